Source: an optimization exercise on an open RTL-to-GDS flow (aim: small area, a short achievable clock period and few clock cycles). Production flows keep margins and buffers that such runs may drop. At most, simulation tests tie the RTL to the original design; equivalence was not proved. Order is by start time. A run may have started before the one above it ended, and the first run may already hold edits. Some runs may be left out. An edit can pass the tests and still lose a function that they never use. Function not checked in runs 9, 15, 17 and 20: the RTL went through the layout flow alone. In runs 6 to 18 and 20 to 24 the design's own scripts or RTL, not TritonCTS, make the clock network. The flow treats the clock pin as an ideal source. Dropping or thinning the clock tree relies on that and would not hold on a real chip. No activity file was given, so power comes from the tool's default toggle rates.

==> flow/design.v <==
`timescale 1ns / 1ns
module L1_cache( out_data, cache_clk, read_select, write_select, write_data, write_enable, rst);
input cache_clk;
input [7:0] write_data;
input [2:0] write_select;
input	[2:0] read_select;
input write_enable;
input rst;
output reg [7:0] out_data;
reg [7:0] data_memory [0:7];				 
integer i;
		always @ (posedge cache_clk)
				begin
					if(rst)
						out_data<=0;
					else
						out_data <= data_memory [read_select];
				end
		always @ (posedge cache_clk)
				begin
					if(rst)
						for (i = 0; i < 8; i = i + 1) 
						begin 
							data_memory[i] <= 8'd0;
						end   
					else
						if(write_enable)
						begin
							data_memory [write_select] <= write_data;
						end
				 end
endmodule
`timescale 1ns / 1ns
module Tag_array( out_data, TA_clk, read_select, write_select, write_data, write_enable, rst, finish, read_enable);
input TA_clk;
input [5:0] write_data;
input [2:0] write_select;
input	[2:0] read_select;
input write_enable;
input rst;
input read_enable;
output reg [5:0] out_data;
output reg finish;
reg [5:0] data_memory [0:7];				 
integer i;		
		always @ (posedge TA_clk)
				begin	
					if(rst)
					begin
						out_data<=0;
						finish<=0;
					end	
					else	if(finish == 1)
						finish <= 0;
					else if(read_enable)
						begin
							finish <= 1;
							out_data <= data_memory [read_select];
						end
				end
		always @ (posedge TA_clk)
				begin
					if(rst)
						for (i = 0; i < 8; i = i + 1) 
						begin 
							data_memory[i] <= 6'd0;
						end  
					else
					if(write_enable)
						begin
							data_memory [write_select] <= write_data;
						end
				 end
endmodule
`timescale 1ns / 1ns
module cache_ctrl (CC_clk, rst, address, read_data, write_data, start, read_operation, cache_busy,
                   write_opn_to_bus, bus_rdata, bus_address, bus_wdata, finish, bus_access, finish_out,
                   flag_snoop, snoop_address);
input CC_clk;
input rst;
input start;
input [7:0] address;
input read_operation;
input [7:0] write_data;
input finish;                    
input [7:0] bus_rdata;
input flag_snoop;
input [7:0] snoop_address;
output reg [7:0] read_data;
output cache_busy;
output reg write_opn_to_bus;
output reg bus_access;
output [7:0] bus_address;
output [7:0] bus_wdata;
output reg finish_out;
localparam IDLE = 2'd0, TAG = 2'd1, BUS = 2'd2;
reg [1:0] state;
reg [7:0] local_address;
reg [7:0] local_data;
reg local_read;
reg [2:0] L1_read_address, TA_read_address;
reg TA_read_enable;
wire [7:0] out_data_L1;
wire [5:0] out_data_TA;
wire TA_finish;
wire own_done = (state == BUS) && finish;
wire hit = out_data_TA[5] && (out_data_TA[4:0] == local_address[7:3]);
wire write_mem_enable_L1 = own_done;
wire [2:0] L1_write_address = local_address[2:0];
wire [7:0] write_data_L1 = local_read ? bus_rdata : local_data;
wire write_mem_enable_TA = own_done || flag_snoop;
wire [2:0] TA_write_address = flag_snoop ? snoop_address[2:0] : local_address[2:0];
wire [5:0] write_data_TA = flag_snoop ? 6'd0 : {1'b1, local_address[7:3]};
L1_cache L1 ( out_data_L1 , CC_clk, L1_read_address , L1_write_address , write_data_L1 , write_mem_enable_L1, rst);
Tag_array TA( out_data_TA , CC_clk, TA_read_address , TA_write_address , write_data_TA , write_mem_enable_TA, rst, TA_finish, TA_read_enable);
assign cache_busy = (state != IDLE);
assign bus_address = local_address;
assign bus_wdata = local_data;
always @(posedge CC_clk)
begin
	if(rst)
	begin
		state <= IDLE;
		local_address <= 0;
		local_data <= 0;
		local_read <= 0;
		L1_read_address <= 0;
		TA_read_address <= 0;
		TA_read_enable <= 0;
		read_data <= 0;
		finish_out <= 0;
		bus_access <= 0;
		write_opn_to_bus <= 0;
	end
	else
	begin
		finish_out <= 0;
		case(state)
		IDLE:
			if(start)
			begin
				local_address <= address;
				local_data <= write_data;
				local_read <= read_operation;
				TA_read_address <= address[2:0];
				L1_read_address <= address[2:0];
				TA_read_enable <= 1;
				state <= TAG;
			end
		TAG:
			if(TA_finish)
			begin
				TA_read_enable <= 0;
				if(local_read && hit)
				begin
					read_data <= out_data_L1;
					finish_out <= 1;
					state <= IDLE;
				end
				else
				begin
					bus_access <= 1;
					write_opn_to_bus <= ~local_read;
					state <= BUS;
				end
			end
		default:
			if(finish)
			begin
				bus_access <= 0;
				finish_out <= 1;
				if(local_read)
					read_data <= bus_rdata;
				state <= IDLE;
			end
		endcase
	end
end
endmodule
`timescale 1ns / 1ns
module bus_arb(clk, rst, write_op1, write_op2, in_address1, in_address2, in_data1, in_data2, start1, start2,
               out_data1, out_data2, finish_flag1, finish_flag2, flag_to_1, flag_to_2, address_to_1, address_to_2,
               mem_req, mem_we, mem_addr, mem_wdata, mem_ack, mem_rdata);
input clk, rst;
input write_op1, write_op2, start1, start2;
input [7:0] in_address1, in_address2, in_data1, in_data2;
output [7:0] out_data1, out_data2;
output finish_flag1, finish_flag2;
output flag_to_1, flag_to_2;
output [7:0] address_to_1, address_to_2;
output reg mem_req;
output reg mem_we;
output reg [7:0] mem_addr;
output reg [7:0] mem_wdata;
input mem_ack;
input [7:0] mem_rdata;
localparam NN = 2'd0, C1 = 2'd1, C2 = 2'd2;
reg [1:0] state;
always @(posedge clk)
begin
	if(rst)
	begin
		state <= NN;
		mem_req <= 0;
		mem_we <= 0;
		mem_addr <= 0;
		mem_wdata <= 0;
	end
	else if(state == NN)
	begin
		if(start1)
		begin
			state <= C1;
			mem_req <= 1;
			mem_we <= write_op1;
			mem_addr <= in_address1;
			mem_wdata <= in_data1;
		end
		else if(start2)
		begin
			state <= C2;
			mem_req <= 1;
			mem_we <= write_op2;
			mem_addr <= in_address2;
			mem_wdata <= in_data2;
		end
	end
	else if(mem_ack)
	begin
		state <= NN;
		mem_req <= 0;
	end
end
assign finish_flag1 = mem_ack && (state == C1);
assign finish_flag2 = mem_ack && (state == C2);
assign out_data1 = mem_rdata;
assign out_data2 = mem_rdata;
assign flag_to_2 = finish_flag1 && mem_we;
assign flag_to_1 = finish_flag2 && mem_we;
assign address_to_1 = mem_addr;
assign address_to_2 = mem_addr;
endmodule
`timescale 1ns / 1ns
module dual_cache(clk, rst,
                  start1, read_operation1, in_address1, in_data1, out_data1, finish1, cache_busy1,
                  start2, read_operation2, in_address2, in_data2, out_data2, finish2, cache_busy2,
                  mem_req, mem_we, mem_addr, mem_wdata, mem_ack, mem_rdata);
input clk, rst;
input start1, read_operation1, start2, read_operation2;
input [7:0] in_address1, in_address2;
input [7:0] in_data1, in_data2;
output [7:0] out_data1, out_data2;
output finish1, finish2;
output cache_busy1, cache_busy2;
output mem_req, mem_we;
output [7:0] mem_addr, mem_wdata;
input mem_ack;
input [7:0] mem_rdata;
wire write_op1, write_op2;
wire finish_flag1, finish_flag2;
wire [7:0] write_select_Mem1, write_select_Mem2, write_data_Mem1, write_data_Mem2;
wire bus_access1, bus_access2;
wire [7:0] out_data_Mem1, out_data_Mem2;
wire flag_to_1, flag_to_2;
wire [7:0] address_to_1, address_to_2;
bus_arb busmem1(clk, rst, write_op1, write_op2, write_select_Mem1, write_select_Mem2, write_data_Mem1, write_data_Mem2,
                bus_access1, bus_access2, out_data_Mem1, out_data_Mem2, finish_flag1, finish_flag2,
                flag_to_1, flag_to_2, address_to_1, address_to_2,
                mem_req, mem_we, mem_addr, mem_wdata, mem_ack, mem_rdata);
cache_ctrl cc1(clk, rst, in_address1, out_data1, in_data1, start1, read_operation1, cache_busy1,
               write_op1, out_data_Mem1, write_select_Mem1, write_data_Mem1, finish_flag1, bus_access1, finish1,
               flag_to_1, address_to_1);
cache_ctrl cc2(clk, rst, in_address2, out_data2, in_data2, start2, read_operation2, cache_busy2,
               write_op2, out_data_Mem2, write_select_Mem2, write_data_Mem2, finish_flag2, bus_access2, finish2,
               flag_to_2, address_to_2);
endmodule
==> flow/run.sh <==
#!/bin/bash
# synth_recipe.tcl (not shown) runs the flow's synth.tcl, then flattens the netlist and writes it again
# the make line also repeats each setting of config.mk as NAME=value (left out here)
make -C /OpenROAD-flow-scripts/flow DESIGN_CONFIG=/design/flow/config.mk WORK_HOME=/design/flow/orfs CLKGATE_MAP_FILE= SYNTH_SCRIPT=/design/flow/synth_recipe.tcl finish
==> flow/config.mk <==
export PLATFORM = sky130hd
export DESIGN_NAME = dual_cache
export DESIGN_NICKNAME = dual_cache
export VERILOG_FILES = /design/flow/design.v
export SDC_FILE = /design/flow/constraint.sdc
export NUM_CORES = 4
export LEC_CHECK = 0
export CAP_MARGIN = 20
export CORE_MARGIN = 2
export CORE_UTILIZATION = 40
export SLEW_MARGIN = 20
==> flow/constraint.sdc <==
create_clock -name core_clock -period 5.0 [get_ports {clk}]
set_input_delay 1.0000 -clock core_clock [delete_from_list [all_inputs] [get_ports {clk}]]
set_output_delay 1.0000 -clock core_clock [all_outputs]
set_load 0.01 [all_outputs]
==> out/qor.csv, run 1 <==
stage,metric,value,unit
outcome,outcome,"complete, no violations",
place,dpl hpwl,26.8,mm
grt,initial antenna violation count,0,
floorplan,Die ar.,38000,um2
yosys,Synth area leader,edfxtp_1,
grt,total gr overflow,0,
final_layout,"commonest non-fill, non-tap cell in the layout",edfxtp_1,
sta,f_max,299,MHz
critical_path,critical path launch point type,input pin,
final_layout,"commonest cells after routing, fill and taps aside","224 x edfxtp_1, 181 x nor2_1, 112 x nand2_1",
floorplan,Die Wd,195,um
clock_network,setup bufs post-CTS,0,
yosys,"Avg Cell Area, Syn",12.6,um2
hold_path,Hold Crit Class,register to register,
floorplan,Starting Density,40.8,%
yosys,Post-synth EDFFs,224,
sta,Period minus WS final,3340,ps
routing,final antenna-violating net count,0,
floorplan,die height,195,um
power,Leak,6.09,nW
place,# port buffers,84,
critical_path,crit path max fanout,20,
yosys,Synth warnings,4,
clock_network,clk buf depth,3,
sta,Rel. slew slack,25.0,%
sta,setup TNS,0,ps
job,max_cap viols,0,
yosys,#FFs+latches synth,336,
clock_network,CTS tree,built,
routing,WL/cell,23.0,um
routing,Via density,5.55,
routing,Pre-Repair DR Iteration Count,5,
sta,Final Hold Fails,0,
clock_network,Clock Pin Slew Worst Setup and Hold Paths,60,ps
floorplan,Core ar.,35700,um2
grt,Tot GR Track Use,20.9,%
sta,skew final,16.9,ps
clock_network,H-tree depth,2,
grt,number of global-route vias before repair,9359,
yosys,Netlist Area Pre-Place,14600,um2
yosys,post-synthesis sequential area ratio,61.5,%
hold_path,Hold Path Depth,2,
floorplan,Site Rows,69,
sta,fin crit share,66.8,%
routing,DRT iter0 DRCs,943,
critical_path,Crit Reg-Reg Startpoint,cc1.L1_read_address[1],
clock_network,root buf cell,clkbuf_16,
critical_path,R2R depth,3,
clock_network,TritonCTS Buffers,36,
critical_path,worst setup path category,input pin to register,
grt,met1 usage,30.4,%
final_layout,Synth-to-Final Area Change,16.8,%
routing,total routed wirelength,39.3,mm
critical_path,Worst R2R Setup Slack,1850,ps
critical_path,worst reg2reg endpoint,cc1.TA.data_memory[3][2],
clock_network,post-cts gate resize count,0,
yosys,"top cells by area, synth","edfxtp_1 46%, dfxtp_1 15%, mux4_2 8.7%",
power,VDD IR max,0.000225,V
hold_path,hold endpoint,cc1.write_opn_to_bus,
yosys,number of distinct library cells after synthesis,47,
power,Final Power,6.47,mW
grt,first-pass GRT wire length,59.8,mm
routing,# DRC,0,
grt,met2 Usage GRT,32.9,%
clock_network,"Hold-fix buffers, CTS",0,
final_layout,fin cells,1707,
final_layout,Inserted Diodes,0,
sta,fin. max-slew vios,0,
grt,most used routing layer,met2,
clock_network,Sink Count,336,
place,global placement routability congestion,0.837,
critical_path,Worst EP required,5150,ps
sta,Final setup viols,0,
clock_network,worst skew pair latency,540,ps
critical_path,Worst setup EP type,register,
grt,largest net degree at the start of global routing,49,
sta,Worst-Margin Slew,1090,ps
critical_path,CP arrival,3490,ps
yosys,Synth top area share,46.2,%
hold_path,hold path start,cc1.write_opn_to_bus,
yosys,fraction of registers with async set/reset,0,%
place,dpl cells,1641,
power,pwr dens,380,nW/um2
final_layout,ratio of cells with drive above 1 in the final layout,13.2,%
final_layout,Filler cells,3192,
sta,RSZ-0062 raised after global routing,false,
yosys,Cells after Synth,1155,
sta,WHS,467,ps
final_layout,Final #Nets,1265,
routing,vias post-DR,9479,
yosys,Synth Flop Type,edfxtp_1,
final_layout,Layout Utilization,47.6,%
critical_path,Setup crit start,mem_ack,
grt,met3 Use GR,3.44,%
floorplan,io pins,85,
yosys,Syn Nets,1202,
==> flip-flops by register name (all words and copies together) (netlist names), 48 cells and up <==
name / count
cc2.TA.data_memory: 48
cc1.TA.data_memory: 48
cc2.L1.data_memory: 64
cc1.L1.data_memory: 64
==> routing by layer <==
layer  vias to the layer above  part of all wire [%]
met5                         -                     0
met4                         0                   2.0
met2                       332                    47
li1                       4345                     -
met1                      4746                    45
met3                        56                   6.7
==> critical path, cell delays in order <==
cell,delay [ps]
clkdlybuf4s50_1,730
and4b_1,310
and3_1,540
a21oi_1,150
o21ai_0,750
==> Yosys cell counts, drive strengths merged, types with 4 or more instances <==
| cell type | number |
|---|---|
| nor3 | 5 |
| a31oi | 17 |
| dfxtp | 112 |
| edfxtp | 224 |
| buf | 38 |
| a21oi | 55 |
| nor2b | 8 |
| mux2i | 79 |
| and3 | 45 |
| nand3 | 7 |
| nor2 | 181 |
| nor4 | 4 |
| nand4b | 4 |
| xor2 | 10 |
| mux4 | 56 |
| clkbuf | 43 |
| o21ai | 28 |
| a211oi | 35 |
| inv | 19 |
| nand2 | 112 |
| and2 | 44 |
==> logic make-up after synthesis <==
logic type      after synthesis  share of synthesized area [%]
simple gates                422                           13.7
buf+inv                     100                           2.94
compound gates              150                           6.95
flops                       336                           61.5
xor+xnor                     10                          0.601
mux                         137                           14.3
==> how the worst max path moves through the flow <==
stage	end	slack, ps	depth (start not counted)
finish	cc1.TA.data_memory[3][2]	1660	5
global route	cc1.TA.data_memory[3][2]	1470	5
floorplan	cc2.TA.data_memory[2][0]	2080	5
detailed placement	cc1.TA.data_memory[3][0]	1170	5
global placement	cc1.TA.data_memory[3][5]	1240	5
CTS	cc2.TA.data_memory[2][4]	1710	5
==> report_power, final <==
| part | switching (mW) | internal (mW) |
|---|---|---|
| combinational | 0.324 | 0.222 |
| clock | 1.10 | 1.64 |
| sequential | 0.113 | 3.07 |
==> cell type report <==
| type | count | area (um2) | area share (%) |
|---|---|---|---|
| Tap cell | 461 | 577 | 3.39 |
| Timing Repair Buffer | 106 | 1000 | 5.90 |
| Clock buffer | 54 | 1070 | 6.29 |
| Sequential cell | 336 | 8970 | 52.7 |
| Clock inverter | 12 | 145 | 0.853 |
| Multi-Input combinational cell | 719 | 5180 | 30.4 |
| Inverter | 19 | 71.3 | 0.419 |
==> through the flow <==
step / setup WS, ps / instance area (um2)
detailed placement: 1170 / 15800
floorplan: 2080 / 14600
global placement: 1240 / 15800
global route: 1470 / 17000
CTS: 1710 / 17000
finish: 1660 / 17000
Testbench counts, summed over its fixed seeds: cycles 18,012.
==> run 2, diff against run 1 <==
==> flow/design.v (replaced) <==
`timescale 1ns / 1ns
module bus_arb(clk, rst,
               start1, read_operation1, in_address1, in_data1,
               start2, read_operation2, in_address2, in_data2,
               out_data1, out_data2, finish1, finish2, cache_busy1, cache_busy2,
               mem_req, mem_we, mem_addr, mem_wdata, mem_ack, mem_rdata);
input clk, rst;
input start1, read_operation1, start2, read_operation2;
input [7:0] in_address1, in_address2, in_data1, in_data2;
output [7:0] out_data1, out_data2;
output reg finish1, finish2;
output cache_busy1, cache_busy2;
output reg mem_req;
output reg mem_we;
output reg [7:0] mem_addr, mem_wdata;
input mem_ack;
input [7:0] mem_rdata;
reg smp;             
reg owner;           
reg [7:0] rdata;
wire start_owner = owner ? start2 : start1;
wire start_other = owner ? start1 : start2;
wire free = ~mem_req | (smp & mem_ack);
wire load = free & start_other;
always @(posedge clk)
begin
	if(rst)
	begin
		mem_req <= 0;
		smp <= 0;
		owner <= 0;
		finish1 <= 0;
		finish2 <= 0;
	end
	else
	begin
		finish1 <= smp & mem_ack & ~owner;
		finish2 <= smp & mem_ack & owner;
		if(mem_req & ~smp)
			smp <= 1;
		else if(free)
		begin
			smp <= 0;
			mem_req <= start_other;
			if(start_other | start_owner)
				owner <= ~owner;
		end
	end
end
always @(posedge clk)
begin
	rdata <= mem_rdata;
	if(load)
	begin
		mem_we <= owner ? ~read_operation1 : ~read_operation2;
		mem_addr <= owner ? in_address1 : in_address2;
		mem_wdata <= owner ? in_data1 : in_data2;
	end
end
assign cache_busy1 = ~(mem_req & ~smp & ~owner);
assign cache_busy2 = ~(mem_req & ~smp & owner);
assign out_data1 = rdata;
assign out_data2 = rdata;
endmodule
`timescale 1ns / 1ns
module dual_cache(clk, rst,
                  start1, read_operation1, in_address1, in_data1, out_data1, finish1, cache_busy1,
                  start2, read_operation2, in_address2, in_data2, out_data2, finish2, cache_busy2,
                  mem_req, mem_we, mem_addr, mem_wdata, mem_ack, mem_rdata);
input clk, rst;
input start1, read_operation1, start2, read_operation2;
input [7:0] in_address1, in_address2;
input [7:0] in_data1, in_data2;
output [7:0] out_data1, out_data2;
output finish1, finish2;
output cache_busy1, cache_busy2;
output mem_req, mem_we;
output [7:0] mem_addr, mem_wdata;
input mem_ack;
input [7:0] mem_rdata;
bus_arb busmem1(.clk(clk), .rst(rst),
                .start1(start1), .read_operation1(read_operation1), .in_address1(in_address1), .in_data1(in_data1),
                .start2(start2), .read_operation2(read_operation2), .in_address2(in_address2), .in_data2(in_data2),
                .out_data1(out_data1), .out_data2(out_data2), .finish1(finish1), .finish2(finish2),
                .cache_busy1(cache_busy1), .cache_busy2(cache_busy2),
                .mem_req(mem_req), .mem_we(mem_we), .mem_addr(mem_addr), .mem_wdata(mem_wdata),
                .mem_ack(mem_ack), .mem_rdata(mem_rdata));
endmodule
==> run 2 against run 1 <==
- clock power fell by 95%
- power fell by 91%
- combinational power fell by about 70%
- largest cell class is now buffers
- highest routed layer unchanged
- fmax rose by 27%
- wire length fell by 93%
- worst setup slack improved by 700 ps
- first-iteration DRC count fell by 99%
==> out/qor.csv, run 2 <==
stage,metric,value,unit,change
sta,Final setup viols,0,,unchanged
place,Placement Setup Slack,2250,ps,was 1170 ps
place,global placement routability congestion,0.748,,was 0.837
floorplan,Core ar.,2980,um2,was 35700 um2
clock_network,"Hold-fix buffers, CTS",0,,unchanged
power,VDD IR max,0.000203,V,was 0.000225 V
yosys,Syn Nets,120,,was 1202
clock_network,TritonCTS Buffers,5,,was 36
grt,first-pass GRT wire length,3.96,mm,was 59.8 mm
floorplan,Starting Density,41.1,%,was 40.8%
yosys,#FFs+latches synth,30,,was 336
outcome,outcome,"complete, no violations",,unchanged
final_layout,Filler cells,242,,was 3192
sta,RSZ-0062 raised after global routing,false,,unchanged
floorplan,Site Rows,20,,was 69
final_layout,post-route cell area,2060,um2,was 17000 um2
yosys,Synth warnings,1,,was 4
yosys,Synth Area in Compound Gates,1.53,%,was 6.95%
final_layout,Synth-to-Final Area Change,68.4,%,was 16.8%
yosys,Adder-Cell Fraction of Synth Area,0,%,unchanged
clock_network,H-tree depth,2,,unchanged
place,dpl hpwl,2.02,mm,was 26.8 mm
grt,met3 Use GR,6.11,%,was 3.44%
critical_path,worst setup path category,register to output port,,was input pin to register
critical_path,cell with the largest stage delay on the worst path,clkdlybuf4s50_1,,was o21ai_0
grt,met2 Usage GRT,28.3,%,was 32.9%
final_layout,Inserted Diodes,0,,unchanged
power,pwr dens,287,nW/um2,was 380 nW/um2
yosys,Synth Flop Type,edfxtp_1,,unchanged
yosys,Synth Area in Simple Gates,4.60,%,was 13.7%
critical_path,CP arrival,1640,ps,was 3490 ps
yosys,post-synthesis sequential area ratio,63.0,%,was 61.5%
routing,vias post-DR,884,,was 9479
routing,WL/cell,13.7,um,was 23.0 um
sta,setup TNS,0,ps,unchanged
yosys,top post-synthesis cells by count,"17 x edfxtp_1, 16 x mux2_4, 13 x dfxtp_1, 8 x buf_4",,"was 224 x edfxtp_1, 181 x nor2_1, 112 x dfxtp_1, 112 x nand2_1, 78 x mux2i_1"
critical_path,crit path max fanout,23,,was 20
sta,skew final,3.80,ps,was 16.9 ps
hold_path,Hold Crit Class,register to register,,unchanged
clock_network,root buf cell,clkbuf_4,,was clkbuf_16
yosys,multiplexer share of the synthesized area,22.2,%,was 14.3%
yosys,"top cells by area, synth","edfxtp_1 42%, dfxtp_1 21%, mux2_4 20%",,"was edfxtp_1 46%, dfxtp_1 15%, mux4_2 8.7%"
yosys,largest family of logic cells by synthesized area,multiplexers,,unchanged
floorplan,die height,59.3,um,was 195 um
power,Leak,0.789,nW,was 6.09 nW
job,max_cap viols,0,,unchanged
critical_path,Worst setup EP type,output port,,was register
clock_network,setup bufs post-CTS,0,,unchanged
routing,# DRC,0,,unchanged
grt,number of global-route vias before repair,922,,was 9359
place,placed inst area,2010,um2,was 15800 um2
clock_network,worst skew pair latency,320,ps,was 540 ps
yosys,number of distinct library cells after synthesis,19,,was 47
yosys,Synth area leader,edfxtp_1,,unchanged
final_layout,Layout Utilization,69.2,%,was 47.6%
yosys,fraction of registers with async set/reset,0,%,unchanged
final_layout,largest registers,"busmem1.mem_addr (8), busmem1.mem_wdata (8), busmem1.rdata (8)",,"was cc1.L1.data_memory (64), cc2.L1.data_memory (64)"
grt,most used routing layer,met2,,unchanged
grt,largest net degree at the start of global routing,24,,was 49
final_layout,"commonest non-fill, non-tap cell in the layout",clkdlybuf4s50_1,,was edfxtp_1
critical_path,Worst EP required,4000,ps,was 5150 ps
routing,DRT iter0 DRCs,8,,was 943
clock_network,Sink Count,30,,was 336
clock_network,CTS tree,built,,unchanged
floorplan,io pins,85,,unchanged
floorplan,Die Wd,59.3,um,was 195 um
grt,initial antenna violation count,0,,unchanged
final_layout,"commonest cells after routing, fill and taps aside","84 x clkdlybuf4s50_1, 17 x edfxtp_1, 16 x mux2_4",,"was 224 x edfxtp_1, 181 x nor2_1, 112 x nand2_1"
clock_network,post-cts gate resize count,0,,unchanged
power,Final Power,591,uW,was 6.47 mW
grt,met1 usage,15.0,%,was 30.4%
sta,fin. max-slew vios,0,,unchanged
yosys,Synth top area share,41.7,%,was 46.2%
sta,Period minus WS final,2640,ps,was 3340 ps
routing,Via density,4.70,,was 5.55
sta,Final Hold Fails,0,,unchanged
floorplan,Die ar.,3520,um2,was 38000 um2
clock_network,Clock Pin Slew Worst Setup and Hold Paths,90,ps,was 60 ps
sta,Worst-Margin Slew,910,ps,was 1090 ps
yosys,most common cell in the netlist,edfxtp_1,,unchanged
yosys,"Avg Cell Area, Syn",16.8,um2,was 12.6 um2
routing,Pre-Repair DR Iteration Count,2,,was 5
critical_path,"Largest stage delay, worst path",500,ps,was 750 ps
sta,Final WS setup,2360,ps,was 1660 ps
sta,fin crit share,52.7,%,was 66.8%
yosys,Cells after Synth,73,,was 1155
yosys,Post-synth EDFFs,17,,was 224
clock_network,clk buf depth,2,,was 3
yosys,post-synthesis xor/xnor area fraction,0,%,was 0.601%
routing,total routed wirelength,2.58,mm,was 39.3 mm
grt,Tot GR Track Use,16.3,%,was 20.9%
final_layout,ratio of cells with drive above 1 in the final layout,17.4,%,was 13.2%
place,# port buffers,84,,unchanged
yosys,Netlist Area Pre-Place,1220,um2,was 14600 um2
final_layout,Final #Nets,201,,was 1265
sta,Rel. slew slack,39.4,%,was 25.0%
grt,total gr overflow,0,,unchanged
sta,f_max,379,MHz,was 299 MHz
critical_path,critical path launch point type,register,,was input pin
routing,final antenna-violating net count,0,,unchanged
critical_path,crit path cell chain,buf_4 > nand3b_1 > clkdlybuf4s50_1,,was clkdlybuf4s50_1 > and4b_1 > and3_1 > a21oi_1 > o21ai_0
## run 2: layout make-up
cell class                 instances  area [um2]  area share (%)
timing repair buffer              85         848            41.2
sequential                        30         771            37.4
multi-input combinational         32         350            17.0
clock buffer                       6        41.3            2.00
tap                               33        41.3            2.00
clock inverter                     2        8.76           0.425
## run 2: logic make-up after synthesis
kind of cell           Yosys count
AO/OA/AOI/OAI                    3
buffers and inverters           11
flip-flops                      30
multiplexers                    19
AND/OR/NAND/NOR                 10
## run 2: final timing paths
| kind | startpoint | slack (ps) | to | cells after the start |
|---|---|---|---|---|
| max | busmem1.owner | 2360 | cache_busy2 | 3 |
| min | busmem1.mem_req | 560 | busmem1.smp | 2 |
| max reg2reg | busmem1.owner | 3080 | busmem1.mem_addr[0] | 3 |
| min reg2reg | busmem1.mem_req | 560 | busmem1.smp | 2 |
## run 2: critical path, delay by kind of cell (launching register included)
| kind | cells | cell delay (ps) |
|---|---|---|
| flops | 1 | 340 |
| simple gates | 1 | 130 |
| buf+inv | 2 | 850 |
## run 2: through the flow
step | hold slack, ps | cells
5_1_grt | 595 | 188
6_report | 556 | 188
3_5_place_dp | 543 | 180
2_1_floorplan | 519 | 73
4_1_cts | 559 | 188
3_3_place_gp | 529 | 180
## run 2: metal layers
metal / routed length [um] / up-vias
met3: 266 / 4
met1: 855 / 409
li1: - / 419
met5: 0 / -
met2: 1420 / 52
met4: 38 / 0
## run 2: where the power goes
part,switching [mW],total [mW],internal [mW]
registers,0.00842,0.299,0.291
clock network,0.0768,0.129,0.0527
logic,0.0555,0.163,0.107
Testbench counts for the RTL of run 2, summed over its fixed seeds: cycles 14,280.
==> run 3, diff against run 2 <==
--- a/flow/design.v
+++ b/flow/design.v
@@ -9,7 +9,7 @@
 input [7:0] in_address1, in_address2, in_data1, in_data2;
 output [7:0] out_data1, out_data2;
 output reg finish1, finish2;
-output cache_busy1, cache_busy2;
+output reg cache_busy1, cache_busy2;
 output reg mem_req;
 output reg mem_we;
 output reg [7:0] mem_addr, mem_wdata;
@@ -21,7 +21,7 @@
 wire start_owner = owner ? start2 : start1;
 wire start_other = owner ? start1 : start2;
 wire free = ~mem_req | (smp & mem_ack);
-wire load = free & start_other;
+wire load = free & start_other;    
 always @(posedge clk)
 begin
 	if(rst)
@@ -31,11 +31,15 @@
 		owner <= 0;
 		finish1 <= 0;
 		finish2 <= 0;
+		cache_busy1 <= 1;
+		cache_busy2 <= 1;
 	end
 	else
 	begin
 		finish1 <= smp & mem_ack & ~owner;
 		finish2 <= smp & mem_ack & owner;
+		cache_busy1 <= ~(load & owner);
+		cache_busy2 <= ~(load & ~owner);
 		if(mem_req & ~smp)
 			smp <= 1;
 		else if(free)
@@ -50,15 +54,13 @@
 always @(posedge clk)
 begin
 	rdata <= mem_rdata;
-	if(load)
+	if(free)
 	begin
 		mem_we <= owner ? ~read_operation1 : ~read_operation2;
 		mem_addr <= owner ? in_address1 : in_address2;
 		mem_wdata <= owner ? in_data1 : in_data2;
 	end
 end
-assign cache_busy1 = ~(mem_req & ~smp & ~owner);
-assign cache_busy2 = ~(mem_req & ~smp & owner);
 assign out_data1 = rdata;
 assign out_data2 = rdata;
 endmodule
--- a/flow/config.mk
+++ b/flow/config.mk
@@ -5,6 +5,7 @@
 export SDC_FILE = /design/flow/constraint.sdc
 export NUM_CORES = 4
 export LEC_CHECK = 0
+export ABC_AREA = 1
 export CAP_MARGIN = 20
 export CORE_MARGIN = 2
 export CORE_UTILIZATION = 40
==> run 3 against run 2 <==
- largest cell class unchanged
- final area decreased by 2.2%
- worst hold slack got worse by 76 ps
- register-to-register slack improved by 290 ps
- synthesized area decreased by 4.8%
- sequential cell count increased by 2
- clock-buffer cell count increased by 1
- worst setup slack improved by 400 ps
- utilization increased by 3.8 points
- sequential power increased by 9.4%
==> out/qor.csv, run 3 <==
stage,metric,value,unit,change
outcome,outcome,"complete, no violations",,unchanged
clock_network,worst skew pair latency,330,ps,was 320 ps
grt,first-pass GRT wire length,4.16,mm,was 3.96 mm
yosys,Synth top area share,43.8,%,was 41.7%
sta,WHS,480,ps,was 556 ps
yosys,Syn Nets,158,,was 120
clock_network,CTS tree,built,,unchanged
clock_network,root buf cell,clkbuf_4,,unchanged
routing,vias post-DR,1027,,was 884
yosys,number of distinct library cells after synthesis,14,,was 19
clock_network,setup bufs post-CTS,0,,unchanged
grt,Tot GR Track Use,17.0,%,was 16.3%
yosys,most common cell in the netlist,nand2_1,,was edfxtp_1
floorplan,Starting Density,42.2,%,was 41.1%
hold_path,hold path start,busmem1.smp,,was busmem1.mem_req
floorplan,Site Rows,19,,was 20
critical_path,crit path max fanout,23,,unchanged
critical_path,worst setup path category,input pin to register,,was register to output port
clock_network,TritonCTS Buffers,5,,unchanged
clock_network,Sink Count,32,,was 30
sta,fin. max-slew vios,0,,unchanged
hold_path,Hold Crit Class,register to register,,unchanged
place,# port buffers,84,,unchanged
yosys,Netlist Area Pre-Place,1160,um2,was 1220 um2
power,switching part of the total,24.8,%,was 23.8%
power,pwr dens,303,nW/um2,was 287 nW/um2
yosys,fraction of registers with async set/reset,0,%,unchanged
power,Clk pwr share,21.8,%,was 21.9%
routing,WL/cell,12.1,um,was 13.7 um
final_layout,ratio of cells with drive above 1 in the final layout,3.65,%,was 17.4%
final_layout,"commonest cells after routing, fill and taps aside","84 x clkdlybuf4s50_1, 54 x nand2_1, 17 x edfxtp_1",,"was 84 x clkdlybuf4s50_1, 17 x edfxtp_1, 16 x mux2_4"
floorplan,Die Wd,58.0,um,was 59.3 um
sta,Worst-Margin Slew,832,ps,was 910 ps
sta,f_max,447,MHz,was 379 MHz
floorplan,io pins,85,,unchanged
routing,Pre-Repair DR Iteration Count,4,,was 2
power,Comb pwr share,24.5,%,was 27.5%
sta,setup TNS,0,ps,unchanged
floorplan,Core ar.,2760,um2,was 2980 um2
final_layout,largest registers,"busmem1.mem_addr (8), busmem1.mem_wdata (8), busmem1.rdata (8)",,unchanged
power,Final Power,610,uW,was 591 uW
yosys,Synth warnings,1,,unchanged
critical_path,worst reg2reg endpoint,busmem1.mem_addr[4],,was busmem1.mem_addr[0]
clock_network,Clock Pin Slew Worst Setup and Hold Paths,90,ps,about the same
clock_network,clk buf depth,2,,unchanged
grt,initial antenna violation count,0,,unchanged
yosys,"Avg Cell Area, Syn",10.5,um2,was 16.8 um2
job,max_cap viols,0,,unchanged
sta,Period minus WS final,2230,ps,was 2640 ps
routing,DRT iter0 DRCs,14,,was 8
final_layout,Synth-to-Final Area Change,72.9,%,was 68.4%
clock_network,post-cts gate resize count,0,,unchanged
clock_network,H-tree depth,2,,unchanged
routing,Via density,4.61,,was 4.70
yosys,post-synthesis sequential area ratio,69.6,%,was 63.0%
final_layout,Inserted Diodes,0,,unchanged
final_layout,Final #Nets,238,,was 201
sta,fin crit share,44.7,%,was 52.7%
yosys,Synth area leader,edfxtp_1,,unchanged
sta,skew final,7.18,ps,was 3.80 ps
yosys,#FFs+latches synth,32,,was 30
grt,total gr overflow,0,,unchanged
sta,RSZ-0062 raised after global routing,false,,unchanged
critical_path,critical path launch point type,input pin,,was register
sta,Rel. slew slack,44.4,%,was 39.4%
routing,final antenna-violating net count,0,,unchanged
yosys,Post-synth EDFFs,17,,unchanged
yosys,top post-synthesis cells by count,"54 x nand2_1, 17 x edfxtp_1, 15 x dfxtp_1, 10 x buf_4, 3 x inv_1",,"was 17 x edfxtp_1, 16 x mux2_4, 13 x dfxtp_1, 8 x buf_4"
yosys,Synth Flop Type,edfxtp_1,,unchanged
critical_path,CP arrival,2450,ps,was 1640 ps
place,placed inst area,1960,um2,was 2010 um2
routing,total routed wirelength,2.71,mm,was 2.58 mm
hold_path,hold endpoint,busmem1.finish2,,was busmem1.smp
yosys,"top cells by area, synth","edfxtp_1 44%, dfxtp_1 26%, nand2_1 17%",,"was edfxtp_1 42%, dfxtp_1 21%, mux2_4 20%"
yosys,Cells after Synth,111,,was 73
critical_path,Worst R2R Setup Slack,3370,ps,was 3080 ps
power,cell internal pwr,459,uW,was 451 uW
grt,largest net degree at the start of global routing,24,,unchanged
critical_path,Worst EP required,5220,ps,was 4000 ps
grt,number of global-route vias before repair,943,,was 922
final_layout,post-route cell area,2010,um2,was 2060 um2
critical_path,Worst setup EP type,register,,was output port
hold_path,Hold Path Depth,2,,unchanged
sta,Final setup viols,0,,unchanged
floorplan,Die ar.,3360,um2,was 3520 um2
routing,# DRC,0,,unchanged
place,dpl hpwl,2.15,mm,was 2.02 mm
critical_path,R2R depth,3,,unchanged
power,sequential share of power,53.7,%,was 50.6%
final_layout,"commonest non-fill, non-tap cell in the layout",clkdlybuf4s50_1,,unchanged
power,VDD IR max,0.000236,V,was 0.000203 V
sta,Final Hold Fails,0,,unchanged
place,global placement routability congestion,0.832,,was 0.748
clock_network,"Hold-fix buffers, CTS",0,,unchanged
critical_path,Crit Reg-Reg Startpoint,busmem1.owner,,unchanged
floorplan,die height,58.0,um,was 59.3 um
power,P_sw,151,uW,was 141 uW
power,Leak,0.844,nW,was 0.789 nW
## run 3: area by class of cell
| type | count | area (um2) |
|---|---|---|
| timing repair buffer | 84 | 841 |
| sequential | 32 | 811 |
| fill | 216 | 743 |
| multi-input combinational | 64 | 259 |
| clock buffer | 7 | 45.0 |
| tap | 31 | 38.8 |
| inverter | 4 | 15.0 |
| clock inverter | 1 | 5.00 |
## run 3: critical path, cell delays in order
cell	delay [ps]
clkdlybuf4s50_1	460
nand2_1	80
nand2_1	620
nand3_1	140
nand2_1	100
nor2_1	40
## run 3: per-layer routing
metal  vias to the layer above  routed length, um  track usage (%)
met5                         -                  0                0
met4                         0                 65             7.97
met3                         9                231             5.80
met2                        43               1560             33.3
met1                       466                847             15.2
li1                        509                  -                -
## run 3: power groups by stage
stage	clock [mW]	combinational, mW	sequential (mW)
floorplan	0	0.0423	0.344
global placement	0	0.148	0.333
detailed placement	0	0.152	0.334
CTS	0.138	0.152	0.328
global route	0.150	0.161	0.331
finish	0.133	0.150	0.327
## run 3: through the flow
stage / cells / setup slack [ps] / utilization [%]
global route: 223 / 2620 / 73.0
detailed placement: 215 / 2400 / 71.2
floorplan: 111 / 3080 / -
CTS: 223 / 2760 / 73.0
finish: 223 / 2770 / 73.0
global placement: 215 / 2460 / 71.2
## run 3: cell families after synthesis
group | after synthesis | synth area share [%]
AOI/OAI and AO/OA | 2 | 0.967
buffers and inverters | 15 | 8.16
DFF | 32 | 69.6
muxes | 1 | 0.859
and+or+nand+nor | 61 | 20.4
## run 3: how the worst max path moves through the flow
| stage | start | depth (start not counted) | endpoint |
|---|---|---|---|
| finish | mem_ack | 6 | busmem1.owner |
| global route | mem_ack | 6 | busmem1.owner |
| CTS | busmem1.rdata[3] | 1 | out_data1[3] |
| detailed placement | mem_ack | 6 | busmem1.owner |
| global placement | mem_ack | 3 | busmem1.mem_addr[4] |
| floorplan | mem_ack | 2 | busmem1.mem_addr[0] |
Testbench counts for the RTL of run 3, summed over its fixed seeds: cycles 14,280.
==> run 4, diff against run 3 <==
==> flow/flow/run.sh (new file) <==
#!/bin/bash
# Standard layout, with the port buffers made from sky130_fd_sc_hd__buf_1
# instead of the delay buffer buffer_ports picks by default.
set -euo pipefail
bash standard.sh 'BUFFER_PORTS_ARGS=-buffer_cell sky130_fd_sc_hd__buf_1' finish > standard_make.log 2>&1
==> flow/standard.sh (new file) <==
#!/bin/bash
# synth_recipe.tcl (not shown) runs the flow's synth.tcl, then flattens the netlist and writes it again
# the make line also repeats each setting of config.mk as NAME=value (left out here)
make -C /OpenROAD-flow-scripts/flow DESIGN_CONFIG=/design/flow/config.mk WORK_HOME=/design/flow/orfs CLKGATE_MAP_FILE= SYNTH_SCRIPT=/design/flow/synth_recipe.tcl "${@:-finish}"
--- a/flow/config.mk
+++ b/flow/config.mk
@@ -5,8 +5,8 @@
 export SDC_FILE = /design/flow/constraint.sdc
 export NUM_CORES = 4
 export LEC_CHECK = 0
-export ABC_AREA = 1
 export CAP_MARGIN = 20
 export CORE_MARGIN = 2
 export CORE_UTILIZATION = 40
+export SETUP_SLACK_MARGIN = 3.5
 export SLEW_MARGIN = 20
removed: flow/run.sh
==> run 4 against run 3 <==
- register-to-register slack better by 330 ps
- worst hold slack better by 3.5 ps
- global-route usage is 2.8 points lower
- clock-buffer cell count is 1 lower
- non-clock buffer count stayed put
- largest cell class is now flip-flops and latches
- die area is 0.10% higher
- sequential share of layout area is 8.5 points higher
- worst setup slack better by 380 ps
- critical path depth is 5 lower
- still clean
- fmax is 20% higher
- cell count is 17% lower
- sequential power hardly changed
- largest power group unchanged
==> out/qor.csv, run 4 <==
stage,metric,value,unit,change
outcome,outcome,"complete, no violations",,unchanged
sta,fin. max-slew vios,0,,unchanged
yosys,"top cells by area, synth","edfxtp_1 44%, dfxtp_1 26%, mux2_2 15%",,"was edfxtp_1 44%, dfxtp_1 26%, nand2_1 17%"
place,global placement routability congestion,0.634,,was 0.832
final_layout,Filler cells,239,,was 216
clock_network,TritonCTS Buffers,5,,unchanged
critical_path,worst reg2reg endpoint,busmem1.mem_wdata[5],,was busmem1.mem_addr[4]
routing,Via density,4.55,,was 4.61
yosys,Netlist Area Pre-Place,1170,um2,was 1160 um2
sta,Worst-Margin Slew,481,ps,was 832 ps
hold_path,Hold Path Depth,2,,unchanged
yosys,post-synthesis sequential area ratio,69.5,%,was 69.6%
routing,Pre-Repair DR Iteration Count,4,,unchanged
routing,# DRC,0,,unchanged
sta,RSZ-0062 raised after global routing,true,,was false
yosys,Cells after Synth,73,,was 111
floorplan,die height,58.0,um,about the same
critical_path,crit path max fanout,1,,was 23
grt,total gr overflow,0,,unchanged
routing,Highest Signal Layer,met4,,unchanged
hold_path,hold endpoint,busmem1.finish1,,was busmem1.finish2
final_layout,largest registers,"busmem1.mem_addr (8), busmem1.mem_wdata (8), busmem1.rdata (8)",,unchanged
yosys,#FFs+latches synth,32,,unchanged
critical_path,Crit Reg-Reg Startpoint,busmem1.owner,,unchanged
critical_path,worst path bufs/invs,1,,unchanged
yosys,Post-synth EDFFs,17,,unchanged
floorplan,io pins,85,,unchanged
sta,f_max,538,MHz,was 447 MHz
grt,largest net degree at the start of global routing,23,,was 24
critical_path,CP arrival,860,ps,was 2450 ps
final_layout,"commonest cells after routing, fill and taps aside","53 x buf_1, 18 x buf_6, 17 x edfxtp_1",,"was 84 x clkdlybuf4s50_1, 54 x nand2_1, 17 x edfxtp_1"
job,max_cap viols,0,,unchanged
critical_path,Setup crit start,busmem1.mem_addr[1],,was mem_ack
final_layout,"commonest non-fill, non-tap cell in the layout",buf_1,,was clkdlybuf4s50_1
routing,total routed wirelength,2.27,mm,was 2.71 mm
clock_network,Clock Pin Slew Worst Setup and Hold Paths,100,ps,was 90 ps
power,Final Power,601,uW,was 610 uW
hold_path,Hold Crit Class,register to register,,unchanged
yosys,most common cell in the netlist,edfxtp_1,,was nand2_1
yosys,Synth warnings,1,,unchanged
critical_path,R2R depth,1,,was 3
place,dpl hpwl,1.59,mm,was 2.15 mm
yosys,Synth area leader,edfxtp_1,,unchanged
sta,fin crit share,37.2,%,was 44.7%
clock_network,worst skew pair latency,330,ps,about the same
clock_network,setup bufs post-CTS,0,,unchanged
floorplan,Die Wd,58.0,um,about the same
critical_path,Worst R2R Setup Slack,3700,ps,was 3370 ps
final_layout,Inserted Diodes,0,,unchanged
clock_network,H-tree depth,2,,unchanged
place,dpl cells,178,,was 215
routing,final antenna-violating net count,0,,unchanged
sta,Period minus WS final,1860,ps,was 2230 ps
floorplan,Core ar.,2760,um2,unchanged
final_layout,fin cells,186,,was 223
clock_network,clk buf depth,2,,unchanged
critical_path,worst setup path category,register to output port,,was input pin to register
sta,Final setup viols,0,,unchanged
hold_path,hold path start,busmem1.smp,,unchanged
critical_path,Worst EP required,4000,ps,was 5220 ps
final_layout,ratio of cells with drive above 1 in the final layout,44.5,%,was 3.65%
yosys,fraction of registers with async set/reset,0,%,unchanged
power,pwr dens,356,nW/um2,was 303 nW/um2
critical_path,Worst setup EP type,output port,,was register
final_layout,Layout Utilization,61.3,%,was 73.0%
floorplan,Die ar.,3360,um2,about the same
sta,setup TNS,0,ps,unchanged
yosys,"Avg Cell Area, Syn",16.0,um2,was 10.5 um2
routing,DRT iter0 DRCs,9,,was 14
place,# port buffers,84,,unchanged
floorplan,Starting Density,42.3,%,was 42.2%
grt,first-pass GRT wire length,3.34,mm,was 4.16 mm
clock_network,root buf cell,clkbuf_4,,unchanged
yosys,Synth top area share,43.8,%,about the same
yosys,top post-synthesis cells by count,"17 x edfxtp_1, 16 x mux2_2, 15 x dfxtp_1, 9 x buf_4, 4 x nor2_1",,"was 54 x nand2_1, 17 x edfxtp_1, 15 x dfxtp_1, 10 x buf_4, 3 x inv_1"
routing,wl on met1,791,um,was 847 um
clock_network,Sink Count,32,,unchanged
critical_path,"Largest stage delay, worst path",390,ps,was 620 ps
critical_path,crit path cell chain,clkbuf_2,,was clkdlybuf4s50_1 > nand2_1 > nand2_1 > nand3_1 > nand2_1 > nor2_1
sta,skew final,11.6,ps,was 7.18 ps
grt,Tot GR Track Use,14.2,%,was 17.0%
routing,vias post-DR,846,,was 1027
power,Leak,0.666,nW,was 0.844 nW
yosys,number of distinct library cells after synthesis,15,,was 14
grt,initial antenna violation count,0,,unchanged
critical_path,critical path launch point type,register,,was input pin
final_layout,Final #Nets,201,,was 238
critical_path,cell with the largest stage delay on the worst path,edfxtp_1,,was nand2_1
grt,number of global-route vias before repair,753,,was 943
routing,routed length on met2,1.15,mm,was 1.56 mm
clock_network,CTS tree,built,,unchanged
sta,Rel. slew slack,67.9,%,was 44.4%
final_layout,Synth-to-Final Area Change,45.0,%,was 72.9%
clock_network,"Hold-fix buffers, CTS",0,,unchanged
yosys,Synth Flop Type,edfxtp_1,,unchanged
floorplan,Site Rows,19,,unchanged
routing,WL/cell,12.2,um,was 12.1 um
critical_path,"Largest delay share family, worst path",flip-flops,,was simple AND/OR/NAND/NOR gates
power,VDD IR max,0.000283,V,was 0.000236 V
yosys,Syn Nets,120,,was 158
routing,WL met3,283,um,was 231 um
sta,Final Hold Fails,0,,unchanged
-- run 4: what timing repair did --
item,CTS,global route
setup endpoints to repair,54,38
gates resized for setup,45,15
endpoints found under the hold margin,0,0
gates cloned,0,0
-- run 4: layout make-up --
type / count / area [um2] / share of cell area, %
Timing Repair Buffer: 84 / 467 / 27.6
Clock inverter: 2 / 11.3 / 0.666
Clock buffer: 6 / 62.6 / 3.70
Multi-Input combinational cell: 31 / 287 / 17.0
Tap cell: 31 / 38.8 / 2.29
Sequential cell: 32 / 825 / 48.8
-- run 4: worst max-delay path by stage --
| stage | end | slack (ps) | cells past startpoint |
|---|---|---|---|
| after floorplan | busmem1.owner | 3400 | 3 |
| after global placement | busmem1.mem_wdata[0] | 3230 | 2 |
| after detailed placement | busmem1.owner | 3200 | 4 |
| after CTS | mem_addr[1] | 3130 | 1 |
| after global routing | mem_wdata[4] | 3070 | 1 |
| final | mem_addr[1] | 3140 | 1 |
-- run 4: kinds of logic after synthesis --
kind of cell	after synthesis	synth area share, %
compound gates	3	1.72
mux	19	18.0
simple gates	9	3.97
buf+inv	10	6.76
flops	32	69.5
-- run 4: per-layer routing --
| metal | global-route usage [%] | up-vias |
|---|---|---|
| met1 | 14.1 | 371 |
| li1 | - | 416 |
| met2 | 24.0 | 53 |
| met3 | 7.81 | 6 |
| met5 | 0 | - |
| met4 | 6.98 | 0 |
-- run 4: power breakdown --
part	internal [mW]	total, mW	switching [mW]
clock	0.0846	0.171	0.0860
sequential	0.312	0.330	0.0184
combinational	0.0569	0.101	0.0439
total	0.453	0.601	0.148
-- run 4: stage by stage --
stage          worst slack (ps)  instance area (um2)  hold slack [ps]
6_report                   3140                 1690              484
2_1_floorplan              3400                 1180              450
3_3_place_gp               3230                 1450              475
3_5_place_dp               3200                 1450              474
5_1_grt                    3070                 1690              519
4_1_cts                    3130                 1660              489
==> run 5, diff against run 4 <==
--- a/flow/config.mk
+++ b/flow/config.mk
@@ -8,5 +8,7 @@
 export CAP_MARGIN = 20
 export CORE_MARGIN = 2
 export CORE_UTILIZATION = 40
-export SETUP_SLACK_MARGIN = 3.5
+export CTS_BUF_LIST = sky130_fd_sc_hd__clkbuf_16
+export CTS_CLUSTER_DIAMETER = 500
+export CTS_CLUSTER_SIZE = 100
 export SLEW_MARGIN = 20
==> run 5 against run 4 <==
- still clean
- combinational power down 15%
- clock power rose by about 60%
- clock-buffer cell count fell by 1
- global-route usage shrank 0.46 points
- fmax up 4.2%
- worst setup slack improved by 75 ps
- synthesized area unchanged
- critical path type is now input pin to register
==> out/qor.csv, run 5 <==
stage,metric,value,unit,change
floorplan,io pins,85,,unchanged
power,pwr dens,434,nW/um2,was 356 nW/um2
floorplan,Site Rows,19,,unchanged
yosys,Post-synth EDFFs,17,,unchanged
place,Placement Setup Slack,2930,ps,was 3200 ps
sta,fin crit share,35.7,%,was 37.2%
critical_path,worst setup path category,input pin to register,,was register to output port
sta,Rel. slew slack,41.4,%,was 67.9%
floorplan,Core ar.,2760,um2,unchanged
critical_path,Stages on worst setup path,4,,was 1
final_layout,Inserted Diodes,0,,unchanged
yosys,number of distinct library cells after synthesis,15,,unchanged
yosys,fraction of registers with async set/reset,0,%,unchanged
clock_network,CTS tree,built,,unchanged
grt,total gr overflow,0,,unchanged
clock_network,post-cts gate resize count,0,,was 45
grt,number of global-route vias before repair,790,,was 753
routing,final antenna-violating net count,0,,unchanged
yosys,most common cell in the netlist,edfxtp_1,,unchanged
yosys,Cells after Synth,73,,unchanged
critical_path,worst path bufs/invs,1,,unchanged
floorplan,Die Wd,58.0,um,unchanged
routing,WL/cell,11.7,um,was 12.2 um
yosys,Synth warnings,1,,unchanged
place,# port buffers,84,,unchanged
clock_network,setup bufs post-CTS,0,,unchanged
grt,met1 usage,16.4,%,was 14.1%
routing,Pre-Repair DR Iteration Count,4,,unchanged
final_layout,"commonest non-fill, non-tap cell in the layout",buf_1,,unchanged
grt,initial antenna violation count,0,,unchanged
yosys,Synth area leader,edfxtp_1,,unchanged
clock_network,TritonCTS Buffers,5,,unchanged
yosys,"Avg Cell Area, Syn",16.0,um2,unchanged
yosys,Netlist Area Pre-Place,1170,um2,unchanged
floorplan,die height,58.0,um,unchanged
critical_path,Worst EP required,5150,ps,was 4000 ps
clock_network,clk buf depth,2,,unchanged
power,cell internal pwr,532,uW,was 453 uW
final_layout,Synth-to-Final Area Change,35.4,%,was 45.0%
yosys,Synth Flop Type,edfxtp_1,,unchanged
clock_network,H-tree depth,2,,unchanged
place,dpl hpwl,1.67,mm,was 1.59 mm
final_layout,Layout Utilization,57.3,%,was 61.3%
floorplan,Starting Density,42.3,%,unchanged
critical_path,R2R depth,1,,unchanged
power,sequential share of power,47.7,%,was 54.9%
routing,DRT iter0 DRCs,11,,was 9
yosys,Synth top area share,43.8,%,unchanged
grt,first-pass GRT wire length,3.37,mm,was 3.34 mm
clock_network,worst skew pair latency,260,ps,was 330 ps
power,Final Power,686,uW,was 601 uW
job,max_cap viols,0,,unchanged
power,Leak,0.568,nW,was 0.666 nW
yosys,#FFs+latches synth,32,,unchanged
grt,met3 Use GR,6.92,%,was 7.81%
critical_path,CP arrival,1930,ps,was 860 ps
grt,met2 Usage GRT,21.1,%,was 24.0%
sta,RSZ-0062 raised after global routing,false,,was true
place,global placement routability congestion,0.652,,was 0.634
hold_path,Hold Path Depth,2,,unchanged
final_layout,largest registers,"busmem1.mem_addr (8), busmem1.mem_wdata (8), busmem1.rdata (8)",,unchanged
critical_path,"Largest delay share family, worst path",compound AO/OA/AOI/OAI gates,,was flip-flops
hold_path,Hold Crit Class,register to register,,unchanged
sta,f_max,560,MHz,was 538 MHz
outcome,outcome,"complete, no violations",,unchanged
critical_path,Worst setup EP type,register,,was output port
floorplan,Die ar.,3360,um2,unchanged
yosys,top post-synthesis cells by count,"17 x edfxtp_1, 16 x mux2_2, 15 x dfxtp_1, 9 x buf_4, 4 x nor2_1",,unchanged
sta,setup TNS,0,ps,unchanged
final_layout,ratio of cells with drive above 1 in the final layout,15.5,%,was 44.5%
sta,Worst-Margin Slew,878,ps,was 481 ps
yosys,post-synthesis sequential area ratio,69.5,%,unchanged
routing,Via density,4.51,,was 4.55
clock_network,Clock Pin Slew Worst Setup and Hold Paths,50,ps,was 100 ps
final_layout,Final #Nets,201,,unchanged
sta,fin. max-slew vios,0,,unchanged
critical_path,cell with the largest stage delay on the worst path,a21bo_2,,was edfxtp_1
power,Comb pwr share,12.5,%,was 16.8%
grt,most used routing layer,met2,,unchanged
routing,total routed wirelength,2.17,mm,was 2.27 mm
yosys,Syn Nets,120,,unchanged
yosys,"top cells by area, synth","edfxtp_1 44%, dfxtp_1 26%, mux2_2 15%",,unchanged
clock_network,"Hold-fix buffers, CTS",0,,unchanged
critical_path,critical path launch point type,input pin,,was register
sta,Final setup viols,0,,unchanged
power,VDD IR max,0.000301,V,was 0.000283 V
clock_network,root buf cell,clkbuf_16,,was clkbuf_4
power,P_sw,153,uW,was 148 uW
grt,largest net degree at the start of global routing,23,,unchanged
sta,Final Hold Fails,0,,unchanged
clock_network,Sink Count,32,,unchanged
sta,Final WS setup,3220,ps,was 3140 ps
power,switching part of the total,22.4,%,was 24.7%
final_layout,"commonest cells after routing, fill and taps aside","84 x buf_1, 17 x edfxtp_1, 16 x mux2_2",,"was 53 x buf_1, 18 x buf_6, 17 x edfxtp_1"
critical_path,crit path max fanout,22,,was 1
sta,Period minus WS final,1780,ps,was 1860 ps
sta,skew final,3.84,ps,was 11.6 ps
critical_path,crit path cell chain,buf_1 > a21bo_2 > o21ai_0 > mux2i_1,,was clkbuf_2
routing,# DRC,0,,unchanged
grt,Tot GR Track Use,13.8,%,was 14.2%
routing,vias post-DR,839,,was 846
power,Clk pwr share,39.8,%,was 28.4%
critical_path,"Largest stage delay, worst path",460,ps,was 390 ps
## run 5: cell counts after synthesis
Identical to the previous run, type by type.
## run 5: routing by layer
layer / share of wire, % / vias to the layer above / routed length (um)
li1: - / 414 / -
met3: 14 / 2 / 305
met4: 0.60 / 0 / 13
met2: 47 / 52 / 1020
met5: 0 / - / 0
met1: 38 / 371 / 834
## run 5: cell type report
cell class	instances	area (um2)
fillers	261	1180
flip-flops and latches	32	811
repair buffers	84	315
multi-input cells	31	277
clock buffers	5	125
well taps	31	38.8
clock inverters	3	12.5
## run 5: path summary, 6_finish.rpt
path | end | slack (ps) | startpoint
setup / recovery | busmem1.owner | 3220 | mem_ack
hold reg to reg | busmem1.finish1 | 470 | busmem1.smp
hold / removal | busmem1.finish1 | 470 | busmem1.smp
setup reg to reg | busmem1.mem_addr[3] | 3430 | busmem1.owner
## run 5: per-stage QoR
stage          instance area (um2)  std cells  hold slack (ps)
2_1_floorplan                 1170         73              437
3_3_place_gp                  1440        178              451
3_5_place_dp                  1440        178              461
4_1_cts                       1580        186              468
5_1_grt                       1580        186              499
6_report                      1580        186              466
## run 5: tightest hold or removal path: stages, from the launching register on
cell	delay [ps]
dfxtp_1	300
nand2_1	70
nor2_1	40
## run 5: cell families (layout without fill, tap and decap cells)
family                 Yosys count  in the layout  share of synthesized area, %
AOI/OAI and AO/OA                3              3                          1.72
and+or+nand+nor                  9              9                          3.97
buffers and inverters           10             92                          6.76
muxes                           19             19                          18.0
DFF                             32             32                          69.5
## run 5: power groups by stage
| stage | registers [mW] | logic [mW] | clock network (mW) |
|---|---|---|---|
| 2_1_floorplan | 0.339 | 0.0483 | 0 |
| 3_3_place_gp | 0.332 | 0.0853 | 0 |
| 3_5_place_dp | 0.333 | 0.0873 | 0 |
| 4_1_cts | 0.328 | 0.0879 | 0.280 |
| 5_1_grt | 0.331 | 0.0956 | 0.293 |
| 6_report | 0.327 | 0.0858 | 0.273 |
==> run 6, diff against run 5 <==
==> flow/flow/run.sh (replaced) <==
#!/bin/bash
# Standard layout with two changes:
#  - the port buffers are sky130_fd_sc_hd__buf_1 instead of the delay buffer
#    buffer_ports picks by default;
#  - after clock tree synthesis, flow/clock.tcl replaces the two-level clock
#    tree with a single clock buffer that drives every flip-flop.
set -euo pipefail
here=$(pwd)
bash standard.sh 'BUFFER_PORTS_ARGS=-buffer_cell sky130_fd_sc_hd__buf_1' "POST_CTS_TCL=$here/flow/clock.tcl" finish > standard_make.log 2>&1
==> flow/flow/clock.tcl (new file) <==
# Replace the clock tree that clock_tree_synthesis built with a single clock
# buffer: clk -> one buffer -> every flip-flop clock pin. The design is small
# enough that one buffer drives all its flip-flops with low slew, and the
# clock then reaches every flip-flop through the same single buffer.
set clkbuf_master sky130_fd_sc_hd__clkbuf_16
if {[info exists ::env(CLOCK_ROOT_BUF)]} { set clkbuf_master $::env(CLOCK_ROOT_BUF) }
set block [ord::get_db_block]
set db [ord::get_db]
set clknet [[$block findBTerm clk] getNet]

# every flip-flop clock pin
set sinks {}
foreach pin [all_registers -clock_pins -edge_triggered] {
  lappend sinks [sta::sta_to_db_pin $pin]
}

# the clock tree cells: everything reached from clk through nets of buffers
# and inverters, that is not a flip-flop
set tree {}
set todo [list $clknet]
while {[llength $todo]} {
  set net [lindex $todo 0]
  set todo [lrange $todo 1 end]
  foreach it [$net getITerms] {
    if {![$it isInputSignal]} { continue }
    set inst [$it getInst]
    if {[lsearch -exact $sinks $it] >= 0} { continue }
    if {[lsearch -exact $tree $inst] >= 0} { continue }
    lappend tree $inst
    foreach o [$inst getITerms] {
      if {[$o isOutputSignal] && [$o getNet] ne "NULL"} { lappend todo [$o getNet] }
    }
  }
}

set newnet [odb::dbNet_create $block clk_root]
$newnet setSigType CLOCK
set sx 0; set sy 0
foreach it $sinks {
  set bb [[$it getInst] getBBox]
  set sx [expr {$sx + ([$bb xMin] + [$bb xMax]) / 2}]
  set sy [expr {$sy + ([$bb yMin] + [$bb yMax]) / 2}]
  $it disconnect
  $it connect $newnet
}
foreach inst $tree {
  puts "clock.tcl: removing [$inst getName] ([[$inst getMaster] getName])"
  set nets {}
  foreach o [$inst getITerms] {
    if {[$o isOutputSignal] && [$o getNet] ne "NULL"} { lappend nets [$o getNet] }
  }
  odb::dbInst_destroy $inst
  foreach n $nets { if {[llength [$n getITerms]] == 0 && [llength [$n getBTerms]] == 0} { odb::dbNet_destroy $n } }
}
set inst [odb::dbInst_create $block [$db findMaster $clkbuf_master] clkbuf_root]
$inst setLocation [expr {$sx / [llength $sinks]}] [expr {$sy / [llength $sinks]}]
$inst setPlacementStatus PLACED
[$inst findITerm A] connect $clknet
[$inst findITerm X] connect $newnet
puts "clock.tcl: [llength $sinks] flip-flops on $clkbuf_master clkbuf_root"
detailed_placement
estimate_parasitics -placement
report_clock_skew
--- a/flow/config.mk
+++ b/flow/config.mk
@@ -8,7 +8,4 @@
 export CAP_MARGIN = 20
 export CORE_MARGIN = 2
 export CORE_UTILIZATION = 40
-export CTS_BUF_LIST = sky130_fd_sc_hd__clkbuf_16
-export CTS_CLUSTER_DIAMETER = 500
-export CTS_CLUSTER_SIZE = 100
 export SLEW_MARGIN = 20
==> run 6 against run 5 <==
- still clean on timing, DRC and antenna
- synthesized cell count unchanged
- clock power is 64% lower
- critical path depth did not move
==> out/qor.csv, run 6 <==
stage,metric,value,unit,change
yosys,top post-synthesis cells by count,"17 x edfxtp_1, 16 x mux2_2, 15 x dfxtp_1, 9 x buf_4, 4 x nor2_1",,unchanged
routing,# DRC,0,,unchanged
critical_path,worst path bufs/invs,1,,unchanged
floorplan,Die Wd,58.0,um,unchanged
power,pwr dens,348,nW/um2,was 434 nW/um2
final_layout,sequential standard cell area,811,um2,unchanged
power,Leak,0.504,nW,was 0.568 nW
sta,Worst-Margin Slew,878,ps,about the same
final_layout,fin cells,179,,was 186
final_layout,"commonest non-fill, non-tap cell in the layout",buf_1,,unchanged
yosys,most common cell in the netlist,edfxtp_1,,unchanged
critical_path,"Largest delay share family, worst path",compound AO/OA/AOI/OAI gates,,unchanged
sta,f_max,538,MHz,was 560 MHz
routing,total routed wirelength,2.12,mm,was 2.17 mm
hold_path,Hold Path Depth,2,,unchanged
yosys,post-synthesis sequential area ratio,69.5,%,unchanged
yosys,number of distinct library cells after synthesis,15,,unchanged
final_layout,largest registers,"busmem1.mem_addr (8), busmem1.mem_wdata (8), busmem1.rdata (8)",,unchanged
final_layout,Final #Nets,201,,unchanged
final_layout,Layout Utilization,53.2,%,was 57.3%
critical_path,Worst setup EP type,register,,unchanged
floorplan,Die ar.,3360,um2,unchanged
outcome,outcome,"complete, no violations",,unchanged
yosys,Synth area leader,edfxtp_1,,unchanged
critical_path,Stages on worst setup path,4,,unchanged
critical_path,Worst EP required,5070,ps,was 5150 ps
final_layout,Synth-to-Final Area Change,25.8,%,was 35.4%
place,dpl cells,178,,unchanged
place,# port buffers,84,,unchanged
critical_path,cell with the largest stage delay on the worst path,a21bo_2,,unchanged
critical_path,CP arrival,1930,ps,about the same
yosys,Netlist Area Pre-Place,1170,um2,unchanged
sta,fin crit share,37.2,%,was 35.7%
grt,first-pass GRT wire length,3.33,mm,was 3.37 mm
hold_path,Hold Crit Class,register to register,,unchanged
critical_path,R2R depth,1,,unchanged
sta,fin. max-slew vios,0,,unchanged
critical_path,worst setup path category,input pin to register,,unchanged
grt,Tot GR Track Use,12.9,%,was 13.8%
yosys,Synth warnings,1,,unchanged
yosys,Post-synth EDFFs,17,,unchanged
place,global placement routability congestion,0.652,,unchanged
routing,final antenna-violating net count,0,,unchanged
final_layout,"commonest cells after routing, fill and taps aside","84 x buf_1, 17 x edfxtp_1, 16 x mux2_2",,unchanged
routing,vias post-DR,818,,was 839
clock_network,Sink Count,32,,unchanged
sta,Final WS setup,3140,ps,was 3220 ps
routing,Via density,4.57,,was 4.51
yosys,#FFs+latches synth,32,,unchanged
grt,initial antenna violation count,0,,unchanged
routing,Pre-Repair DR Iteration Count,4,,unchanged
yosys,Synth Flop Type,edfxtp_1,,unchanged
place,Placement Setup Slack,2930,ps,unchanged
sta,Period minus WS final,1860,ps,was 1780 ps
final_layout,Inserted Diodes,0,,unchanged
sta,Final Hold Fails,0,,unchanged
clock_network,worst skew pair latency,170,ps,was 260 ps
job,max_cap viols,0,,unchanged
critical_path,crit path cell chain,buf_1 > a21bo_2 > o21ai_0 > mux2i_1,,unchanged
sta,Rel. slew slack,41.4,%,about the same
yosys,Synth top area share,43.8,%,unchanged
routing,WL/cell,11.8,um,was 11.7 um
sta,setup TNS,0,ps,unchanged
yosys,Syn Nets,120,,unchanged
critical_path,"Largest stage delay, worst path",460,ps,about the same
floorplan,Core ar.,2760,um2,unchanged
critical_path,critical path launch point type,input pin,,unchanged
yosys,"Avg Cell Area, Syn",16.0,um2,unchanged
grt,total gr overflow,0,,unchanged
floorplan,die height,58.0,um,unchanged
critical_path,crit path max fanout,22,,unchanged
final_layout,ratio of cells with drive above 1 in the final layout,12.8,%,was 15.5%
yosys,Cells after Synth,73,,unchanged
floorplan,Starting Density,42.3,%,unchanged
final_layout,Filler cells,271,,was 261
routing,DRT iter0 DRCs,10,,was 11
clock_network,Clock Pin Slew Worst Setup and Hold Paths,110,ps,was 50 ps
sta,skew final,4.12,ps,was 3.84 ps
yosys,"top cells by area, synth","edfxtp_1 44%, dfxtp_1 26%, mux2_2 15%",,unchanged
sta,Final setup viols,0,,unchanged
power,VDD IR max,0.000248,V,was 0.000301 V
place,dpl hpwl,1.67,mm,unchanged
sta,WHS,475,ps,was 466 ps
floorplan,Site Rows,19,,unchanged
floorplan,io pins,85,,unchanged
final_layout,area of the multi-input gates,277,um2,unchanged
yosys,fraction of registers with async set/reset,0,%,unchanged
sta,RSZ-0062 raised after global routing,false,,unchanged
grt,number of global-route vias before repair,758,,was 790
grt,largest net degree at the start of global routing,33,,was 23
-- run 6: cell count changes in the layout (fill, tap and decap cells not counted), sizes merged --
cell | previous run | this run
clkbuf | 5 | 1
clkinv | 1 | 0
inv | 2 | 0
-- run 6: final cells by class --
| class | instances | share of cell area, % |
|---|---|---|
| flip-flops and latches | 32 | 55.3 |
| plain buffers | 1 | 1.71 |
| well taps | 31 | 2.65 |
| repair buffers | 84 | 21.5 |
| multi-input cells | 31 | 18.9 |
-- run 6: path summary, 6_finish.rpt --
kind / endpoint / from / slack [ps]
worst min register to register: busmem1.finish1 / busmem1.smp / 480
worst min-delay path: busmem1.finish1 / busmem1.smp / 480
worst max-delay path: busmem1.owner / mem_ack / 3140
worst max register to register: busmem1.mem_wdata[5] / busmem1.owner / 3420
-- run 6: metrics by stage --
stage | power [mW] | area, um2
2_1_floorplan | 0.388 | 1170
3_3_place_gp | 0.417 | 1440
3_5_place_dp | 0.420 | 1440
5_1_grt | 0.539 | 1470
6_report | 0.510 | 1470
-- run 6: power breakdown --
group | leakage [nW] | internal [mW] | total, mW | switching [mW]
Clock | 0.0123 | 0.0373 | 0.0984 | 0.0611
Sequential | 0.297 | 0.310 | 0.326 | 0.0156
Combinational | 0.195 | 0.0419 | 0.0857 | 0.0438
-- run 6: logic make-up (layout without fill, tap and decap cells) --
group,after synthesis,in the layout,share of synthesized area [%]
and+or+nand+nor,9,9,3.97
DFF,32,32,69.5
muxes,19,19,18.0
buffers and inverters,10,85,6.76
AOI/OAI and AO/OA,3,3,1.72
-- run 6: per-layer routing --
layer	part of all wire, %	wire [um]	GRT usage, %
met2	48	1010	21.6
met1	37	784	16.2
met4	0.80	17	1.99
met5	0	0	0
met3	14	304	4.91
==> run 7, diff against run 6 <==
==> flow/flow/run.sh (replaced) <==
#!/bin/bash
# Standard layout with three changes:
#  - the port buffers are sky130_fd_sc_hd__buf_1 instead of the delay buffer
#    buffer_ports picks by default;
#  - after clock tree synthesis, flow/clock.tcl replaces the two-level clock
#    tree with a single clock buffer that drives every flip-flop;
#  - it then repairs setup timing with a margin, so that the resizer works on
#    the paths that set the achieved clock period.
set -euo pipefail
here=$(pwd)
export CLOCK_REPAIR_MARGIN=3.3
bash standard.sh 'BUFFER_PORTS_ARGS=-buffer_cell sky130_fd_sc_hd__buf_1' "POST_CTS_TCL=$here/flow/clock.tcl" finish > standard_make.log 2>&1
--- a/flow/flow/clock.tcl
+++ b/flow/flow/clock.tcl
@@ -61,3 +61,13 @@
 detailed_placement
 estimate_parasitics -placement
 report_clock_skew
+
+# With the final clock tree in place, let the resizer work on the paths that
+# set the achieved period, aiming for CLOCK_REPAIR_MARGIN ns of setup slack.
+if {[info exists ::env(CLOCK_REPAIR_MARGIN)]} {
+  repair_timing -setup -setup_margin $::env(CLOCK_REPAIR_MARGIN) -verbose
+  detailed_placement
+  estimate_parasitics -placement
+}
+report_worst_slack -max
+report_design_area
==> run 7 against run 6 <==
- still clean on timing, DRC and antenna
- register-to-register slack hardly changed
- clock skew up 5.0 ps
- combinational power rose by 2%
- sequential share of layout area decreased by 0.33 points
- worst hold slack gained 13 ps
- sequential power about the same
- synthesized cell count unchanged
- die area is the same
- cell count is the same
- wire length is 0.28% higher
- fmax grew 9.3%
- final area increased by 0.60%
- largest power group unchanged
==> out/qor.csv, run 7 <==
stage,metric,value,unit,change
sta,Final setup viols,0,,unchanged
critical_path,R2R depth,1,,unchanged
yosys,fraction of registers with async set/reset,0,%,unchanged
final_layout,largest registers,"busmem1.mem_addr (8), busmem1.mem_wdata (8), busmem1.rdata (8)",,unchanged
yosys,Synth warnings,1,,unchanged
critical_path,cell with the largest stage delay on the worst path,edfxtp_1,,was a21bo_2
yosys,"top cells by area, synth","edfxtp_1 44%, dfxtp_1 26%, mux2_2 15%",,unchanged
final_layout,"commonest non-fill, non-tap cell in the layout",buf_1,,unchanged
sta,setup TNS,0,ps,unchanged
yosys,Synth Flop Type,edfxtp_1,,unchanged
grt,first-pass GRT wire length,3.36,mm,was 3.33 mm
final_layout,Layout Utilization,53.5,%,was 53.2%
sta,skew final,9.14,ps,was 4.12 ps
floorplan,io pins,85,,unchanged
power,switching part of the total,23.5,%,was 23.6%
power,Leak,0.512,nW,was 0.504 nW
place,# port buffers,84,,unchanged
final_layout,Synth-to-Final Area Change,26.5,%,was 25.8%
power,Comb pwr share,17.1,%,was 16.8%
routing,DRT iter0 DRCs,8,,was 10
grt,initial antenna violation count,0,,unchanged
critical_path,Worst setup EP type,output port,,was register
sta,fin crit share,34.0,%,was 37.2%
routing,Via density,4.57,,unchanged
routing,# DRC,0,,unchanged
sta,f_max,589,MHz,was 538 MHz
outcome,outcome,"complete, no violations",,unchanged
routing,final antenna-violating net count,0,,unchanged
grt,largest net degree at the start of global routing,33,,unchanged
routing,WL/cell,11.8,um,about the same
grt,Tot GR Track Use,13.0,%,was 12.9%
critical_path,"Largest delay share family, worst path",flip-flops,,was compound AO/OA/AOI/OAI gates
critical_path,"Largest stage delay, worst path",390,ps,was 460 ps
sta,Period minus WS final,1700,ps,was 1860 ps
final_layout,Final #Nets,201,,unchanged
critical_path,crit path cell chain,buf_1,,was buf_1 > a21bo_2 > o21ai_0 > mux2i_1
floorplan,Core ar.,2760,um2,unchanged
routing,total routed wirelength,2.12,mm,about the same
routing,vias post-DR,818,,unchanged
final_layout,Filler cells,270,,was 271
critical_path,worst setup path category,register to output port,,was input pin to register
job,max_cap viols,0,,unchanged
yosys,most common cell in the netlist,edfxtp_1,,unchanged
yosys,post-synthesis sequential area ratio,69.5,%,unchanged
sta,fin. max-slew vios,0,,unchanged
critical_path,Stages on worst setup path,1,,was 4
floorplan,die height,58.0,um,unchanged
hold_path,Hold Path Depth,2,,unchanged
critical_path,critical path launch point type,register,,was input pin
yosys,number of distinct library cells after synthesis,15,,unchanged
critical_path,CP arrival,700,ps,was 1930 ps
yosys,Cells after Synth,73,,unchanged
clock_network,worst skew pair latency,170,ps,about the same
place,dpl hpwl,1.67,mm,unchanged
floorplan,Site Rows,19,,unchanged
floorplan,Die Wd,58.0,um,unchanged
grt,number of global-route vias before repair,765,,was 758
place,placed inst area,1440,um2,unchanged
critical_path,worst path bufs/invs,1,,unchanged
final_layout,"commonest cells after routing, fill and taps aside","82 x buf_1, 17 x edfxtp_1, 16 x mux2_2",,"was 84 x buf_1, 17 x edfxtp_1, 16 x mux2_2"
floorplan,Starting Density,42.3,%,unchanged
place,dpl cells,178,,unchanged
final_layout,fin cells,179,,unchanged
clock_network,Clock Pin Slew Worst Setup and Hold Paths,110,ps,about the same
yosys,top post-synthesis cells by count,"17 x edfxtp_1, 16 x mux2_2, 15 x dfxtp_1, 9 x buf_4, 4 x nor2_1",,unchanged
yosys,Synth top area share,43.8,%,unchanged
power,Clk pwr share,19.2,%,was 19.3%
power,cell internal pwr,391,uW,was 389 uW
yosys,Syn Nets,120,,unchanged
floorplan,Die ar.,3360,um2,unchanged
yosys,Post-synth EDFFs,17,,unchanged
power,sequential share of power,63.8,%,was 63.9%
final_layout,post-route cell area,1480,um2,was 1470 um2
power,pwr dens,346,nW/um2,was 348 nW/um2
yosys,"Avg Cell Area, Syn",16.0,um2,unchanged
grt,total gr overflow,0,,unchanged
place,global placement routability congestion,0.652,,unchanged
yosys,Synth area leader,edfxtp_1,,unchanged
sta,Final Hold Fails,0,,unchanged
final_layout,Inserted Diodes,0,,unchanged
clock_network,Sink Count,32,,unchanged
hold_path,Hold Crit Class,register to register,,unchanged
final_layout,ratio of cells with drive above 1 in the final layout,14.2,%,was 12.8%
sta,RSZ-0062 raised after global routing,false,,unchanged
sta,Worst-Margin Slew,880,ps,was 878 ps
power,P_sw,120,uW,was 121 uW
critical_path,Worst EP required,4000,ps,was 5070 ps
yosys,#FFs+latches synth,32,,unchanged
power,VDD IR max,0.000247,V,was 0.000248 V
yosys,Netlist Area Pre-Place,1170,um2,unchanged
sta,Rel. slew slack,41.2,%,was 41.4%
routing,Pre-Repair DR Iteration Count,4,,unchanged
critical_path,crit path max fanout,1,,was 22
[run 7: layout make-up]
type                            instances  area [um2]  share of cell area (%)
Multi-Input combinational cell         31         283                    19.2
Tap cell                               31        38.8                    2.63
Buffer                                  1        25.0                    1.70
Timing Repair Buffer                   84         318                    21.5
Sequential cell                        32         811                    55.0
[run 7: cells by family (layout without fill, tap and decap cells)]
kind of cell | Yosys count | count (layout) | share of synthesized area (%)
AOI/OAI and AO/OA | 3 | 3 | 1.72
buffers and inverters | 10 | 85 | 6.76
DFF | 32 | 32 | 69.5
muxes | 19 | 19 | 18.0
and+or+nand+nor | 9 | 9 | 3.97
[run 7: path summary, 6_finish.rpt]
| kind | from | end | slack (ps) |
|---|---|---|---|
| worst min register to register | busmem1.smp | busmem1.finish1 | 490 |
| worst max register to register | busmem1.owner | busmem1.mem_wdata[5] | 3420 |
| worst max-delay path | busmem1.mem_wdata[2] | mem_wdata[2] | 3300 |
| worst min-delay path | busmem1.smp | busmem1.finish1 | 490 |
[run 7: through the flow]
stage               setup slack (ps)  total power, mW  hold slack [ps]
floorplan                       3210            0.388              437
global placement                2980            0.417              451
detailed placement              2930            0.420              461
global route                    3250            0.541              522
finish                          3300            0.511              488
[run 7: routing by layer]
layer	up-vias	track usage (%)	part of all wire, %
li1	402	-	-
met1	364	16.2	39
met2	50	22.1	46
met3	2	4.91	14
met4	0	1.99	0.80
met5	-	0	0
[run 7: power groups by stage]
stage          sequential (mW)  combinational, mW  clock (mW)
6_report                 0.326             0.0871      0.0980
2_1_floorplan            0.339             0.0483           0
3_5_place_dp             0.333             0.0873           0
5_1_grt                  0.331             0.0974       0.112
3_3_place_gp             0.332             0.0853           0
==> run 8, diff against run 7 <==
--- a/flow/flow/run.sh
+++ b/flow/flow/run.sh
@@ -8,5 +8,5 @@
 #    the paths that set the achieved clock period.
 set -euo pipefail
 here=$(pwd)
-export CLOCK_REPAIR_MARGIN=3.3
+export CLOCK_REPAIR_MARGIN=3.45
 bash standard.sh 'BUFFER_PORTS_ARGS=-buffer_cell sky130_fd_sc_hd__buf_1' "POST_CTS_TCL=$here/flow/clock.tcl" finish > standard_make.log 2>&1
--- a/flow/config.mk
+++ b/flow/config.mk
@@ -6,6 +6,6 @@
 export NUM_CORES = 4
 export LEC_CHECK = 0
 export CAP_MARGIN = 20
-export CORE_MARGIN = 2
-export CORE_UTILIZATION = 40
+export CORE_AREA = 2.5 2.5 59.5 59.5
+export DIE_AREA = 0 0 62 62
 export SLEW_MARGIN = 20
==> run 8 against run 7 <==
- first-iteration DRC count up 25%
- cell count grew 8.4%
- fmax increased by 0.14%
- worst hold slack better by 21 ps
- clock power rose by 0.9%
- still clean
- critical path depth did not move
- clock skew is 4.4 ps lower
- utilization grew 0.73 points
- wire length rose by 14%
- highest routed layer is now met3
- combinational power up 18%
==> out/qor.csv, run 8 <==
stage,metric,value,unit,change
sta,Rel. slew slack,66.8,%,was 41.2%
yosys,Synth area leader,edfxtp_1,,unchanged
final_layout,largest registers,"busmem1.mem_addr (8), busmem1.mem_wdata (8), busmem1.rdata (8)",,unchanged
clock_network,Sink Count,32,,unchanged
power,Leak,0.637,nW,was 0.512 nW
yosys,Adder-Cell Fraction of Synth Area,0,%,unchanged
place,placed inst area,1460,um2,was 1440 um2
routing,DRT iter0 DRCs,10,,was 8
final_layout,"commonest cells after routing, fill and taps aside","55 x buf_1, 18 x buf_6, 17 x edfxtp_1",,"was 82 x buf_1, 17 x edfxtp_1, 16 x mux2_2"
critical_path,critical path launch point type,register,,unchanged
sta,Period minus WS final,1700,ps,about the same
critical_path,crit path max fanout,1,,unchanged
yosys,post-synthesis xor/xnor area fraction,0,%,unchanged
sta,Final setup viols,0,,unchanged
yosys,largest family of logic cells by synthesized area,multiplexers,,unchanged
grt,number of global-route vias before repair,809,,was 765
power,pwr dens,319,nW/um2,was 346 nW/um2
sta,Worst-Margin Slew,498,ps,was 880 ps
clock_network,worst skew pair latency,170,ps,about the same
floorplan,Site Rows,20,,was 19
sta,fin. max-slew vios,0,,unchanged
sta,f_max,589,MHz,about the same
routing,WL/cell,12.5,um,was 11.8 um
place,Placement Setup Slack,2910,ps,was 2930 ps
yosys,fraction of registers with async set/reset,0,%,unchanged
yosys,Synth top area share,43.8,%,unchanged
place,dpl cells,191,,was 178
final_layout,fin cells,194,,was 179
floorplan,Starting Density,37.9,%,was 42.3%
yosys,"Avg Cell Area, Syn",16.0,um2,unchanged
final_layout,Final #Nets,202,,was 201
place,dpl hpwl,1.73,mm,was 1.67 mm
sta,Final Hold Fails,0,,unchanged
final_layout,Synth-to-Final Area Change,43.1,%,was 26.5%
yosys,Synth Area in Simple Gates,3.97,%,unchanged
grt,first-pass GRT wire length,3.35,mm,was 3.36 mm
critical_path,Worst EP required,4000,ps,about the same
job,max_cap viols,0,,unchanged
routing,vias post-DR,866,,was 818
outcome,outcome,"complete, no violations",,unchanged
yosys,Netlist Area Pre-Place,1170,um2,unchanged
yosys,post-synthesis sequential area ratio,69.5,%,unchanged
place,global placement routability congestion,0.641,,was 0.652
routing,final antenna-violating net count,0,,unchanged
grt,largest net degree at the start of global routing,33,,unchanged
yosys,Post-synth EDFFs,17,,unchanged
hold_path,Hold Crit Class,register to register,,unchanged
yosys,"top cells by area, synth","edfxtp_1 44%, dfxtp_1 26%, mux2_2 15%",,unchanged
floorplan,die height,62,um,was 58.0 um
critical_path,Worst setup EP type,output port,,unchanged
place,# port buffers,84,,unchanged
sta,fin crit share,33.9,%,was 34.0%
critical_path,worst path bufs/invs,1,,unchanged
final_layout,ratio of cells with drive above 1 in the final layout,40.7,%,was 14.2%
critical_path,crit path cell chain,buf_1,,unchanged
grt,initial antenna violation count,0,,unchanged
final_layout,"commonest non-fill, non-tap cell in the layout",buf_1,,unchanged
floorplan,Die Wd,62,um,was 58.0 um
floorplan,Die ar.,3840,um2,was 3360 um2
sta,RSZ-0062 raised after global routing,false,,unchanged
yosys,#FFs+latches synth,32,,unchanged
yosys,number of distinct library cells after synthesis,15,,unchanged
yosys,most common cell in the netlist,edfxtp_1,,unchanged
critical_path,worst setup path category,register to output port,,unchanged
sta,setup TNS,0,ps,unchanged
routing,Pre-Repair DR Iteration Count,4,,unchanged
routing,Via density,4.46,,was 4.57
sta,WHS,509,ps,was 488 ps
grt,Tot GR Track Use,12.0,%,was 13.0%
grt,total gr overflow,0,,unchanged
floorplan,io pins,85,,unchanged
critical_path,"Largest delay share family, worst path",flip-flops,,unchanged
yosys,multiplexer share of the synthesized area,18.0,%,unchanged
yosys,top post-synthesis cells by count,"17 x edfxtp_1, 16 x mux2_2, 15 x dfxtp_1, 9 x buf_4, 4 x nor2_1",,unchanged
final_layout,post-route cell area,1670,um2,was 1480 um2
power,VDD IR max,0.000165,V,was 0.000247 V
yosys,Synth Area in Compound Gates,1.72,%,unchanged
routing,total routed wirelength,2.43,mm,was 2.12 mm
sta,Final WS setup,3300,ps,about the same
yosys,Cells after Synth,73,,unchanged
critical_path,cell with the largest stage delay on the worst path,edfxtp_1,,unchanged
sta,skew final,4.71,ps,was 9.14 ps
floorplan,Core ar.,3080,um2,was 2760 um2
yosys,Synth Flop Type,edfxtp_1,,unchanged
routing,# DRC,0,,unchanged
final_layout,Inserted Diodes,0,,unchanged
critical_path,CP arrival,700,ps,about the same
yosys,Synth warnings,1,,unchanged
critical_path,"Largest stage delay, worst path",390,ps,about the same
yosys,Syn Nets,120,,unchanged
clock_network,Clock Pin Slew Worst Setup and Hold Paths,110,ps,about the same
[run 8: cell counts after synthesis]
No cell type changed its count.
[run 8: worst paths after layout]
path                       start             endpoint  slack, ps  cells past startpoint
setup / recovery  busmem1.mem_we               mem_we       3300                      1
hold / removal       busmem1.smp      busmem1.finish1        510                      2
setup reg to reg   busmem1.owner  busmem1.mem_addr[5]       3690                      1
hold reg to reg      busmem1.smp      busmem1.finish1        510                      2
[run 8: report_power, final]
group	switching (mW)	internal, mW
registers	0.0189	0.311
logic	0.0446	0.0580
clock network	0.0615	0.0373
total	0.125	0.407
[run 8: layout make-up]
class | instances | area (um2)
Sequential cell | 32 | 825
Fill cell | 269 | 1410
Multi-Input combinational cell | 32 | 293
Buffer | 1 | 25.0
Tap cell | 44 | 55.1
Timing Repair Buffer | 85 | 472
[run 8: cells by family after synthesis]
logic type,Yosys count
simple gates,9
mux,19
compound gates,3
buf+inv,10
flops,32
[run 8: stage by stage]
stage | util [%] | total power, mW
2_1_floorplan | - | 0.388
3_3_place_gp | 47.4 | 0.418
3_5_place_dp | 47.4 | 0.421
5_1_grt | 54.2 | 0.559
6_report | 54.2 | 0.532
[run 8: metal layers]
metal | vias up | wire (um) | global-route usage, %
met5 | - | 0 | 0
met4 | 0 | 0 | 0.912
met3 | 0 | 225 | 2.90
met2 | 51 | 1300 | 25.0
met1 | 404 | 898 | 12.2
li1 | 411 | - | -
==> run 9, diff against run 8 <==
--- a/flow/design.v
+++ b/flow/design.v
@@ -51,15 +51,15 @@
 		end
 	end
 end
+wire sel1 = free & owner;
+wire sel2 = free & ~owner;
+wire hold = ~free;
 always @(posedge clk)
 begin
 	rdata <= mem_rdata;
-	if(free)
-	begin
-		mem_we <= owner ? ~read_operation1 : ~read_operation2;
-		mem_addr <= owner ? in_address1 : in_address2;
-		mem_wdata <= owner ? in_data1 : in_data2;
-	end
+	mem_we <= (sel1 & ~read_operation1) | (sel2 & ~read_operation2) | (hold & mem_we);
+	mem_addr <= ({8{sel1}} & in_address1) | ({8{sel2}} & in_address2) | ({8{hold}} & mem_addr);
+	mem_wdata <= ({8{sel1}} & in_data1) | ({8{sel2}} & in_data2) | ({8{hold}} & mem_wdata);
 end
 assign out_data1 = rdata;
 assign out_data2 = rdata;
--- a/flow/flow/run.sh
+++ b/flow/flow/run.sh
@@ -8,5 +8,5 @@
 #    the paths that set the achieved clock period.
 set -euo pipefail
 here=$(pwd)
-export CLOCK_REPAIR_MARGIN=3.45
+export CLOCK_REPAIR_MARGIN=3.3
 bash standard.sh 'BUFFER_PORTS_ARGS=-buffer_cell sky130_fd_sc_hd__buf_1' "POST_CTS_TCL=$here/flow/clock.tcl" finish > standard_make.log 2>&1
==> run 9 against run 8 <==
- cell count rose by 19%
- still clean on timing, DRC and antenna
- critical path depth did not move
- critical path type unchanged
- worst hold slack got worse by 47 ps
- clock skew rose by 1.0 ps
- worst setup slack got worse by 36 ps
- largest power group unchanged
- highest routed layer is now met4
==> out/qor.csv, run 9 <==
stage,metric,value,unit,change
floorplan,Site Rows,20,,unchanged
critical_path,worst reg2reg endpoint,busmem1.mem_we,,was busmem1.mem_addr[5]
final_layout,"commonest non-fill, non-tap cell in the layout",buf_1,,unchanged
yosys,"Avg Cell Area, Syn",10.3,um2,was 16.0 um2
hold_path,Hold Path Depth,2,,unchanged
yosys,largest family of logic cells by synthesized area,multiplexers,,unchanged
yosys,top post-synthesis cells by count,"32 x dfxtp_1, 17 x mux2i_1, 17 x nand2_1, 17 x o21ai_0, 11 x buf_4",,"was 17 x edfxtp_1, 16 x mux2_2, 15 x dfxtp_1, 9 x buf_4, 4 x nor2_1"
floorplan,die height,62,um,unchanged
outcome,outcome,"complete, no violations",,unchanged
grt,total gr overflow,0,,unchanged
clock_network,Sink Count,32,,unchanged
sta,fin. max-slew vios,0,,unchanged
hold_path,Hold Crit Class,register to register,,unchanged
sta,skew final,5.75,ps,was 4.71 ps
critical_path,R2R depth,2,,was 1
grt,largest net degree at the start of global routing,33,,unchanged
hold_path,hold path start,busmem1.mem_addr[2],,was busmem1.smp
floorplan,Die Wd,62,um,unchanged
critical_path,Worst EP required,4000,ps,about the same
routing,# DRC,0,,unchanged
critical_path,Worst R2R Setup Slack,3650,ps,was 3690 ps
final_layout,Layout Utilization,49.0,%,was 54.2%
yosys,Synth area leader,dfxtp_1,,was edfxtp_1
place,# port buffers,84,,unchanged
sta,Period minus WS final,1730,ps,was 1700 ps
routing,final antenna-violating net count,0,,unchanged
critical_path,crit path max fanout,4,,was 1
routing,Pre-Repair DR Iteration Count,3,,was 4
yosys,fraction of registers with async set/reset,0,%,unchanged
sta,f_max,577,MHz,was 589 MHz
sta,WHS,462,ps,was 509 ps
power,Final Power,513,uW,was 532 uW
yosys,number of distinct library cells after synthesis,17,,was 15
final_layout,"commonest cells after routing, fill and taps aside","81 x buf_1, 31 x dfxtp_1, 17 x mux2i_1, 17 x nand2_1, 17 x o21ai_0",,"was 55 x buf_1, 18 x buf_6, 17 x edfxtp_1"
final_layout,Filler cells,318,,was 269
yosys,#FFs+latches synth,32,,unchanged
clock_network,worst skew pair latency,170,ps,about the same
floorplan,io pins,85,,unchanged
critical_path,CP arrival,730,ps,was 700 ps
critical_path,"Largest delay share family, worst path",flip-flops,,unchanged
critical_path,cell with the largest stage delay on the worst path,dfxtp_1,,was edfxtp_1
critical_path,Crit Reg-Reg Startpoint,busmem1.owner,,unchanged
floorplan,Core ar.,3080,um2,unchanged
critical_path,"Largest stage delay, worst path",400,ps,was 390 ps
final_layout,ratio of cells with drive above 1 in the final layout,5.91,%,was 40.7%
grt,Tot GR Track Use,11.6,%,was 12.0%
yosys,Synth Area in Compound Gates,10.5,%,was 1.72%
yosys,Post-synth EDFFs,0,,was 17
sta,fin crit share,34.6,%,was 33.9%
yosys,post-synthesis sequential area ratio,55.7,%,was 69.5%
job,max_cap viols,0,,unchanged
sta,Final setup viols,0,,unchanged
critical_path,Setup crit start,busmem1.mem_req,,was busmem1.mem_we
final_layout,Inserted Diodes,0,,unchanged
routing,DRT iter0 DRCs,21,,was 10
critical_path,critical path launch point type,register,,unchanged
yosys,Synth Flop Type,dfxtp_1,,was edfxtp_1
power,pwr dens,340,nW/um2,was 319 nW/um2
grt,initial antenna violation count,0,,unchanged
power,Leak,0.550,nW,was 0.637 nW
hold_path,hold endpoint,busmem1.mem_addr[2],,was busmem1.finish1
yosys,Synth top area share,55.7,%,was 43.8%
final_layout,area of the multi-input gates,440,um2,was 293 um2
critical_path,worst setup path category,register to output port,,unchanged
critical_path,crit path cell chain,buf_1,,unchanged
power,VDD IR max,0.000167,V,was 0.000165 V
critical_path,Worst setup EP type,output port,,unchanged
place,global placement routability congestion,0.715,,was 0.641
yosys,multiplexer share of the synthesized area,15.8,%,was 18.0%
floorplan,Starting Density,37.4,%,was 37.9%
final_layout,post-route cell area,1510,um2,was 1670 um2
routing,Via density,4.44,,was 4.46
sta,Worst-Margin Slew,626,ps,was 498 ps
floorplan,Die ar.,3840,um2,unchanged
final_layout,largest registers,"busmem1.mem_addr (8), busmem1.mem_wdata (8), busmem1.rdata (8)",,unchanged
yosys,post-synthesis xor/xnor area fraction,0,%,unchanged
yosys,Synth Area in Simple Gates,9.67,%,was 3.97%
final_layout,sequential standard cell area,642,um2,was 825 um2
final_layout,Final #Nets,239,,was 202
yosys,Cells after Synth,112,,was 73
final_layout,Synth-to-Final Area Change,31.1,%,was 43.1%
sta,RSZ-0062 raised after global routing,false,,unchanged
place,dpl hpwl,1.80,mm,was 1.73 mm
critical_path,worst path bufs/invs,1,,unchanged
yosys,Netlist Area Pre-Place,1150,um2,was 1170 um2
clock_network,Clock Pin Slew Worst Setup and Hold Paths,110,ps,about the same
routing,vias post-DR,1022,,was 866
yosys,most common cell in the netlist,dfxtp_1,,was edfxtp_1
place,placed inst area,1430,um2,was 1460 um2
yosys,"top cells by area, synth","dfxtp_1 56%, mux2i_1 15%, o21ai_0 7.4%",,"was edfxtp_1 44%, dfxtp_1 26%, mux2_2 15%"
yosys,Synth warnings,1,,unchanged
routing,WL/cell,10.8,um,was 12.5 um
grt,first-pass GRT wire length,3.36,mm,was 3.35 mm
grt,number of global-route vias before repair,799,,was 809
sta,Rel. slew slack,58.3,%,was 66.8%
sta,setup TNS,0,ps,unchanged
sta,Final Hold Fails,0,,unchanged
yosys,Adder-Cell Fraction of Synth Area,0,%,unchanged
routing,total routed wirelength,2.47,mm,was 2.43 mm
yosys,Syn Nets,159,,was 120
run 9: kinds of logic (layout without fill, tap and decap cells):
| logic type | Yosys count | in the layout |
|---|---|---|
| muxes | 18 | 18 |
| DFF | 32 | 32 |
| AOI/OAI and AO/OA | 22 | 23 |
| buffers and inverters | 14 | 87 |
| and+or+nand+nor | 26 | 26 |
run 9: worst max-delay path by stage:
stage	end	cells past startpoint	slack [ps]
global placement	busmem1.owner	4	2610
global route	mem_req	1	3200
floorplan	busmem1.mem_addr[0]	3	3350
detailed placement	busmem1.owner	4	2560
finish	mem_req	1	3270
run 9: area by class of cell:
cell class,instances,area share [%]
sequential,32,42.5
multi-input combinational,67,29.2
timing repair buffer,86,23.0
tap,44,3.65
buffer,1,1.66
run 9: per-stage QoR:
stage / worst slack, ps / std cells
after floorplan: 3350 / 112
after global placement: 2610 / 226
after detailed placement: 2560 / 226
after global routing: 3200 / 230
final: 3270 / 230
run 9: metal layers:
metal | part of all wire, % | global-route usage [%]
met1 | 40 | 13.4
met3 | 11 | 3.31
met2 | 48 | 21.6
met5 | 0 | 0
met4 | 0.40 | 1.82
run 9: worst reg2reg max path, stage by stage (launching register included):
cell     delay [ps]
dfxtp_2         750
mux2_2          410
a21oi_1         130
run 9: power by group:
group          total, mW  switching [mW]  internal [mW]  leakage, nW
Sequential         0.311          0.0245          0.286        0.269
Clock             0.0976          0.0603         0.0373       0.0123
Combinational      0.105          0.0547         0.0503        0.270
Total              0.513           0.139          0.374        0.550
==> run 10, diff against run 9 <==
--- a/flow/design.v
+++ b/flow/design.v
@@ -51,15 +51,15 @@
 		end
 	end
 end
-wire sel1 = free & owner;
-wire sel2 = free & ~owner;
-wire hold = ~free;
 always @(posedge clk)
 begin
 	rdata <= mem_rdata;
-	mem_we <= (sel1 & ~read_operation1) | (sel2 & ~read_operation2) | (hold & mem_we);
-	mem_addr <= ({8{sel1}} & in_address1) | ({8{sel2}} & in_address2) | ({8{hold}} & mem_addr);
-	mem_wdata <= ({8{sel1}} & in_data1) | ({8{sel2}} & in_data2) | ({8{hold}} & mem_wdata);
+	if(free)
+	begin
+		mem_we <= owner ? ~read_operation1 : ~read_operation2;
+		mem_addr <= owner ? in_address1 : in_address2;
+		mem_wdata <= owner ? in_data1 : in_data2;
+	end
 end
 assign out_data1 = rdata;
 assign out_data2 = rdata;
==> run 10 against run 9 <==
- sequential share of layout area increased by 11 points
- cell count down 16%
- fmax grew 0.71%
- first-iteration DRC count decreased by 14%
- global-route usage decreased by 0.46 points
- sequential cell count stayed put
==> out/qor.csv, run 10 <==
stage,metric,value,unit,change
outcome,outcome,"complete, no violations",,unchanged
critical_path,worst setup path category,register to output port,,unchanged
place,global placement routability congestion,0.641,,was 0.715
critical_path,Worst EP required,4000,ps,about the same
sta,fin. max-slew vios,0,,unchanged
final_layout,sequential standard cell area,811,um2,was 642 um2
place,dpl cells,191,,was 226
routing,Pre-Repair DR Iteration Count,4,,was 3
critical_path,Worst setup EP type,output port,,unchanged
final_layout,Inserted Diodes,0,,unchanged
yosys,Synth warnings,1,,unchanged
critical_path,"Largest stage delay, worst path",380,ps,was 400 ps
sta,setup TNS,0,ps,unchanged
sta,Rel. slew slack,38.1,%,was 58.3%
critical_path,CP arrival,720,ps,was 730 ps
power,pwr dens,344,nW/um2,was 340 nW/um2
yosys,fraction of registers with async set/reset,0,%,unchanged
routing,final antenna-violating net count,0,,unchanged
critical_path,crit path cell chain,buf_1,,unchanged
yosys,Cells after Synth,73,,was 112
final_layout,Filler cells,288,,was 318
floorplan,die height,62,um,unchanged
final_layout,fin cells,193,,was 230
sta,WHS,511,ps,was 462 ps
yosys,number of distinct library cells after synthesis,15,,was 17
floorplan,Die Wd,62,um,unchanged
sta,Period minus WS final,1720,ps,was 1730 ps
sta,fin crit share,34.4,%,was 34.6%
critical_path,"Largest delay share family, worst path",flip-flops,,unchanged
critical_path,Setup crit start,busmem1.mem_req,,unchanged
yosys,#FFs+latches synth,32,,unchanged
routing,# DRC,0,,unchanged
grt,total gr overflow,0,,unchanged
critical_path,cell with the largest stage delay on the worst path,dfxtp_1,,unchanged
floorplan,Site Rows,20,,unchanged
hold_path,hold endpoint,busmem1.finish1,,was busmem1.mem_addr[2]
critical_path,Worst R2R Setup Slack,3390,ps,was 3650 ps
yosys,Netlist Area Pre-Place,1170,um2,was 1150 um2
sta,f_max,581,MHz,was 577 MHz
floorplan,io pins,85,,unchanged
sta,RSZ-0062 raised after global routing,false,,unchanged
clock_network,Clock Pin Slew Worst Setup and Hold Paths,110,ps,about the same
critical_path,Crit Reg-Reg Startpoint,busmem1.owner,,unchanged
final_layout,area of the multi-input gates,293,um2,was 440 um2
hold_path,Hold Path Depth,2,,unchanged
sta,skew final,3.01,ps,was 5.75 ps
final_layout,"commonest non-fill, non-tap cell in the layout",buf_1,,unchanged
critical_path,critical path launch point type,register,,unchanged
power,VDD IR max,0.000166,V,was 0.000167 V
power,Leak,0.523,nW,was 0.550 nW
yosys,Synth top area share,43.8,%,was 55.7%
critical_path,worst reg2reg endpoint,busmem1.mem_addr[5],,was busmem1.mem_we
hold_path,hold path start,busmem1.smp,,was busmem1.mem_addr[2]
floorplan,Die ar.,3840,um2,unchanged
yosys,Synth Flop Type,edfxtp_1,,was dfxtp_1
floorplan,Core ar.,3080,um2,unchanged
routing,vias post-DR,842,,was 1022
grt,number of global-route vias before repair,762,,was 799
yosys,Synth area leader,edfxtp_1,,was dfxtp_1
yosys,Syn Nets,120,,was 159
routing,Via density,4.36,,was 4.44
hold_path,Hold Crit Class,register to register,,unchanged
routing,DRT iter0 DRCs,18,,was 21
grt,Tot GR Track Use,11.2,%,was 11.6%
yosys,"top cells by area, synth","edfxtp_1 44%, dfxtp_1 26%, mux2_2 15%",,"was dfxtp_1 56%, mux2i_1 15%, o21ai_0 7.4%"
clock_network,Sink Count,32,,unchanged
final_layout,Synth-to-Final Area Change,29.0,%,was 31.1%
critical_path,crit path max fanout,3,,was 4
job,max_cap viols,0,,unchanged
yosys,post-synthesis sequential area ratio,69.5,%,was 55.7%
yosys,"Avg Cell Area, Syn",16.0,um2,was 10.3 um2
routing,WL/cell,11.9,um,was 10.8 um
clock_network,worst skew pair latency,170,ps,about the same
routing,total routed wirelength,2.29,mm,was 2.47 mm
grt,largest net degree at the start of global routing,33,,unchanged
grt,initial antenna violation count,0,,unchanged
grt,first-pass GRT wire length,3.13,mm,was 3.36 mm
sta,Final setup viols,0,,unchanged
floorplan,Starting Density,37.9,%,was 37.4%
final_layout,largest registers,"busmem1.mem_addr (8), busmem1.mem_wdata (8), busmem1.rdata (8)",,unchanged
sta,Worst-Margin Slew,927,ps,was 626 ps
critical_path,R2R depth,1,,was 2
place,# port buffers,84,,unchanged
sta,Final Hold Fails,0,,unchanged
yosys,top post-synthesis cells by count,"17 x edfxtp_1, 16 x mux2_2, 15 x dfxtp_1, 9 x buf_4, 4 x nor2_1",,"was 32 x dfxtp_1, 17 x mux2i_1, 17 x nand2_1, 17 x o21ai_0, 11 x buf_4"
yosys,Post-synth EDFFs,17,,was 0
yosys,most common cell in the netlist,edfxtp_1,,was dfxtp_1
final_layout,"commonest cells after routing, fill and taps aside","80 x buf_1, 17 x edfxtp_1, 16 x mux2_2",,"was 81 x buf_1, 31 x dfxtp_1, 17 x mux2i_1, 17 x nand2_1, 17 x o21ai_0"
critical_path,worst path bufs/invs,1,,unchanged
final_layout,ratio of cells with drive above 1 in the final layout,16.1,%,was 5.91%
final_layout,Layout Utilization,48.9,%,was 49.0%
final_layout,Final #Nets,201,,was 239
place,dpl hpwl,1.73,mm,was 1.80 mm
## run 10: cell count changes after synthesis, moves of 14 or more
cell      previous run  this run
o21ai_0             17         1
dfxtp_1             32        15
edfxtp_1             0        17
nand2_1             17         1
mux2_2               1        16
mux2i_1             17         3
## run 10: final cells by class
class,instances,area share (%)
Buffer,1,1.66
Multi-Input combinational cell,32,19.5
Sequential cell,32,53.9
Tap cell,44,3.66
Timing Repair Buffer,84,21.3
## run 10: worst max-delay path by stage
| stage | to | depth (start not counted) | slack, ps |
|---|---|---|---|
| 3_3_place_gp | busmem1.owner | 4 | 2970 |
| 6_report | mem_req | 1 | 3280 |
| 5_1_grt | mem_req | 1 | 3230 |
| 3_5_place_dp | busmem1.owner | 4 | 2910 |
| 2_1_floorplan | busmem1.owner | 3 | 3210 |
## run 10: logic make-up after synthesis
logic type,after synthesis,synth area share (%)
AO/OA/AOI/OAI,3,1.72
buffers and inverters,10,6.76
flip-flops,32,69.5
multiplexers,19,18.0
AND/OR/NAND/NOR,9,3.97
## run 10: per-layer routing
metal	vias to the layer above	part of all wire (%)	GRT usage, %
met5	-	0	0
met4	0	0	0.912
met3	0	9.8	3.11
met2	51	52	22.3
met1	384	38	11.9
li1	407	-	-
## run 10: per-stage QoR
stage | setup WS (ps) | cell area, um2 | power, mW
global route | 3230 | 1500 | 0.543
global placement | 2970 | 1460 | 0.418
floorplan | 3210 | 1170 | 0.388
finish | 3280 | 1500 | 0.518
detailed placement | 2910 | 1460 | 0.421
## run 10: where the power goes
part	switching (mW)	internal (mW)	total, mW	leakage, nW
Clock	0.0641	0.0374	0.102	0.0123
Combinational	0.0437	0.0450	0.0887	0.213
Sequential	0.0174	0.310	0.328	0.297
Total	0.125	0.393	0.518	0.523
Testbench counts for the RTL of run 10, summed over its fixed seeds: cycles 14,280.
==> run 11, diff against run 10 <==
==> flow/flow/run.sh (replaced) <==
#!/bin/bash
# Standard layout with three changes:
#  - the port buffers are sky130_fd_sc_hd__buf_1 instead of the delay buffer
#    buffer_ports picks by default;
#  - after clock tree synthesis, flow/clock.tcl replaces the two-level clock
#    tree with two clock buffers, each driving half of the flip-flops;
#  - it then repairs setup timing with a margin, so that the resizer works on
#    the paths that set the achieved clock period.
set -euo pipefail
here=$(pwd)
export CLOCK_REPAIR_MARGIN=3.33
export CLOCK_ROOT_BUFS=2
export CLOCK_ROOT_BUF=sky130_fd_sc_hd__clkbuf_8
bash standard.sh 'BUFFER_PORTS_ARGS=-buffer_cell sky130_fd_sc_hd__buf_1' "POST_CTS_TCL=$here/flow/clock.tcl" finish > standard_make.log 2>&1
--- a/flow/flow/clock.tcl
+++ b/flow/flow/clock.tcl
@@ -33,16 +33,16 @@
   }
 }
 
-set newnet [odb::dbNet_create $block clk_root]
-$newnet setSigType CLOCK
-set sx 0; set sy 0
+# CLOCK_ROOT_BUFS buffers (default 1), each driving an equal share of the
+# flip-flops, split by position (left to right).
+set nbuf 1
+if {[info exists ::env(CLOCK_ROOT_BUFS)]} { set nbuf $::env(CLOCK_ROOT_BUFS) }
+set keyed {}
 foreach it $sinks {
   set bb [[$it getInst] getBBox]
-  set sx [expr {$sx + ([$bb xMin] + [$bb xMax]) / 2}]
-  set sy [expr {$sy + ([$bb yMin] + [$bb yMax]) / 2}]
-  $it disconnect
-  $it connect $newnet
+  lappend keyed [list [expr {([$bb xMin] + [$bb xMax]) / 2}] [expr {([$bb yMin] + [$bb yMax]) / 2}] $it]
 }
+set keyed [lsort -integer -index 0 $keyed]
 foreach inst $tree {
   puts "clock.tcl: removing [$inst getName] ([[$inst getMaster] getName])"
   set nets {}
@@ -52,12 +52,27 @@
   odb::dbInst_destroy $inst
   foreach n $nets { if {[llength [$n getITerms]] == 0 && [llength [$n getBTerms]] == 0} { odb::dbNet_destroy $n } }
 }
-set inst [odb::dbInst_create $block [$db findMaster $clkbuf_master] clkbuf_root]
-$inst setLocation [expr {$sx / [llength $sinks]}] [expr {$sy / [llength $sinks]}]
-$inst setPlacementStatus PLACED
-[$inst findITerm A] connect $clknet
-[$inst findITerm X] connect $newnet
-puts "clock.tcl: [llength $sinks] flip-flops on $clkbuf_master clkbuf_root"
+set total [llength $keyed]
+for {set b 0} {$b < $nbuf} {incr b} {
+  set lo [expr {$b * $total / $nbuf}]
+  set hi [expr {($b + 1) * $total / $nbuf - 1}]
+  set group [lrange $keyed $lo $hi]
+  set newnet [odb::dbNet_create $block clk_root_$b]
+  $newnet setSigType CLOCK
+  set sx 0; set sy 0
+  foreach k $group {
+    lassign $k x y it
+    set sx [expr {$sx + $x}]; set sy [expr {$sy + $y}]
+    $it disconnect
+    $it connect $newnet
+  }
+  set inst [odb::dbInst_create $block [$db findMaster $clkbuf_master] clkbuf_root_$b]
+  $inst setLocation [expr {$sx / [llength $group]}] [expr {$sy / [llength $group]}]
+  $inst setPlacementStatus PLACED
+  [$inst findITerm A] connect $clknet
+  [$inst findITerm X] connect $newnet
+  puts "clock.tcl: [llength $group] flip-flops on $clkbuf_master clkbuf_root_$b"
+}
 detailed_placement
 estimate_parasitics -placement
 report_clock_skew
--- a/flow/config.mk
+++ b/flow/config.mk
@@ -6,6 +6,6 @@
 export NUM_CORES = 4
 export LEC_CHECK = 0
 export CAP_MARGIN = 20
-export CORE_AREA = 2.5 2.5 59.5 59.5
-export DIE_AREA = 0 0 62 62
+export CORE_AREA = 2.3 2.3 57.7 57.7
+export DIE_AREA = 0 0 60 60
 export SLEW_MARGIN = 20
==> run 11 against run 10 <==
- still clean
- via count increased by 2.0%
- worst setup slack improved by 27 ps
- combinational power about the same
- power decreased by 0.70%
- worst hold slack got worse by 1.4 ps
- critical path type unchanged
- critical endpoint unchanged
- largest power group unchanged
- highest routed layer unchanged
==> out/qor.csv, run 11 <==
stage,metric,value,unit,change
place,dpl hpwl,1.64,mm,was 1.73 mm
critical_path,Stages on worst setup path,1,,unchanged
grt,Tot GR Track Use,12.8,%,was 11.2%
sta,fin. max-slew vios,0,,unchanged
grt,first-pass GRT wire length,3.44,mm,was 3.13 mm
yosys,Synth top area share,43.8,%,unchanged
final_layout,Synth-to-Final Area Change,28.0,%,was 29.0%
critical_path,crit path max fanout,3,,unchanged
yosys,most common cell in the netlist,edfxtp_1,,unchanged
routing,final antenna-violating net count,0,,unchanged
yosys,fraction of registers with async set/reset,0,%,unchanged
routing,WL/cell,12.1,um,was 11.9 um
routing,vias post-DR,859,,was 842
grt,total gr overflow,0,,unchanged
sta,skew final,4.01,ps,was 3.01 ps
yosys,Synth area leader,edfxtp_1,,unchanged
power,Leak,0.525,nW,was 0.523 nW
sta,WHS,510,ps,was 511 ps
critical_path,Worst R2R Setup Slack,3400,ps,was 3390 ps
final_layout,Final #Nets,204,,was 201
yosys,Synth warnings,1,,unchanged
yosys,number of distinct library cells after synthesis,15,,unchanged
sta,Final setup viols,0,,unchanged
floorplan,Site Rows,20,,unchanged
routing,# DRC,0,,unchanged
critical_path,R2R depth,1,,unchanged
critical_path,worst path bufs/invs,1,,unchanged
floorplan,Starting Density,38.8,%,was 37.9%
power,VDD IR max,0.000250,V,was 0.000166 V
clock_network,Sink Count,32,,unchanged
critical_path,CP arrival,690,ps,was 720 ps
routing,Pre-Repair DR Iteration Count,2,,was 4
power,cell internal pwr,392,uW,was 393 uW
floorplan,io pins,85,,unchanged
place,Placement Setup Slack,2890,ps,was 2910 ps
hold_path,Hold Path Depth,2,,unchanged
hold_path,Hold Crit Class,register to register,,unchanged
final_layout,Inserted Diodes,0,,unchanged
critical_path,"Largest stage delay, worst path",380,ps,about the same
yosys,Post-synth EDFFs,17,,unchanged
yosys,post-synthesis sequential area ratio,69.5,%,unchanged
yosys,#FFs+latches synth,32,,unchanged
floorplan,die height,60,um,was 62 um
grt,largest net degree at the start of global routing,23,,was 33
final_layout,"commonest cells after routing, fill and taps aside","80 x buf_1, 17 x edfxtp_1, 16 x mux2_2",,unchanged
routing,total routed wirelength,2.22,mm,was 2.29 mm
power,sequential share of power,63.6,%,was 63.3%
sta,Worst-Margin Slew,910,ps,was 927 ps
place,global placement routability congestion,0.633,,was 0.641
sta,Rel. slew slack,39.2,%,was 38.1%
critical_path,"Largest delay share family, worst path",flip-flops,,unchanged
job,max_cap viols,0,,unchanged
power,switching part of the total,23.7,%,was 24.2%
floorplan,Die Wd,60,um,was 62 um
critical_path,cell with the largest stage delay on the worst path,dfxtp_1,,unchanged
sta,fin crit share,33.9,%,was 34.4%
clock_network,Clock Pin Slew Worst Setup and Hold Paths,100,ps,was 110 ps
yosys,"top cells by area, synth","edfxtp_1 44%, dfxtp_1 26%, mux2_2 15%",,unchanged
final_layout,ratio of cells with drive above 1 in the final layout,16.7,%,was 16.1%
critical_path,Worst setup EP type,output port,,unchanged
power,Clk pwr share,19.1,%,was 19.6%
sta,f_max,591,MHz,was 581 MHz
power,Final Power,514,uW,was 518 uW
grt,number of global-route vias before repair,806,,was 762
power,pwr dens,344,nW/um2,about the same
yosys,Synth Flop Type,edfxtp_1,,unchanged
routing,DRT iter0 DRCs,9,,was 18
critical_path,Worst EP required,4000,ps,about the same
clock_network,worst skew pair latency,150,ps,was 170 ps
final_layout,Layout Utilization,49.7,%,was 48.9%
power,P_sw,122,uW,was 125 uW
final_layout,largest registers,"busmem1.mem_addr (8), busmem1.mem_wdata (8), busmem1.rdata (8)",,unchanged
final_layout,Filler cells,294,,was 288
critical_path,critical path launch point type,register,,unchanged
floorplan,Die ar.,3600,um2,was 3840 um2
sta,Final WS setup,3310,ps,was 3280 ps
critical_path,crit path cell chain,buf_1,,unchanged
yosys,Netlist Area Pre-Place,1170,um2,unchanged
floorplan,Core ar.,3000,um2,was 3080 um2
final_layout,"commonest non-fill, non-tap cell in the layout",buf_1,,unchanged
yosys,Syn Nets,120,,unchanged
critical_path,worst setup path category,register to output port,,unchanged
power,Comb pwr share,17.2,%,was 17.1%
outcome,outcome,"complete, no violations",,unchanged
place,# port buffers,84,,unchanged
sta,setup TNS,0,ps,unchanged
grt,initial antenna violation count,0,,unchanged
sta,Period minus WS final,1690,ps,was 1720 ps
sta,Final Hold Fails,0,,unchanged
yosys,top post-synthesis cells by count,"17 x edfxtp_1, 16 x mux2_2, 15 x dfxtp_1, 9 x buf_4, 4 x nor2_1",,unchanged
yosys,"Avg Cell Area, Syn",16.0,um2,unchanged
yosys,Cells after Synth,73,,unchanged
routing,Via density,4.69,,was 4.36
sta,RSZ-0062 raised after global routing,false,,unchanged
run 11: changes by cell type in the layout (fill, tap and decap cells not counted), sizes merged:
cell / before / now
clkbuf: 5 / 6
run 11: layer usage:
layer / track usage (%) / vias to the layer above / wire length, um
met3: 4.11 / 0 / 203
met4: 0.952 / 0 / 0
met2: 25.6 / 51 / 1200
met5: 0 / - / 0
met1: 13.1 / 398 / 818
li1: - / 410 / -
run 11: worst paths after layout:
check	start	to
setup reg to reg	busmem1.owner	busmem1.mem_wdata[5]
hold reg to reg	busmem1.smp	busmem1.finish1
hold / removal	busmem1.smp	busmem1.finish1
setup / recovery	busmem1.mem_req	mem_req
run 11: power groups by stage:
stage / logic, mW / registers (mW) / clock network, mW
2_1_floorplan: 0.0483 / 0.339 / 0
3_3_place_gp: 0.0847 / 0.333 / 0
3_5_place_dp: 0.0864 / 0.333 / 0
5_1_grt: 0.0982 / 0.331 / 0.111
6_report: 0.0887 / 0.327 / 0.0983
run 11: final cells by class:
| class | instances | area [um2] | area share, % |
|---|---|---|---|
| repair buffers | 84 | 320 | 21.5 |
| flip-flops and latches | 32 | 811 | 54.3 |
| plain buffers | 2 | 27.5 | 1.84 |
| multi-input cells | 32 | 293 | 19.6 |
| well taps | 33 | 41.3 | 2.77 |
run 11: per-stage QoR:
step | cell area, um2 | instances
after detailed placement | 1440 | 180
after global placement | 1440 | 180
final | 1490 | 183
after floorplan | 1170 | 73
after global routing | 1490 | 183
run 11: logic make-up after synthesis:
logic type / count (synthesis) / synth area share (%)
simple gates: 9 / 3.97
mux: 19 / 18.0
buf+inv: 10 / 6.76
compound gates: 3 / 1.72
flops: 32 / 69.5
==> run 12, diff against run 11 <==
--- a/flow/design.v
+++ b/flow/design.v
@@ -16,17 +16,19 @@
 input mem_ack;
 input [7:0] mem_rdata;
 reg smp;             
+reg idle;            
 reg owner;           
 reg [7:0] rdata;
 wire start_owner = owner ? start2 : start1;
 wire start_other = owner ? start1 : start2;
-wire free = ~mem_req | (smp & mem_ack);
+wire free = idle | (smp & mem_ack);
 wire load = free & start_other;    
 always @(posedge clk)
 begin
 	if(rst)
 	begin
 		mem_req <= 0;
+		idle <= 1;
 		smp <= 0;
 		owner <= 0;
 		finish1 <= 0;
@@ -40,26 +42,27 @@
 		finish2 <= smp & mem_ack & owner;
 		cache_busy1 <= ~(load & owner);
 		cache_busy2 <= ~(load & ~owner);
-		if(mem_req & ~smp)
+		if(~idle & ~smp)
 			smp <= 1;
 		else if(free)
 		begin
 			smp <= 0;
 			mem_req <= start_other;
+			idle <= ~start_other;
 			if(start_other | start_owner)
 				owner <= ~owner;
 		end
 	end
 end
+wire sel1 = free & owner;
+wire sel2 = free & ~owner;
+wire hold = ~free;
 always @(posedge clk)
 begin
 	rdata <= mem_rdata;
-	if(free)
-	begin
-		mem_we <= owner ? ~read_operation1 : ~read_operation2;
-		mem_addr <= owner ? in_address1 : in_address2;
-		mem_wdata <= owner ? in_data1 : in_data2;
-	end
+	mem_we <= (sel1 & ~read_operation1) | (sel2 & ~read_operation2) | (hold & mem_we);
+	mem_addr <= ({8{sel1}} & in_address1) | ({8{sel2}} & in_address2) | ({8{hold}} & mem_addr);
+	mem_wdata <= ({8{sel1}} & in_data1) | ({8{sel2}} & in_data2) | ({8{hold}} & mem_wdata);
 end
 assign out_data1 = rdata;
 assign out_data2 = rdata;
==> run 12 against run 11 <==
- sequential power about the same
- clock power about the same
- worst setup slack better by 29 ps
- critical path depth unchanged
- die area unchanged
- power up 5.2%
- wire length up 14%
- sequential cell count up 1
- highest routed layer is now met4
==> out/qor.csv, run 12 <==
stage,metric,value,unit,change
final_layout,largest registers,"busmem1.mem_addr (8), busmem1.mem_wdata (8), busmem1.rdata (8)",,unchanged
floorplan,Core ar.,3000,um2,unchanged
final_layout,"commonest cells after routing, fill and taps aside","81 x buf_1, 32 x dfxtp_1, 17 x mux2i_1, 17 x nand2_1, 17 x o21ai_1",,"was 80 x buf_1, 17 x edfxtp_1, 16 x mux2_2"
sta,fin crit share,33.3,%,was 33.9%
hold_path,Hold Path Depth,2,,unchanged
critical_path,Worst setup EP type,output port,,unchanged
sta,Final WS setup,3340,ps,was 3310 ps
final_layout,Synth-to-Final Area Change,29.4,%,was 28.0%
routing,total routed wirelength,2.54,mm,was 2.22 mm
critical_path,CP arrival,660,ps,was 690 ps
critical_path,R2R depth,2,,was 1
power,sequential share of power,60.3,%,was 63.6%
hold_path,Hold Crit Class,register to register,,unchanged
floorplan,Starting Density,39.1,%,was 38.8%
floorplan,io pins,85,,unchanged
final_layout,Final #Nets,246,,was 204
sta,setup TNS,0,ps,unchanged
place,global placement routability congestion,0.601,,was 0.633
critical_path,crit path cell chain,buf_1,,unchanged
yosys,most common cell in the netlist,dfxtp_1,,was edfxtp_1
yosys,Synth warnings,1,,unchanged
clock_network,worst skew pair latency,150,ps,about the same
power,cell internal pwr,388,uW,was 392 uW
critical_path,Worst EP required,4000,ps,about the same
grt,number of global-route vias before repair,874,,was 806
sta,Rel. slew slack,59.8,%,was 39.2%
power,VDD IR max,0.000159,V,was 0.000250 V
yosys,number of distinct library cells after synthesis,17,,was 15
grt,initial antenna violation count,0,,unchanged
power,Clk pwr share,18.6,%,was 19.1%
grt,first-pass GRT wire length,3.71,mm,was 3.44 mm
power,Leak,0.566,nW,was 0.525 nW
routing,Pre-Repair DR Iteration Count,4,,was 2
sta,Worst-Margin Slew,602,ps,was 910 ps
power,P_sw,153,uW,was 122 uW
place,Placement Setup Slack,2930,ps,was 2890 ps
final_layout,fin cells,225,,was 183
job,max_cap viols,0,,unchanged
yosys,#FFs+latches synth,33,,was 32
critical_path,Stages on worst setup path,1,,unchanged
yosys,Synth top area share,56.3,%,was 43.8%
critical_path,worst path bufs/invs,1,,unchanged
yosys,top post-synthesis cells by count,"33 x dfxtp_1, 17 x mux2i_1, 17 x nand2_1, 17 x o21ai_1",,"was 17 x edfxtp_1, 16 x mux2_2, 15 x dfxtp_1, 9 x buf_4, 4 x nor2_1"
routing,vias post-DR,1054,,was 859
sta,fin. max-slew vios,0,,unchanged
yosys,Cells after Synth,115,,was 73
yosys,Synth area leader,dfxtp_1,,was edfxtp_1
grt,largest net degree at the start of global routing,22,,was 23
sta,Period minus WS final,1660,ps,was 1690 ps
yosys,"Avg Cell Area, Syn",10.2,um2,was 16.0 um2
place,dpl hpwl,1.77,mm,was 1.64 mm
sta,skew final,3.28,ps,was 4.01 ps
final_layout,ratio of cells with drive above 1 in the final layout,5.73,%,was 16.7%
critical_path,"Largest stage delay, worst path",350,ps,was 380 ps
outcome,outcome,"complete, no violations",,unchanged
routing,WL/cell,11.3,um,was 12.1 um
grt,total gr overflow,0,,unchanged
yosys,Syn Nets,162,,was 120
critical_path,"Largest delay share family, worst path",flip-flops,,unchanged
floorplan,Site Rows,20,,unchanged
final_layout,Inserted Diodes,0,,unchanged
place,dpl cells,219,,was 180
floorplan,die height,60,um,unchanged
final_layout,Layout Utilization,50.6,%,was 49.7%
power,pwr dens,356,nW/um2,was 344 nW/um2
routing,final antenna-violating net count,0,,unchanged
final_layout,"commonest non-fill, non-tap cell in the layout",buf_1,,unchanged
routing,# DRC,0,,unchanged
yosys,Synth Flop Type,dfxtp_1,,was edfxtp_1
grt,Tot GR Track Use,14.0,%,was 12.8%
routing,Via density,4.68,,was 4.69
yosys,Netlist Area Pre-Place,1170,um2,about the same
floorplan,Die Wd,60,um,unchanged
critical_path,crit path max fanout,2,,was 3
sta,RSZ-0062 raised after global routing,false,,unchanged
power,Final Power,541,uW,was 514 uW
power,switching part of the total,28.4,%,was 23.7%
yosys,fraction of registers with async set/reset,0,%,unchanged
yosys,Post-synth EDFFs,0,,was 17
sta,Final Hold Fails,0,,unchanged
critical_path,worst setup path category,register to output port,,unchanged
critical_path,cell with the largest stage delay on the worst path,dfxtp_1,,unchanged
place,# port buffers,84,,unchanged
clock_network,Sink Count,33,,was 32
final_layout,Filler cells,321,,was 294
clock_network,Clock Pin Slew Worst Setup and Hold Paths,100,ps,about the same
yosys,post-synthesis sequential area ratio,56.3,%,was 69.5%
routing,DRT iter0 DRCs,13,,was 9
critical_path,critical path launch point type,register,,unchanged
floorplan,Die ar.,3600,um2,unchanged
power,Comb pwr share,21.1,%,was 17.2%
sta,Final setup viols,0,,unchanged
yosys,"top cells by area, synth","dfxtp_1 56%, mux2i_1 14%, o21ai_1 7.2%",,"was edfxtp_1 44%, dfxtp_1 26%, mux2_2 15%"
sta,f_max,601,MHz,was 591 MHz
[run 12: cell types whose count changed after synthesis, sizes merged, moves of 2 or more]
cell / delta
buf: +3
dfxtp: +18
o21ai: +16
mux2: -15
mux2i: +14
a21o: +2
nand2: +16
edfxtp: -17
nor2: +4
[run 12: area by class of cell]
| type | instances | area (um2) | area share (%) |
|---|---|---|---|
| flip-flops and latches | 33 | 662 | 43.6 |
| multi-input cells | 71 | 454 | 29.9 |
| repair buffers | 86 | 334 | 22.0 |
| well taps | 33 | 41.3 | 2.72 |
| plain buffers | 2 | 27.5 | 1.81 |
[run 12: cells by family after synthesis]
kind of cell           count (synthesis)  synth area share, %
flip-flops                            33                 56.3
AND/OR/NAND/NOR                       29                 10.1
AO/OA/AOI/OAI                         22                 10.3
multiplexers                          18                 15.5
buffers and inverters                 13                 7.78
[run 12: power by group through the flow]
stage / sequential (mW) / clock [mW] / combinational, mW
6_report: 0.326 / 0.100 / 0.114
5_1_grt: 0.332 / 0.116 / 0.128
3_5_place_dp: 0.331 / 0 / 0.110
3_3_place_gp: 0.329 / 0 / 0.107
2_1_floorplan: 0.335 / 0 / 0.0637
[run 12: through the flow]
step | hold slack [ps] | area [um2]
2_1_floorplan | 463 | 1170
3_3_place_gp | 435 | 1440
3_5_place_dp | 441 | 1450
5_1_grt | 474 | 1520
6_report | 450 | 1520
[run 12: metal layers]
| layer | vias to the layer above | global-route usage, % | part of all wire, % |
|---|---|---|---|
| met2 | 47 | 24.1 | 48 |
| met3 | 3 | 4.55 | 8.9 |
| met4 | 0 | 3.81 | 1.1 |
| li1 | 535 | - | - |
| met5 | - | 0 | 0 |
| met1 | 469 | 16.5 | 42 |
[run 12: tightest hold or removal path, cell delays in order, from the launching register on]
cell and delay, ps:
dfxtp_1 320, nand2_1 40, o21ai_1 50
[run 12: final timing paths]
check / from / endpoint / slack (ps)
worst min-delay path: busmem1.mem_addr[6] / busmem1.mem_addr[6] / 450
worst max register to register: busmem1.owner / busmem1.cache_busy1 / 3610
worst max-delay path: busmem1.mem_wdata[5] / mem_wdata[5] / 3340
worst min register to register: busmem1.mem_addr[6] / busmem1.mem_addr[6] / 450
Testbench counts for the RTL of run 12, summed over its fixed seeds: cycles 14,280.
==> run 13, diff against run 12 <==
==> flow/design.v (replaced) <==
`timescale 1ns / 1ns
module cache_ctrl(clk, rst, start, read_operation, address, busy, hit,
                  own_ack, other_write_ack, mem_we, mem_addr, mem_wdata, mem_rdata, read_data);
input clk, rst;
input start, read_operation;
input [7:0] address;
input busy;                      
output hit;
input own_ack;                   
input other_write_ack;           
input mem_we;
input [7:0] mem_addr, mem_wdata, mem_rdata;
output reg [7:0] read_data;
reg [7:0] tag;
reg valid;
assign hit = start & busy & read_operation & valid & (address == tag);
always @(posedge clk)
begin
	if(rst)
		valid <= 0;
	else if(own_ack)
		valid <= 1;
	else if(other_write_ack)
		valid <= 0;
end
always @(posedge clk)
begin
	if(own_ack)
	begin
		tag <= mem_addr;
		read_data <= mem_we ? mem_wdata : mem_rdata;
	end
end
endmodule
`timescale 1ns / 1ns
module bus_arb(clk, rst,
               start1, read_operation1, in_address1, in_data1, hit1,
               start2, read_operation2, in_address2, in_data2, hit2,
               finish1, finish2, cache_busy1, cache_busy2, ack1, ack2,
               mem_req, mem_we, mem_addr, mem_wdata, mem_ack);
input clk, rst;
input start1, read_operation1, start2, read_operation2;
input [7:0] in_address1, in_address2, in_data1, in_data2;
input hit1, hit2;
output reg finish1, finish2;
output reg cache_busy1, cache_busy2;
output ack1, ack2;
output reg mem_req;
output reg mem_we;
output reg [7:0] mem_addr, mem_wdata;
input mem_ack;
reg smp;             
reg owner;           
wire start_other = owner ? start1 : start2;
wire busy_other  = owner ? cache_busy1 : cache_busy2;
wire hit_other   = owner ? hit1 : hit2;
wire free = ~mem_req | (smp & mem_ack);
wire load = free & start_other & busy_other & ~hit_other;    
assign ack1 = smp & mem_ack & ~owner;
assign ack2 = smp & mem_ack & owner;
always @(posedge clk)
begin
	if(rst)
	begin
		mem_req <= 0;
		smp <= 0;
		owner <= 0;
		finish1 <= 0;
		finish2 <= 0;
		cache_busy1 <= 1;
		cache_busy2 <= 1;
	end
	else
	begin
		finish1 <= ack1 | hit1;
		finish2 <= ack2 | hit2;
		cache_busy1 <= ~((load & owner) | hit1);
		cache_busy2 <= ~((load & ~owner) | hit2);
		if(mem_req & ~smp)
			smp <= 1;
		else if(free)
		begin
			smp <= 0;
			mem_req <= load;
			if(start1 | start2)
				owner <= ~owner;
		end
	end
end
always @(posedge clk)
begin
	if(free)
	begin
		mem_we <= owner ? ~read_operation1 : ~read_operation2;
		mem_addr <= owner ? in_address1 : in_address2;
		mem_wdata <= owner ? in_data1 : in_data2;
	end
end
endmodule
`timescale 1ns / 1ns
module dual_cache(clk, rst,
                  start1, read_operation1, in_address1, in_data1, out_data1, finish1, cache_busy1,
                  start2, read_operation2, in_address2, in_data2, out_data2, finish2, cache_busy2,
                  mem_req, mem_we, mem_addr, mem_wdata, mem_ack, mem_rdata);
input clk, rst;
input start1, read_operation1, start2, read_operation2;
input [7:0] in_address1, in_address2;
input [7:0] in_data1, in_data2;
output [7:0] out_data1, out_data2;
output finish1, finish2;
output cache_busy1, cache_busy2;
output mem_req, mem_we;
output [7:0] mem_addr, mem_wdata;
input mem_ack;
input [7:0] mem_rdata;
wire hit1, hit2, ack1, ack2;
bus_arb busmem1(.clk(clk), .rst(rst),
                .start1(start1), .read_operation1(read_operation1), .in_address1(in_address1), .in_data1(in_data1), .hit1(hit1),
                .start2(start2), .read_operation2(read_operation2), .in_address2(in_address2), .in_data2(in_data2), .hit2(hit2),
                .finish1(finish1), .finish2(finish2), .cache_busy1(cache_busy1), .cache_busy2(cache_busy2),
                .ack1(ack1), .ack2(ack2),
                .mem_req(mem_req), .mem_we(mem_we), .mem_addr(mem_addr), .mem_wdata(mem_wdata), .mem_ack(mem_ack));
cache_ctrl cc1(.clk(clk), .rst(rst), .start(start1), .read_operation(read_operation1), .address(in_address1),
               .busy(cache_busy1), .hit(hit1), .own_ack(ack1), .other_write_ack(ack2 & mem_we),
               .mem_we(mem_we), .mem_addr(mem_addr), .mem_wdata(mem_wdata), .mem_rdata(mem_rdata), .read_data(out_data1));
cache_ctrl cc2(.clk(clk), .rst(rst), .start(start2), .read_operation(read_operation2), .address(in_address2),
               .busy(cache_busy2), .hit(hit2), .own_ack(ack2), .other_write_ack(ack1 & mem_we),
               .mem_we(mem_we), .mem_addr(mem_addr), .mem_wdata(mem_wdata), .mem_rdata(mem_rdata), .read_data(out_data2));
endmodule
==> flow/flow/run.sh (replaced) <==
#!/bin/bash
# Standard layout with three changes:
#  - the port buffers are sky130_fd_sc_hd__buf_1 instead of the delay buffer
#    buffer_ports picks by default;
#  - after clock tree synthesis, flow/clock.tcl replaces the two-level clock
#    tree with four clock buffers, each driving a quarter of the flip-flops;
#  - it then repairs setup timing with a margin, so that the resizer works on
#    the paths that set the achieved clock period.
set -euo pipefail
here=$(pwd)
export CLOCK_REPAIR_MARGIN=3.33
export CLOCK_ROOT_BUFS=4
export CLOCK_ROOT_BUF=sky130_fd_sc_hd__clkbuf_8
bash standard.sh 'BUFFER_PORTS_ARGS=-buffer_cell sky130_fd_sc_hd__buf_1' "POST_CTS_TCL=$here/flow/clock.tcl" finish > standard_make.log 2>&1
--- a/flow/config.mk
+++ b/flow/config.mk
@@ -5,7 +5,8 @@
 export SDC_FILE = /design/flow/constraint.sdc
 export NUM_CORES = 4
 export LEC_CHECK = 0
+export ABC_CLOCK_PERIOD_IN_PS = 1500
 export CAP_MARGIN = 20
-export CORE_AREA = 2.3 2.3 57.7 57.7
-export DIE_AREA = 0 0 60 60
+export CORE_AREA = 2.3 2.3 72.7 72.7
+export DIE_AREA = 0 0 75 75
 export SLEW_MARGIN = 20
==> run 13 against run 12 <==
- clock power increased by 85%
- power increased by 89%
- still clean
- clock skew increased by 5.0 ps
- global-route usage increased by 3.6 points
- sequential cell count increased by 25
- critical path type is now input pin to register
- worst hold slack improved by 34 ps
- fmax decreased by 19%
- worst setup slack got worse by 390 ps
- via count increased by 42%
- cell count increased by 36%
==> out/qor.csv, run 13 <==
stage,metric,value,unit,change
outcome,outcome,"complete, no violations",,unchanged
routing,Pre-Repair DR Iteration Count,4,,unchanged
floorplan,Starting Density,47.5,%,was 39.1%
critical_path,critical path launch point type,input pin,,was register
final_layout,ratio of cells with drive above 1 in the final layout,35.8,%,was 5.73%
grt,total gr overflow,0,,unchanged
place,global placement routability congestion,0.766,,was 0.601
floorplan,io pins,85,,unchanged
floorplan,Die ar.,5630,um2,was 3600 um2
grt,initial antenna violation count,0,,unchanged
critical_path,Worst EP required,5030,ps,was 4000 ps
yosys,number of distinct library cells after synthesis,18,,was 17
final_layout,Filler cells,390,,was 321
yosys,most common cell in the netlist,edfxtp_1,,was dfxtp_1
floorplan,Site Rows,25,,was 20
sta,Worst-Margin Slew,386,ps,was 602 ps
critical_path,Worst R2R Setup Slack,3440,ps,was 3610 ps
sta,fin crit share,41.1,%,was 33.3%
power,Leak,1.08,nW,was 0.566 nW
yosys,Synth Flop Type,edfxtp_1,,was dfxtp_1
floorplan,Core ar.,4790,um2,was 3000 um2
critical_path,CP endpoint,busmem1.mem_req,,was mem_wdata[5]
routing,WL/cell,15.8,um,was 11.3 um
grt,Tot GR Track Use,17.6,%,was 14.0%
clock_network,Clock Pin Slew Worst Setup and Hold Paths,90,ps,was 100 ps
yosys,fraction of registers with async set/reset,0,%,unchanged
routing,Via density,4.88,,was 4.68
sta,fin. max-slew vios,0,,unchanged
clock_network,Sink Count,58,,was 33
yosys,Synth top area share,64.7,%,was 56.3%
place,dpl hpwl,3.29,mm,was 1.77 mm
sta,Period minus WS final,2050,ps,was 1660 ps
power,Final Power,1.02,mW,was 541 uW
floorplan,die height,75,um,was 60 um
final_layout,"commonest cells after routing, fill and taps aside","60 x buf_1, 49 x edfxtp_1, 24 x mux2_2",,"was 81 x buf_1, 32 x dfxtp_1, 17 x mux2i_1, 17 x nand2_1, 17 x o21ai_1"
routing,vias post-DR,1497,,was 1054
yosys,Synth warnings,2,,was 1
final_layout,Final #Nets,298,,was 246
clock_network,worst skew pair latency,150,ps,about the same
critical_path,crit path max fanout,3,,was 2
routing,total routed wirelength,4.84,mm,was 2.54 mm
yosys,Syn Nets,184,,was 162
yosys,post-synthesis sequential area ratio,72.6,%,was 56.3%
hold_path,Hold Crit Class,register to register,,unchanged
final_layout,Inserted Diodes,0,,unchanged
critical_path,CP arrival,2080,ps,was 660 ps
sta,setup TNS,0,ps,unchanged
yosys,Post-synth EDFFs,49,,was 0
yosys,Netlist Area Pre-Place,2270,um2,was 1170 um2
yosys,Synth area leader,edfxtp_1,,was dfxtp_1
critical_path,worst reg2reg endpoint,busmem1.mem_req,,was busmem1.cache_busy1
yosys,"top cells by area, synth","edfxtp_1 65%, mux2_2 12%, dfxtp_1 7.9%",,"was dfxtp_1 56%, mux2i_1 14%, o21ai_1 7.2%"
critical_path,R2R depth,5,,was 2
critical_path,Worst setup EP type,register,,was output port
sta,f_max,487,MHz,was 601 MHz
sta,Final setup viols,0,,unchanged
sta,RSZ-0062 raised after global routing,false,,unchanged
final_layout,"commonest non-fill, non-tap cell in the layout",buf_1,,unchanged
critical_path,Setup crit start,in_address1[7],,was busmem1.mem_wdata[5]
yosys,"Avg Cell Area, Syn",16.6,um2,was 10.2 um2
sta,skew final,8.28,ps,was 3.28 ps
final_layout,Synth-to-Final Area Change,34.9,%,was 29.4%
grt,first-pass GRT wire length,7.25,mm,was 3.71 mm
yosys,top post-synthesis cells by count,"49 x edfxtp_1, 24 x mux2_2, 14 x xnor2_1, 9 x dfxtp_1",,"was 33 x dfxtp_1, 17 x mux2i_1, 17 x nand2_1, 17 x o21ai_1"
routing,final antenna-violating net count,0,,unchanged
job,max_cap viols,0,,unchanged
routing,# DRC,0,,unchanged
critical_path,worst setup path category,input pin to register,,was register to output port
power,VDD IR max,0.000216,V,was 0.000159 V
critical_path,Crit Reg-Reg Startpoint,cc1.tag[5],,was busmem1.owner
sta,Final Hold Fails,0,,unchanged
power,pwr dens,333,nW/um2,was 356 nW/um2
floorplan,Die Wd,75,um,was 60 um
yosys,Cells after Synth,137,,was 115
grt,largest net degree at the start of global routing,24,,was 22
yosys,#FFs+latches synth,58,,was 33
routing,DRT iter0 DRCs,47,,was 13
place,# port buffers,84,,unchanged
grt,number of global-route vias before repair,1533,,was 874
sta,Rel. slew slack,74.2,%,was 59.8%
-- run 13: cell count changes after synthesis, sizes merged, moves of 3 or more --
cell    delta
o21ai     -16
mux2i     -16
nand2     -12
dfxtp     -24
nand3      +3
edfxtp    +49
nand4      +6
xor2       +3
mux2      +23
buf       -11
xnor2     +14
-- run 13: routing by layer --
metal / wire, um / track usage [%]
met3: 247 / 3.61
met5: 0 / 0
met2: 2580 / 31.0
met4: 16 / 2.38
met1: 2000 / 23.2
-- run 13: area by class of cell --
| type | instances | area [um2] | share of cell area [%] |
|---|---|---|---|
| flip-flops and latches | 58 | 1650 | 53.9 |
| plain buffers | 4 | 55.1 | 1.80 |
| multi-input cells | 74 | 706 | 23.0 |
| repair buffers | 102 | 558 | 18.2 |
| inverters | 2 | 11.3 | 0.367 |
| well taps | 67 | 83.8 | 2.73 |
-- run 13: how the worst min path moves through the flow --
| stage | startpoint | to | slack, ps | cells past startpoint |
|---|---|---|---|---|
| finish | busmem1.mem_addr[5] | cc1.tag[5] | 480 | 0 |
| global route | busmem1.mem_addr[5] | cc1.tag[5] | 520 | 0 |
| detailed placement | busmem1.mem_addr[1] | cc2.tag[1] | 460 | 0 |
| global placement | busmem1.mem_addr[2] | cc2.tag[2] | 460 | 0 |
| floorplan | cc1.valid | cc1.valid | 460 | 2 |
-- run 13: worst max-delay path, cell delays in order --
cell	delay, ps
buf_8	100
xnor2_2	130
nand4_1	120
or4_4	550
nand4_1	110
a31oi_1	80
-- run 13: stage by stage --
step | worst slack (ps) | utilization [%] | hold WS (ps) | instances | cell area, um2
after floorplan | 2790 | - | 457 | 137 | 2270
final | 2950 | 64.1 | 484 | 307 | 3070
after detailed placement | 2390 | 55.8 | 465 | 286 | 2670
after global routing | 2880 | 64.1 | 524 | 307 | 3070
after global placement | 2510 | 55.8 | 464 | 286 | 2670
-- run 13: power breakdown --
group / switching, mW / internal (mW)
registers: 0.0247 / 0.591
logic: 0.109 / 0.111
clock network: 0.111 / 0.0738
total: 0.246 / 0.776
-- run 13: logic make-up after synthesis --
logic type | count (synthesis) | synth area share (%)
AOI/OAI and AO/OA | 8 | 2.04
xor gates and xnor gates | 17 | 6.55
buffers and inverters | 6 | 1.10
DFF | 58 | 72.6
muxes | 25 | 12.3
and+or+nand+nor | 23 | 5.34
Testbench counts for the RTL of run 13, summed over its fixed seeds: cycles 14,041.
==> run 14, diff against run 13 <==
--- a/flow/config.mk
+++ b/flow/config.mk
@@ -5,7 +5,6 @@
 export SDC_FILE = /design/flow/constraint.sdc
 export NUM_CORES = 4
 export LEC_CHECK = 0
-export ABC_CLOCK_PERIOD_IN_PS = 1500
 export CAP_MARGIN = 20
 export CORE_AREA = 2.3 2.3 72.7 72.7
 export DIE_AREA = 0 0 75 75
==> run 14 against run 13 <==
- still clean on timing, DRC and antenna
- power is the same
- register-to-register slack hardly changed
- final area is the same
- cell count did not move
- worst hold slack stayed put
- worst setup slack is the same
- fmax did not move
- combinational power about the same
- clock skew did not move
- synthesized area stayed put
- sequential share of layout area unchanged
- via count did not move
- critical path type unchanged
==> out/qor.csv, run 14 <==
stage,metric,value,unit,change
outcome,outcome,"complete, no violations",,unchanged
grt,initial antenna violation count,0,,unchanged
critical_path,cell with the largest stage delay on the worst path,or4_4,,unchanged
place,global placement routability congestion,0.766,,unchanged
power,P_sw,246,uW,unchanged
hold_path,Hold Crit Class,register to register,,unchanged
yosys,post-synthesis sequential area ratio,72.6,%,unchanged
sta,skew final,8.28,ps,unchanged
yosys,Netlist Area Pre-Place,2270,um2,unchanged
routing,# DRC,0,,unchanged
floorplan,die height,75,um,unchanged
yosys,most common cell in the netlist,edfxtp_1,,unchanged
yosys,Synth area leader,edfxtp_1,,unchanged
yosys,"Avg Cell Area, Syn",16.6,um2,unchanged
critical_path,worst setup path category,input pin to register,,unchanged
final_layout,Synth-to-Final Area Change,34.9,%,unchanged
power,Leak,1.08,nW,unchanged
critical_path,crit path max fanout,3,,unchanged
yosys,Post-synth EDFFs,49,,unchanged
place,dpl hpwl,3.29,mm,unchanged
floorplan,Site Rows,25,,unchanged
yosys,Synth top area share,64.7,%,unchanged
floorplan,Starting Density,47.5,%,unchanged
yosys,Syn Nets,184,,unchanged
critical_path,crit path cell chain,buf_8 > xnor2_2 > nand4_1 > or4_4 > nand4_1 > a31oi_1,,unchanged
routing,Pre-Repair DR Iteration Count,4,,unchanged
place,Placement Setup Slack,2390,ps,unchanged
sta,Period minus WS final,2050,ps,unchanged
critical_path,Worst EP required,5030,ps,about the same
routing,vias post-DR,1497,,unchanged
sta,RSZ-0062 raised after global routing,false,,unchanged
final_layout,Final #Nets,298,,unchanged
final_layout,Filler cells,390,,unchanged
floorplan,io pins,85,,unchanged
sta,Final WS setup,2950,ps,unchanged
critical_path,Worst setup EP type,register,,unchanged
yosys,Synth Flop Type,edfxtp_1,,unchanged
yosys,Cells after Synth,137,,unchanged
critical_path,CP most frequent cell,nand4_1,,unchanged
sta,fin. max-slew vios,0,,unchanged
routing,total routed wirelength,4.84,mm,unchanged
grt,largest net degree at the start of global routing,24,,unchanged
power,Clk pwr share,18.1,%,about the same
grt,first-pass GRT wire length,7.25,mm,unchanged
final_layout,Inserted Diodes,0,,unchanged
grt,number of global-route vias before repair,1533,,unchanged
final_layout,area of the multi-input gates,706,um2,unchanged
final_layout,"commonest cells after routing, fill and taps aside","60 x buf_1, 49 x edfxtp_1, 24 x mux2_2",,unchanged
routing,Via density,4.88,,unchanged
place,# port buffers,84,,unchanged
critical_path,critical path launch point type,input pin,,unchanged
power,switching part of the total,24.0,%,unchanged
power,cell internal pwr,776,uW,unchanged
grt,total gr overflow,0,,unchanged
power,pwr dens,333,nW/um2,unchanged
clock_network,Clock Pin Slew Worst Setup and Hold Paths,90,ps,about the same
sta,Final Hold Fails,0,,unchanged
job,max_cap viols,0,,unchanged
clock_network,worst skew pair latency,150,ps,about the same
critical_path,worst path bufs/invs,1,,unchanged
floorplan,Die Wd,75,um,unchanged
critical_path,CP arrival,2080,ps,about the same
yosys,#FFs+latches synth,58,,unchanged
routing,DRT iter0 DRCs,47,,unchanged
floorplan,Die ar.,5630,um2,unchanged
power,Comb pwr share,21.6,%,about the same
yosys,"top cells by area, synth","edfxtp_1 65%, mux2_2 12%, dfxtp_1 7.9%",,unchanged
sta,fin crit share,41.1,%,unchanged
final_layout,sequential standard cell area,1650,um2,unchanged
grt,Tot GR Track Use,17.6,%,unchanged
power,sequential share of power,60.3,%,about the same
sta,f_max,487,MHz,unchanged
sta,Rel. slew slack,74.2,%,unchanged
sta,Final setup viols,0,,unchanged
yosys,top post-synthesis cells by count,"49 x edfxtp_1, 24 x mux2_2, 14 x xnor2_1, 9 x dfxtp_1",,unchanged
yosys,Synth warnings,2,,unchanged
sta,Worst-Margin Slew,386,ps,unchanged
final_layout,"commonest non-fill, non-tap cell in the layout",buf_1,,unchanged
yosys,fraction of registers with async set/reset,0,%,unchanged
clock_network,Sink Count,58,,unchanged
final_layout,ratio of cells with drive above 1 in the final layout,35.8,%,unchanged
floorplan,Core ar.,4790,um2,unchanged
routing,final antenna-violating net count,0,,unchanged
yosys,number of distinct library cells after synthesis,18,,unchanged
routing,WL/cell,15.8,um,unchanged
power,VDD IR max,0.000216,V,unchanged
sta,setup TNS,0,ps,unchanged
critical_path,"Largest delay share family, worst path",simple AND/OR/NAND/NOR gates,,unchanged
critical_path,"Largest stage delay, worst path",550,ps,about the same
run 14: cell counts in the layout (fill, tap and decap cells not counted):
Identical to the previous run, type by type.
run 14: cell families after synthesis:
logic type	after synthesis	share of synthesized area, %
muxes	25	12.3
and+or+nand+nor	23	5.34
buffers and inverters	6	1.10
AOI/OAI and AO/OA	8	2.04
DFF	58	72.6
xor gates and xnor gates	17	6.55
run 14: path summary, 6_finish.rpt:
kind              depth (start not counted)               to  slack (ps)                 from
hold / removal                            0       cc1.tag[5]         480  busmem1.mem_addr[5]
setup / recovery                          6  busmem1.mem_req        2950       in_address1[7]
setup reg to reg                          5  busmem1.mem_req        3440           cc1.tag[5]
hold reg to reg                           0       cc1.tag[5]         480  busmem1.mem_addr[5]
run 14: final cells by class:
| type | instances | share of cell area [%] |
|---|---|---|
| Sequential cell | 58 | 53.9 |
| Inverter | 2 | 0.367 |
| Tap cell | 67 | 2.73 |
| Buffer | 4 | 1.80 |
| Timing Repair Buffer | 102 | 18.2 |
| Multi-Input combinational cell | 74 | 23.0 |
run 14: power groups by stage:
stage                     clock (mW)  sequential, mW  combinational (mW)
after floorplan                    0           0.640              0.0896
after global placement             0           0.629               0.163
after detailed placement           0           0.631               0.167
after global routing           0.206           0.622               0.239
final                          0.185           0.616               0.221
run 14: metal layers:
metal  vias to the layer above  part of all wire, %  routed length [um]  global-route usage (%)
li1                        717                    -                   -                       -
met1                       728                   41                2000                    23.2
met2                        50                   53                2580                    31.0
met3                         2                  5.1                 247                    3.61
met4                         0                 0.33                  16                    2.38
met5                         -                    0                   0                       0
run 14: metrics by stage:
stage	std cells	total power, mW	instance area, um2	util (%)	hold WS (ps)
2_1_floorplan	137	0.729	2270	-	457
3_3_place_gp	286	0.792	2670	55.8	464
3_5_place_dp	286	0.798	2670	55.8	465
5_1_grt	307	1.07	3070	64.1	524
6_report	307	1.02	3070	64.1	484
==> run 15, diff against run 14 <==
==> flow/design.v (replaced) <==
`timescale 1ns / 1ns
module bus_arb(clk, rst,
               start1, read_operation1, in_address1, in_data1,
               start2, read_operation2, in_address2, in_data2,
               out_data1, out_data2, finish1, finish2, cache_busy1, cache_busy2,
               mem_req, mem_we, mem_addr, mem_wdata, mem_ack, mem_rdata);
input clk, rst;
input start1, read_operation1, start2, read_operation2;
input [7:0] in_address1, in_address2, in_data1, in_data2;
output [7:0] out_data1, out_data2;
output reg finish1, finish2;
output reg cache_busy1, cache_busy2;
output reg mem_req;
output reg mem_we;
output reg [7:0] mem_addr;
output [7:0] mem_wdata;
input mem_ack;
input [7:0] mem_rdata;
reg smp;             
reg idle;            
reg owner;           
reg [7:0] data;      
wire start_owner = owner ? start2 : start1;
wire start_other = owner ? start1 : start2;
wire free = idle | (smp & mem_ack);
wire read_ack = smp & mem_ack & ~mem_we;
wire start_ok = start_other & ~(read_ack & (owner ? ~read_operation1 : ~read_operation2));
wire load = free & start_ok;    
always @(posedge clk)
begin
	if(rst)
	begin
		mem_req <= 0;
		idle <= 1;
		smp <= 0;
		owner <= 0;
		finish1 <= 0;
		finish2 <= 0;
		cache_busy1 <= 1;
		cache_busy2 <= 1;
	end
	else
	begin
		finish1 <= smp & mem_ack & ~owner;
		finish2 <= smp & mem_ack & owner;
		cache_busy1 <= ~(load & owner);
		cache_busy2 <= ~(load & ~owner);
		if(~idle & ~smp)
			smp <= 1;
		else if(free)
		begin
			smp <= 0;
			mem_req <= start_ok;
			idle <= ~start_ok;
			if(start_ok | start_owner)
				owner <= ~owner;
		end
	end
end
always @(posedge clk)
begin
	if(free)
	begin
		mem_we <= owner ? ~read_operation1 : ~read_operation2;
		mem_addr <= owner ? in_address1 : in_address2;
	end
	if(read_ack)
		data <= mem_rdata;
	else if(free)
		data <= owner ? in_data1 : in_data2;
end
assign mem_wdata = data;
assign out_data1 = data;
assign out_data2 = data;
endmodule
`timescale 1ns / 1ns
module dual_cache(clk, rst,
                  start1, read_operation1, in_address1, in_data1, out_data1, finish1, cache_busy1,
                  start2, read_operation2, in_address2, in_data2, out_data2, finish2, cache_busy2,
                  mem_req, mem_we, mem_addr, mem_wdata, mem_ack, mem_rdata);
input clk, rst;
input start1, read_operation1, start2, read_operation2;
input [7:0] in_address1, in_address2;
input [7:0] in_data1, in_data2;
output [7:0] out_data1, out_data2;
output finish1, finish2;
output cache_busy1, cache_busy2;
output mem_req, mem_we;
output [7:0] mem_addr, mem_wdata;
input mem_ack;
input [7:0] mem_rdata;
bus_arb busmem1(.clk(clk), .rst(rst),
                .start1(start1), .read_operation1(read_operation1), .in_address1(in_address1), .in_data1(in_data1),
                .start2(start2), .read_operation2(read_operation2), .in_address2(in_address2), .in_data2(in_data2),
                .out_data1(out_data1), .out_data2(out_data2), .finish1(finish1), .finish2(finish2),
                .cache_busy1(cache_busy1), .cache_busy2(cache_busy2),
                .mem_req(mem_req), .mem_we(mem_we), .mem_addr(mem_addr), .mem_wdata(mem_wdata),
                .mem_ack(mem_ack), .mem_rdata(mem_rdata));
endmodule
==> flow/flow/run.sh (replaced) <==
#!/bin/bash
# Standard layout with three changes:
#  - the port buffers are sky130_fd_sc_hd__buf_1 instead of the delay buffer
#    buffer_ports picks by default;
#  - after clock tree synthesis, flow/clock.tcl replaces the two-level clock
#    tree with two clock buffers, each driving half of the flip-flops;
#  - it then repairs setup timing with a margin, so that the resizer works on
#    the paths that set the achieved clock period.
set -euo pipefail
here=$(pwd)
export CLOCK_REPAIR_MARGIN=3.33
export CLOCK_ROOT_BUFS=2
export CLOCK_ROOT_BUF=sky130_fd_sc_hd__clkbuf_8
bash standard.sh 'BUFFER_PORTS_ARGS=-buffer_cell sky130_fd_sc_hd__buf_1' "POST_CTS_TCL=$here/flow/clock.tcl" finish > standard_make.log 2>&1
--- a/flow/config.mk
+++ b/flow/config.mk
@@ -6,6 +6,6 @@
 export NUM_CORES = 4
 export LEC_CHECK = 0
 export CAP_MARGIN = 20
-export CORE_AREA = 2.3 2.3 72.7 72.7
-export DIE_AREA = 0 0 75 75
+export CORE_AREA = 2.3 2.3 57.7 57.7
+export DIE_AREA = 0 0 60 60
 export SLEW_MARGIN = 20
==> run 15 against run 14 <==
- synthesized area shrank 46%
- worst setup slack gained 310 ps
- critical path depth shrank 1
==> out/qor.csv, run 15 <==
stage,metric,value,unit,change
power,cell internal pwr,339,uW,was 776 uW
yosys,Synth area leader,edfxtp_1,,unchanged
power,Comb pwr share,24.1,%,was 21.6%
sta,Period minus WS final,1750,ps,was 2050 ps
routing,Via density,4.79,,was 4.88
yosys,fraction of registers with async set/reset,0,%,unchanged
yosys,Synth top area share,41.8,%,was 64.7%
power,sequential share of power,57.8,%,was 60.3%
place,# port buffers,84,,unchanged
routing,# DRC,0,,unchanged
routing,DRT iter0 DRCs,25,,was 47
floorplan,die height,60,um,was 75 um
sta,Worst-Margin Slew,581,ps,was 386 ps
critical_path,critical path launch point type,input pin,,unchanged
power,P_sw,131,uW,was 246 uW
yosys,Cells after Synth,102,,was 137
routing,WL/cell,12.4,um,was 15.8 um
grt,largest net degree at the start of global routing,24,,unchanged
yosys,"Avg Cell Area, Syn",12.0,um2,was 16.6 um2
sta,Final WS setup,3250,ps,was 2950 ps
yosys,"top cells by area, synth","edfxtp_1 42%, dfxtp_1 13%, buf_4 9.8%",,"was edfxtp_1 65%, mux2_2 12%, dfxtp_1 7.9%"
final_layout,Inserted Diodes,0,,unchanged
sta,WHS,462,ps,was 484 ps
floorplan,Site Rows,20,,was 25
yosys,Post-synth EDFFs,17,,was 49
place,Placement Setup Slack,2740,ps,was 2390 ps
sta,fin. max-slew vios,0,,unchanged
place,dpl cells,198,,was 286
grt,Tot GR Track Use,13.8,%,was 17.6%
sta,Rel. slew slack,61.3,%,was 74.2%
critical_path,Worst EP required,4890,ps,was 5030 ps
final_layout,Synth-to-Final Area Change,24.6,%,was 34.9%
critical_path,CP arrival,1640,ps,was 2080 ps
final_layout,"commonest cells after routing, fill and taps aside","80 x buf_1, 17 x edfxtp_1, 9 x mux2i_1, 9 x o21ai_1, 8 x mux2_2",,"was 60 x buf_1, 49 x edfxtp_1, 24 x mux2_2"
grt,first-pass GRT wire length,3.64,mm,was 7.25 mm
yosys,post-synthesis sequential area ratio,54.9,%,was 72.6%
yosys,Synth warnings,1,,was 2
sta,RSZ-0062 raised after global routing,false,,unchanged
final_layout,Final #Nets,221,,was 298
job,max_cap viols,0,,unchanged
final_layout,Layout Utilization,50.7,%,was 64.1%
final_layout,ratio of cells with drive above 1 in the final layout,16.0,%,was 35.8%
sta,Final Hold Fails,0,,unchanged
floorplan,io pins,85,,unchanged
critical_path,worst setup path category,input pin to register,,unchanged
outcome,outcome,"complete, no violations",,unchanged
grt,initial antenna violation count,0,,unchanged
grt,total gr overflow,0,,unchanged
clock_network,worst skew pair latency,140,ps,was 150 ps
routing,vias post-DR,968,,was 1497
final_layout,fin cells,202,,was 307
hold_path,Hold Crit Class,register to register,,unchanged
final_layout,largest registers,"busmem1.data (8), busmem1.mem_addr (8)",,
clock_network,Clock Pin Slew Worst Setup and Hold Paths,80,ps,was 90 ps
floorplan,Die ar.,3600,um2,was 5630 um2
routing,final antenna-violating net count,0,,unchanged
sta,skew final,8.30,ps,was 8.28 ps
yosys,#FFs+latches synth,25,,was 58
power,switching part of the total,28.0,%,was 24.0%
power,Leak,0.529,nW,was 1.08 nW
sta,fin crit share,34.9,%,was 41.1%
power,Clk pwr share,18.1,%,about the same
place,global placement routability congestion,0.695,,was 0.766
floorplan,Core ar.,3000,um2,was 4790 um2
routing,Pre-Repair DR Iteration Count,4,,unchanged
sta,setup TNS,0,ps,unchanged
power,Final Power,470,uW,was 1.02 mW
critical_path,crit path max fanout,8,,was 3
power,VDD IR max,0.000134,V,was 0.000216 V
floorplan,Starting Density,40.7,%,was 47.5%
sta,Final setup viols,0,,unchanged
grt,number of global-route vias before repair,853,,was 1533
yosys,most common cell in the netlist,edfxtp_1,,unchanged
place,dpl hpwl,1.96,mm,was 3.29 mm
routing,total routed wirelength,2.50,mm,was 4.84 mm
final_layout,Filler cells,298,,was 390
yosys,Syn Nets,149,,was 184
final_layout,post-route cell area,1520,um2,was 3070 um2
place,placed inst area,1430,um2,was 2670 um2
final_layout,"commonest non-fill, non-tap cell in the layout",buf_1,,unchanged
floorplan,Die Wd,60,um,was 75 um
power,pwr dens,309,nW/um2,was 333 nW/um2
critical_path,Worst setup EP type,register,,unchanged
yosys,Synth Flop Type,edfxtp_1,,unchanged
sta,f_max,572,MHz,was 487 MHz
yosys,number of distinct library cells after synthesis,23,,was 18
clock_network,Sink Count,25,,was 58
yosys,Netlist Area Pre-Place,1220,um2,was 2270 um2
yosys,top post-synthesis cells by count,"17 x edfxtp_1, 16 x buf_4, 11 x nand2_1, 9 x mux2i_1",,"was 49 x edfxtp_1, 24 x mux2_2, 14 x xnor2_1, 9 x dfxtp_1"
==> run 15: changes by cell type after synthesis, sizes merged, moves of 8 or more <==
cell	delta
edfxtp	-32
o21ai	+8
buf	+19
mux2	-16
mux2i	+9
xnor2	-14
==> run 15: per-layer routing <==
metal / track usage (%) / part of all wire (%)
met1: 14.5 / 37
met4: 2.86 / 0.56
met5: 0 / 0
met3: 4.55 / 8.4
met2: 26.4 / 54
==> run 15: cell families (layout without fill, tap and decap cells) <==
kind of cell	after synthesis	count (layout)	synth area share, %
buffers and inverters	24	91	13.3
and+or+nand+nor	18	18	6.65
DFF	25	25	54.9
muxes	18	18	16.6
AOI/OAI and AO/OA	17	17	8.60
==> run 15: power by group through the flow <==
stage	logic [mW]	registers (mW)	clock network, mW
global placement	0.107	0.275	0
global route	0.126	0.276	0.0952
finish	0.113	0.271	0.0852
detailed placement	0.108	0.276	0
floorplan	0.0832	0.278	0
==> run 15: final timing paths <==
| path | to | from | slack (ps) | cells after the start |
|---|---|---|---|---|
| max | busmem1.data[1] | mem_ack | 3250 | 5 |
| max reg2reg | busmem1.owner | busmem1.owner | 3380 | 4 |
| min | busmem1.mem_req | busmem1.mem_req | 460 | 2 |
| min reg2reg | busmem1.mem_req | busmem1.mem_req | 460 | 2 |
==> run 15: critical path, cell delays in order <==
cell and delay [ps]:
buf_8 100, and3b_2 250, buf_6 150, nand2_1 60, o21ai_1 70
==> run 15: final cells by class <==
class | instances | area [um2] | area share (%)
Timing Repair Buffer | 86 | 353 | 23.2
Sequential cell | 25 | 672 | 44.1
Inverter | 3 | 13.8 | 0.904
Tap cell | 33 | 41.3 | 2.71
Buffer | 2 | 27.5 | 1.81
Multi-Input combinational cell | 53 | 415 | 27.3
==> run 16, diff against run 15 <==
--- a/flow/design.v
+++ b/flow/design.v
@@ -12,20 +12,17 @@
 output reg cache_busy1, cache_busy2;
 output reg mem_req;
 output reg mem_we;
-output reg [7:0] mem_addr;
-output [7:0] mem_wdata;
+output reg [7:0] mem_addr, mem_wdata;
 input mem_ack;
 input [7:0] mem_rdata;
 reg smp;             
 reg idle;            
 reg owner;           
-reg [7:0] data;      
+reg [7:0] rdata;
 wire start_owner = owner ? start2 : start1;
 wire start_other = owner ? start1 : start2;
 wire free = idle | (smp & mem_ack);
-wire read_ack = smp & mem_ack & ~mem_we;
-wire start_ok = start_other & ~(read_ack & (owner ? ~read_operation1 : ~read_operation2));
-wire load = free & start_ok;    
+wire load = free & start_other;    
 always @(posedge clk)
 begin
 	if(rst)
@@ -50,28 +47,25 @@
 		else if(free)
 		begin
 			smp <= 0;
-			mem_req <= start_ok;
-			idle <= ~start_ok;
-			if(start_ok | start_owner)
+			mem_req <= start_other;
+			idle <= ~start_other;
+			if(start_other | start_owner)
 				owner <= ~owner;
 		end
 	end
 end
+wire sel1 = free & owner;
+wire sel2 = free & ~owner;
+wire hold = ~free;
 always @(posedge clk)
 begin
-	if(free)
-	begin
-		mem_we <= owner ? ~read_operation1 : ~read_operation2;
-		mem_addr <= owner ? in_address1 : in_address2;
-	end
-	if(read_ack)
-		data <= mem_rdata;
-	else if(free)
-		data <= owner ? in_data1 : in_data2;
+	rdata <= mem_rdata;
+	mem_we <= (sel1 & ~read_operation1) | (sel2 & ~read_operation2) | (hold & mem_we);
+	mem_addr <= ({8{sel1}} & in_address1) | ({8{sel2}} & in_address2) | ({8{hold}} & mem_addr);
+	mem_wdata <= ({8{sel1}} & in_data1) | ({8{sel2}} & in_data2) | ({8{hold}} & mem_wdata);
 end
-assign mem_wdata = data;
-assign out_data1 = data;
-assign out_data2 = data;
+assign out_data1 = rdata;
+assign out_data2 = rdata;
 endmodule
 `timescale 1ns / 1ns
 module dual_cache(clk, rst,
--- a/flow/config.mk
+++ b/flow/config.mk
@@ -5,6 +5,7 @@
 export SDC_FILE = /design/flow/constraint.sdc
 export NUM_CORES = 4
 export LEC_CHECK = 0
+export ABC_AREA = 1
 export CAP_MARGIN = 20
 export CORE_AREA = 2.3 2.3 57.7 57.7
 export DIE_AREA = 0 0 60 60
==> run 16 against run 15 <==
- power increased by 19%
- sequential share of layout area decreased by 0.33 points
- critical path depth decreased by 4
- synthesized area increased by 1.1%
- largest cell class unchanged
- largest power group unchanged
==> out/qor.csv, run 16 <==
stage,metric,value,unit,change
routing,# DRC,0,,unchanged
final_layout,Synth-to-Final Area Change,22.3,%,was 24.6%
critical_path,"Largest stage delay, worst path",350,ps,was 250 ps
power,Leak,0.624,nW,was 0.529 nW
yosys,"top cells by area, synth","dfxtp_1 53%, nand3_1 21%, nand2_1 7.0%",,"was edfxtp_1 42%, dfxtp_1 13%, buf_4 9.8%"
grt,largest net degree at the start of global routing,42,,was 24
place,dpl hpwl,1.97,mm,was 1.96 mm
floorplan,Starting Density,41.2,%,was 40.7%
clock_network,Sink Count,33,,was 25
sta,skew final,7.47,ps,was 8.30 ps
yosys,post-synthesis sequential area ratio,53.4,%,was 54.9%
grt,first-pass GRT wire length,4.33,mm,was 3.64 mm
floorplan,Die ar.,3600,um2,unchanged
sta,fin. max-slew vios,0,,unchanged
final_layout,largest registers,"busmem1.mem_addr (8), busmem1.mem_wdata (8), busmem1.rdata (8)",,"was busmem1.data (8), busmem1.mem_addr (8)"
floorplan,io pins,85,,unchanged
place,global placement routability congestion,0.613,,was 0.695
final_layout,Filler cells,320,,was 298
final_layout,"commonest non-fill, non-tap cell in the layout",buf_1,,unchanged
routing,final antenna-violating net count,0,,unchanged
power,VDD IR max,0.000185,V,was 0.000134 V
critical_path,worst setup path category,register to output port,,was input pin to register
critical_path,Worst EP required,4000,ps,was 4890 ps
grt,most used routing layer,met2,,unchanged
final_layout,Final #Nets,266,,was 221
yosys,fraction of registers with async set/reset,0,%,unchanged
yosys,Synth top area share,53.4,%,was 41.8%
final_layout,area of the multi-input gates,428,um2,was 415 um2
sta,Rel. slew slack,70.8,%,was 61.3%
sta,Worst-Margin Slew,439,ps,was 581 ps
routing,WL/cell,11.3,um,was 12.4 um
sta,fin crit share,33.2,%,was 34.9%
floorplan,die height,60,um,unchanged
grt,initial antenna violation count,0,,unchanged
grt,met3 Use GR,4.33,%,was 4.55%
sta,RSZ-0062 raised after global routing,false,,unchanged
floorplan,Die Wd,60,um,unchanged
outcome,outcome,"complete, no violations",,unchanged
yosys,Syn Nets,190,,was 149
critical_path,"Largest delay share family, worst path",flip-flops,,was simple AND/OR/NAND/NOR gates
floorplan,Core ar.,3000,um2,unchanged
routing,DRT iter0 DRCs,28,,was 25
critical_path,Worst setup EP type,output port,,was register
final_layout,sequential standard cell area,662,um2,was 672 um2
yosys,Netlist Area Pre-Place,1240,um2,was 1220 um2
critical_path,worst path bufs/invs,1,,was 2
routing,total routed wirelength,2.76,mm,was 2.50 mm
yosys,number of distinct library cells after synthesis,17,,was 23
sta,Final Hold Fails,0,,unchanged
sta,Final setup viols,0,,unchanged
sta,Period minus WS final,1660,ps,was 1750 ps
power,pwr dens,369,nW/um2,was 309 nW/um2
floorplan,Site Rows,20,,unchanged
routing,Via density,4.89,,was 4.79
final_layout,ratio of cells with drive above 1 in the final layout,7.08,%,was 16.0%
yosys,#FFs+latches synth,33,,was 25
critical_path,CP arrival,660,ps,was 1640 ps
final_layout,"commonest cells after routing, fill and taps aside","76 x buf_1, 51 x nand3_1, 32 x dfxtp_1",,"was 80 x buf_1, 17 x edfxtp_1, 9 x mux2i_1, 9 x o21ai_1, 8 x mux2_2"
yosys,Synth area leader,dfxtp_1,,was edfxtp_1
yosys,Synth Flop Type,dfxtp_1,,was edfxtp_1
routing,Pre-Repair DR Iteration Count,4,,unchanged
grt,number of global-route vias before repair,994,,was 853
grt,total gr overflow,0,,unchanged
grt,met1 usage,18.4,%,was 14.5%
sta,f_max,602,MHz,was 572 MHz
sta,Final WS setup,3340,ps,was 3250 ps
routing,vias post-DR,1199,,was 968
clock_network,worst skew pair latency,160,ps,was 140 ps
place,Placement Setup Slack,3020,ps,was 2740 ps
yosys,Post-synth EDFFs,0,,was 17
grt,Tot GR Track Use,15.8,%,was 13.8%
final_layout,Inserted Diodes,0,,unchanged
yosys,most common cell in the netlist,nand3_1,,was edfxtp_1
clock_network,Clock Pin Slew Worst Setup and Hold Paths,100,ps,was 80 ps
yosys,Cells after Synth,143,,was 102
place,# port buffers,84,,unchanged
critical_path,crit path cell chain,buf_1,,was buf_8 > and3b_2 > buf_6 > nand2_1 > o21ai_1
critical_path,cell with the largest stage delay on the worst path,dfxtp_1,,was and3b_2
job,max_cap viols,0,,unchanged
hold_path,Hold Crit Class,register to register,,unchanged
critical_path,crit path max fanout,2,,was 8
yosys,"Avg Cell Area, Syn",8.64,um2,was 12.0 um2
sta,setup TNS,0,ps,unchanged
yosys,top post-synthesis cells by count,"51 x nand3_1, 33 x dfxtp_1, 23 x nand2_1, 11 x buf_4, 4 x inv_1",,"was 17 x edfxtp_1, 16 x buf_4, 11 x nand2_1, 9 x mux2i_1"
critical_path,critical path launch point type,register,,was input pin
yosys,Synth warnings,1,,unchanged
grt,met2 Usage GRT,28.3,%,was 26.4%
-- run 16: changes by cell type in the layout (fill, tap and decap cells not counted), sizes merged, moves of 2 or more --
| cell | previous run | this run |
|---|---|---|
| nand3 | 1 | 51 |
| mux2i | 10 | 0 |
| dfxtp | 8 | 33 |
| nand4 | 0 | 2 |
| a21boi | 2 | 0 |
| clkbuf | 5 | 10 |
| edfxtp | 17 | 0 |
| mux2 | 8 | 0 |
| nand3b | 0 | 2 |
| nand2 | 11 | 25 |
| inv | 3 | 6 |
| buf | 83 | 76 |
| o21ai | 9 | 1 |
-- run 16: final timing paths --
path / from / to / slack, ps / cells past startpoint
worst max-delay path: busmem1.mem_addr[2] / mem_addr[2] / 3340 / 1
worst min-delay path: busmem1.mem_addr[5] / busmem1.mem_addr[5] / 480 / 2
worst max register to register: busmem1.owner / busmem1.mem_req / 3700 / 5
worst min register to register: busmem1.mem_addr[5] / busmem1.mem_addr[5] / 480 / 2
-- run 16: cells by family (layout without fill, tap and decap cells) --
logic type	Yosys count	in the layout	share of synthesized area [%]
buf+inv	23	92	12.7
simple gates	84	84	32.7
flops	33	33	53.4
compound gates	3	3	1.21
-- run 16: final cells by class --
class / count / share of cell area (%)
buffer: 2 / 1.82
multi-input combinational: 87 / 28.3
tap: 33 / 2.73
inverter: 6 / 1.82
sequential: 33 / 43.8
timing repair buffer: 84 / 21.5
-- run 16: through the flow --
stage	instances	cell area [um2]	utilization [%]	total power [mW]	hold slack (ps)
5_1_grt	245	1510	50.3	0.596	501
2_1_floorplan	143	1240	-	0.418	472
6_report	245	1510	50.3	0.558	476
3_5_place_dp	243	1460	48.7	0.456	454
3_3_place_gp	243	1460	48.7	0.453	456
-- run 16: metal layers --
layer  wire length (um)  vias up
li1                   -      607
met1               1110      538
met2               1400       52
met3                224        2
met4                 15        0
met5                  0        -
-- run 16: worst register-to-register path, delay by kind of cell (launching register included) --
kind,cells,cell delay [ps]
flip-flops,1,620
AND/OR/NAND/NOR,3,250
buffers and inverters,1,270
AO/OA/AOI/OAI,1,60
-- run 16: power breakdown --
| group | internal, mW | switching, mW |
|---|---|---|
| sequential | 0.301 | 0.0246 |
| clock | 0.0372 | 0.0661 |
| combinational | 0.0505 | 0.0786 |
Testbench counts for the RTL of run 16, summed over its fixed seeds: cycles 14,280.
==> run 17, diff against run 16 <==
==> flow/design.v (replaced) <==
`timescale 1ns / 1ns
module cache_ctrl(clk, rst, start, read_operation, address, busy, hit,
                  own_ack, write_ack, mem_addr, mem_rdata, read_data);
input clk, rst;
input start, read_operation;
input [7:0] address;
input busy;                      
output hit;
input own_ack;                   
input write_ack;                 
input [7:0] mem_addr, mem_rdata;
output reg [7:0] read_data;
reg [7:0] tag;
reg valid;
assign hit = start & busy & read_operation & valid & (address == tag);
always @(posedge clk)
begin
	if(rst)
		valid <= 0;
	else if(write_ack)
		valid <= 0;
	else if(own_ack)
		valid <= 1;
end
always @(posedge clk)
begin
	if(own_ack)
	begin
		tag <= mem_addr;
		read_data <= mem_rdata;
	end
end
endmodule
`timescale 1ns / 1ns
module bus_arb(clk, rst,
               start1, read_operation1, in_address1, in_data1, hit1,
               start2, read_operation2, in_address2, in_data2, hit2,
               finish1, finish2, cache_busy1, cache_busy2, ack1, ack2,
               mem_req, mem_we, mem_addr, mem_wdata, mem_ack);
input clk, rst;
input start1, read_operation1, start2, read_operation2;
input [7:0] in_address1, in_address2, in_data1, in_data2;
input hit1, hit2;
output reg finish1, finish2;
output reg cache_busy1, cache_busy2;
output ack1, ack2;
output reg mem_req;
output reg mem_we;
output reg [7:0] mem_addr, mem_wdata;
input mem_ack;
reg smp;             
reg owner;           
wire start_other = owner ? start1 : start2;
wire busy_other  = owner ? cache_busy1 : cache_busy2;
wire hit_other   = owner ? hit1 : hit2;
wire free = ~mem_req | (smp & mem_ack);
wire load = free & start_other & busy_other & ~hit_other;    
assign ack1 = smp & mem_ack & ~owner;
assign ack2 = smp & mem_ack & owner;
always @(posedge clk)
begin
	if(rst)
	begin
		mem_req <= 0;
		smp <= 0;
		owner <= 0;
		finish1 <= 0;
		finish2 <= 0;
		cache_busy1 <= 1;
		cache_busy2 <= 1;
	end
	else
	begin
		finish1 <= ack1 | hit1;
		finish2 <= ack2 | hit2;
		cache_busy1 <= ~((load & owner) | hit1);
		cache_busy2 <= ~((load & ~owner) | hit2);
		if(mem_req & ~smp)
			smp <= 1;
		else if(free)
		begin
			smp <= 0;
			mem_req <= load;
			if(start1 | start2)
				owner <= ~owner;
		end
	end
end
always @(posedge clk)
begin
	if(free)
	begin
		mem_we <= owner ? ~read_operation1 : ~read_operation2;
		mem_addr <= owner ? in_address1 : in_address2;
		mem_wdata <= owner ? in_data1 : in_data2;
	end
end
endmodule
`timescale 1ns / 1ns
module dual_cache(clk, rst,
                  start1, read_operation1, in_address1, in_data1, out_data1, finish1, cache_busy1,
                  start2, read_operation2, in_address2, in_data2, out_data2, finish2, cache_busy2,
                  mem_req, mem_we, mem_addr, mem_wdata, mem_ack, mem_rdata);
input clk, rst;
input start1, read_operation1, start2, read_operation2;
input [7:0] in_address1, in_address2;
input [7:0] in_data1, in_data2;
output [7:0] out_data1, out_data2;
output finish1, finish2;
output cache_busy1, cache_busy2;
output mem_req, mem_we;
output [7:0] mem_addr, mem_wdata;
input mem_ack;
input [7:0] mem_rdata;
wire hit1, hit2, ack1, ack2;
bus_arb busmem1(.clk(clk), .rst(rst),
                .start1(start1), .read_operation1(read_operation1), .in_address1(in_address1), .in_data1(in_data1), .hit1(hit1),
                .start2(start2), .read_operation2(read_operation2), .in_address2(in_address2), .in_data2(in_data2), .hit2(hit2),
                .finish1(finish1), .finish2(finish2), .cache_busy1(cache_busy1), .cache_busy2(cache_busy2),
                .ack1(ack1), .ack2(ack2),
                .mem_req(mem_req), .mem_we(mem_we), .mem_addr(mem_addr), .mem_wdata(mem_wdata), .mem_ack(mem_ack));
cache_ctrl cc1(.clk(clk), .rst(rst), .start(start1), .read_operation(read_operation1), .address(in_address1),
               .busy(cache_busy1), .hit(hit1), .own_ack(ack1), .write_ack((ack1 | ack2) & mem_we),
               .mem_addr(mem_addr), .mem_rdata(mem_rdata), .read_data(out_data1));
cache_ctrl cc2(.clk(clk), .rst(rst), .start(start2), .read_operation(read_operation2), .address(in_address2),
               .busy(cache_busy2), .hit(hit2), .own_ack(ack2), .write_ack((ack1 | ack2) & mem_we),
               .mem_addr(mem_addr), .mem_rdata(mem_rdata), .read_data(out_data2));
endmodule
==> flow/flow/run.sh (replaced) <==
#!/bin/bash
# Standard layout with three changes:
#  - the port buffers are sky130_fd_sc_hd__buf_1 instead of the delay buffer
#    buffer_ports picks by default;
#  - after clock tree synthesis, flow/clock.tcl replaces the two-level clock
#    tree with four clock buffers, each driving a quarter of the flip-flops;
#  - it then repairs setup timing with a margin, so that the resizer works on
#    the paths that set the achieved clock period.
set -euo pipefail
here=$(pwd)
export CLOCK_REPAIR_MARGIN=3.05
export CLOCK_ROOT_BUFS=4
export CLOCK_ROOT_BUF=sky130_fd_sc_hd__clkbuf_8
bash standard.sh 'BUFFER_PORTS_ARGS=-buffer_cell sky130_fd_sc_hd__buf_1' "POST_CTS_TCL=$here/flow/clock.tcl" finish > standard_make.log 2>&1
==> flow/config.mk (replaced) <==
export PLATFORM = sky130hd
export DESIGN_NAME = dual_cache
export DESIGN_NICKNAME = dual_cache
export VERILOG_FILES = /design/flow/design.v
export SDC_FILE = /design/flow/constraint.sdc
export NUM_CORES = 4
export LEC_CHECK = 0
export CAP_MARGIN = 20
export CORE_AREA = 2.3 2.3 67.7 67.7
export DIE_AREA = 0 0 70 70
export SLEW_MARGIN = 20
==> run 17 against run 16 <==
- still clean on timing, DRC and antenna
- cell count grew 6.9%
- combinational power about the same
- die area rose by 36%
- worst hold slack worse by 5.3 ps
- worst setup slack lost 340 ps
- clock skew is 0.85 ps higher
- first-iteration DRC count grew to 3.3 times the previous value
- fmax is 17% lower
- utilization increased by 14 points
- power is 68% higher
- synthesized area grew 76%
- global-route usage is 2.5 points higher
- critical path type is now input pin to register
==> out/qor.csv, run 17 <==
stage,metric,value,unit,change
floorplan,Die Wd,70,um,was 60 um
clock_network,Clock Pin Slew Worst Setup and Hold Paths,90,ps,was 100 ps
grt,number of global-route vias before repair,1488,,was 994
routing,vias post-DR,1365,,was 1199
routing,# DRC,0,,unchanged
yosys,Synth area leader,edfxtp_1,,was dfxtp_1
yosys,#FFs+latches synth,58,,was 33
hold_path,Hold Crit Class,register to register,,unchanged
final_layout,post-route cell area,2640,um2,was 1510 um2
floorplan,Core ar.,4090,um2,was 3000 um2
routing,total routed wirelength,4.29,mm,was 2.76 mm
floorplan,Die ar.,4900,um2,was 3600 um2
power,Leak,0.863,nW,was 0.624 nW
sta,Final WS setup,3000,ps,was 3340 ps
yosys,Synth Flop Type,edfxtp_1,,was dfxtp_1
yosys,"Avg Cell Area, Syn",17.2,um2,was 8.64 um2
power,sequential share of power,65.9,%,was 58.3%
power,switching part of the total,23.6,%,was 30.4%
outcome,outcome,"complete, no violations",,unchanged
place,# port buffers,84,,unchanged
final_layout,ratio of cells with drive above 1 in the final layout,14.6,%,was 7.08%
sta,f_max,499,MHz,was 602 MHz
final_layout,Filler cells,320,,unchanged
critical_path,critical path launch point type,input pin,,was register
yosys,multiplexer share of the synthesized area,8.75,%,was 0%
sta,Final Hold Fails,0,,unchanged
yosys,Post-synth EDFFs,49,,was 0
power,Final Power,937,uW,was 558 uW
power,Clk pwr share,20.4,%,was 18.5%
final_layout,"commonest non-fill, non-tap cell in the layout",buf_1,,unchanged
sta,fin. max-slew vios,0,,unchanged
critical_path,crit path max fanout,3,,was 2
routing,Pre-Repair DR Iteration Count,4,,unchanged
final_layout,Inserted Diodes,0,,unchanged
yosys,post-synthesis sequential area ratio,76.0,%,was 53.4%
sta,Worst-Margin Slew,556,ps,was 439 ps
yosys,Synth warnings,2,,was 1
final_layout,Final #Nets,270,,was 266
floorplan,Site Rows,23,,was 20
clock_network,worst skew pair latency,150,ps,was 160 ps
routing,Via density,5.21,,was 4.89
sta,Period minus WS final,2000,ps,was 1660 ps
critical_path,CP arrival,2030,ps,was 660 ps
floorplan,io pins,85,,unchanged
final_layout,Synth-to-Final Area Change,21.6,%,was 22.3%
grt,total gr overflow,0,,unchanged
critical_path,"Largest stage delay, worst path",510,ps,was 350 ps
sta,Rel. slew slack,63.0,%,was 70.8%
sta,skew final,8.32,ps,was 7.47 ps
final_layout,area of the multi-input gates,526,um2,was 428 um2
floorplan,die height,70,um,was 60 um
grt,initial antenna violation count,0,,unchanged
yosys,Netlist Area Pre-Place,2170,um2,was 1240 um2
power,VDD IR max,0.000233,V,was 0.000185 V
sta,RSZ-0062 raised after global routing,false,,unchanged
sta,fin crit share,40.1,%,was 33.2%
power,pwr dens,354,nW/um2,was 369 nW/um2
yosys,post-synthesis xor/xnor area fraction,6.85,%,was 0%
floorplan,Starting Density,53.2,%,was 41.2%
job,max_cap viols,0,,unchanged
critical_path,Worst EP required,5030,ps,was 4000 ps
critical_path,Worst setup EP type,register,,was output port
routing,final antenna-violating net count,0,,unchanged
place,Placement Setup Slack,2480,ps,was 3020 ps
yosys,most common cell in the netlist,edfxtp_1,,was nand3_1
yosys,Syn Nets,173,,was 190
yosys,Cells after Synth,126,,was 143
critical_path,crit path cell chain,buf_8 > xnor2_2 > nand3_1 > or4_4 > nand2_1 > a31oi_1,,was buf_1
critical_path,cell with the largest stage delay on the worst path,or4_4,,was dfxtp_1
grt,first-pass GRT wire length,6.99,mm,was 4.33 mm
sta,setup TNS,0,ps,unchanged
yosys,fraction of registers with async set/reset,0,%,unchanged
grt,Tot GR Track Use,18.3,%,was 15.8%
routing,DRT iter0 DRCs,92,,was 28
yosys,largest family of logic cells by synthesized area,multiplexers,,was simple AND/OR/NAND/NOR gates
power,cell internal pwr,716,uW,was 388 uW
yosys,Synth Area in Simple Gates,4.78,%,was 32.7%
grt,largest net degree at the start of global routing,24,,was 42
yosys,Synth Area in Compound Gates,2.65,%,was 1.21%
place,global placement routability congestion,0.820,,was 0.613
power,Comb pwr share,13.7,%,was 23.2%
yosys,Synth top area share,67.7,%,was 53.4%
final_layout,"commonest cells after routing, fill and taps aside","81 x buf_1, 49 x edfxtp_1, 16 x mux2_2",,"was 76 x buf_1, 51 x nand3_1, 32 x dfxtp_1"
place,placed inst area,2540,um2,was 1460 um2
power,P_sw,221,uW,was 169 uW
final_layout,sequential standard cell area,1650,um2,was 662 um2
yosys,number of distinct library cells after synthesis,21,,was 17
yosys,top post-synthesis cells by count,"49 x edfxtp_1, 16 x mux2_2, 9 x dfxtp_1, 9 x xnor2_1, 8 x xor2_1",,"was 51 x nand3_1, 33 x dfxtp_1, 23 x nand2_1, 11 x buf_4, 4 x inv_1"
critical_path,worst setup path category,input pin to register,,was register to output port
routing,WL/cell,16.4,um,was 11.3 um
sta,Final setup viols,0,,unchanged
yosys,"top cells by area, synth","edfxtp_1 68%, dfxtp_1 8.3%, mux2_2 8.3%",,"was dfxtp_1 53%, nand3_1 21%, nand2_1 7.0%"
yosys,Adder-Cell Fraction of Synth Area,0,%,unchanged
clock_network,Sink Count,58,,was 33
place,dpl hpwl,3.12,mm,was 1.97 mm
-- run 17: cell types whose count changed in the layout (fill, tap and decap cells not counted), sizes merged, moves of 5 or more --
cell    before  now
nand3       51    2
dfxtp       33    9
mux2         0   16
nand2       25    5
inv          6    1
buf         76   83
edfxtp       0   49
xnor2        0    9
xor2         0    8
-- run 17: path summary, 6_finish.rpt --
check	from	to	slack [ps]	cells after the start
max reg2reg	busmem1.owner	cc2.tag[1]	3350	2
max	in_address2[6]	busmem1.mem_req	3000	6
min reg2reg	busmem1.mem_addr[5]	cc2.tag[5]	470	0
min	busmem1.mem_addr[5]	cc2.tag[5]	470	0
-- run 17: logic make-up after synthesis --
family | count (synthesis)
flops | 58
simple gates | 20
xor+xnor | 17
mux | 17
compound gates | 9
buf+inv | 5
-- run 17: cell type report --
| cell class | count | share of cell area, % |
|---|---|---|
| Buffer | 4 | 2.08 |
| Tap cell | 50 | 2.37 |
| Multi-Input combinational cell | 63 | 19.9 |
| Timing Repair Buffer | 85 | 12.7 |
| Sequential cell | 58 | 62.5 |
| Inverter | 2 | 0.426 |
-- run 17: through the flow --
| stage | cells | hold WS [ps] | util (%) |
|---|---|---|---|
| 6_report | 262 | 471 | 64.7 |
| 3_3_place_gp | 258 | 449 | 62.3 |
| 3_5_place_dp | 258 | 458 | 62.3 |
| 5_1_grt | 262 | 489 | 64.7 |
| 2_1_floorplan | 126 | 440 | - |
-- run 17: critical path, delay by kind of cell --
| kind | cells | cell delay (ps) |
|---|---|---|
| XOR/XNOR | 1 | 140 |
| buffers and inverters | 1 | 100 |
| AO/OA/AOI/OAI | 1 | 70 |
| AND/OR/NAND/NOR | 3 | 710 |
-- run 17: power by group through the flow --
stage	clock network, mW	registers [mW]	logic, mW
final	0.191	0.617	0.128
after global routing	0.214	0.624	0.140
after detailed placement	0	0.628	0.128
after global placement	0	0.625	0.123
after floorplan	0	0.629	0.0664
-- run 17: per-layer routing --
metal	track usage, %	share of wire, %
met4	2.56	0.49
met3	4.62	6.3
met2	34.9	53
met5	0	0
met1	21.0	40
==> run 18, diff against run 17 <==
--- a/flow/design.v
+++ b/flow/design.v
@@ -49,11 +49,12 @@
 output reg [7:0] mem_addr, mem_wdata;
 input mem_ack;
 reg smp;             
+reg idle;            
 reg owner;           
 wire start_other = owner ? start1 : start2;
 wire busy_other  = owner ? cache_busy1 : cache_busy2;
 wire hit_other   = owner ? hit1 : hit2;
-wire free = ~mem_req | (smp & mem_ack);
+wire free = idle | (smp & mem_ack);
 wire load = free & start_other & busy_other & ~hit_other;    
 assign ack1 = smp & mem_ack & ~owner;
 assign ack2 = smp & mem_ack & owner;
@@ -62,6 +63,7 @@
 	if(rst)
 	begin
 		mem_req <= 0;
+		idle <= 1;
 		smp <= 0;
 		owner <= 0;
 		finish1 <= 0;
@@ -75,25 +77,26 @@
 		finish2 <= ack2 | hit2;
 		cache_busy1 <= ~((load & owner) | hit1);
 		cache_busy2 <= ~((load & ~owner) | hit2);
-		if(mem_req & ~smp)
+		if(~idle & ~smp)
 			smp <= 1;
 		else if(free)
 		begin
 			smp <= 0;
 			mem_req <= load;
+			idle <= ~load;
 			if(start1 | start2)
 				owner <= ~owner;
 		end
 	end
 end
+wire sel1 = free & owner;
+wire sel2 = free & ~owner;
+wire hold = ~free;
 always @(posedge clk)
 begin
-	if(free)
-	begin
-		mem_we <= owner ? ~read_operation1 : ~read_operation2;
-		mem_addr <= owner ? in_address1 : in_address2;
-		mem_wdata <= owner ? in_data1 : in_data2;
-	end
+	mem_we <= (sel1 & ~read_operation1) | (sel2 & ~read_operation2) | (hold & mem_we);
+	mem_addr <= ({8{sel1}} & in_address1) | ({8{sel2}} & in_address2) | ({8{hold}} & mem_addr);
+	mem_wdata <= ({8{sel1}} & in_data1) | ({8{sel2}} & in_data2) | ({8{hold}} & mem_wdata);
 end
 endmodule
 `timescale 1ns / 1ns
--- a/flow/flow/run.sh
+++ b/flow/flow/run.sh
@@ -8,7 +8,7 @@
 #    the paths that set the achieved clock period.
 set -euo pipefail
 here=$(pwd)
-export CLOCK_REPAIR_MARGIN=3.05
+export CLOCK_REPAIR_MARGIN=3.15
 export CLOCK_ROOT_BUFS=4
 export CLOCK_ROOT_BUF=sky130_fd_sc_hd__clkbuf_8
 bash standard.sh 'BUFFER_PORTS_ARGS=-buffer_cell sky130_fd_sc_hd__buf_1' "POST_CTS_TCL=$here/flow/clock.tcl" finish > standard_make.log 2>&1
--- a/flow/config.mk
+++ b/flow/config.mk
@@ -5,6 +5,7 @@
 export SDC_FILE = /design/flow/constraint.sdc
 export NUM_CORES = 4
 export LEC_CHECK = 0
+export ABC_AREA = 1
 export CAP_MARGIN = 20
 export CORE_AREA = 2.3 2.3 67.7 67.7
 export DIE_AREA = 0 0 70 70
==> run 18 against run 17 <==
- sequential share of layout area down 6.7 points
- worst setup slack better by 140 ps
- wire length rose by 9.0%
- synthesized area rose by 3.1%
- clock power about the same
- clock skew down 0.90 ps
- fmax up 7.8%
- critical path depth rose by 2
- worst hold slack worse by 9.8 ps
- sequential cell count is 1 higher
- die area is the same
- synthesized cell count increased by 75%
- critical path type unchanged
- highest routed layer is now met3
==> out/qor.csv, run 18 <==
stage,metric,value,unit,change
power,Comb pwr share,21.2,%,was 13.7%
clock_network,worst skew pair latency,150,ps,about the same
critical_path,worst setup path category,input pin to register,,unchanged
floorplan,Core ar.,4090,um2,unchanged
floorplan,Starting Density,54.8,%,was 53.2%
routing,WL/cell,13.0,um,was 16.4 um
grt,first-pass GRT wire length,7.83,mm,was 6.99 mm
power,pwr dens,386,nW/um2,was 354 nW/um2
critical_path,crit path max fanout,17,,was 3
floorplan,io pins,85,,unchanged
routing,total routed wirelength,4.68,mm,was 4.29 mm
sta,Worst-Margin Slew,289,ps,was 556 ps
yosys,Cells after Synth,220,,was 126
yosys,"Avg Cell Area, Syn",10.2,um2,was 17.2 um2
yosys,Netlist Area Pre-Place,2240,um2,was 2170 um2
yosys,Synth Flop Type,edfxtp_1,,unchanged
power,VDD IR max,0.000352,V,was 0.000233 V
yosys,Synth area leader,edfxtp_1,,unchanged
sta,setup TNS,0,ps,unchanged
critical_path,Worst EP required,5040,ps,was 5030 ps
grt,Tot GR Track Use,20.1,%,was 18.3%
yosys,#FFs+latches synth,59,,was 58
yosys,most common cell in the netlist,nand2_1,,was edfxtp_1
yosys,top post-synthesis cells by count,"80 x nand2_1, 32 x edfxtp_1, 27 x dfxtp_1, 16 x nand3_1, 14 x nor2_1",,"was 49 x edfxtp_1, 16 x mux2_2, 9 x dfxtp_1, 9 x xnor2_1, 8 x xor2_1"
critical_path,critical path launch point type,input pin,,unchanged
sta,Final Hold Fails,0,,unchanged
yosys,fraction of registers with async set/reset,0,%,unchanged
sta,fin crit share,37.2,%,was 40.1%
power,cell internal pwr,735,uW,was 716 uW
power,switching part of the total,29.2,%,was 23.6%
final_layout,"commonest cells after routing, fill and taps aside","84 x buf_1, 80 x nand2_1, 32 x edfxtp_1",,"was 81 x buf_1, 49 x edfxtp_1, 16 x mux2_2"
grt,total gr overflow,0,,unchanged
floorplan,Die Wd,70,um,unchanged
yosys,"top cells by area, synth","edfxtp_1 43%, dfxtp_1 24%, nand2_1 13%",,"was edfxtp_1 68%, dfxtp_1 8.3%, mux2_2 8.3%"
yosys,post-synthesis sequential area ratio,67.0,%,was 76.0%
critical_path,CP arrival,1900,ps,was 2030 ps
grt,largest net degree at the start of global routing,19,,was 24
place,Placement Setup Slack,2890,ps,was 2480 ps
grt,initial antenna violation count,0,,unchanged
power,Clk pwr share,18.5,%,was 20.4%
floorplan,Site Rows,23,,unchanged
hold_path,hold path start,cc2.valid,,was busmem1.mem_addr[5]
sta,f_max,538,MHz,was 499 MHz
job,max_cap viols,0,,unchanged
yosys,Syn Nets,267,,was 173
power,P_sw,303,uW,was 221 uW
sta,RSZ-0062 raised after global routing,false,,unchanged
sta,Final setup viols,0,,unchanged
sta,Final WS setup,3140,ps,was 3000 ps
yosys,Synth top area share,42.9,%,was 67.7%
routing,Via density,4.92,,was 5.21
yosys,number of distinct library cells after synthesis,20,,was 21
sta,Rel. slew slack,80.5,%,was 63.0%
final_layout,Inserted Diodes,0,,unchanged
critical_path,Crit Reg-Reg Startpoint,busmem1.owner,,unchanged
yosys,Post-synth EDFFs,32,,was 49
routing,DRT iter0 DRCs,83,,was 92
place,global placement routability congestion,0.974,,was 0.820
floorplan,Die ar.,4900,um2,unchanged
critical_path,worst reg2reg endpoint,cc2.read_data[4],,was cc2.tag[1]
final_layout,ratio of cells with drive above 1 in the final layout,6.80,%,was 14.6%
hold_path,hold endpoint,cc2.valid,,was cc2.tag[5]
critical_path,R2R depth,3,,was 2
place,# port buffers,84,,unchanged
yosys,Synth warnings,2,,unchanged
power,sequential share of power,60.3,%,was 65.9%
routing,# DRC,0,,unchanged
final_layout,"commonest non-fill, non-tap cell in the layout",buf_1,,unchanged
hold_path,Hold Crit Class,register to register,,unchanged
critical_path,Worst setup EP type,register,,unchanged
hold_path,Hold Path Depth,2,,was 0
sta,Period minus WS final,1860,ps,was 2000 ps
grt,number of global-route vias before repair,1664,,was 1488
floorplan,die height,70,um,unchanged
sta,fin. max-slew vios,0,,unchanged
power,Leak,1.03,nW,was 0.863 nW
routing,Pre-Repair DR Iteration Count,4,,unchanged
sta,skew final,7.42,ps,was 8.32 ps
clock_network,Clock Pin Slew Worst Setup and Hold Paths,90,ps,about the same
final_layout,Filler cells,367,,was 320
place,dpl hpwl,3.34,mm,was 3.12 mm
routing,vias post-DR,1767,,was 1365
outcome,outcome,"complete, no violations",,unchanged
routing,final antenna-violating net count,0,,unchanged
clock_network,Sink Count,59,,was 58
final_layout,Final #Nets,367,,was 270
final_layout,Synth-to-Final Area Change,20.0,%,was 21.6%
critical_path,Worst R2R Setup Slack,3730,ps,was 3350 ps
[run 18: cell count changes in the layout (fill, tap and decap cells not counted), sizes merged, moves of 12 or more]
cell,change
nand3,+14
edfxtp,-17
nor2,+12
mux2,-16
nand2,+78
dfxtp,+18
inv,+17
[run 18: through the flow]
step | util, % | total power, mW | area, um2 | hold WS (ps) | cells
3_3_place_gp | 64.1 | 0.847 | 2620 | 452 | 353
6_report | 65.8 | 1.04 | 2690 | 461 | 359
5_1_grt | 65.8 | 1.10 | 2690 | 501 | 359
2_1_floorplan | - | 0.762 | 2240 | 430 | 220
3_5_place_dp | 64.1 | 0.848 | 2620 | 447 | 353
[run 18: cells by family after synthesis]
family | count (synthesis) | synth area share [%]
AOI/OAI and AO/OA | 13 | 3.41
xor gates and xnor gates | 12 | 4.69
buffers and inverters | 21 | 3.74
DFF | 59 | 67.0
and+or+nand+nor | 115 | 21.2
[run 18: area by class of cell]
type / count / area (um2) / share of cell area, %
Tap cell: 50 / 62.6 / 2.33
Multi-Input combinational cell: 140 / 656 / 24.4
Sequential cell: 59 / 1500 / 55.8
Buffer: 4 / 55.1 / 2.05
Timing Repair Buffer: 88 / 345 / 12.8
Inverter: 18 / 70.1 / 2.60
[run 18: metal layers]
metal / global-route usage, % / share of wire [%] / up-vias
met4: 3.63 / 0 / 0
met2: 34.4 / 49 / 77
met1: 26.4 / 44 / 800
met3: 4.91 / 7.1 / 0
li1: - / - / 890
met5: 0 / 0 / -
[run 18: worst max-delay path by stage]
stage	from	slack, ps	endpoint	cells after the start
floorplan	mem_ack	2770	cc1.read_data[0]	2
global placement	mem_ack	2900	busmem1.mem_we	7
detailed placement	mem_ack	2890	busmem1.mem_addr[7]	7
global route	in_address2[6]	3020	busmem1.mem_req	9
finish	mem_ack	3140	busmem1.mem_addr[5]	8
[run 18: power groups by stage]
stage / logic (mW) / clock network [mW] / registers, mW
after floorplan: 0.109 / 0 / 0.653
after global placement: 0.211 / 0 / 0.635
after detailed placement: 0.214 / 0 / 0.634
after global routing: 0.249 / 0.212 / 0.634
final: 0.220 / 0.192 / 0.626
[run 18: worst max-delay path, cell delays in order]
cell and delay [ps]:
buf_1 80, nand2_2 120, nand2_4 110, inv_4 190
nor2_4 60, buf_4 190, nand2_1 70, nand3_1 60
Testbench counts for the RTL of run 18, summed over its fixed seeds: cycles 14,154.
==> run 19, diff against run 18 <==
==> flow/design.v: back to that of run 12 <==
==> flow/run.sh (new file) <==
#!/bin/bash
# synth_recipe.tcl (not shown) runs the flow's synth.tcl, then flattens the netlist and writes it again
# the make line also repeats each setting of config.mk as NAME=value (left out here)
make -C /OpenROAD-flow-scripts/flow DESIGN_CONFIG=/design/flow/config.mk WORK_HOME=/design/flow/orfs CLKGATE_MAP_FILE= SYNTH_SCRIPT=/design/flow/synth_recipe.tcl finish
--- a/flow/config.mk
+++ b/flow/config.mk
@@ -7,6 +7,7 @@
 export LEC_CHECK = 0
 export ABC_AREA = 1
 export CAP_MARGIN = 20
-export CORE_AREA = 2.3 2.3 67.7 67.7
-export DIE_AREA = 0 0 70 70
+export CORE_MARGIN = 2
+export CORE_UTILIZATION = 40
+export SETUP_SLACK_MARGIN = 2.9
 export SLEW_MARGIN = 20
removed: flow/flow/run.sh
removed: flow/flow/clock.tcl
removed: flow/standard.sh
==> run 19 against run 18 <==
- still clean
- power is 39% lower
- sequential power is 48% lower
- global-route usage is 1.8 points lower
- register-to-register slack worse by 370 ps
- sequential cell count is 26 lower
- worst setup slack worse by 190 ps
- clock power is 29% lower
- critical endpoint is now busmem1.mem_wdata[1]
- largest power group unchanged
==> out/qor.csv, run 19 <==
stage,metric,value,unit,change
clock_network,root buf cell,clkbuf_4,,
routing,WL met3,300,um,was 333 um
yosys,number of distinct library cells after synthesis,17,,was 20
yosys,Synth top area share,53.4,%,was 42.9%
final_layout,Final #Nets,264,,was 367
yosys,post-synthesis xor/xnor area fraction,0,%,was 4.69%
critical_path,cell with the largest stage delay on the worst path,clkdlybuf4s50_1,,was inv_4
yosys,fraction of registers with async set/reset,0,%,unchanged
clock_network,clk buf depth,2,,
yosys,Synth Area in Simple Gates,32.7,%,was 21.2%
clock_network,"Hold-fix buffers, CTS",0,,
clock_network,worst skew pair latency,320,ps,was 150 ps
floorplan,Site Rows,20,,was 23
power,Leak,0.909,nW,was 1.03 nW
yosys,multiplexer share of the synthesized area,0,%,unchanged
routing,routed length on met2,1.48,mm,was 2.31 mm
yosys,Syn Nets,190,,was 267
sta,Period minus WS final,2050,ps,was 1860 ps
grt,first-pass GRT wire length,4.73,mm,was 7.83 mm
yosys,Netlist Area Pre-Place,1240,um2,was 2240 um2
floorplan,Die Wd,59.6,um,was 70 um
outcome,outcome,"complete, no violations",,unchanged
yosys,#FFs+latches synth,33,,was 59
yosys,Synth warnings,1,,was 2
sta,fin crit share,40.9,%,was 37.2%
job,max_cap viols,0,,unchanged
clock_network,H-tree depth,2,,
critical_path,crit path max fanout,41,,was 17
sta,f_max,489,MHz,was 538 MHz
yosys,largest family of logic cells by synthesized area,simple AND/OR/NAND/NOR gates,,unchanged
critical_path,Worst EP required,5210,ps,was 5040 ps
routing,wl on met1,1.19,mm,was 2.04 mm
clock_network,TritonCTS Buffers,5,,
final_layout,Inserted Diodes,0,,unchanged
sta,RSZ-0062 raised after global routing,false,,unchanged
routing,vias post-DR,1226,,was 1767
final_layout,"commonest cells after routing, fill and taps aside","51 x nand3_1, 46 x clkdlybuf4s50_1, 38 x dlygate4sd2_1",,"was 84 x buf_1, 80 x nand2_1, 32 x edfxtp_1"
sta,Worst-Margin Slew,798,ps,was 289 ps
sta,skew final,4.25,ps,was 7.42 ps
floorplan,Starting Density,41.2,%,was 54.8%
routing,# DRC,0,,unchanged
yosys,Adder-Cell Fraction of Synth Area,0,%,unchanged
routing,Pre-Repair DR Iteration Count,4,,unchanged
yosys,"Avg Cell Area, Syn",8.64,um2,was 10.2 um2
critical_path,Worst setup EP type,register,,unchanged
yosys,Cells after Synth,143,,was 220
final_layout,Filler cells,283,,was 367
sta,Rel. slew slack,46.7,%,was 80.5%
routing,Via density,4.88,,was 4.92
final_layout,area of the multi-input gates,419,um2,was 656 um2
yosys,Synth Area in Compound Gates,1.21,%,was 3.41%
yosys,Synth Flop Type,dfxtp_1,,was edfxtp_1
final_layout,sequential standard cell area,661,um2,was 1500 um2
clock_network,Clock Pin Slew Worst Setup and Hold Paths,90,ps,about the same
routing,final antenna-violating net count,0,,unchanged
place,dpl hpwl,2.18,mm,was 3.34 mm
power,VDD IR max,0.000172,V,was 0.000352 V
sta,setup TNS,0,ps,unchanged
critical_path,worst setup path category,input pin to register,,unchanged
grt,initial antenna violation count,0,,unchanged
sta,Final Hold Fails,0,,unchanged
yosys,Synth area leader,dfxtp_1,,was edfxtp_1
hold_path,Hold Crit Class,register to register,,unchanged
yosys,post-synthesis sequential area ratio,53.4,%,was 67.0%
routing,WL/cell,12.0,um,was 13.0 um
power,pwr dens,316,nW/um2,was 386 nW/um2
routing,total routed wirelength,3.02,mm,was 4.68 mm
clock_network,CTS tree,built,,
routing,DRT iter0 DRCs,25,,was 83
clock_network,setup bufs post-CTS,0,,
yosys,most common cell in the netlist,nand3_1,,was nand2_1
power,Final Power,629,uW,was 1.04 mW
final_layout,"commonest non-fill, non-tap cell in the layout",nand3_1,,was buf_1
floorplan,Core ar.,3000,um2,was 4090 um2
grt,largest net degree at the start of global routing,42,,was 19
yosys,"top cells by area, synth","dfxtp_1 53%, nand3_1 21%, nand2_1 7.0%",,"was edfxtp_1 43%, dfxtp_1 24%, nand2_1 13%"
clock_network,Sink Count,33,,was 59
floorplan,Die ar.,3550,um2,was 4900 um2
critical_path,crit path cell chain,clkdlybuf4s50_1 > nand2_2 > nand2_4 > inv_4 > nand2_1 > nand3_1,,was buf_1 > nand2_2 > nand2_4 > inv_4 > nor2_4 > buf_4 > nand2_1 > nand3_1
final_layout,Synth-to-Final Area Change,61.0,%,was 20.0%
critical_path,critical path launch point type,input pin,,unchanged
grt,total gr overflow,0,,unchanged
grt,number of global-route vias before repair,1102,,was 1664
place,global placement routability congestion,0.678,,was 0.974
sta,fin. max-slew vios,0,,unchanged
clock_network,post-cts gate resize count,38,,
critical_path,CP arrival,2250,ps,was 1900 ps
final_layout,largest registers,"busmem1.mem_addr (8), busmem1.mem_wdata (8), busmem1.rdata (8)",,
critical_path,"Largest stage delay, worst path",470,ps,was 190 ps
yosys,top post-synthesis cells by count,"51 x nand3_1, 33 x dfxtp_1, 23 x nand2_1, 11 x buf_4, 4 x inv_1",,"was 80 x nand2_1, 32 x edfxtp_1, 27 x dfxtp_1, 16 x nand3_1, 14 x nor2_1"
floorplan,io pins,85,,unchanged
sta,WHS,478,ps,was 461 ps
final_layout,Layout Utilization,66.3,%,was 65.8%
routing,Highest Signal Layer,met4,,was met3
sta,Final setup viols,0,,unchanged
grt,Tot GR Track Use,18.3,%,was 20.1%
floorplan,die height,59.6,um,was 70 um
final_layout,ratio of cells with drive above 1 in the final layout,5.05,%,was 6.80%
yosys,Post-synth EDFFs,0,,was 32
place,# port buffers,84,,unchanged
run 19: critical path: cells and delay by family:
| family | cells | cell delay [ps] |
|---|---|---|
| buf+inv | 2 | 640 |
| simple gates | 4 | 600 |
run 19: cell families (layout without fill, tap and decap cells):
family          after synthesis  count (layout)
simple gates                 84              84
flops                        33              33
buf+inv                      23              98
compound gates                3               3
run 19: final cells by class:
type	instances	share of cell area [%]
repair buffers	84	39.8
inverters	6	1.26
multi-input cells	87	21.1
well taps	33	2.07
clock inverters	2	0.503
clock buffers	6	2.07
flip-flops and latches	33	33.2
run 19: metal layers:
| layer | vias to the layer above | GRT usage, % |
|---|---|---|
| met2 | 58 | 31.9 |
| met5 | - | 0 |
| met3 | 5 | 8.52 |
| met1 | 545 | 19.2 |
| met4 | 0 | 6.67 |
| li1 | 618 | - |
run 19: through the flow:
stage / cells / setup slack, ps / area [um2]
finish: 251 / 2950 / 1990
global route: 251 / 2900 / 1990
CTS: 251 / 2970 / 1990
detailed placement: 243 / 2620 / 1990
global placement: 243 / 2660 / 1990
floorplan: 143 / 3430 / 1240
run 19: worst paths after layout:
path                                          start                    to  slack (ps)  depth (start not counted)
worst max-delay path                        mem_ack  busmem1.mem_wdata[1]        2950                          6
worst min register to register  busmem1.mem_addr[5]   busmem1.mem_addr[5]         480                          2
worst max register to register        busmem1.owner       busmem1.mem_req        3360                          5
worst min-delay path            busmem1.mem_addr[5]   busmem1.mem_addr[5]         480                          2
run 19: where the power goes:
| group | internal (mW) | switching (mW) |
|---|---|---|
| Combinational | 0.0892 | 0.0796 |
| Sequential | 0.300 | 0.0234 |
| Clock | 0.0535 | 0.0828 |
| Total | 0.443 | 0.186 |
Testbench counts for the RTL of run 19, summed over its fixed seeds: cycles 14,280.
==> run 20, diff against run 19 <==
--- a/flow/design.v
+++ b/flow/design.v
@@ -15,12 +15,12 @@
 output reg [7:0] mem_addr, mem_wdata;
 input mem_ack;
 input [7:0] mem_rdata;
-reg smp;             
 reg idle;            
 reg owner;           
 reg [7:0] rdata;
 wire start_owner = owner ? start2 : start1;
 wire start_other = owner ? start1 : start2;
+wire smp = ~idle & cache_busy1 & cache_busy2;
 wire free = idle | (smp & mem_ack);
 wire load = free & start_other;    
 always @(posedge clk)
@@ -29,7 +29,6 @@
 	begin
 		mem_req <= 0;
 		idle <= 1;
-		smp <= 0;
 		owner <= 0;
 		finish1 <= 0;
 		finish2 <= 0;
@@ -42,11 +41,8 @@
 		finish2 <= smp & mem_ack & owner;
 		cache_busy1 <= ~(load & owner);
 		cache_busy2 <= ~(load & ~owner);
-		if(~idle & ~smp)
-			smp <= 1;
-		else if(free)
+		if(free)
 		begin
-			smp <= 0;
 			mem_req <= start_other;
 			idle <= ~start_other;
 			if(start_other | start_owner)
==> flow/flow/run.sh (new file) <==
#!/bin/bash
# Standard layout with three changes:
#  - the port buffers are sky130_fd_sc_hd__buf_1 instead of the delay buffer
#    buffer_ports picks by default;
#  - after clock tree synthesis, flow/clock.tcl replaces the two-level clock
#    tree with two clock buffers, each driving half of the flip-flops;
#  - it then repairs setup timing with a margin, so that the resizer works on
#    the paths that set the achieved clock period.
set -euo pipefail
here=$(pwd)
export CLOCK_REPAIR_MARGIN=3.33
export CLOCK_ROOT_BUFS=2
export CLOCK_ROOT_BUF=sky130_fd_sc_hd__clkbuf_8
bash standard.sh 'BUFFER_PORTS_ARGS=-buffer_cell sky130_fd_sc_hd__buf_1' "POST_CTS_TCL=$here/flow/clock.tcl" finish > standard_make.log 2>&1
==> flow/flow/clock.tcl: back to that of run 11 <==
==> flow/standard.sh (new file) <==
#!/bin/bash
# synth_recipe.tcl (not shown) runs the flow's synth.tcl, then flattens the netlist and writes it again
# the make line also repeats each setting of config.mk as NAME=value (left out here)
make -C /OpenROAD-flow-scripts/flow DESIGN_CONFIG=/design/flow/config.mk WORK_HOME=/design/flow/orfs CLKGATE_MAP_FILE= SYNTH_SCRIPT=/design/flow/synth_recipe.tcl "${@:-finish}"
--- a/flow/config.mk
+++ b/flow/config.mk
@@ -7,7 +7,6 @@
 export LEC_CHECK = 0
 export ABC_AREA = 1
 export CAP_MARGIN = 20
-export CORE_MARGIN = 2
-export CORE_UTILIZATION = 40
-export SETUP_SLACK_MARGIN = 2.9
+export CORE_AREA = 2.3 2.3 57.7 57.7
+export DIE_AREA = 0 0 60 60
 export SLEW_MARGIN = 20
removed: flow/run.sh
==> run 20 against run 19 <==
- worst hold slack better by 28 ps
- final area shrank 18%
- critical endpoint is now busmem1.mem_wdata[7]
- clock skew grew 1.2 ps
- critical path depth is the same
- sequential share of layout area increased by 6.7 points
- first-iteration DRC count up 84%
- highest routed layer unchanged
- largest power group unchanged
==> out/qor.csv, run 20 <==
stage,metric,value,unit,change
outcome,outcome,"complete, no violations",,unchanged
yosys,Syn Nets,187,,was 190
grt,largest net degree at the start of global routing,24,,was 42
yosys,Synth Flop Type,dfxtp_1,,unchanged
place,# port buffers,84,,unchanged
grt,total gr overflow,0,,unchanged
clock_network,Sink Count,32,,was 33
power,Comb pwr share,25.7,%,was 26.8%
yosys,Synth Area in Simple Gates,35.4,%,was 32.7%
yosys,Cells after Synth,140,,was 143
critical_path,worst setup path category,input pin to register,,unchanged
critical_path,Worst EP required,5100,ps,was 5210 ps
sta,Worst-Margin Slew,665,ps,was 798 ps
yosys,most common cell in the netlist,nand3_1,,unchanged
clock_network,Clock Pin Slew Worst Setup and Hold Paths,90,ps,about the same
critical_path,"Largest stage delay, worst path",190,ps,was 470 ps
sta,Final WS setup,3300,ps,was 2950 ps
yosys,multiplexer share of the synthesized area,0,%,unchanged
routing,# DRC,0,,unchanged
critical_path,cell with the largest stage delay on the worst path,o21bai_4,,was clkdlybuf4s50_1
hold_path,Hold Path Depth,2,,unchanged
yosys,Synth area leader,dfxtp_1,,unchanged
final_layout,sequential standard cell area,649,um2,was 661 um2
yosys,#FFs+latches synth,32,,was 33
power,cell internal pwr,386,uW,was 443 uW
sta,fin. max-slew vios,0,,unchanged
final_layout,largest registers,"busmem1.mem_addr (8), busmem1.mem_wdata (8), busmem1.rdata (8)",,unchanged
final_layout,ratio of cells with drive above 1 in the final layout,12.6,%,was 5.05%
final_layout,Filler cells,301,,was 283
routing,WL/cell,13.8,um,was 12.0 um
grt,met3 Use GR,5.41,%,was 8.52%
sta,Rel. slew slack,55.6,%,was 46.7%
critical_path,R2R depth,5,,unchanged
critical_path,Worst setup EP type,register,,unchanged
critical_path,Setup crit start,mem_ack,,unchanged
yosys,Synth Area in Compound Gates,2.19,%,was 1.21%
final_layout,"commonest non-fill, non-tap cell in the layout",buf_1,,was nand3_1
critical_path,worst reg2reg endpoint,busmem1.mem_req,,unchanged
floorplan,Starting Density,41.9,%,was 41.2%
yosys,Synth top area share,50.9,%,was 53.4%
routing,DRT iter0 DRCs,46,,was 25
yosys,Netlist Area Pre-Place,1260,um2,was 1240 um2
floorplan,Die Wd,60,um,was 59.6 um
final_layout,Final #Nets,268,,was 264
final_layout,Layout Utilization,54.2,%,was 66.3%
grt,met2 Usage GRT,35.1,%,was 31.9%
final_layout,Inserted Diodes,0,,unchanged
critical_path,Crit Reg-Reg Startpoint,busmem1.owner,,unchanged
yosys,post-synthesis sequential area ratio,50.9,%,was 53.4%
job,max_cap viols,0,,unchanged
power,switching part of the total,30.8,%,was 29.5%
sta,Final setup viols,0,,unchanged
critical_path,CP arrival,1800,ps,was 2250 ps
critical_path,worst path bufs/invs,2,,unchanged
yosys,number of distinct library cells after synthesis,19,,was 17
final_layout,Synth-to-Final Area Change,29.2,%,was 61.0%
power,sequential share of power,56.6,%,was 51.5%
sta,Final Hold Fails,0,,unchanged
hold_path,hold path start,busmem1.mem_wdata[4],,was busmem1.mem_addr[5]
routing,total routed wirelength,3.42,mm,was 3.02 mm
yosys,post-synthesis xor/xnor area fraction,0,%,unchanged
critical_path,"Largest delay share family, worst path",buffers and inverters,,unchanged
yosys,"Avg Cell Area, Syn",8.99,um2,was 8.64 um2
critical_path,crit path max fanout,4,,was 41
power,Clk pwr share,17.8,%,was 21.7%
grt,Tot GR Track Use,19.3,%,was 18.3%
floorplan,io pins,85,,unchanged
routing,Via density,5.21,,was 4.88
sta,setup TNS,0,ps,unchanged
hold_path,Hold Crit Class,register to register,,unchanged
floorplan,die height,60,um,was 59.6 um
yosys,Adder-Cell Fraction of Synth Area,0,%,unchanged
yosys,"top cells by area, synth","dfxtp_1 51%, nand3_1 27%, buf_4 5.4%",,"was dfxtp_1 53%, nand3_1 21%, nand2_1 7.0%"
routing,final antenna-violating net count,0,,unchanged
clock_network,worst skew pair latency,150,ps,was 320 ps
floorplan,Core ar.,3000,um2,unchanged
hold_path,hold endpoint,busmem1.mem_wdata[4],,was busmem1.mem_addr[5]
critical_path,critical path launch point type,input pin,,unchanged
routing,vias post-DR,1288,,was 1226
critical_path,crit path cell chain,clkbuf_2 > nand2_4 > o21bai_4 > buf_4 > nand3_1 > nand3_1,,was clkdlybuf4s50_1 > nand2_2 > nand2_4 > inv_4 > nand2_1 > nand3_1
sta,fin crit share,34.0,%,was 40.9%
final_layout,"commonest cells after routing, fill and taps aside","77 x buf_1, 67 x nand3_1, 29 x dfxtp_1",,"was 51 x nand3_1, 46 x clkdlybuf4s50_1, 38 x dlygate4sd2_1"
grt,number of global-route vias before repair,1136,,was 1102
critical_path,Worst R2R Setup Slack,3470,ps,was 3360 ps
grt,first-pass GRT wire length,5.20,mm,was 4.73 mm
yosys,Synth warnings,1,,unchanged
sta,skew final,5.47,ps,was 4.25 ps
routing,Pre-Repair DR Iteration Count,4,,unchanged
floorplan,Die ar.,3600,um2,was 3550 um2
yosys,top post-synthesis cells by count,"67 x nand3_1, 32 x dfxtp_1, 9 x buf_4, 5 x buf_2",,"was 51 x nand3_1, 33 x dfxtp_1, 23 x nand2_1, 11 x buf_4, 4 x inv_1"
final_layout,fin cells,247,,was 251
floorplan,Site Rows,20,,unchanged
grt,met1 usage,22.8,%,was 19.2%
place,dpl hpwl,2.17,mm,was 2.18 mm
critical_path,CP most frequent cell,nand3_1,,
place,Placement Setup Slack,2670,ps,was 2620 ps
final_layout,area of the multi-input gates,534,um2,was 419 um2
sta,f_max,588,MHz,was 489 MHz
grt,initial antenna violation count,0,,unchanged
power,VDD IR max,0.000179,V,was 0.000172 V
place,dpl cells,239,,was 243
yosys,Post-synth EDFFs,0,,unchanged
sta,RSZ-0062 raised after global routing,false,,unchanged
yosys,fraction of registers with async set/reset,0,%,unchanged
sta,WHS,507,ps,was 478 ps
place,global placement routability congestion,0.721,,was 0.678
sta,Period minus WS final,1700,ps,was 2050 ps
power,Leak,0.645,nW,was 0.909 nW
power,pwr dens,343,nW/um2,was 316 nW/um2
yosys,largest family of logic cells by synthesized area,simple AND/OR/NAND/NOR gates,,unchanged
grt,most used routing layer,met2,,unchanged
power,P_sw,172,uW,was 186 uW
[run 20: changes by cell type in the layout (fill, tap and decap cells not counted), sizes merged, moves of 2 or more]
cell / delta
buf: +80
clkdlybuf4s50: -46
dlygate4sd2: -38
nand2: -20
nand3: +17
o21bai: +4
clkbuf: +3
clkinv: -2
inv: -2
[run 20: layer usage]
layer	vias up	part of all wire (%)
met2	60	49
met3	3	8.4
met4	0	0.56
met5	-	0
met1	588	42
li1	637	-
[run 20: cell type report]
type,count,area share [%]
plain buffers,2,1.69
inverters,4,0.923
multi-input cells,89,32.8
flip-flops and latches,32,39.9
well taps,33,2.54
repair buffers,87,22.1
[run 20: cells by family after synthesis]
kind of cell / Yosys count
compound gates: 2
buf+inv: 22
flops: 32
simple gates: 84
[run 20: how the worst max path moves through the flow]
stage,cells past startpoint,slack (ps),to
floorplan,6,3390,busmem1.owner
global placement,6,2760,busmem1.owner
detailed placement,6,2670,busmem1.owner
global route,5,3230,busmem1.mem_addr[2]
finish,6,3300,busmem1.mem_wdata[7]
[run 20: through the flow]
stage               area, um2  power, mW
global route             1630      0.591
global placement         1490      0.444
finish                   1630      0.558
floorplan                1260      0.405
detailed placement       1490      0.448
[run 20: worst reg2reg max path: cells and delay by family, from the launching register on]
family / cells / cell delay [ps]
buf+inv: 1 / 440
flops: 1 / 630
simple gates: 4 / 370
[run 20: power by group through the flow]
stage | Combinational [mW] | Sequential [mW] | Clock (mW)
6_report | 0.143 | 0.315 | 0.0990
5_1_grt | 0.160 | 0.320 | 0.111
3_5_place_dp | 0.128 | 0.320 | 0
3_3_place_gp | 0.124 | 0.319 | 0
2_1_floorplan | 0.0754 | 0.330 | 0
==> run 21, diff against run 20 <==
==> flow/design.v: back to that of run 18 <==
==> flow/flow/run.sh (replaced) <==
#!/bin/bash
# Standard layout with three changes:
#  - the port buffers are sky130_fd_sc_hd__buf_1 instead of the delay buffer
#    buffer_ports picks by default;
#  - after clock tree synthesis, flow/clock.tcl replaces the two-level clock
#    tree with four clock buffers, each driving a quarter of the flip-flops;
#  - it then repairs setup timing with a margin, so that the resizer works on
#    the paths that set the achieved clock period.
set -euo pipefail
here=$(pwd)
export CLOCK_REPAIR_MARGIN=3.3
export CLOCK_ROOT_BUFS=4
export CLOCK_ROOT_BUF=sky130_fd_sc_hd__clkbuf_8
bash standard.sh 'BUFFER_PORTS_ARGS=-buffer_cell sky130_fd_sc_hd__buf_1' "POST_CTS_TCL=$here/flow/clock.tcl" finish > standard_make.log 2>&1
--- a/flow/config.mk
+++ b/flow/config.mk
@@ -7,6 +7,6 @@
 export LEC_CHECK = 0
 export ABC_AREA = 1
 export CAP_MARGIN = 20
-export CORE_AREA = 2.3 2.3 57.7 57.7
-export DIE_AREA = 0 0 60 60
+export CORE_AREA = 2.3 2.3 67.7 67.7
+export DIE_AREA = 0 0 70 70
 export SLEW_MARGIN = 20
==> run 21 against run 20 <==
- wire length grew 49%
- via count grew 44%
- fmax shrank 7.0%
- critical path depth grew 4
- global-route usage grew 2.4 points
- register-to-register slack gained 150 ps
- die area grew 36%
- sequential power grew 100%
- worst setup slack lost 130 ps
- clock skew grew 4.4 ps
- clock power grew 96%
- power grew 96%
- critical endpoint is now busmem1.mem_req
==> out/qor.csv, run 21 <==
stage,metric,value,unit,change
yosys,Netlist Area Pre-Place,2240,um2,was 1260 um2
place,# port buffers,84,,unchanged
clock_network,worst skew pair latency,150,ps,about the same
grt,number of global-route vias before repair,1802,,was 1136
routing,DRT iter0 DRCs,115,,was 46
sta,Rel. slew slack,72.5,%,was 55.6%
critical_path,Worst EP required,5050,ps,was 5100 ps
power,P_sw,322,uW,was 172 uW
power,Leak,1.15,nW,was 0.645 nW
power,Clk pwr share,17.8,%,about the same
clock_network,Clock Pin Slew Worst Setup and Hold Paths,100,ps,was 90 ps
power,switching part of the total,29.6,%,was 30.8%
critical_path,Worst setup EP type,register,,unchanged
sta,fin crit share,36.5,%,was 34.0%
hold_path,Hold Crit Class,register to register,,unchanged
yosys,Cells after Synth,220,,was 140
yosys,Synth top area share,42.9,%,was 50.9%
sta,Final Hold Fails,0,,unchanged
final_layout,post-route cell area,2900,um2,was 1630 um2
sta,Period minus WS final,1830,ps,was 1700 ps
sta,WHS,470,ps,was 507 ps
grt,first-pass GRT wire length,8.43,mm,was 5.20 mm
final_layout,Synth-to-Final Area Change,29.6,%,was 29.2%
yosys,number of distinct library cells after synthesis,20,,was 19
yosys,most common cell in the netlist,nand2_1,,was nand3_1
power,Comb pwr share,24.2,%,was 25.7%
sta,Final setup viols,0,,unchanged
clock_network,Sink Count,59,,was 32
floorplan,Die Wd,70,um,was 60 um
sta,f_max,547,MHz,was 588 MHz
yosys,Synth Flop Type,edfxtp_1,,was dfxtp_1
critical_path,critical path launch point type,input pin,,unchanged
routing,Pre-Repair DR Iteration Count,4,,unchanged
grt,initial antenna violation count,0,,unchanged
floorplan,Starting Density,54.8,%,was 41.9%
critical_path,worst setup path category,input pin to register,,unchanged
floorplan,io pins,85,,unchanged
routing,WL/cell,13.8,um,about the same
outcome,outcome,"complete, no violations",,unchanged
yosys,post-synthesis sequential area ratio,67.0,%,was 50.9%
place,global placement routability congestion,0.974,,was 0.721
final_layout,Final #Nets,377,,was 268
yosys,"Avg Cell Area, Syn",10.2,um2,was 8.99 um2
final_layout,"commonest cells after routing, fill and taps aside","78 x nand2_1, 74 x buf_1, 32 x edfxtp_1",,"was 77 x buf_1, 67 x nand3_1, 29 x dfxtp_1"
floorplan,Site Rows,23,,was 20
yosys,fraction of registers with async set/reset,0,%,unchanged
floorplan,die height,70,um,was 60 um
grt,largest net degree at the start of global routing,19,,was 24
routing,final antenna-violating net count,0,,unchanged
yosys,Synth warnings,2,,was 1
final_layout,"commonest non-fill, non-tap cell in the layout",nand2_1,,was buf_1
sta,setup TNS,0,ps,unchanged
grt,Tot GR Track Use,21.7,%,was 19.3%
floorplan,Core ar.,4090,um2,was 3000 um2
critical_path,crit path max fanout,3,,was 4
floorplan,Die ar.,4900,um2,was 3600 um2
final_layout,Inserted Diodes,0,,unchanged
critical_path,CP arrival,1880,ps,was 1800 ps
power,sequential share of power,58.0,%,was 56.6%
yosys,Post-synth EDFFs,32,,was 0
yosys,Synth area leader,edfxtp_1,,was dfxtp_1
routing,# DRC,0,,unchanged
sta,Worst-Margin Slew,411,ps,was 665 ps
yosys,"top cells by area, synth","edfxtp_1 43%, dfxtp_1 24%, nand2_1 13%",,"was dfxtp_1 51%, nand3_1 27%, buf_4 5.4%"
job,max_cap viols,0,,unchanged
routing,total routed wirelength,5.09,mm,was 3.42 mm
yosys,top post-synthesis cells by count,"80 x nand2_1, 32 x edfxtp_1, 27 x dfxtp_1, 16 x nand3_1, 14 x nor2_1",,"was 67 x nand3_1, 32 x dfxtp_1, 9 x buf_4, 5 x buf_2"
sta,fin. max-slew vios,0,,unchanged
yosys,#FFs+latches synth,59,,was 32
routing,vias post-DR,1854,,was 1288
grt,total gr overflow,0,,unchanged
place,placed inst area,2620,um2,was 1490 um2
power,Final Power,1.09,mW,was 558 uW
sta,skew final,9.89,ps,was 5.47 ps
sta,RSZ-0062 raised after global routing,false,,unchanged
place,dpl hpwl,3.34,mm,was 2.17 mm
final_layout,ratio of cells with drive above 1 in the final layout,17.2,%,was 12.6%
power,pwr dens,375,nW/um2,was 343 nW/um2
yosys,Syn Nets,267,,was 187
power,VDD IR max,0.000380,V,was 0.000179 V
power,cell internal pwr,768,uW,was 386 uW
routing,Via density,5.02,,was 5.21
run 21: cell count changes after synthesis, moves of 4 or more:
cell / before / now
inv_2: 2 / 7
dfxtp_1: 32 / 27
a21oi_1: 0 / 4
buf_4: 9 / 0
xnor2_1: 0 / 12
inv_1: 2 / 10
nand3_1: 67 / 16
edfxtp_1: 0 / 32
nand2_1: 3 / 80
nor2_1: 3 / 14
run 21: layout make-up:
cell class,instances,area (um2)
well taps,50,62.6
multi-input cells,140,713
flip-flops and latches,59,1510
fillers,320,1180
inverters,18,82.6
plain buffers,4,55.1
repair buffers,98,483
run 21: metrics by stage:
step	utilization (%)	worst slack [ps]	cells
final	71.1	3170	369
after detailed placement	64.1	2890	353
after global routing	71.1	3030	369
after floorplan	-	2770	220
after global placement	64.1	2900	353
run 21: cell families (layout without fill, tap and decap cells):
logic type	count (synthesis)	after routing	synth area share, %
XOR/XNOR	12	12	4.69
AO/OA/AOI/OAI	13	13	3.41
flip-flops	59	59	67.0
AND/OR/NAND/NOR	115	115	21.2
buffers and inverters	21	120	3.74
run 21: power by group through the flow:
stage,logic (mW),clock network [mW],registers (mW)
floorplan,0.109,0,0.653
global route,0.293,0.212,0.639
finish,0.264,0.194,0.632
detailed placement,0.214,0,0.634
global placement,0.211,0,0.635
run 21: layer usage:
| metal | track usage [%] | part of all wire (%) | wire length [um] |
|---|---|---|---|
| met5 | 0 | 0 | 0 |
| met4 | 4.27 | 0.35 | 18 |
| met3 | 4.91 | 7.4 | 375 |
| met2 | 37.2 | 51 | 2580 |
| met1 | 28.3 | 42 | 2120 |
run 21: worst paths after layout:
kind | from | to | slack, ps | depth (start not counted)
worst min register to register | cc2.valid | cc2.valid | 470 | 2
worst max-delay path | start1 | busmem1.mem_req | 3170 | 10
worst max register to register | busmem1.owner | cc2.read_data[0] | 3620 | 3
worst min-delay path | cc2.valid | cc2.valid | 470 | 2
run 21: critical path: stages:
cell,delay [ps]
buf_1,130
nand2_1,100
nor2_1,110
nand3_1,90
nor2_1,90
nand2_1,90
nand2_1,70
nand3_1,80
nand2_2,80
nor2_2,30
Testbench counts for the RTL of run 21, summed over its fixed seeds: cycles 14,154.
==> run 22, diff against run 21 <==
==> flow/design.v: back to that of run 12 <==
==> flow/flow/run.sh (replaced) <==
#!/bin/bash
# Standard layout with three changes:
#  - the port buffers are sky130_fd_sc_hd__buf_1 instead of the delay buffer
#    buffer_ports picks by default;
#  - after clock tree synthesis, flow/clock.tcl replaces the two-level clock
#    tree with two clock buffers, each driving half of the flip-flops;
#  - it then repairs setup timing with a margin, so that the resizer works on
#    the paths that set the achieved clock period.
set -euo pipefail
here=$(pwd)
export CLOCK_REPAIR_MARGIN=3.28
export CLOCK_ROOT_BUFS=2
export CLOCK_ROOT_BUF=sky130_fd_sc_hd__clkbuf_8
bash standard.sh 'BUFFER_PORTS_ARGS=-buffer_cell sky130_fd_sc_hd__buf_1' "POST_CTS_TCL=$here/flow/clock.tcl" finish > standard_make.log 2>&1
--- a/flow/config.mk
+++ b/flow/config.mk
@@ -7,6 +7,6 @@
 export LEC_CHECK = 0
 export ABC_AREA = 1
 export CAP_MARGIN = 20
-export CORE_AREA = 2.3 2.3 67.7 67.7
-export DIE_AREA = 0 0 70 70
+export CORE_AREA = 2.3 2.3 57.7 57.7
+export DIE_AREA = 0 0 60 60
 export SLEW_MARGIN = 20
==> run 22 against run 21 <==
- still clean
- synthesized area fell by 45%
- worst hold slack better by 5.8 ps
- clock skew decreased by 3.0 ps
- die area down 27%
- largest power group unchanged
==> out/qor.csv, run 22 <==
stage,metric,value,unit,change
outcome,outcome,"complete, no violations",,unchanged
routing,# DRC,0,,unchanged
yosys,Post-synth EDFFs,0,,was 32
critical_path,crit path max fanout,41,,was 3
power,VDD IR max,0.000183,V,was 0.000380 V
hold_path,Hold Crit Class,register to register,,unchanged
sta,Rel. slew slack,46.4,%,was 72.5%
routing,WL/cell,11.1,um,was 13.8 um
yosys,post-synthesis sequential area ratio,53.4,%,was 67.0%
routing,total routed wirelength,2.71,mm,was 5.09 mm
routing,Pre-Repair DR Iteration Count,4,,unchanged
final_layout,Final #Nets,266,,was 377
clock_network,worst skew pair latency,160,ps,was 150 ps
critical_path,Worst R2R Setup Slack,3350,ps,was 3620 ps
yosys,number of distinct library cells after synthesis,17,,was 20
floorplan,die height,60,um,was 70 um
sta,f_max,596,MHz,was 547 MHz
floorplan,Die ar.,3600,um2,was 4900 um2
clock_network,Sink Count,33,,was 59
critical_path,"Largest delay share family, worst path",simple AND/OR/NAND/NOR gates,,unchanged
place,Placement Setup Slack,3020,ps,was 2890 ps
yosys,Synth top area share,53.4,%,was 42.9%
final_layout,ratio of cells with drive above 1 in the final layout,2.83,%,was 17.2%
sta,Final WS setup,3320,ps,was 3170 ps
yosys,Cells after Synth,143,,was 220
critical_path,Worst EP required,5110,ps,was 5050 ps
sta,Period minus WS final,1680,ps,was 1830 ps
final_layout,Inserted Diodes,0,,unchanged
sta,RSZ-0062 raised after global routing,false,,unchanged
final_layout,largest registers,"busmem1.mem_addr (8), busmem1.mem_wdata (8), busmem1.rdata (8)",,
power,Leak,0.600,nW,was 1.15 nW
floorplan,Die Wd,60,um,was 70 um
sta,Final setup viols,0,,unchanged
floorplan,Core ar.,3000,um2,was 4090 um2
final_layout,sequential standard cell area,661,um2,was 1510 um2
critical_path,worst path bufs/invs,2,,was 1
sta,Worst-Margin Slew,803,ps,was 411 ps
sta,fin crit share,33.5,%,was 36.5%
floorplan,io pins,85,,unchanged
yosys,#FFs+latches synth,33,,was 59
critical_path,crit path cell chain,buf_1 > nand2_2 > nand2_8 > inv_4 > nand2_1 > nand3_1,,was buf_1 > nand2_1 > nor2_1 > nand3_1 > nor2_1 > nand2_1 > nand2_1 > nand3_1 > nand2_2 > nor2_2
final_layout,"commonest non-fill, non-tap cell in the layout",buf_1,,was nand2_1
final_layout,Filler cells,317,,was 320
critical_path,"Largest stage delay, worst path",220,ps,was 130 ps
yosys,Syn Nets,190,,was 267
final_layout,Synth-to-Final Area Change,21.2,%,was 29.6%
yosys,Synth Flop Type,dfxtp_1,,was edfxtp_1
clock_network,Clock Pin Slew Worst Setup and Hold Paths,100,ps,about the same
yosys,most common cell in the netlist,nand3_1,,was nand2_1
sta,skew final,6.93,ps,was 9.89 ps
place,dpl hpwl,1.97,mm,was 3.34 mm
final_layout,"commonest cells after routing, fill and taps aside","84 x buf_1, 51 x nand3_1, 33 x dfxtp_1",,"was 78 x nand2_1, 74 x buf_1, 32 x edfxtp_1"
routing,vias post-DR,1198,,was 1854
sta,fin. max-slew vios,0,,unchanged
yosys,Synth area leader,dfxtp_1,,was edfxtp_1
grt,total gr overflow,0,,unchanged
critical_path,Worst setup EP type,register,,unchanged
routing,final antenna-violating net count,0,,unchanged
sta,WHS,476,ps,was 470 ps
final_layout,area of the multi-input gates,428,um2,was 713 um2
grt,number of global-route vias before repair,981,,was 1802
place,global placement routability congestion,0.613,,was 0.974
critical_path,cell with the largest stage delay on the worst path,inv_4,,was buf_1
yosys,fraction of registers with async set/reset,0,%,unchanged
grt,largest net degree at the start of global routing,42,,was 19
routing,DRT iter0 DRCs,23,,was 115
grt,initial antenna violation count,0,,unchanged
grt,Tot GR Track Use,15.6,%,was 21.7%
place,# port buffers,84,,unchanged
floorplan,Starting Density,41.2,%,was 54.8%
routing,Via density,4.89,,was 5.02
power,pwr dens,369,nW/um2,was 375 nW/um2
grt,first-pass GRT wire length,4.28,mm,was 8.43 mm
job,max_cap viols,0,,unchanged
yosys,top post-synthesis cells by count,"51 x nand3_1, 33 x dfxtp_1, 23 x nand2_1, 11 x buf_4, 4 x inv_1",,"was 80 x nand2_1, 32 x edfxtp_1, 27 x dfxtp_1, 16 x nand3_1, 14 x nor2_1"
yosys,Synth warnings,1,,was 2
yosys,"top cells by area, synth","dfxtp_1 53%, nand3_1 21%, nand2_1 7.0%",,"was edfxtp_1 43%, dfxtp_1 24%, nand2_1 13%"
critical_path,critical path launch point type,input pin,,unchanged
sta,Final Hold Fails,0,,unchanged
sta,setup TNS,0,ps,unchanged
floorplan,Site Rows,20,,was 23
critical_path,worst setup path category,input pin to register,,unchanged
critical_path,CP arrival,1790,ps,was 1880 ps
yosys,"Avg Cell Area, Syn",8.64,um2,was 10.2 um2
power,Final Power,552,uW,was 1.09 mW
yosys,Netlist Area Pre-Place,1240,um2,was 2240 um2
run 22: per-stage QoR:
step           area (um2)  util (%)  instances
2_1_floorplan        1240         -        143
3_3_place_gp         1460      48.7        243
3_5_place_dp         1460      48.7        243
5_1_grt              1500      49.9        245
6_report             1500      49.9        245
run 22: cell type report:
| class | instances | area share (%) |
|---|---|---|
| repair buffers | 84 | 21.1 |
| inverters | 6 | 1.67 |
| multi-input cells | 87 | 28.6 |
| plain buffers | 2 | 1.84 |
| well taps | 33 | 2.76 |
| flip-flops and latches | 33 | 44.1 |
run 22: cell families (layout without fill, tap and decap cells):
| family | after synthesis | after routing | synth area share (%) |
|---|---|---|---|
| flops | 33 | 33 | 53.4 |
| buf+inv | 23 | 92 | 12.7 |
| simple gates | 84 | 84 | 32.7 |
| compound gates | 3 | 3 | 1.21 |
run 22: worst paths after layout:
check,from,end,cells past startpoint
max reg2reg,busmem1.owner,busmem1.mem_req,5
max,mem_ack,busmem1.mem_wdata[3],6
min,busmem1.mem_addr[5],busmem1.mem_addr[5],2
min reg2reg,busmem1.mem_addr[5],busmem1.mem_addr[5],2
run 22: worst reg2reg max path, delay by kind of cell (launching register included):
| kind | cells | cell delay (ps) |
|---|---|---|
| AOI/OAI and AO/OA | 1 | 60 |
| buffers and inverters | 1 | 350 |
| DFF | 1 | 860 |
| and+or+nand+nor | 3 | 270 |
run 22: per-layer routing:
metal / global-route usage, % / part of all wire, % / vias up
li1: - / - / 608
met1: 18.7 / 40 / 534
met2: 27.3 / 51 / 54
met3: 4.33 / 8.6 / 2
met4: 3.81 / 0.55 / 0
met5: 0 / 0 / -
run 22: where the power goes:
| group | switching, mW | total [mW] | internal (mW) |
|---|---|---|---|
| clock network | 0.0656 | 0.103 | 0.0372 |
| logic | 0.0778 | 0.125 | 0.0470 |
| registers | 0.0244 | 0.325 | 0.300 |
Testbench counts for the RTL of run 22, summed over its fixed seeds: cycles 14,280.
==> run 23, diff against run 22 <==
--- a/flow/flow/run.sh
+++ b/flow/flow/run.sh
@@ -8,7 +8,7 @@
 #    the paths that set the achieved clock period.
 set -euo pipefail
 here=$(pwd)
-export CLOCK_REPAIR_MARGIN=3.28
+export CLOCK_REPAIR_MARGIN=3.38
 export CLOCK_ROOT_BUFS=2
 export CLOCK_ROOT_BUF=sky130_fd_sc_hd__clkbuf_8
 bash standard.sh 'BUFFER_PORTS_ARGS=-buffer_cell sky130_fd_sc_hd__buf_1' "POST_CTS_TCL=$here/flow/clock.tcl" finish > standard_make.log 2>&1
==> run 23 against run 22 <==
- still clean
- cell count rose by 0.82%
- power is 11% higher
- die area did not move
- final area increased by 13%
- wire length increased by 11%
- largest cell class unchanged
- largest power group unchanged
==> out/qor.csv, run 23 <==
stage,metric,value,unit,change
final_layout,Synth-to-Final Area Change,37.1,%,was 21.2%
yosys,Synth top area share,53.4,%,unchanged
critical_path,worst path bufs/invs,1,,was 2
final_layout,fin cells,247,,was 245
sta,skew final,9.45,ps,was 6.93 ps
place,dpl cells,243,,unchanged
critical_path,Worst R2R Setup Slack,3690,ps,was 3350 ps
final_layout,Layout Utilization,56.5,%,was 49.9%
floorplan,Core ar.,3000,um2,unchanged
power,Leak,0.751,nW,was 0.600 nW
grt,met2 Usage GRT,30.9,%,was 27.3%
sta,fin crit share,32.4,%,was 33.5%
yosys,fraction of registers with async set/reset,0,%,unchanged
yosys,most common cell in the netlist,nand3_1,,unchanged
yosys,"top cells by area, synth","dfxtp_1 53%, nand3_1 21%, nand2_1 7.0%",,unchanged
sta,fin. max-slew vios,0,,unchanged
place,# port buffers,84,,unchanged
critical_path,critical path launch point type,register,,was input pin
critical_path,Crit Reg-Reg Startpoint,busmem1.owner,,unchanged
hold_path,hold path start,busmem1.mem_addr[3],,was busmem1.mem_addr[5]
routing,vias post-DR,1236,,was 1198
yosys,Synth warnings,1,,unchanged
routing,final antenna-violating net count,0,,unchanged
critical_path,Worst EP required,4000,ps,was 5110 ps
routing,Pre-Repair DR Iteration Count,4,,unchanged
final_layout,Final #Nets,268,,was 266
floorplan,Starting Density,41.2,%,unchanged
critical_path,"Largest stage delay, worst path",350,ps,was 220 ps
yosys,Synth area leader,dfxtp_1,,unchanged
grt,largest net degree at the start of global routing,24,,was 42
place,Placement Setup Slack,3020,ps,unchanged
sta,setup TNS,0,ps,unchanged
critical_path,CP arrival,620,ps,was 1790 ps
hold_path,Hold Path Depth,2,,unchanged
yosys,post-synthesis sequential area ratio,53.4,%,unchanged
final_layout,"commonest non-fill, non-tap cell in the layout",nand3_1,,was buf_1
sta,RSZ-0062 raised after global routing,false,,unchanged
floorplan,die height,60,um,unchanged
grt,first-pass GRT wire length,4.74,mm,was 4.28 mm
clock_network,worst skew pair latency,160,ps,about the same
place,dpl hpwl,1.97,mm,unchanged
sta,Final Hold Fails,0,,unchanged
grt,Tot GR Track Use,17.4,%,was 15.6%
final_layout,"commonest cells after routing, fill and taps aside","51 x nand3_1, 47 x buf_1, 27 x dfxtp_2",,"was 84 x buf_1, 51 x nand3_1, 33 x dfxtp_1"
critical_path,crit path cell chain,buf_6,,was buf_1 > nand2_2 > nand2_8 > inv_4 > nand2_1 > nand3_1
routing,Via density,5.00,,was 4.89
yosys,Post-synth EDFFs,0,,unchanged
critical_path,crit path max fanout,2,,was 41
sta,Rel. slew slack,70.7,%,was 46.4%
sta,Period minus WS final,1620,ps,was 1680 ps
final_layout,Filler cells,306,,was 317
yosys,number of distinct library cells after synthesis,17,,unchanged
floorplan,Die Wd,60,um,unchanged
hold_path,Hold Crit Class,register to register,,unchanged
job,max_cap viols,0,,unchanged
grt,met1 usage,20.8,%,was 18.7%
outcome,outcome,"complete, no violations",,unchanged
critical_path,worst setup path category,register to output port,,was input pin to register
critical_path,"Largest delay share family, worst path",flip-flops,,was simple AND/OR/NAND/NOR gates
yosys,"Avg Cell Area, Syn",8.64,um2,unchanged
critical_path,cell with the largest stage delay on the worst path,dfxtp_2,,was inv_4
yosys,Syn Nets,190,,unchanged
critical_path,worst reg2reg endpoint,busmem1.mem_req,,unchanged
grt,met3 Use GR,4.76,%,was 4.33%
floorplan,io pins,85,,unchanged
routing,DRT iter0 DRCs,27,,was 23
routing,total routed wirelength,3.01,mm,was 2.71 mm
sta,Worst-Margin Slew,440,ps,was 803 ps
final_layout,largest registers,"busmem1.mem_addr (8), busmem1.mem_wdata (8), busmem1.rdata (8)",,unchanged
floorplan,Die ar.,3600,um2,unchanged
critical_path,Worst setup EP type,output port,,was register
sta,Final setup viols,0,,unchanged
sta,f_max,616,MHz,was 596 MHz
place,global placement routability congestion,0.613,,unchanged
floorplan,Site Rows,20,,unchanged
grt,number of global-route vias before repair,1064,,was 981
grt,total gr overflow,0,,unchanged
sta,WHS,470,ps,was 476 ps
final_layout,post-route cell area,1700,um2,was 1500 um2
hold_path,hold endpoint,busmem1.mem_addr[3],,was busmem1.mem_addr[5]
routing,WL/cell,12.2,um,was 11.1 um
power,Final Power,610,uW,was 552 uW
final_layout,Inserted Diodes,0,,unchanged
yosys,#FFs+latches synth,33,,unchanged
routing,# DRC,0,,unchanged
yosys,Synth Flop Type,dfxtp_1,,unchanged
clock_network,Clock Pin Slew Worst Setup and Hold Paths,100,ps,about the same
critical_path,R2R depth,5,,unchanged
grt,most used routing layer,met2,,unchanged
place,placed inst area,1460,um2,unchanged
sta,Final WS setup,3380,ps,was 3320 ps
yosys,Netlist Area Pre-Place,1240,um2,unchanged
yosys,Cells after Synth,143,,unchanged
power,pwr dens,360,nW/um2,was 369 nW/um2
final_layout,ratio of cells with drive above 1 in the final layout,33.6,%,was 2.83%
yosys,top post-synthesis cells by count,"51 x nand3_1, 33 x dfxtp_1, 23 x nand2_1, 11 x buf_4, 4 x inv_1",,unchanged
clock_network,Sink Count,33,,unchanged
power,VDD IR max,0.000220,V,was 0.000183 V
grt,initial antenna violation count,0,,unchanged
-- run 23: cell counts after synthesis --
No cell type changed its count.
-- run 23: worst min-delay path: stages (launching register included) --
cell     delay [ps]
dfxtp_2         340
nand2_1          50
nand3_1          60
-- run 23: logic make-up (layout without fill, tap and decap cells) --
logic type | Yosys count | in the layout | synth area share [%]
AND/OR/NAND/NOR | 84 | 85 | 32.7
flip-flops | 33 | 33 | 53.4
buffers and inverters | 23 | 93 | 12.7
AO/OA/AOI/OAI | 3 | 3 | 1.21
-- run 23: how the worst max path moves through the flow --
stage	from	slack, ps	end	depth (start not counted)
final	busmem1.mem_wdata[5]	3380	mem_wdata[5]	1
after global routing	mem_ack	3320	busmem1.mem_wdata[0]	6
after detailed placement	mem_ack	3020	busmem1.mem_wdata[1]	6
after global placement	mem_ack	3050	busmem1.mem_wdata[7]	6
after floorplan	mem_ack	3430	busmem1.mem_we	5
-- run 23: where the power goes --
part           leakage (nW)  internal, mW  switching [mW]
clock network        0.0144        0.0372          0.0661
registers             0.278         0.308          0.0295
logic                 0.459        0.0865          0.0834
-- run 23: area by class of cell --
cell class	instances	area [um2]	area share (%)
Sequential cell	33	694	41.0
Inverter	6	30.0	1.77
Buffer	2	27.5	1.62
Tap cell	33	41.3	2.44
Timing Repair Buffer	85	463	27.3
Multi-Input combinational cell	88	439	25.9
-- run 23: layer usage --
metal / routed length (um) / vias to the layer above
li1: - / 613
met1: 1210 / 562
met2: 1530 / 59
met3: 253 / 2
met4: 15 / 0
met5: 0 / -
==> run 24, diff against run 23 <==
--- a/flow/flow/run.sh
+++ b/flow/flow/run.sh
@@ -8,7 +8,7 @@
 #    the paths that set the achieved clock period.
 set -euo pipefail
 here=$(pwd)
-export CLOCK_REPAIR_MARGIN=3.38
+export CLOCK_REPAIR_MARGIN=3.36
 export CLOCK_ROOT_BUFS=2
-export CLOCK_ROOT_BUF=sky130_fd_sc_hd__clkbuf_8
+export CLOCK_ROOT_BUF=sky130_fd_sc_hd__clkbuf_16
 bash standard.sh 'BUFFER_PORTS_ARGS=-buffer_cell sky130_fd_sc_hd__buf_1' "POST_CTS_TCL=$here/flow/clock.tcl" finish > standard_make.log 2>&1
==> run 24 against run 23 <==
- sequential power shrank 3%
- critical endpoint is now busmem1.mem_addr[2]
- die area is the same
- worst hold slack lost 1.7 ps
- still clean
- synthesized cell count is the same
- register-to-register slack gained 20 ps
==> out/qor.csv, run 24 <==
stage,metric,value,unit,change
floorplan,Die ar.,3600,um2,unchanged
routing,WL/cell,11.7,um,was 12.2 um
place,dpl hpwl,1.97,mm,unchanged
sta,setup TNS,0,ps,unchanged
hold_path,Hold Crit Class,register to register,,unchanged
grt,number of global-route vias before repair,1033,,was 1064
grt,initial antenna violation count,0,,unchanged
critical_path,critical path launch point type,input pin,,was register
yosys,post-synthesis sequential area ratio,53.4,%,unchanged
yosys,number of distinct library cells after synthesis,17,,unchanged
floorplan,Site Rows,20,,unchanged
power,Clk pwr share,23.1,%,was 16.9%
routing,# DRC,0,,unchanged
routing,vias post-DR,1233,,was 1236
grt,largest net degree at the start of global routing,24,,unchanged
sta,Period minus WS final,1640,ps,was 1620 ps
sta,Rel. slew slack,70.6,%,was 70.7%
floorplan,Starting Density,41.2,%,unchanged
floorplan,Die Wd,60,um,unchanged
power,sequential share of power,54.9,%,was 55.3%
sta,RSZ-0062 raised after global routing,false,,unchanged
power,switching part of the total,28.8,%,was 29.3%
final_layout,Inserted Diodes,0,,unchanged
yosys,fraction of registers with async set/reset,0,%,unchanged
final_layout,Final #Nets,267,,was 268
yosys,top post-synthesis cells by count,"51 x nand3_1, 33 x dfxtp_1, 23 x nand2_1, 11 x buf_4, 4 x inv_1",,unchanged
critical_path,CP arrival,1660,ps,was 620 ps
power,VDD IR max,0.000209,V,was 0.000220 V
routing,Pre-Repair DR Iteration Count,4,,unchanged
yosys,Syn Nets,190,,unchanged
floorplan,io pins,85,,unchanged
sta,Final setup viols,0,,unchanged
critical_path,worst path bufs/invs,2,,was 1
yosys,Synth top area share,53.4,%,unchanged
place,global placement routability congestion,0.613,,unchanged
critical_path,worst setup path category,input pin to register,,was register to output port
floorplan,die height,60,um,unchanged
final_layout,"commonest cells after routing, fill and taps aside","79 x buf_1, 51 x nand3_1, 32 x dfxtp_1",,"was 51 x nand3_1, 47 x buf_1, 27 x dfxtp_2"
floorplan,Core ar.,3000,um2,unchanged
critical_path,"Largest delay share family, worst path",simple AND/OR/NAND/NOR gates,,was flip-flops
final_layout,Synth-to-Final Area Change,24.9,%,was 37.1%
routing,total routed wirelength,2.88,mm,was 3.01 mm
sta,skew final,3.45,ps,was 9.45 ps
job,max_cap viols,0,,unchanged
grt,Tot GR Track Use,16.7,%,was 17.4%
clock_network,Sink Count,33,,unchanged
sta,fin crit share,32.7,%,was 32.4%
critical_path,Worst setup EP type,register,,was output port
yosys,Cells after Synth,143,,unchanged
grt,first-pass GRT wire length,4.56,mm,was 4.74 mm
place,placed inst area,1460,um2,unchanged
routing,DRT iter0 DRCs,33,,was 27
critical_path,cell with the largest stage delay on the worst path,nand2_8,,was dfxtp_2
outcome,outcome,"complete, no violations",,unchanged
sta,f_max,611,MHz,was 616 MHz
power,cell internal pwr,422,uW,was 431 uW
final_layout,"commonest non-fill, non-tap cell in the layout",buf_1,,was nand3_1
final_layout,largest registers,"busmem1.mem_addr (8), busmem1.mem_wdata (8), busmem1.rdata (8)",,unchanged
routing,final antenna-violating net count,0,,unchanged
final_layout,Filler cells,316,,was 306
power,pwr dens,384,nW/um2,was 360 nW/um2
place,# port buffers,84,,unchanged
clock_network,worst skew pair latency,140,ps,was 160 ps
yosys,Netlist Area Pre-Place,1240,um2,unchanged
power,P_sw,171,uW,was 179 uW
critical_path,Worst EP required,5030,ps,was 4000 ps
yosys,"top cells by area, synth","dfxtp_1 53%, nand3_1 21%, nand2_1 7.0%",,unchanged
critical_path,crit path cell chain,buf_1 > nand2_2 > nand2_8 > inv_8 > nand2_1 > nand3_1,,was buf_6
final_layout,ratio of cells with drive above 1 in the final layout,6.10,%,was 33.6%
power,Leak,0.632,nW,was 0.751 nW
critical_path,crit path max fanout,21,,was 2
yosys,Synth area leader,dfxtp_1,,unchanged
sta,Final WS setup,3360,ps,was 3380 ps
critical_path,"Largest stage delay, worst path",200,ps,was 350 ps
sta,Final Hold Fails,0,,unchanged
yosys,Post-synth EDFFs,0,,unchanged
yosys,Synth Flop Type,dfxtp_1,,unchanged
sta,WHS,468,ps,was 470 ps
final_layout,post-route cell area,1540,um2,was 1700 um2
grt,total gr overflow,0,,unchanged
power,Comb pwr share,22.0,%,was 27.8%
yosys,"Avg Cell Area, Syn",8.64,um2,unchanged
yosys,Synth warnings,1,,unchanged
yosys,most common cell in the netlist,nand3_1,,unchanged
clock_network,Clock Pin Slew Worst Setup and Hold Paths,70,ps,was 100 ps
routing,Via density,5.01,,was 5.00
sta,fin. max-slew vios,0,,unchanged
yosys,#FFs+latches synth,33,,unchanged
place,Placement Setup Slack,3020,ps,unchanged
sta,Worst-Margin Slew,441,ps,was 440 ps
-- run 24: cell families after synthesis --
| kind of cell | after synthesis | synth area share [%] |
|---|---|---|
| buffers and inverters | 23 | 12.7 |
| AOI/OAI and AO/OA | 3 | 1.21 |
| DFF | 33 | 53.4 |
| and+or+nand+nor | 84 | 32.7 |
-- run 24: layout make-up --
cell class	instances	area, um2	area share (%)
Multi-Input combinational cell	88	439	28.4
Inverter	6	30.0	1.94
Buffer	2	50.0	3.24
Timing Repair Buffer	84	322	20.8
Sequential cell	33	662	42.9
Tap cell	33	41.3	2.67
-- run 24: power by group through the flow --
stage                     registers [mW]  logic, mW  clock network (mW)
after floorplan                    0.341     0.0768                   0
after global placement             0.330      0.122                   0
after detailed placement           0.330      0.126                   0
after global routing               0.331      0.148               0.155
final                              0.326      0.131               0.137
-- run 24: worst paths after layout --
check,start,endpoint,slack [ps],depth (start not counted)
max reg2reg,busmem1.owner,busmem1.mem_req,3710,5
min reg2reg,busmem1.mem_addr[5],busmem1.mem_addr[5],470,2
min,busmem1.mem_addr[5],busmem1.mem_addr[5],470,2
max,mem_ack,busmem1.mem_addr[2],3360,6
-- run 24: metrics by stage --
stage          cells  power, mW  util (%)
2_1_floorplan    143      0.418         -
3_3_place_gp     243      0.453      48.7
3_5_place_dp     243      0.456      48.7
5_1_grt          246      0.634      51.4
6_report         246      0.593      51.4
-- run 24: tightest hold or removal path, delay by kind of cell (launching register included) --
kind	cells	cell delay, ps
flip-flops	1	330
AND/OR/NAND/NOR	2	110
-- run 24: per-layer routing --
layer | vias to the layer above | wire length, um | part of all wire (%) | GRT usage (%)
li1 | 611 | - | - | -
met1 | 568 | 1140 | 40 | 20.2
met4 | 0 | 26 | 0.90 | 3.81
met3 | 3 | 226 | 7.9 | 4.33
met5 | - | 0 | 0 | 0
met2 | 51 | 1480 | 52 | 29.7

==> what the ideal ports hide <==
No port has a modelled driver above. Below, the same layouts with a new extraction and two added sets of constraints. Step 1 assumes that a clkbuf_16 drives the clock port and a buf_2 every other input. Step 2 moves the port delays by t, midway between the first and last clock arrival at a register: inputs arrive t later, outputs are due t later. That takes back most of the time a late clock gives input paths. Three values: no drivers, after step 1, after step 2; two values: the first two.
| run | t, ns | slack for setup (ns) | worst setup path after step 2 | worst register clock-pin slew, ns | worst slew at a driven data input, ns |
|---|---|---|---|---|---|
| run 1 | 0.577 | 1.659 / 1.624 / 1.047 | input to register | 0.06 / 0.06 | 0.08 |
| run 2 | 0.342 | 2.363 / 2.341 / 2.274 | input to register | 0.09 / 0.09 | 0.04 |
| run 3 | 0.344 | 2.765 / 2.763 / 2.420 | input to register | 0.10 / 0.10 | 0.04 |
| run 4 | 0.348 | 3.141 / 3.119 / 3.213 | input to register | 0.10 / 0.10 | 0.03 |
| run 5 | 0.290 | 3.216 / 3.207 / 2.930 | input to register | 0.05 / 0.05 | 0.03 |
| run 6 | 0.196 | 3.142 / 3.148 / 2.952 | input to register | 0.11 / 0.11 | 0.03 |
| run 7 | 0.195 | 3.301 / 3.273 / 3.123 | input to register | 0.11 / 0.11 | 0.03 |
| run 8 | 0.196 | 3.304 / 3.276 / 3.184 | input to register | 0.11 / 0.11 | 0.04 |
| run 9 | 0.197 | 3.268 / 3.238 / 3.158 | input to register | 0.11 / 0.11 | 0.03 |
| run 10 | 0.199 | 3.280 / 3.253 / 3.185 | input to register | 0.11 / 0.11 | 0.04 |
| run 11 | 0.182 | 3.307 / 3.277 / 3.167 | input to register | 0.10 / 0.10 | 0.04 |
| run 12 | 0.188 | 3.336 / 3.301 / 3.164 | input to register | 0.10 / 0.10 | 0.03 |
| run 13 | 0.193 | 2.947 / 2.956 / 2.763 | input to register | 0.09 / 0.09 | 0.05 |
| run 14 | 0.193 | 2.947 / 2.956 / 2.763 | input to register | 0.09 / 0.09 | 0.05 |
| run 15 | 0.170 | 3.253 / 3.237 / 3.067 | input to register | 0.08 / 0.08 | 0.06 |
| run 16 | 0.190 | 3.338 / 3.304 / 3.157 | input to register | 0.10 / 0.10 | 0.04 |
| run 17 | 0.197 | 2.996 / 3.003 / 2.807 | input to register | 0.09 / 0.09 | 0.05 |
| run 18 | 0.196 | 3.140 / 3.165 / 2.969 | input to register | 0.09 / 0.09 | 0.04 |
| run 19 | 0.342 | 2.954 / 2.945 / 2.603 | input to register | 0.09 / 0.09 | 0.04 |
| run 20 | 0.183 | 3.300 / 3.302 / 3.124 | input to register | 0.10 / 0.10 | 0.04 |
| run 21 | 0.198 | 3.173 / 3.192 / 2.994 | input to register | 0.10 / 0.10 | 0.04 |
| run 22 | 0.189 | 3.323 / 3.291 / 3.141 | input to register | 0.10 / 0.10 | 0.04 |
| run 23 | 0.191 | 3.378 / 3.343 / 3.208 | input to register | 0.10 / 0.10 | 0.04 |
| run 24 | 0.178 | 3.364 / 3.323 / 3.199 | input to register | 0.07 / 0.07 | 0.04 |
After both steps every run listed still meets setup and hold. For run 1, which loses most, drivers alone change the setup slack by -0.035 ns; drivers and shift together by -0.612 ns.
